Source: an optimization exercise on an open RTL-to-GDS flow (aim: small area). Production flows keep margins and buffers that such runs may drop.
At most, simulation tests tie the RTL to the original design; equivalence was not proved.
Runs are listed by start time; runs that overlapped did not see each other's results, and the first one shown may already differ from the original design.
Not every run is shown, and edits may drop behaviour that the tests do not exercise.
For runs 3 and 4, only the layout was checked, not whether the RTL still works.

==> flow/design.v <==
module keypress(input logic Clk, input logic Reset, input logic [7:0] keyCode, input logic press, output logic [13:0]keys);
logic [13:0] key ; 
always_ff @ (posedge Clk)
begin
	if (Reset)
		key <= 14'd0;
	else
	case (keyCode)
	8'h1d:  
	begin
		if(press == 1'b1)
		begin
			key[13] <= 1'b1;
		end
		else if(press == 1'b0)
		begin
			key[13] <= 1'b0;
		end
	end
	8'h1c:  
	begin
		if(press == 1'b1)
		begin
			key[12] <= 1'b1;
		end
		else if(press == 1'b0)
		begin
			key[12] <= 1'b0;
		end
	end
	8'h1b:  
	begin
		if(press == 1'b1)
		begin
			key[11] <= 1'b1;
		end
		else if(press == 1'b0)
		begin
			key[11] <= 1'b0;
		end
	end
	8'h23:  
	begin
		if(press == 1'b1)
		begin
			key[10] <= 1'b1;
		end
		else if(press == 1'b0)
		begin
			key[10] <= 1'b0;
		end
	end
	8'h2c:  
	begin
		if(press == 1'b1)
		begin
			key[9] <= 1'b1;
		end
		else if(press == 1'b0)
		begin
			key[9] <= 1'b0;
		end
	end
	8'h35:  
	begin
		if(press == 1'b1)
		begin
			key[8] <= 1'b1;
		end
		else if(press == 1'b0)
		begin
			key[8] <= 1'b0;
		end
	end
	8'h3c:  
	begin
		if(press == 1'b1)
		begin
			key[7] <= 1'b1;
		end
		else if(press == 1'b0)
		begin
			key[7] <= 1'b0;
		end
	end
	8'h41:  
	begin
		if(press == 1'b1)
		begin
			key[2] <= 1'b1;
		end
		else if(press == 1'b0)
		begin
			key[2] <= 1'b0;
		end
	end
	8'h49:  
	begin
		if(press == 1'b1)
		begin
			key[1] <= 1'b1;
		end
		else if(press == 1'b0)
		begin
			key[1] <= 1'b0;
		end
	end
	8'h4a:  
	begin
		if(press == 1'b1)
		begin
			key[0] <= 1'b1;
		end
		else if(press == 1'b0)
		begin
			key[0] <= 1'b0;
		end
	end
	8'h75:  
	begin
		if(press == 1'b1)
		begin
			key[6] <= 1'b1;
		end
		else if(press == 1'b0)
		begin
			key[6] <= 1'b0;
		end
	end
	8'h6b:  
	begin
		if(press == 1'b1)
		begin
			key[4] <= 1'b1;
		end
		else if(press == 1'b0)
		begin
			key[4] <= 1'b0;
		end
	end
	8'h72:  
	begin
		if(press == 1'b1)
		begin
			key[5] <= 1'b1;
		end
		else if(press == 1'b0)
		begin
			key[5] <= 1'b0;
		end
	end
	8'h74:  
	begin
		if(press == 1'b1)
		begin
			key[3] <= 1'b1;
		end
		else if(press == 1'b0)
		begin
			key[3] <= 1'b0;
		end
	end
	endcase
end
assign keys = key;
endmodule
module gamestate(input logic Clk, input frame_clk, input logic Reset, input logic [13:0] keys, input logic ko, output logic st, output logic gamescreen, output logic dis, output logic [3:0] gamestate);
enum logic [3:0] {start, startgame, three, two, one, fight, game, KO} state, next_state;
logic [9:0] gameC;
assign gamestate = state;
logic frame_clk_delayed, frame_clk_rising_edge;
always_ff @ (posedge Clk)
begin
	if(Reset)
	begin
		state <= start;
		gameC <= 10'd0;
		frame_clk_delayed <= 1'b0;
		frame_clk_rising_edge <= 1'b0;
		st <= 1'b0;
		dis <= 1'b0;
	end
	else begin
	frame_clk_delayed <= frame_clk;
   frame_clk_rising_edge <= (frame_clk == 1'b1) && (frame_clk_delayed == 1'b0);
	if(frame_clk_rising_edge)
	begin
		state <= next_state;
		if(state == startgame)
			st <= 1'b1;
		else
			st <= 1'b0;
		if(state == startgame)
			gameC <= 10'd0;
		if(state == three || state == two || state == one || state == fight || state == KO)
		begin
			gameC <= gameC + 1;
			dis <= 1'b1;
		end
		else
			dis <= 1'b0;
	end
end
end
always_comb
begin
	case(state)
	start:
	begin
		gamescreen = 1'b1;
		if(keys[0] == 1)
			next_state = startgame;
		else
			next_state = start;
	end
	startgame:
	begin
		gamescreen = 1'b0;
		next_state = three;
	end
	three:
	begin
		gamescreen = 1'b0;
		if(gameC == 10'd90)
			next_state = two;
		else
			next_state = three;
	end
	two:
	begin
		gamescreen = 1'b0;
		if(gameC == 10'd180)
			next_state = one;
		else
			next_state = two;
	end
	one:
	begin
		gamescreen = 1'b0;
		if(gameC == 10'd270)
			next_state = fight;
		else
			next_state = one;
	end
	fight:
	begin
		gamescreen = 1'b0;
		if(gameC == 10'd360)
			next_state = game;
		else
			next_state = fight;
	end
	game:
	begin
		gamescreen = 1'b0;
		if(ko)
			next_state = KO;
		else 
			next_state = game;
	end
	KO:
	begin
		gamescreen = 1'b0;
		if(gameC == 10'd500)
			next_state = start;
		else
			next_state = KO;
	end
	default:
	begin
		gamescreen = 1'b0;
		next_state = start;
	end
	endcase
end
endmodule
module Ken(input logic Clk, input logic Reset, input logic frame_clk, input logic [13:0] key,input isdead, output logic [5:0] out, 
           output logic [7:0] jc, output logic hit, input logic [9:0] KS, output logic gen);
enum logic [5:0]{StartI, Idle1, Idle2, Idle3, StartW, Walk1, Walk2, Walk3,
			        StartP, Punch1, Punch2, Punch3, StartPu, Punish1, Punish2, Punish3,
					  StartK, Kick1, Kick2, Kick3, Crouch, StartCP, CrouchP, CrouchPunish,
					  StartJ, Jump1, Jump2, Jump3, Jump4, StartSpesh, Spesh1,Spesh2, Spesh3, startKO, KO1,KO2} state, next_state;
logic [7:0] IdleC;
logic [7:0] WalkC;
logic [7:0] PunchC;
logic [7:0] PunishC;
logic [7:0] KickC;
logic [7:0] CPunchC;
logic [7:0] JumpC;
logic [7:0] SpeshC;
logic [7:0] KOC;
logic [7:0] IdleC_n, WalkC_n, PunchC_n, PunishC_n, KickC_n, CPunchC_n, JumpC_n, SpeshC_n, KOC_n;
logic hit_n, gen_n;
	 logic frame_clk_delayed, frame_clk_rising_edge;
    always_comb begin
        IdleC_n = IdleC;
        WalkC_n = WalkC;
        PunchC_n = PunchC;
        PunishC_n = PunishC;
        KickC_n = KickC;
        CPunchC_n = CPunchC;
        JumpC_n = JumpC;
        SpeshC_n = SpeshC;
        KOC_n = KOC;
        hit_n = hit;
        gen_n = gen;
			if(state == StartI)
				IdleC_n = 8'd0;
			if(state == StartW)
				WalkC_n = 8'd0;
			if(state == StartP)
				PunchC_n = 8'd0;
			if(state == StartPu)
				PunishC_n = 8'd0;
			if(state == StartK)
				KickC_n = 8'd0;
			if(state == StartCP)
				CPunchC_n = 8'd0;
			if(state == StartJ)
				JumpC_n = 8'd0;
			if(state==StartSpesh)
				SpeshC_n = 8'D0;
			if(state == startKO)
				KOC_n = 8'd0;
			if(state == KO1)
				KOC_n = KOC_n + 1;
			if(SpeshC_n == 10'd44)
				gen_n = 1'b1;
			else
				gen_n = 1'b0;
			if(state == Jump1 || state == Jump2 || state == Jump3 || state == Jump4)
				JumpC_n = JumpC_n + 1;
			if(state == Kick1 || state == Kick2 || state == Kick3)
				KickC_n = KickC_n + 1;
			if(state == CrouchP)
				CPunchC_n = CPunchC_n + 1;
			if(state == Punish1 || state == Punish2 || state == Punish3)
				PunishC_n = PunishC_n + 1;
			if(state == Idle1 || state == Idle2 || state == Idle3)
				IdleC_n = IdleC_n + 1;
			if(state == Walk1 || state == Walk2 || state == Walk3)
				WalkC_n = WalkC_n + 1;
			if(state == Punch1 || state == Punch2 || state == Punch3)
				PunchC_n = PunchC_n + 1;
			if(state == Spesh1 || state==Spesh2 || state==Spesh3)
				SpeshC_n = SpeshC_n+1;
			if(PunchC_n == 8'd4 || KickC_n == 8'd4 || CPunchC_n == 8'd1)
				hit_n = 1'b1;
			else
				hit_n = 1'b0;
    end
    always_ff @ (posedge Clk) begin
      if (Reset) begin
        frame_clk_delayed <= 1'b0;
        frame_clk_rising_edge <= 1'b0;
        state <= StartI;
        IdleC <= 8'd0;
        WalkC <= 8'd0;
        PunchC <= 8'd0;
        PunishC <= 8'd0;
        KickC <= 8'd0;
        CPunchC <= 8'd0;
        JumpC <= 8'd0;
        SpeshC <= 8'd0;
        KOC <= 8'd0;
        hit <= 1'b0;
        gen <= 1'b0;
      end else begin
        frame_clk_delayed <= frame_clk;
        frame_clk_rising_edge <= (frame_clk == 1'b1) && (frame_clk_delayed == 1'b0);
        if (frame_clk_rising_edge) begin
          state <= next_state;
          IdleC <= IdleC_n;
          WalkC <= WalkC_n;
          PunchC <= PunchC_n;
          PunishC <= PunishC_n;
          KickC <= KickC_n;
          CPunchC <= CPunchC_n;
          JumpC <= JumpC_n;
          SpeshC <= SpeshC_n;
          KOC <= KOC_n;
          hit <= hit_n;
          gen <= gen_n;
        end
      end
    end
	always_comb
	begin 
		unique case(state)
		StartI:
		begin
			next_state = Idle1;
		end
		Idle1:
		begin
			if(key[13] == 1)
				next_state = StartJ;
			else if(key[11] == 1)
				next_state = Crouch;
			else if(key[8] == 1)
				next_state = StartK;
			else if(key[9] == 1)
				next_state = StartP;
			else if(key[12] == 1'b1 || key[10] == 1'b1)
				next_state = StartW;
			else if(key[7] == 1'b1 && KS == 10'd200)
				next_state = StartSpesh;
			else if(IdleC == 8'd8)
				next_state = Idle2;
         else if(isdead)
				next_state = startKO;
			else
				next_state = Idle1;
		end
		Idle2:
		begin
			if(key[13] == 1)
				next_state = StartJ;
			else if(key[11] == 1)
				next_state = Crouch;
			else if(key[8] == 1)
				next_state = StartK;
			else if(key[9] == 1)
				next_state = StartP;
			else if(key[12] == 1'b1 || key[10] == 1'b1)
				next_state = StartW;
			else if(key[7] == 1'b1 && KS == 10'd200)
				next_state = StartSpesh;
			else if(IdleC == 8'd16)
				next_state = Idle3;
			else if(isdead)
				next_state = startKO;
			else
				next_state = Idle2;
		end
		Idle3:
		begin
			if(key[13] == 1)
				next_state = StartJ;
			else if(key[11] == 1)
				next_state = Crouch;
			else if(key[8] == 1)
				next_state = StartK;
			else if(key[9] == 1)
				next_state = StartP;
			else if(key[12] == 1'b1 || key[10] == 1'b1)
				next_state = StartW;
			else if(key[7] == 1'b1 && KS == 10'd200)
				next_state = StartSpesh;
			else if(IdleC == 8'd24)
				next_state = StartI;
			else if(isdead)
				next_state = startKO;
			else
				next_state = Idle3;
		end
		StartW:
		begin
			next_state = Walk1;
		end
		Walk1:
		begin
			if(key[13] == 1)
				next_state = StartJ;
			else if(key[11] == 1)
				next_state = Crouch;
			else if(key[8] == 1)
				next_state = StartK;
			else if(key[9] == 1)
				next_state = StartP;
			else if(!(key[12] == 1'b1 || key[10] == 1'b1))
				next_state = StartI;
			else if(key[7] == 1'b1 && KS == 10'd200)
				next_state = StartSpesh;
			else if(WalkC == 8'd8)
				next_state = Walk2;
			else if(isdead)
				next_state = startKO;
			else
				next_state = Walk1;
		end
		Walk2:
		begin
			if(key[13] == 1)
				next_state = StartJ;
			else if(key[11] == 1)
				next_state = Crouch;
			else if(key[8] == 1)
				next_state = StartK;
			else if(key[9] == 1)
				next_state = StartP;
			else if(!(key[12] == 1'b1 || key[10] == 1'b1))
				next_state = StartI;
			else if(key[7] == 1'b1 && KS == 10'd200)
				next_state = StartSpesh;
			else if(WalkC == 8'd16)
				next_state = Walk3;
			else if(isdead)
				next_state = startKO;
			else
				next_state = Walk2;
		end
		Walk3:
		begin
			if(key[13] == 1)
				next_state = StartJ;
			else if(key[11] == 1)
				next_state = Crouch;
			else if(key[8] == 1)
				next_state = StartK;
			else if(key[9] == 1)
				next_state = StartP;
			else if(!(key[12] == 1'b1 || key[10] == 1'b1))
				next_state = StartI;
			else if(key[7] == 1'b1 && KS == 10'd200)
				next_state = StartSpesh;
			else if(WalkC == 8'd24)
				next_state = StartW;
			else if(isdead)
				next_state = startKO;
			else
				next_state = Walk3;
		end
		StartP:
		begin
			next_state = Punch1;
		end
		Punch1:
		begin
			if(PunchC == 8'd3)
				next_state = Punch2;
			else
				next_state = Punch1;
		end
		Punch2:
		begin
			if(PunchC == 8'd10)
				next_state = Punch3;
			else
				next_state = Punch2;
		end
		Punch3:
		begin
			if(PunchC == 8'd15)
				next_state = StartPu;
			else
				next_state = Punch3;
		end
		StartPu:
		begin
			next_state = Punish1;
		end
		Punish1:
		begin
			if(key[9] == 1 || key[8] == 1)
			begin
				if(PunishC == 8'd8)
					next_state = Punish2;
				else
					next_state = Punish1;
			end
			else
				next_state = StartI;
		end
		Punish2:
		begin
			if(key[9] == 1 || key[8] == 1)
			begin
				if(PunishC == 8'd16)
					next_state = Punish2;
				else
					next_state = Punish3;
			end
			else
				next_state = StartI;
		end
		Punish3:
		begin
			if(key[9] == 1 || key[8] == 1)
			begin
				if(PunishC == 8'd24)
					next_state = StartPu;
				else
					next_state = Punish3;
			end
			else
				next_state = StartI;
		end
		StartK:
		begin
			next_state = Kick1;
		end
		Kick1:
		begin
			if(KickC == 8'd3)
				next_state = Kick2;
			else
				next_state = Kick1;
		end
		Kick2:
		begin
			if(KickC == 8'd10)
				next_state = Kick3;
			else
				next_state = Kick2;
		end
		Kick3:
		begin
			if(KickC == 8'd15)
				next_state = StartPu;
			else
				next_state = Kick3;
		end
		Crouch:
		begin
			if(key[11] == 1)
			begin
				if(key[9] == 1)
					next_state = StartCP;
				else
					next_state = Crouch;
			end
		   else if(isdead)
				next_state = startKO;
			else
				next_state = StartI;
		end
		StartCP:
			next_state = CrouchP;
		CrouchP:
		begin
			if(CPunchC == 8'd5)
				next_state = CrouchPunish;
			else
				next_state = CrouchP;
		end
		CrouchPunish:
		begin
			if(key[9] == 1)
				next_state = CrouchPunish;
			else
				next_state = Crouch;
		end
		StartJ:
		begin
			next_state = Jump1;
		end
		Jump1:
		begin
			if(JumpC == 8'd5)
				next_state = Jump2;
			else
				next_state = Jump1;
		end
		Jump2:
		begin
			if(JumpC == 8'd15)
				next_state = Jump3;
			else
				next_state = Jump2;
		end
		Jump3:
		begin
			if(JumpC == 8'd35)
				next_state = Jump4;
			else
				next_state = Jump3;
		end
		Jump4:
		begin
			if(JumpC == 8'd45)
				next_state = StartI;
			else
				next_state = Jump4;
		end
		StartSpesh:
		begin
			next_state=Spesh1;
		end
		Spesh1:
		begin
			if(SpeshC==8'd15)
				next_state = Spesh2;
			else
				next_state = Spesh1;
		end
		Spesh2:
		begin
			if(SpeshC==8'd30)
				next_state = Spesh3;
			else
				next_state = Spesh2;
		end
		Spesh3:
		begin
			if(SpeshC==8'd45)
				next_state = StartI;
			else
				next_state = Spesh3;
		end
		startKO:
		begin
			next_state = KO1;
		end
		KO1:
		begin
			if(KOC == 8'd10)
			next_state=KO2;
			else
			next_state=KO1;
		end
		KO2:
		begin
			if(isdead)
			next_state=KO2;
			else
			next_state=StartI;
		end
		default:
		begin
			next_state = StartI;
		end
		endcase
	end
assign out = state;
assign jc = JumpC;
endmodule
module Bat(input logic Clk, input logic Reset, input logic frame_clk, input logic [13:0] key,input logic isdead, output logic [5:0] out, output logic [7:0] jc,
            output logic hit, input logic [9:0] BS, output logic gen);
enum logic [5:0]{StartI, Idle1, Idle2, Idle3, StartW, Walk1, Walk2, Walk3,
			        StartP, Punch1, Punch2, Punch3, StartPu, Punish1, Punish2, Punish3,
					  StartK, Kick1, Kick2, Kick3, Crouch, StartCP, CrouchP, CrouchPunish,
					  StartJ, Jump1, Jump2, Jump3, Jump4, StartSpesh ,Spesh1, Spesh2, Spesh3, startKO, KO1, KO2} state, next_state;
logic [7:0] IdleC;
logic [7:0] WalkC;
logic [7:0] PunchC;
logic [7:0] PunishC;
logic [7:0] KickC;
logic [7:0] CPunchC;
logic [7:0] JumpC;
logic [7:0] SpeshC;
logic [7:0] KOC;
logic [7:0] IdleC_n, WalkC_n, PunchC_n, PunishC_n, KickC_n, CPunchC_n, JumpC_n, SpeshC_n, KOC_n;
logic hit_n, gen_n;
	 logic frame_clk_delayed, frame_clk_rising_edge;
    always_comb begin
        IdleC_n = IdleC;
        WalkC_n = WalkC;
        PunchC_n = PunchC;
        PunishC_n = PunishC;
        KickC_n = KickC;
        CPunchC_n = CPunchC;
        JumpC_n = JumpC;
        SpeshC_n = SpeshC;
        KOC_n = KOC;
        hit_n = hit;
        gen_n = gen;
			if(state == StartI)
				IdleC_n = 8'd0;
			if(state == StartW)
				WalkC_n = 8'd0;
			if(state == StartP)
				PunchC_n = 8'd0;
			if(state == StartPu)
				PunishC_n = 8'd0;
			if(state == StartK)
				KickC_n = 8'd0;
			if(state == StartCP)
				CPunchC_n = 8'd0;
			if(state == StartJ)
				JumpC_n = 8'd0;
			if(state == StartSpesh)
				SpeshC_n = 8'd0;
			if(state == startKO)
				KOC_n = 8'd0;
			if(state == KO1)
				KOC_n = KOC_n + 1;
			if(SpeshC_n == 10'd44)
				gen_n = 1'b1;
			else
				gen_n = 1'b0;
			if(state == Jump1 || state == Jump2 || state == Jump3 || state == Jump4)
				JumpC_n = JumpC_n + 1;
			if(state == Kick1 || state == Kick2 || state == Kick3)
				KickC_n = KickC_n + 1;
			if(state == CrouchP)
				CPunchC_n = CPunchC_n + 1;
			if(state == Punish1 || state == Punish2 || state == Punish3)
				PunishC_n = PunishC_n + 1;
			if(state == Idle1 || state == Idle2 || state == Idle3)
				IdleC_n = IdleC_n + 1;
			if(state == Walk1 || state == Walk2 || state == Walk3)
				WalkC_n = WalkC_n + 1;
			if(state == Punch1 || state == Punch2 || state == Punch3)
				PunchC_n = PunchC_n + 1;
			if(state == Spesh1 || state == Spesh2 || state == Spesh3)
				SpeshC_n = SpeshC_n + 1;
			if(PunchC_n == 8'd4 || KickC_n == 8'd4 || CPunchC_n == 8'd1)
				hit_n = 1'b1;
			else
				hit_n = 1'b0;
    end
    always_ff @ (posedge Clk) begin
      if (Reset) begin
        frame_clk_delayed <= 1'b0;
        frame_clk_rising_edge <= 1'b0;
        state <= StartI;
        IdleC <= 8'd0;
        WalkC <= 8'd0;
        PunchC <= 8'd0;
        PunishC <= 8'd0;
        KickC <= 8'd0;
        CPunchC <= 8'd0;
        JumpC <= 8'd0;
        SpeshC <= 8'd0;
        KOC <= 8'd0;
        hit <= 1'b0;
        gen <= 1'b0;
      end else begin
        frame_clk_delayed <= frame_clk;
        frame_clk_rising_edge <= (frame_clk == 1'b1) && (frame_clk_delayed == 1'b0);
        if (frame_clk_rising_edge) begin
          state <= next_state;
          IdleC <= IdleC_n;
          WalkC <= WalkC_n;
          PunchC <= PunchC_n;
          PunishC <= PunishC_n;
          KickC <= KickC_n;
          CPunchC <= CPunchC_n;
          JumpC <= JumpC_n;
          SpeshC <= SpeshC_n;
          KOC <= KOC_n;
          hit <= hit_n;
          gen <= gen_n;
        end
      end
    end
	always_comb
	begin 
		unique case(state)
		StartI:
		begin
			next_state = Idle1;
		end
		Idle1:
		begin
			if(key[6] == 1)
				next_state = StartJ;
			else if(key[5] == 1)
				next_state = Crouch;
			else if(key[1] == 1)
				next_state = StartK;
			else if(key[2] == 1)
				next_state = StartP;
			else if(key[4] == 1'b1 || key[3] == 1'b1)
				next_state = StartW;
			else if(key[0] == 1'b1 && BS == 10'd200)
				next_state = StartSpesh;
			else if(IdleC == 8'd8)
				next_state = Idle2;
			else if(isdead)
				next_state = startKO;
			else
				next_state = Idle1;
		end
		Idle2:
		begin
			if(key[6] == 1)
				next_state = StartJ;
			else if(key[5] == 1)
				next_state = Crouch;
			else if(key[1] == 1)
				next_state = StartK;
			else if(key[2] == 1)
				next_state = StartP;
			else if(key[4] == 1'b1 || key[3] == 1'b1)
				next_state = StartW;
			else if(key[0] == 1'b1 && BS == 10'd200)
				next_state = StartSpesh;
			else if(IdleC == 8'd16)
				next_state = Idle3;
			else if(isdead)
				next_state = startKO;
			else
				next_state = Idle2;
		end
		Idle3:
		begin
			if(key[6] == 1)
				next_state = StartJ;
			else if(key[5] == 1)
				next_state = Crouch;
			else if(key[1] == 1)
				next_state = StartK;
			else if(key[2] == 1)
				next_state = StartP;
			else if(key[4] == 1'b1 || key[3] == 1'b1)
				next_state = StartW;
			else if(key[0] == 1'b1 && BS == 10'd200)
				next_state = StartSpesh;
			else if(IdleC == 8'd24)
				next_state = StartI;
			else if(isdead)
				next_state = startKO;
			else
				next_state = Idle3;
		end
		StartW:
		begin
			next_state = Walk1;
		end
		Walk1:
		begin
			if(key[6] == 1)
				next_state = StartJ;
			else if(key[5] == 1)
				next_state = Crouch;
			else if(key[1] == 1)
				next_state = StartK;
			else if(key[2] == 1)
				next_state = StartP;
			else if(!(key[4] == 1'b1 || key[3] == 1'b1))
				next_state = StartI;
			else if(key[0] == 1'b1 && BS == 10'd200)
				next_state = StartSpesh;
			else if(WalkC == 8'd8)
				next_state = Walk2;
			else if(isdead)
				next_state = startKO;
			else
				next_state = Walk1;
		end
		Walk2:
		begin
			if(key[6] == 1)
				next_state = StartJ;
			else if(key[5] == 1)
				next_state = Crouch;
			else if(key[1] == 1)
				next_state = StartK;
			else if(key[2] == 1)
				next_state = StartP;
			else if(!(key[4] == 1'b1 || key[3] == 1'b1))
				next_state = StartI;
			else if(key[0] == 1'b1 && BS == 10'd200)
				next_state = StartSpesh;
			else if(WalkC == 8'd16)
				next_state = Walk3;
			else if(isdead)
				next_state = startKO;
			else
				next_state = Walk2;
		end
		Walk3:
		begin
			if(key[6] == 1)
				next_state = StartJ;
			else if(key[5] == 1)
				next_state = Crouch;
			else if(key[1] == 1)
				next_state = StartK;
			else if(key[2] == 1)
				next_state = StartP;
			else if(!(key[4] == 1'b1 || key[3] == 1'b1))
				next_state = StartI;
			else if(key[0] == 1'b1 && BS == 10'd200)
				next_state = StartSpesh;
			else if(WalkC == 8'd24)
				next_state = StartW;
			else if(isdead)
				next_state = startKO;
			else
				next_state = Walk3;
		end
		StartP:
		begin
			next_state = Punch1;
		end
		Punch1:
		begin
			if(PunchC == 8'd3)
				next_state = Punch2;
			else
				next_state = Punch1;
		end
		Punch2:
		begin
			if(PunchC == 8'd10)
				next_state = Punch3;
			else
				next_state = Punch2;
		end
		Punch3:
		begin
			if(PunchC == 8'd15)
				next_state = StartPu;
			else
				next_state = Punch3;
		end
		StartPu:
		begin
			next_state = Punish1;
		end
		Punish1:
		begin
			if(key[2] == 1 || key[1] == 1)
			begin
				if(PunishC == 8'd8)
					next_state = Punish2;
				else
					next_state = Punish1;
			end
			else
				next_state = StartI;
		end
		Punish2:
		begin
			if(key[2] == 1 || key[1] == 1)
			begin
				if(PunishC == 8'd16)
					next_state = Punish2;
				else
					next_state = Punish3;
			end
			else
				next_state = StartI;
		end
		Punish3:
		begin
			if(key[2] == 1 || key[1] == 1)
			begin
				if(PunishC == 8'd24)
					next_state = StartPu;
				else
					next_state = Punish3;
			end
			else
				next_state = StartI;
		end
		StartK:
		begin
			next_state = Kick1;
		end
		Kick1:
		begin
			if(KickC == 8'd3)
				next_state = Kick2;
			else
				next_state = Kick1;
		end
		Kick2:
		begin
			if(KickC == 8'd10)
				next_state = Kick3;
			else
				next_state = Kick2;
		end
		Kick3:
		begin
			if(KickC == 8'd15)
				next_state = StartPu;
			else
				next_state = Kick3;
		end
		Crouch:
		begin
			if(key[5] == 1)
			begin
				if(key[2] == 1)
					next_state = StartCP;
				else
					next_state = Crouch;
			end
			else if(isdead)
				next_state = startKO;
			else
				next_state = StartI;
		end
		StartCP:
			next_state = CrouchP;
		CrouchP:
		begin
			if(CPunchC == 8'd5)
				next_state = CrouchPunish;
			else
				next_state = CrouchP;
		end
		CrouchPunish:
		begin
			if(key[2] == 1)
				next_state = CrouchPunish;
			else
				next_state = Crouch;
		end
		StartJ:
		begin
			next_state = Jump1;
		end
		Jump1:
		begin
			if(JumpC == 8'd5)
				next_state = Jump2;
			else
				next_state = Jump1;
		end
		Jump2:
		begin
			if(JumpC == 8'd15)
				next_state = Jump3;
			else
				next_state = Jump2;
		end
		Jump3:
		begin
			if(JumpC == 8'd55)
				next_state = Jump4;
			else
				next_state = Jump3;
		end
		Jump4:
		begin
			if(JumpC == 8'd75)
				next_state = StartI;
			else
				next_state = Jump4;
		end
		StartSpesh:
		begin
			next_state=Spesh1;
		end
		Spesh1:
		begin
			if(SpeshC == 8'd15)
				next_state=Spesh2;
			else
				next_state=Spesh1;
		end
		Spesh2:
		begin
			if(SpeshC==8'd30)
				next_state = Spesh3;
			else
				next_state = Spesh2;
		end
		Spesh3:
		begin
			if(SpeshC==8'd45)
				next_state = StartI;
			else 
				next_state = Spesh3;
		end
		startKO:
		begin
			next_state = KO1;
		end
		KO1:
		begin
			if(KOC == 8'd10)
			next_state=KO2;
			else
			next_state=KO1;
		end
		KO2:
		begin
			if(isdead)
			next_state=KO2;
			else
			next_state=StartI;
		end
		default:
		begin
			next_state = StartI;
		end
		endcase
	end
assign out = state;
assign jc = JumpC;
endmodule
module  ball ( input         Clk,                 
                             Reset,               
                             frame_clk,           
               input [9:0]   DrawX, DrawY,        
					input [13:0]   keycode,
					input [5:0] ken,
					input [5:0] bat,
					input [13:0] key,
					input [7:0] jc,
					input [7:0] jc2,
               output logic  is_ryu,
					output logic  is_bat,
					output logic  [9:0]Ryu_X,
					output logic  [9:0]Ryu_Y, 
					output logic  [9:0]Bat_X,
					output logic  [9:0]Bat_Y,
					output logic bato,
					output logic keno,
					output logic ishealth,
					output logic isLetter,
					input logic bhit,
					input logic khit,
					input logic Kengen,
					input logic Batgen,
					output logic isoutline,
					output logic isSp,
					output logic batdead,
					output logic kendead,
					output logic [9:0] KS,
					output logic [9:0] BS,
					output logic isKenSpecial,
					output logic isBatSpecial,
					input logic [3:0] gamestate,
					output logic [9:0] KSP,
					output logic [9:0] BSP,
					output logic [9:0] bX 
              );
    parameter [9:0] Ryu_X_Center = 10'd150;   
    parameter [9:0] Ryu_Y_Center = 10'd279;   
    parameter [9:0] Ryu_X_Min = 10'd0;        
    parameter [9:0] Ryu_X_Max = 10'd639;      
    parameter [9:0] Ryu_Y_Min = 10'd0;        
    parameter [9:0] Ryu_Y_Max = 10'd479;      
    parameter [9:0] Ryu_X_Step = 10'd5;       
    parameter [9:0] Ryu_Y_Step = 10'd5;       
	 logic [9:0] Ryu_X_Size ; 
	 logic [9:0] Ryu_Y_Size ; 
	 logic [9:0] BatSpecial;
	 logic [9:0] KenSpecial;
	 logic [9:0] BatSpecialin;
	 logic [9:0] KenSpecialin;
	 logic bsp;
	 logic ksp;
	 parameter [9:0] Bat_X_Min = 10'd0;        
    parameter [9:0] Bat_X_Max = 10'd639;      
    parameter [9:0] Bat_Y_Min = 10'd0;        
    parameter [9:0] Bat_Y_Max = 10'd479;      
    parameter [9:0] Bat_X_Step = 10'd5;       
    parameter [9:0] Bat_Y_Step = 10'd5;       
	 parameter [9:0] Bat_X_Center = 10'd330;   
    parameter [9:0] Bat_Y_Center = 10'd279;   
	 logic [9:0] Bat_X_Size ; 
	 logic [9:0] Bat_Y_Size ; 
	 logic [9:0] Bat_Sp;
	 logic [9:0] Ken_Sp;
	 assign KS = Ken_Sp;
	 assign BS = Bat_Sp;
	 logic isSpesh;
	 logic backl;
	 logic backr;
	 assign bX = backX;
    logic [9:0] Ryu_X_Pos, Ryu_X_Motion, Ryu_Y_Pos, Ryu_Y_Motion;
    logic [9:0] Ryu_X_Pos_in, Ryu_X_Motion_in, Ryu_Y_Pos_in, Ryu_Y_Motion_in;
	 logic [9:0] Bat_X_Pos, Bat_X_Motion, Bat_Y_Pos, Bat_Y_Motion;
    logic [9:0] Bat_X_Pos_in, Bat_X_Motion_in, Bat_Y_Pos_in, Bat_Y_Motion_in;
	 logic bathit;
	 logic kenhit;
	 logic batleftmove;
	 logic kenleftmove;
	 logic [9:0] kenhealth;
	 logic [9:0] bathealth;
	 logic [9:0] backX;
	 logic batspecialhit;
	 logic kenspecialhit;
	 always_comb
	 begin
		keno = 1'b1;
		bato = 1'b0;
		if(bathealth == 10'd0)
			batdead=1'b1;
		else
			batdead=1'b0;
		if(kenhealth == 10'd0)
			kendead=1'b1;
		else
			kendead=1'b0;
	 end
	 always_comb
	 begin
		case(ken)
		6'b00000:
		begin
			Ryu_X_Size = 10'd100;
			Ryu_Y_Size = 10'd200; 
			Ryu_Y_Pos_in = 10'd479 - 10'd200 - 10'd25;
		end
		6'b00001:
		begin
			Ryu_X_Size = 10'd100;
			Ryu_Y_Size = 10'd200;
			Ryu_Y_Pos_in = 10'd479 - 10'd200 - 10'd25;
		end
		6'b000010:
		begin
			Ryu_X_Size = 10'd100;
			Ryu_Y_Size = 10'd205;
			Ryu_Y_Pos_in = 10'd479 - 10'd205 - 10'd25;
		end
		6'b000011:
		begin
			Ryu_X_Size = 10'd100;
			Ryu_Y_Size = 10'd210;
			Ryu_Y_Pos_in = 10'd479 - 10'd210 - 10'd25;
		end
		6'b000100:
		begin
			Ryu_X_Size = 10'd100;
			Ryu_Y_Size = 10'd200;
			Ryu_Y_Pos_in = 10'd479 - 10'd200 - 10'd25;
		end
		6'b000101:
		begin
			Ryu_X_Size = 10'd100;
			Ryu_Y_Size = 10'd200;
			Ryu_Y_Pos_in = 10'd479 - 10'd200 - 10'd25;
		end
		6'b000110:
		begin
			Ryu_X_Size = 10'd100;
			Ryu_Y_Size = 10'd200;
			Ryu_Y_Pos_in = 10'd479 - 10'd200 - 10'd25;
		end
		6'b000111:
		begin
			Ryu_X_Size = 10'd100;
			Ryu_Y_Size = 10'd200;
			Ryu_Y_Pos_in = 10'd479 - 10'd200 - 10'd25;
		end
		6'b001000:
		begin
			Ryu_X_Size = 10'd100;
			Ryu_Y_Size = 10'd200;
			Ryu_Y_Pos_in = 10'd479 - 10'd200 - 10'd25;
		end
		6'b001001:
		begin
			Ryu_X_Size = 10'd100;
			Ryu_Y_Size = 10'd200;
			Ryu_Y_Pos_in = 10'd479 - 10'd200 - 10'd25;
		end
		6'b001010:
		begin
			Ryu_X_Size = 10'd150;
			Ryu_Y_Size = 10'd200;
			Ryu_Y_Pos_in = 10'd479 - 10'd200 - 10'd25;
		end
		6'b001011:
		begin
			Ryu_X_Size = 10'd100;
			Ryu_Y_Size = 10'd200;
			Ryu_Y_Pos_in = 10'd479 - 10'd200 - 10'd25;
		end
		6'b001100:
		begin
			Ryu_X_Size = 10'd100;
			Ryu_Y_Size = 10'd200;
			Ryu_Y_Pos_in = 10'd479 - 10'd200 - 10'd25;
		end
		6'b001101:
		begin
			Ryu_X_Size = 10'd100;
			Ryu_Y_Size = 10'd200;
			Ryu_Y_Pos_in = 10'd479 - 10'd200 - 10'd25;
		end
		6'b001110:
		begin
			Ryu_X_Size = 10'd100;
			Ryu_Y_Size = 10'd205;
			Ryu_Y_Pos_in = 10'd479 - 10'd205 - 10'd25;
		end
		6'b001111:
		begin
			Ryu_X_Size = 10'd100;
			Ryu_Y_Size = 10'd210;
			Ryu_Y_Pos_in = 10'd479 - 10'd210 - 10'd25;
		end
		6'b010000:
		begin
			Ryu_X_Size = 10'd100;
			Ryu_Y_Size = 10'd200;
			Ryu_Y_Pos_in = 10'd479 - 10'd200 - 10'd25;
		end
		6'b010001:
		begin
			Ryu_X_Size = 10'd100;
			Ryu_Y_Size = 10'd200;
			Ryu_Y_Pos_in = 10'd479 - 10'd200 - 10'd25;
		end
		6'b010010:
		begin
			Ryu_X_Size = 10'd150;
			Ryu_Y_Size = 10'd200;
			Ryu_Y_Pos_in = 10'd479 - 10'd200 - 10'd25;
		end
		6'b010011:
		begin
			Ryu_X_Size = 10'd100;
			Ryu_Y_Size = 10'd200;
			Ryu_Y_Pos_in = 10'd479 - 10'd200 - 10'd25;
		end
		6'b010100:  
		begin
			Ryu_X_Size = 10'd100;
			Ryu_Y_Size = 10'd150;
			Ryu_Y_Pos_in = 10'd479 - 10'd150 - 10'd25;
		end
		6'b010101:  
		begin
			Ryu_X_Size = 10'd100;
			Ryu_Y_Size = 10'd150;
			Ryu_Y_Pos_in = 10'd479 - 10'd150 - 10'd25;
		end
		6'b010110:  
		begin
			Ryu_X_Size = 10'd150;
			Ryu_Y_Size = 10'd150;
			Ryu_Y_Pos_in = 10'd479 - 10'd150 - 10'd25;
		end
		6'b010111:  
		begin
			Ryu_X_Size = 10'd100;
			Ryu_Y_Size = 10'd150;
			Ryu_Y_Pos_in = 10'd479 - 10'd150 - 10'd25;
		end
		6'b011000:  
		begin
			Ryu_X_Size = 10'd100;
			Ryu_Y_Size = 10'd250;
			Ryu_Y_Pos_in = 10'd479 - 10'd250 - 10'd25;
		end
		6'b011001:  
		begin
			Ryu_X_Size = 10'd100;
			Ryu_Y_Size = 10'd250;
			Ryu_Y_Pos_in = 10'd479 - 10'd250 - 10'd6*jc - 10'd25;
		end
		6'b011010:  
		begin
			Ryu_X_Size = 10'd100;
			Ryu_Y_Size = 10'd150;
			Ryu_Y_Pos_in = 10'd479 - 10'd250 - 10'd6*jc - 10'd25;
		end
		6'b011011:  
		begin
			Ryu_X_Size = 10'd100;
			Ryu_Y_Size = 10'd150;
			Ryu_Y_Pos_in = 10'd479 - 10'd250 - 10'd6*10'd30 + 10'd3*(jc-8'd15) - 10'd25;
		end
		6'b011100:  
		begin
			Ryu_X_Size = 10'd100;
			Ryu_Y_Size = 10'd250;
			Ryu_Y_Pos_in = 10'd479 - 10'd250 - 10'd6*10'd30 + 10'd3*(jc-8'd15) - 10'd25;
		end
		6'b011101:
		begin
			Ryu_X_Size = 10'd150;
			Ryu_Y_Size = 10'd200;
			Ryu_Y_Pos_in = 10'd479 - 10'd200 - 10'd25;
		end
		6'b011110:
		begin
			Ryu_X_Size = 10'd150;
			Ryu_Y_Size = 10'd200;
			Ryu_Y_Pos_in = 10'd479 - 10'd200 - 10'd25;
		end
		6'b011111:
		begin
			Ryu_X_Size = 10'd150;
			Ryu_Y_Size = 10'd200;
			Ryu_Y_Pos_in = 10'd479 - 10'd200 - 10'd25;
		end
		6'b100000:
		begin
			Ryu_X_Size = 10'd150;
			Ryu_Y_Size = 10'd200;
			Ryu_Y_Pos_in = 10'd479 - 10'd200 - 10'd25;
		end
		6'b100001:
		begin
		   Ryu_X_Size = 10'd150;
			Ryu_Y_Size = 10'd100;
			Ryu_Y_Pos_in = 10'd479 - 10'd100 - 10'd25;
		end
		6'b100010:
		begin
		   Ryu_X_Size = 10'd150;
			Ryu_Y_Size = 10'd100;
			Ryu_Y_Pos_in = 10'd479 - 10'd100 - 10'd25;
		end
		6'b100011:
		begin
		   Ryu_X_Size = 10'd200;
			Ryu_Y_Size = 10'd50;
			Ryu_Y_Pos_in = 10'd479 - 10'd50 - 10'd25;
		end
		default:
		begin
			Ryu_X_Size = 10'd100;
			Ryu_Y_Size = 10'd200;
			Ryu_Y_Pos_in = 10'd479 - 10'd200 - 10'd25;
		end
		endcase
	 end
	 always_comb
	 begin
		case(bat)
		6'b000000:
		begin
			Bat_X_Size = 10'd100;
			Bat_Y_Size = 10'd200;
			Bat_Y_Pos_in = 10'd479 - 10'd200 - 10'd25;
		end
		6'b000001:
		begin
			Bat_X_Size = 10'd100;
			Bat_Y_Size = 10'd200;
			Bat_Y_Pos_in = 10'd479 - 10'd200 - 10'd25;
		end
		6'b000010:
		begin
			Bat_X_Size = 10'd100;
			Bat_Y_Size = 10'd205;
			Bat_Y_Pos_in = 10'd479 - 10'd205 - 10'd25;
		end
		6'b000011:
		begin
			Bat_X_Size = 10'd100;
			Bat_Y_Size = 10'd210;
			Bat_Y_Pos_in = 10'd479 - 10'd210 - 10'd25;
		end
		6'b00100:
		begin
			Bat_X_Size = 10'd100;
			Bat_Y_Size = 10'd200;
			Bat_Y_Pos_in = 10'd479 - 10'd200 - 10'd25;
		end
		6'b000101:
		begin
			Bat_X_Size = 10'd100;
			Bat_Y_Size = 10'd200;
			Bat_Y_Pos_in = 10'd479 - 10'd200 - 10'd25;
		end
		6'b000110:
		begin
			Bat_X_Size = 10'd100;
			Bat_Y_Size = 10'd200;
			Bat_Y_Pos_in = 10'd479 - 10'd200 - 10'd25;
		end
		6'b000111:
		begin
			Bat_X_Size = 10'd100;
			Bat_Y_Size = 10'd200;
			Bat_Y_Pos_in = 10'd479 - 10'd200 - 10'd25;
		end
		6'b001000:
		begin
			Bat_X_Size = 10'd100;
			Bat_Y_Size = 10'd200;
			Bat_Y_Pos_in = 10'd479 - 10'd200 - 10'd25;
		end
		6'b001001:
		begin
			Bat_X_Size = 10'd100;
			Bat_Y_Size = 10'd200;
			Bat_Y_Pos_in = 10'd479 - 10'd200 - 10'd25;
		end
		6'b001010:
		begin
			Bat_X_Size = 10'd150;
			Bat_Y_Size = 10'd200;
			Bat_Y_Pos_in = 10'd479 - 10'd200 - 10'd25;
		end
		6'b001011:
		begin
			Bat_X_Size = 10'd100;
			Bat_Y_Size = 10'd200;
			Bat_Y_Pos_in = 10'd479 - 10'd200 - 10'd25;
		end
		6'b001100:
		begin
			Bat_X_Size = 10'd100;
			Bat_Y_Size = 10'd200;
			Bat_Y_Pos_in = 10'd479 - 10'd200 - 10'd25;
		end
		6'b001101:
		begin
			Bat_X_Size = 10'd100;
			Bat_Y_Size = 10'd200;
			Bat_Y_Pos_in = 10'd479 - 10'd200 - 10'd25;
		end
		6'b001110:
		begin
			Bat_X_Size = 10'd100;
			Bat_Y_Size = 10'd205;
			Bat_Y_Pos_in = 10'd479 - 10'd205 - 10'd25;
		end
		6'b001111:
		begin
			Bat_X_Size = 10'd100;
			Bat_Y_Size = 10'd210;
			Bat_Y_Pos_in = 10'd479 - 10'd210 - 10'd25;
		end 
		6'b010000:
		begin
			Bat_X_Size = 10'd100;
			Bat_Y_Size = 10'd200;
			Bat_Y_Pos_in = 10'd479 - 10'd200 - 10'd25;
		end
		6'b010001:
		begin
			Bat_X_Size = 10'd100;
			Bat_Y_Size = 10'd200;
			Bat_Y_Pos_in = 10'd479 - 10'd200 - 10'd25;
		end
		6'b010010:
		begin
			Bat_X_Size = 10'd150;
			Bat_Y_Size = 10'd200;
			Bat_Y_Pos_in = 10'd479 - 10'd200 - 10'd25;
		end
		6'b010011:
		begin
			Bat_X_Size = 10'd100;
			Bat_Y_Size = 10'd200;
			Bat_Y_Pos_in = 10'd479 - 10'd200 - 10'd25;
		end
		6'b010100:  
		begin
			Bat_X_Size = 10'd100;
			Bat_Y_Size = 10'd150;
			Bat_Y_Pos_in = 10'd479 - 10'd150 - 10'd25;
		end
		6'b010101:  
		begin
			Bat_X_Size = 10'd100;
			Bat_Y_Size = 10'd150;
			Bat_Y_Pos_in = 10'd479 - 10'd150 - 10'd25;
		end
		6'b010110:  
		begin
			Bat_X_Size = 10'd150;
			Bat_Y_Size = 10'd150;
			Bat_Y_Pos_in = 10'd479 - 10'd150 - 10'd25;
		end
		6'b010111:  
		begin
			Bat_X_Size = 10'd100;
			Bat_Y_Size = 10'd150;
			Bat_Y_Pos_in = 10'd479 - 10'd150 - 10'd25;
		end
		6'b011000:  
		begin
			Bat_X_Size = 10'd100;
			Bat_Y_Size = 10'd250;
			Bat_Y_Pos_in = 10'd479 - 10'd250 - 10'd25;
		end
		6'b011001:  
		begin
			Bat_X_Size = 10'd100;
			Bat_Y_Size = 10'd200;
			Bat_Y_Pos_in = 10'd479 - 10'd200 - 10'd15*jc2 - 10'd25;
		end
		6'b011010:  
		begin
			Bat_X_Size = 10'd100;
			Bat_Y_Size = 10'd200;
			Bat_Y_Pos_in = 10'd479 - 10'd200 - 10'd15*jc2 - 10'd25;
		end
		6'b011011:  
		begin
			Bat_X_Size = 10'd100;
			Bat_Y_Size = 10'd250;
			Bat_Y_Pos_in = 10'd479 - 10'd250 - 10'd175 + 10'd3*(jc2-8'd15) - 10'd25;
		end
		6'b011100:  
		begin
			Bat_X_Size = 10'd100;
			Bat_Y_Size = 10'd250;
			Bat_Y_Pos_in = 10'd479 - 10'd250 - 10'd175 + 10'd3*(jc2-8'd15) - 10'd25;
		end
		6'b011101:
		begin
			Bat_X_Size = 10'd100;
			Bat_Y_Size = 10'd200;
			Bat_Y_Pos_in = 10'd479 - 10'd200 - 10'd25;
		end
		6'b011110:
		begin
			Bat_X_Size = 10'd100;
			Bat_Y_Size = 10'd200;
			Bat_Y_Pos_in = 10'd479 - 10'd200 - 10'd25;
		end
		6'b011111:
		begin
			Bat_X_Size = 10'd150;
			Bat_Y_Size = 10'd200;
			Bat_Y_Pos_in = 10'd479 - 10'd200 - 10'd25;
		end
		6'b100000:
		begin
			Bat_X_Size = 10'd100;
			Bat_Y_Size = 10'd200;
			Bat_Y_Pos_in = 10'd479 - 10'd200 - 10'd25;
		end
		6'b100001:
		begin
			Bat_X_Size = 10'd150;
			Bat_Y_Size = 10'd100;
			Bat_Y_Pos_in = 10'd479 - 10'd100 - 10'd25;
		end
		6'b100010:
		begin
			Bat_X_Size = 10'd150;
			Bat_Y_Size = 10'd100;
			Bat_Y_Pos_in = 10'd479 - 10'd100 - 10'd25;
		end
		6'b100011:
		begin
			Bat_X_Size = 10'd200;
			Bat_Y_Size = 10'd50;
			Bat_Y_Pos_in = 10'd479 - 10'd50 - 10'd25;
		end
		default:
		begin
			Bat_X_Size = 10'd100;
			Bat_Y_Size = 10'd200;
			Bat_Y_Pos_in = 10'd479 - 10'd200 - 10'd25;
		end 
		endcase
	 end
	 assign Ryu_X = Ryu_X_Pos;
	 assign Ryu_Y = Ryu_Y_Pos;
	 assign Bat_X = Bat_X_Pos;
	 assign Bat_Y = Bat_Y_Pos;
    logic frame_clk_delayed, frame_clk_rising_edge;
    always_ff @ (posedge Clk) begin
        if (Reset) begin
            frame_clk_delayed <= 1'b0;
            frame_clk_rising_edge <= 1'b0;
        end else begin
            frame_clk_delayed <= frame_clk;
            frame_clk_rising_edge <= (frame_clk == 1'b1) && (frame_clk_delayed == 1'b0);
        end
    end
    logic [9:0] kenhealth_n, bathealth_n, backX_n;
    logic ksp_n, bsp_n;
    always_comb
    begin
        kenhealth_n = kenhealth;
        bathealth_n = bathealth;
        backX_n = backX;
        ksp_n = ksp;
        bsp_n = bsp;
		   if(bhit && kenhit && kenhealth_n >= 10'd5)
			begin
				kenhealth_n = kenhealth_n - 10'd5;
			end
			if(khit && bathit && bathealth_n >= 10'd5)
			begin
				bathealth_n = bathealth_n - 10'd5;
			end
			if(batspecialhit == 1'b1)
			begin
				if(bathealth_n >= 10'd20)
				bathealth_n = bathealth_n - 10'd20;
				else if(bathealth_n < 10'd20 && bathealth_n > 10'd0)
				bathealth_n = 10'd0;
				ksp_n = 1'b0;
			end
			if(kenspecialhit == 1'b1)
			begin
				if(kenhealth_n >= 10'd20)
				kenhealth_n = kenhealth_n - 10'd20;
				else if(kenhealth_n < 10'd20 && kenhealth_n > 10'd0)
				kenhealth_n = 10'd0;
				bsp_n = 1'b0;
			end
			if(backl == 1'b1)
				backX_n = backX_n - 10'd5;
			if(backr == 1'b1)
				backX_n = backX_n + 10'd5;
			if(Kengen)
				ksp_n = 1'b1;
			if(Batgen)
				bsp_n = 1'b1;
    end
    always_ff @ (posedge Clk)
    begin
        if (Reset)
        begin
            Ryu_X_Pos <= Ryu_X_Center;
            Ryu_Y_Pos <= 10'd10;
            Ryu_X_Motion <= 10'd0;
            Ryu_Y_Motion <= 10'd0;
				Bat_X_Pos <= 10'd550;
            Bat_Y_Pos <= 10'd10;
            Bat_X_Motion <= 10'd0;
            Bat_Y_Motion <= 10'd0;
				kenhealth <= 10'd200;
				bathealth <= 10'd200;
				Ken_Sp <= 10'd0;
				Bat_Sp <= 10'd0;
				ksp <= 1'b0;
				bsp <= 1'b0;
				KenSpecial <= 10'd0;
				BatSpecial <= 10'd0;
				backX <= 10'd106;
        end
        else
        begin
            Ryu_X_Pos <= Ryu_X_Pos_in;
				Ryu_Y_Pos <= Ryu_Y_Pos_in;
            Ryu_X_Motion <= Ryu_X_Motion_in;
            Ryu_Y_Motion <= Ryu_Y_Motion_in;
            Bat_X_Pos <= Bat_X_Pos_in;
				Bat_Y_Pos <= Bat_Y_Pos_in;
            Bat_X_Motion <= Bat_X_Motion_in;
            Bat_Y_Motion <= Bat_Y_Motion_in;
				KenSpecial <= KenSpecialin;
				BatSpecial <= BatSpecialin;
		  if(frame_clk_rising_edge)
		  begin
				kenhealth <= kenhealth_n;
				bathealth <= bathealth_n;
				backX <= backX_n;
				ksp <= ksp_n;
				bsp <= bsp_n;
			if(bhit && kenhit && Bat_Sp < 200)
			begin
				Bat_Sp <= Bat_Sp + 10'd20;
			end
			if(khit && bathit && Ken_Sp < 200)
			begin
				Ken_Sp <= Ken_Sp + 10'd20;
			end
			if(Kengen)
			begin
				Ken_Sp <= 10'd0;
			end
			if(Batgen)
			begin
				Bat_Sp <= 10'd0;
			end
		  end
        end
    end
	 always_comb
	 begin
			KenSpecialin = KenSpecial;
			BatSpecialin = BatSpecial;
		if(frame_clk_rising_edge)
		begin
		if(ksp == 1'b0)
			KenSpecialin = Ryu_X_Pos + Ryu_X_Size + 10'd5;
		else
			KenSpecialin = KenSpecial + 10'd5;
		if(bsp == 1'b0)
			BatSpecialin = Bat_X_Pos - Bat_X_Size - 10'd5;
		else
			BatSpecialin = BatSpecial - 10'd5;
		end
	 end
    always_comb
    begin
		  batspecialhit = 1'b0;
		  kenspecialhit = 1'b0;
		  bathit = 1'b0;
		  kenhit = 1'b0;
		  backl = 1'b0;
		  backr = 1'b0;
		  batleftmove = 1'b0;
		  kenleftmove = 1'b0;
		  Ryu_X_Pos_in = Ryu_X_Pos;
		  Ryu_X_Motion_in = Ryu_X_Motion;
		  Ryu_Y_Motion_in = Ryu_Y_Motion;
		  Bat_X_Pos_in = Bat_X_Pos;
		  Bat_X_Motion_in = Bat_X_Motion;
		  Bat_Y_Motion_in = Bat_Y_Motion;
        if (frame_clk_rising_edge)
        begin
			if(keno == 1'b1)
			begin
				if(Bat_X_Pos - Bat_X_Size <= KenSpecial && ksp == 1)
				begin
					batspecialhit = 1'b1;
					Bat_X_Motion_in = Bat_X_Step;
				end
				else if(Ryu_X_Pos + Ryu_X_Size >= BatSpecial && bsp == 1)
				begin
					kenspecialhit = 1'b1;
					Ryu_X_Motion_in = ~(Ryu_X_Step) + 1'b1;
				end
				else if(Ryu_X_Pos + Ryu_X_Size >= Bat_X_Pos - Bat_X_Size) 
				begin
					if((ken == 6'd18 && bat != 6'd20)|| ken == 6'd10 || ken == 6'd22)
					begin
						bathit = 1'b1;
						Bat_X_Pos_in = Ryu_X_Pos + Ryu_X_Size + Bat_X_Size + 1'b1;
					end
					else if((bat == 6'd18&& ken != 6'd20) || bat == 6'd22 || bat == 6'd10)
					begin
						kenhit = 1'b1;
						Ryu_X_Pos_in = Bat_X_Pos - Bat_X_Size - Ryu_X_Size - 1'b1;
						if(Ryu_X_Pos_in + 10'd50 < 10'd55)
						begin
							Ryu_X_Pos_in = 10'd5;
							Bat_X_Pos_in = 10'd5 + Ryu_X_Size+Bat_X_Size;
						end
					end
					else
					begin
						Bat_X_Motion_in = Bat_X_Step;
						Ryu_X_Motion_in = (~(Ryu_X_Step) + 1'b1);
					end
				end
				else
				begin  
					if ( Ryu_X_Pos + Ryu_X_Size >= Ryu_X_Max)
					begin  
						Ryu_X_Motion_in = (~(Ryu_X_Step) + 1'b1);
					end  
					else if ( Ryu_X_Pos + 10'd50<= Ryu_X_Min + 10'd6 + 10'd50)
					begin 
						if(Bat_X_Pos + 10'd5 <= Bat_X_Max && backX >= 10'd5)
						begin
							Ryu_X_Pos_in = Ryu_X_Pos + 10'd5;
							Bat_X_Pos_in = Bat_X_Pos + 10'd5;
							backl = 1'b1;
						end
						else
						Ryu_X_Motion_in = Ryu_X_Step;
					end  
					else
					begin  
						if(ken == 6'b001001 || ken == 6'b001010 || ken == 6'b001011 || ken == 6'b001000 ||
							ken == 6'b010000 || ken == 6'b010001 || ken == 6'b010010 || ken == 6'b010011 ||
							ken == 6'b010100 || ken == 6'b010101 || ken == 6'b010110 || ken == 6'b010111 ||
							ken == 6'b011101 || ken == 6'b011110 || ken == 6'b011111 || ken == 6'b100000)
							Ryu_X_Motion_in = 10'd0;
						else if(key[12] == 1'b1)
							Ryu_X_Motion_in = (~(Ryu_X_Step) + 1'b1);
						else if(key[10] == 1'b1) 
							Ryu_X_Motion_in = Ryu_X_Step;
						else
							Ryu_X_Motion_in = 10'd0;
					end  
					if ( Bat_X_Pos >= Bat_X_Max)
					begin  
						if(Ryu_X_Pos > Ryu_X_Min + 10'd10 && backX <= 10'd208)
						begin
							Ryu_X_Pos_in = Ryu_X_Pos - 10'd5;
							Bat_X_Pos_in = Bat_X_Pos - 10'd5;
							backr = 1'b1;
						end
						else
						Bat_X_Motion_in = (~(Bat_X_Step) + 1'b1);
					end  
					else if (Bat_X_Pos - Bat_X_Size <= Bat_X_Min + 3'd5)
					begin 
						Bat_X_Motion_in = Bat_X_Step;
					end 
					else
					begin 
						if(bat == 6'b001001 || bat == 6'b001010 || bat == 6'b001011 || bat == 6'b001000 ||
							bat == 6'b010000 || bat == 6'b010001 || bat == 6'b010010 || bat == 6'b010011 ||
							bat == 6'b010100 || bat == 6'b010101 || bat == 6'b010110 || bat == 6'b010111 ||
							bat == 6'b011101 || bat == 6'b011110 || bat == 6'b011111 || bat == 6'b100000)
							Bat_X_Motion_in = 10'd0;
						else if(key[4] == 1'b1)
							Bat_X_Motion_in = (~(Bat_X_Step) + 1'b1);
						else if(key[3] == 1'b1) 
							Bat_X_Motion_in = Bat_X_Step;
						else
							Bat_X_Motion_in = 10'd0;
					end 
				end 
		   end 
			 if(bathit == 1'b0 && kenhit == 1'b0 && backr == 1'b0 && backl == 1'b0)
			 begin
			 Ryu_X_Pos_in = Ryu_X_Pos + Ryu_X_Motion;
			 Bat_X_Pos_in = Bat_X_Pos + Bat_X_Motion;
		    end
	 end  
	end  
	always_comb
	begin
		isSpesh = 1'b0;
		if((DrawX > 10'd5 && DrawX < Ken_Sp + 10'd5 && DrawY > 10'd25 && DrawY < 10'd35) || 
		(DrawX + Bat_Sp > 10'd434 + 10'd200 && DrawX < 10'd634 && DrawY > 10'd25 && DrawY < 10'd35))
		begin
			isSpesh = 1'b1;
		end
	end
	 always_comb
	 begin
		ishealth = 1'b0;
		isoutline = 1'b0;
		if(
		(
		(DrawY == 10'd5 || DrawY == 10'd25)&&
		((DrawX >= 10'd5 && DrawX <= 10'd205) || (DrawX >= 10'd434 && DrawX <= 10'd634))
		)|| 
		(
		(DrawX == 10'd5 || DrawX == 10'd205 || DrawX == 10'd434 || DrawX == 10'd634) 
		&& 
		(DrawY >= 10'd5 && DrawY <= 10'd25))
		)
		begin
			isoutline = 1'b1;
		end
		else if((DrawX > 10'd5 && DrawX < kenhealth + 10'd5 && DrawY > 10'd5 && DrawY < 10'd25) || 
		(DrawX + bathealth > 10'd434 + 10'd200 && DrawX < 10'd634 && DrawY > 10'd5 && DrawY < 10'd25))
		begin
			ishealth = 1'b1;
		end
	 end
    always_comb begin
		if(keno == 1'b1) 
		begin
			if(DrawX >= 10'd283 && DrawX < 10'd358 && DrawY >= 10'd150 && DrawY < 10'd225 && (gamestate == 4'b0010 || gamestate == 4'b0011 || gamestate == 4'b0100))
				isLetter = 1'b1;
			else if(DrawX >= 10'd270 && DrawX < 10'd370 && DrawY >= 10'd150 && DrawY < 10'd225 && (gamestate == 4'b0111))
				isLetter = 1'b1;
			else if(DrawX >= 10'd220 && DrawX < 10'd420 && DrawY >= 10'd150 && DrawY < 10'd225 && (gamestate == 4'b0101))
				isLetter = 1'b1;
			else
				isLetter = 1'b0;
        if (DrawX >= Ryu_X_Pos && DrawX < (Ryu_X_Pos + Ryu_X_Size) && DrawY >= Ryu_Y_Pos && DrawY < (Ryu_Y_Pos + Ryu_Y_Size)) 
            is_ryu = 1'b1;
        else
            is_ryu = 1'b0;
        if (DrawX >= (Bat_X_Pos - Bat_X_Size) && DrawX < Bat_X_Pos && DrawY >= Bat_Y_Pos && DrawY < (Bat_Y_Pos + Bat_Y_Size)) 
            is_bat = 1'b1;
        else
            is_bat = 1'b0;
		  if (DrawX >= KenSpecial && DrawX < KenSpecial + 10'd50 && DrawY >= (10'd479 - 10'd200) && DrawY < (10'd479 - 10'd150) && ksp == 1'b1)
				isKenSpecial = 1'b1;
			else
				isKenSpecial = 1'b0;
		  if (DrawX + 10'd50 >= BatSpecial&& DrawX < BatSpecial && DrawY >= (10'd479 - 10'd200) && DrawY < (10'd479 - 10'd150) && bsp == 1'b1)
				isBatSpecial = 1'b1;
			else
				isBatSpecial = 1'b0;	
		end
		else
		begin
			isLetter =1'b0;
			isBatSpecial = 1'b0;
			isKenSpecial = 1'b0;
		  if (DrawX >= (Ryu_X_Pos - Ryu_X_Size) && DrawX < Ryu_X_Pos && DrawY >= Ryu_Y_Pos && DrawY < (Ryu_Y_Pos + Ryu_Y_Size)) 
            is_ryu = 1'b1;
        else
            is_ryu = 1'b0;
        if (DrawX >= Bat_X_Pos && DrawX < (Bat_X_Pos + Bat_X_Size) && DrawY >= Bat_Y_Pos && DrawY < (Bat_Y_Pos + Bat_Y_Size)) 
            is_bat = 1'b1;
        else
            is_bat = 1'b0;
		end
    end
	 	 assign isSp = isSpesh;
		 assign KSP = KenSpecial;
		 assign BSP = BatSpecial;
endmodule
module sf2_game (
    input  logic       clk,
    input  logic       reset,         
    input  logic       frame_clk,     
    input  logic [7:0] key_code,      
    input  logic       key_press,     
    input  logic [9:0] draw_x,        
    input  logic [9:0] draw_y,
    output logic [9:0] ken_x,
    output logic [9:0] ken_y,
    output logic [9:0] bat_x,
    output logic [9:0] bat_y,
    output logic [5:0] ken_sprite,
    output logic [5:0] bat_sprite,
    output logic [9:0] ken_special_meter,
    output logic [9:0] bat_special_meter,
    output logic [9:0] background_x,
    output logic       ken_dead,
    output logic       bat_dead,
    output logic [3:0] game_state,
    output logic       game_screen,
    output logic       is_ken,
    output logic       is_bat,
    output logic       is_health,
    output logic       is_outline,
    output logic       is_special_bar,
    output logic       is_ken_projectile,
    output logic       is_bat_projectile,
    output logic       is_letter
);
    logic [13:0] keys;
    logic [5:0]  ken, bat;
    logic [7:0]  jc, jc2;
    logic        khit, bhit, kengen, batgen;
    logic        kenot, batot, st, dis;
    logic [9:0]  KSP, BSP;
    keypress key (.Clk(clk), .Reset(reset), .keyCode(key_code), .press(key_press), .keys(keys));
    gamestate gms (.Clk(clk), .Reset(reset), .frame_clk(frame_clk), .keys(keys),
                   .ko(ken_dead | bat_dead), .st(st), .gamescreen(game_screen), .dis(dis),
                   .gamestate(game_state));
    Ken k (.Clk(clk), .Reset(reset), .frame_clk(frame_clk), .key(keys), .isdead(ken_dead),
           .out(ken), .jc(jc), .hit(khit), .KS(ken_special_meter), .gen(kengen));
    Bat b (.Clk(clk), .Reset(reset), .frame_clk(frame_clk), .key(keys), .isdead(bat_dead),
           .out(bat), .jc(jc2), .hit(bhit), .BS(bat_special_meter), .gen(batgen));
    ball ball_instance (.Clk(clk), .Reset(reset), .frame_clk(frame_clk),
        .DrawX(draw_x), .DrawY(draw_y), .keycode(14'd0), .ken(ken), .bat(bat), .key(keys),
        .jc(jc), .jc2(jc2), .is_ryu(is_ken), .is_bat(is_bat),
        .Ryu_X(ken_x), .Ryu_Y(ken_y), .Bat_X(bat_x), .Bat_Y(bat_y),
        .bato(batot), .keno(kenot), .ishealth(is_health), .isLetter(is_letter),
        .bhit(bhit), .khit(khit), .Kengen(kengen), .Batgen(batgen),
        .isoutline(is_outline), .isSp(is_special_bar), .batdead(bat_dead), .kendead(ken_dead),
        .KS(ken_special_meter), .BS(bat_special_meter),
        .isKenSpecial(is_ken_projectile), .isBatSpecial(is_bat_projectile),
        .gamestate(game_state), .KSP(KSP), .BSP(BSP), .bX(background_x));
    assign ken_sprite = ken;
    assign bat_sprite = bat;
endmodule
==> flow/run.sh <==
#!/bin/bash
# synth_recipe.tcl (not shown) runs the flow's synth.tcl, then flattens the netlist and writes it again
# the make line also repeats each setting of config.mk as NAME=value (left out here)
make -C /OpenROAD-flow-scripts/flow DESIGN_CONFIG=/design/flow/config.mk WORK_HOME=/design/flow/orfs CLKGATE_MAP_FILE= SYNTH_SCRIPT=/design/flow/synth_recipe.tcl finish
==> flow/config.mk <==
export PLATFORM = sky130hd
export DESIGN_NAME = sf2_game
export DESIGN_NICKNAME = sf2_game
export VERILOG_FILES = /design/flow/design.v
export SDC_FILE = /design/flow/constraint.sdc
export NUM_CORES = 4
export LEC_CHECK = 0
export CAP_MARGIN = 20
export CORE_MARGIN = 2
export CORE_UTILIZATION = 40
export SLEW_MARGIN = 20
==> flow/constraint.sdc <==
create_clock -name core_clock -period 12.0 [get_ports {clk}]
set_input_delay 2.4000 -clock core_clock [delete_from_list [all_inputs] [get_ports {clk}]]
set_output_delay 2.4000 -clock core_clock [all_outputs]
set_load 0.01 [all_outputs]
==> results of run 1 <==
==> per-layer routing <==
metal  track usage [%]  vias to the layer above  routed length, um
met4              6.84                        4               2800
met3              3.75                      170               6600
met2              42.1                     1001              48100
met5                 0                        -                 24
met1              34.0                    14628              47800
li1                  -                    15346                  -
==> state kept, by name, indices dropped and copies added (netlist names), 10 cells and up <==
name / flops
ball_instance.Ryu_X_Pos: 10
ball_instance.kenhealth: 10
key.key: 14
ball_instance.backX: 10
ball_instance.BatSpecial: 10
ball_instance.bathealth: 10
gms.gameC: 10
ball_instance.Bat_X_Pos: 10
ball_instance.Ryu_Y_Pos: 10
ball_instance.Bat_Y_Pos: 10
ball_instance.KenSpecial: 10
==> area by class of cell <==
| class | instances | area share [%] |
|---|---|---|
| tap | 1040 | 3.73 |
| timing repair buffer | 179 | 4.74 |
| inverter | 238 | 2.56 |
| clock buffer | 57 | 3.46 |
| multi-input combinational | 3512 | 67.5 |
| sequential | 303 | 17.4 |
| clock inverter | 17 | 0.599 |
==> stage by stage <==
| stage | worst slack (ps) | hold WS [ps] | util, % | std cells | cell area (sq um) |
|---|---|---|---|---|---|
| finish | 1730 | 372 | 45.1 | 5346 | 34900 |
| global route | 1250 | 399 | 45.1 | 5346 | 34900 |
| CTS | 1740 | 373 | 45.1 | 5346 | 34900 |
| detailed placement | 2420 | 370 | 43.3 | 5272 | 33500 |
| global placement | 2710 | 363 | 43.3 | 5272 | 33500 |
| floorplan | 4270 | 367 | - | 4255 | 31300 |
==> worst paths after layout <==
check	startpoint	end	slack (ps)
worst min register to register	k.frame_clk_delayed	k.frame_clk_rising_edge	370
worst min-delay path	k.frame_clk_delayed	k.frame_clk_rising_edge	370
worst max register to register	k.state[1]	ball_instance.Ryu_X_Motion[8]	3120
worst max-delay path	k.state[1]	is_ken	1730
==> layout by cell type (no fill, tap or decap), types with 56 or more instances in the layout <==
master / instances
buf_4: 56
clkdlybuf4s50_1: 122
ha_1: 380
inv_1: 233
a21oi_1: 319
nand3_1: 116
xnor2_1: 200
dfxtp_1: 302
nor2b_1: 68
a21o_1: 85
xor2_1: 93
nor2_1: 492
nand4_1: 87
nand2b_1: 60
nor3_1: 135
nand2_1: 398
o21ai_0: 233
==> worst reg2reg max path: stages, from the launching register on <==
cell,delay [ps]
dfxtp_1,710
inv_1,400
nor2_1,600
a32oi_1,190
o21ai_0,240
buf_4,240
inv_1,80
ha_1,240
inv_1,160
nand2_1,160
inv_1,180
ha_1,200
inv_1,60
fa_1,390
nand2b_1,180
a21oi_1,280
o31a_1,240
o211a_1,320
inv_2,140
ha_1,360
and2_0,190
or3_1,360
a311oi_2,1000
nor3_1,360
o31ai_1,930
a311oi_1,250
a211oi_1,330
==> cells by family after synthesis <==
group                    count (synthesis)
AND/OR/NAND/NOR                       1647
AO/OA/AOI/OAI                         1116
buffers and inverters                  440
adder cells (fa/ha/maj)                408
flip-flops                             303
XOR/XNOR                               295
multiplexers                            41
other                                    1
==> metrics.md, run 1 <==
| Metric | Value |
|---|---|
| EDFF count, synth | `0` |
| Ant. Diodes | `0` |
| Vias per cell | `5.83` |
| Total CTS buffers | `slightly above 40` |
| Synthesis-stage register bit count | `roughly 300` |
| XOR/XNOR Fraction of Synth Area | `between 8 and 9%` |
| Clk pin slew, worst setup/hold paths | `roughly 60 ps` |
| Crit path capture type | `output pin` |
| Cts repair resizes | `0` |
| Number of stages on the worst hold path | `1` |
| Area grow syn2layout | `11.7%` |
| Fillers | `~8100` |
| Global-route wire length before repair | `about 170 mm` |
| Ys Warns | `5` |
| TritonRoute pass-1 iters | `6` |
| Final WL | `105 mm` |
| Minimum clock period | `10270 ps` |
| Unrepaired setup endpoints after global routing | `no` |
| Clk Latency, worst-skew pair | `slightly below 600 ps` |
| Largest area contributor in the netlist | `dfxtp_1` |
| Unique masters post-synth | `slightly below 100` |
| Pin count of the biggest net entering global routing | `73` |
| IO Pins | `129` |
| Synth top area share | `19.4%` |
| Proportion of layout cells with a drive suffix above 1 | `under 10%` |
| Final #Nets | `between 4000 and 5000` |
| Num rows | `102` |
| Height of the chip | `roughly 280 um` |
| Post-synthesis adder-cell area fraction | `~17%` |
| Area occupied by multi-input gates | `between 0.02 and 0.025 sq mm` |
| Status | `complete, no violations` |
| Kind of critical path | `flip-flop to output pin` |
| Main flop type after synthesis | `dfxtp_1` |
| Initial cell density of the core | `around two fifths` |
| Final Hold Vio Count | `0` |
| Clk Tree Root Cell | `clkbuf_16` |
| Grt ovf | `0` |
| CP arrival | `between 7000 and 8000 ps` |
| GRT Overall Usage | `between 20% and 30%` |
| Max-cap violations | `0` |
| Post-Syn Area | `roughly 0.031 sq mm` |
| CP bufs+invs | `8` |
| Max incr delay on CP | `710 ps` |
| CP required | `9600 ps` |
| Max_slew headroom | `a little over a fifth` |
| RePlAce Congestion | `0.948` |
| Antenna viol nets, final | `0` |
| WL per Instance | `between 15 and 20 um` |
| CP top delay family | `buffers and inverters` |
| Ratio of final minimum period to clock period | `85.6%` |
| Min-delay worst type | `flip-flop to flip-flop` |
| Largest family of logic cells by synthesized area | `simple AND/OR/NAND/NOR gates` |
| Die area | `~0.080 sq mm` |
| Post-synthesis mux area share | `under 10%` |
| Most common library cells after synthesis | `nor2_1 (494), nand2_1 (398), ha_1 (380), a21oi_1 (319), dfxtp_1 (303)` |
| Worst Path Max Fanout | `19` |
| Post CTS Setup Buffer Count | `0` |
| Post-route setup TNS | `0 ps` |
| Synth async-reset ratio | `0%` |
| Initial antenna violation count | `3` |
| DRC | `0` |
| Vias in the first global route | `approximately 29000` |
| Critical path depth | `25` |
| DR iter-0 viols | `between 2000 and 3000` |
| Core area | `0.0773 sq mm` |
| Port Buf Inserts | `123` |
| Hold-fix buffer count after cts | `0` |
| Count leader, synth | `nor2_1` |
| Crit-path slowest cell | `dfxtp_1` |
| CTS Buffer Depth | `3` |
| Crit-path most repeated cell | `inv_1` |
| Cells on worst reg2reg path | `26` |
| Clock Skew | `25.3 ps` |
| Dpl hpwl | `~80 mm` |
| CTS tree | `done` |
| Mapped Avg Cell Area | `about 7.4 sq um` |
| Worst-Margin Slew | `between 1000 and 1500 ps` |
| Post-Synth Simple-Gate Area | `between 20% and 30%` |
| Top post-synthesis cells by area | `dfxtp_1 (19%), ha_1 (15%), nor2_1 (5.9%), xnor2_1 (5.6%), a21oi_1 (5.1%)` |
| Register Area | `between 0.006 and 0.007 sq mm` |
| Clock sinks | `303` |
| Slew Viols, Final | `0` |
| DR vias | `roughly 31000` |
| Max Freq | `97.3 MHz` |
| Post-synthesis sequential area ratio | `approximately a fifth` |
| H-tree Lvls | `2` |
| Die X | `about 280 um` |
| Mapped Cells | `4251` |
| Compound-Gate Fraction of Synth Area | `a little under a quarter` |
| Final setup violation count | `0` |
| CP startpoint kind | `flip-flop` |
Power of run 1 is not shown: the default activity estimate is doubtful for this run.
==> run 2, diff against run 1 <==
==> flow/design.v (replaced) <==
module keypress (
    input  logic        Clk,
    input  logic        Reset,
    input  logic [7:0]  keyCode,
    input  logic        press,
    output logic [13:0] keys
);
    always_ff @(posedge Clk) begin
        if (Reset)
            keys <= 14'd0;
        else
            case (keyCode)
                8'h1d: keys[13] <= press;   
                8'h1c: keys[12] <= press;   
                8'h1b: keys[11] <= press;   
                8'h23: keys[10] <= press;   
                8'h2c: keys[9]  <= press;   
                8'h35: keys[8]  <= press;   
                8'h3c: keys[7]  <= press;   
                8'h75: keys[6]  <= press;   
                8'h72: keys[5]  <= press;   
                8'h6b: keys[4]  <= press;   
                8'h74: keys[3]  <= press;   
                8'h41: keys[2]  <= press;   
                8'h49: keys[1]  <= press;   
                8'h4a: keys[0]  <= press;   
                default: ;
            endcase
    end
endmodule
module gamestate (
    input  logic       Clk,
    input  logic       Reset,
    input  logic       fre,         
    input  logic       start_key,   
    input  logic       ko,
    output logic       gamescreen,
    output logic [3:0] gamestate
);
    localparam logic [2:0] START = 3'd0, STARTGAME = 3'd1, THREE = 3'd2, TWO = 3'd3,
                           ONE = 3'd4, FIGHT = 3'd5, GAME = 3'd6, KO = 3'd7;
    logic [2:0] state, next_state;
    logic [8:0] gameC;
    assign gamestate  = {1'b0, state};
    assign gamescreen = (state == START);
    always_comb begin
        next_state = state;
        case (state)
            START:     if (start_key) next_state = STARTGAME;
            STARTGAME: next_state = THREE;
            THREE:     if (gameC == 9'd90)  next_state = TWO;
            TWO:       if (gameC == 9'd180) next_state = ONE;
            ONE:       if (gameC == 9'd270) next_state = FIGHT;
            FIGHT:     if (gameC == 9'd360) next_state = GAME;
            GAME:      if (ko) next_state = KO;
            KO:        if (gameC == 9'd500) next_state = START;
        endcase
    end
    always_ff @(posedge Clk) begin
        if (Reset) begin
            state <= START;
            gameC <= 9'd0;
        end else if (fre) begin
            state <= next_state;
            if (state == STARTGAME)
                gameC <= 9'd0;
            else if (state != START && state != GAME)
                gameC <= gameC + 9'd1;
        end
    end
endmodule
module fighter #(
    parameter int CW = 6,             
    parameter int J3 = 35,            
    parameter int J4 = 45             
) (
    input  logic          Clk,
    input  logic          Reset,
    input  logic          fre,
    input  logic          kj,         
    input  logic          kc,         
    input  logic          kk,         
    input  logic          kp,         
    input  logic          kw,         
    input  logic          ks,         
    input  logic          full,       
    input  logic          isdead,
    output logic [5:0]    state,
    output logic [CW-1:0] cnt,
    output logic          hit,
    output logic          gen
);
    localparam logic [5:0]
        StartI = 6'd0, Idle1 = 6'd1, Idle2 = 6'd2, Idle3 = 6'd3,
        StartW = 6'd4, Walk1 = 6'd5, Walk2 = 6'd6, Walk3 = 6'd7,
        StartP = 6'd8, Punch1 = 6'd9, Punch2 = 6'd10, Punch3 = 6'd11,
        StartPu = 6'd12, Punish1 = 6'd13, Punish2 = 6'd14, Punish3 = 6'd15,
        StartK = 6'd16, Kick1 = 6'd17, Kick2 = 6'd18, Kick3 = 6'd19,
        Crouch = 6'd20, StartCP = 6'd21, CrouchP = 6'd22, CrouchPunish = 6'd23,
        StartJ = 6'd24, Jump1 = 6'd25, Jump2 = 6'd26, Jump3 = 6'd27, Jump4 = 6'd28,
        StartSpesh = 6'd29, Spesh1 = 6'd30, Spesh2 = 6'd31, Spesh3 = 6'd32,
        StartKO = 6'd33, KO1 = 6'd34, KO2 = 6'd35;
    logic [5:0] next_state;
    logic       is_start;
    always_comb begin
        next_state = StartI;
        case (state)
            StartI:  next_state = Idle1;
            Idle1, Idle2, Idle3: begin
                if (kj) next_state = StartJ;
                else if (kc) next_state = Crouch;
                else if (kk) next_state = StartK;
                else if (kp) next_state = StartP;
                else if (kw) next_state = StartW;
                else if (ks && full) next_state = StartSpesh;
                else if (state == Idle1 && (cnt == 8))  next_state = Idle2;
                else if (state == Idle2 && (cnt == 16)) next_state = Idle3;
                else if (state == Idle3 && (cnt == 24)) next_state = StartI;
                else if (isdead) next_state = StartKO;
                else next_state = state;
            end
            StartW:  next_state = Walk1;
            Walk1, Walk2, Walk3: begin
                if (kj) next_state = StartJ;
                else if (kc) next_state = Crouch;
                else if (kk) next_state = StartK;
                else if (kp) next_state = StartP;
                else if (!kw) next_state = StartI;
                else if (ks && full) next_state = StartSpesh;
                else if (state == Walk1 && (cnt == 8))  next_state = Walk2;
                else if (state == Walk2 && (cnt == 16)) next_state = Walk3;
                else if (state == Walk3 && (cnt == 24)) next_state = StartW;
                else if (isdead) next_state = StartKO;
                else next_state = state;
            end
            StartP:  next_state = Punch1;
            Punch1:  next_state = (cnt == 3)  ? Punch2  : Punch1;
            Punch2:  next_state = (cnt == 10) ? Punch3  : Punch2;
            Punch3:  next_state = (cnt == 15) ? StartPu : Punch3;
            StartPu: next_state = Punish1;
            Punish1: next_state = !(kp || kk) ? StartI : (cnt == 8)  ? Punish2 : Punish1;
            Punish2: next_state = !(kp || kk) ? StartI : (cnt == 16) ? Punish2 : Punish3;
            Punish3: next_state = !(kp || kk) ? StartI : (cnt == 24) ? StartPu : Punish3;
            StartK:  next_state = Kick1;
            Kick1:   next_state = (cnt == 3)  ? Kick2   : Kick1;
            Kick2:   next_state = (cnt == 10) ? Kick3   : Kick2;
            Kick3:   next_state = (cnt == 15) ? StartPu : Kick3;
            Crouch:  next_state = kc ? (kp ? StartCP : Crouch) : isdead ? StartKO : StartI;
            StartCP: next_state = CrouchP;
            CrouchP: next_state = (cnt == 5) ? CrouchPunish : CrouchP;
            CrouchPunish: next_state = kp ? CrouchPunish : Crouch;
            StartJ:  next_state = Jump1;
            Jump1:   next_state = (cnt == 5)  ? Jump2 : Jump1;
            Jump2:   next_state = (cnt == 15) ? Jump3 : Jump2;
            Jump3:   next_state = (cnt == J3) ? Jump4 : Jump3;
            Jump4:   next_state = (cnt == J4) ? StartI : Jump4;
            StartSpesh: next_state = Spesh1;
            Spesh1:  next_state = (cnt == 15) ? Spesh2 : Spesh1;
            Spesh2:  next_state = (cnt == 30) ? Spesh3 : Spesh2;
            Spesh3:  next_state = (cnt == 45) ? StartI : Spesh3;
            StartKO: next_state = KO1;
            KO1:     next_state = (cnt == 10) ? KO2 : KO1;
            KO2:     next_state = isdead ? KO2 : StartI;
            default: next_state = StartI;
        endcase
    end
    assign is_start = (state == StartI) || (state == StartW) || (state == StartP) ||
                      (state == StartPu) || (state == StartK) || (state == StartCP) ||
                      (state == StartJ) || (state == StartSpesh) || (state == StartKO);
    always_ff @(posedge Clk) begin
        if (Reset) begin
            state <= StartI;
            cnt   <= '0;
            hit   <= 1'b0;
            gen   <= 1'b0;
        end else if (fre) begin
            state <= next_state;
            cnt   <= is_start ? '0 : cnt + 1'b1;
            hit   <= ((state == Punch1 || state == Kick1) && (cnt == 3)) ||
                     (state == CrouchP && (cnt == 0));
            gen   <= (state == Spesh3) && (cnt == 44);
        end
    end
endmodule
module ball (
    input  logic       Clk,
    input  logic       Reset,
    input  logic       fre,
    input  logic [9:0] DrawX,
    input  logic [9:0] DrawY,
    input  logic [5:0] ken,
    input  logic [5:0] bat,
    input  logic [5:0] jc,           
    input  logic [6:0] jc2,          
    input  logic       k_left, k_right, b_left, b_right,
    input  logic       khit, bhit, Kengen, Batgen,
    input  logic [3:0] gamestate,
    output logic [9:0] Ryu_X, Ryu_Y, Bat_X, Bat_Y,
    output logic [9:0] KS, BS,
    output logic       ks_full, bs_full,
    output logic [9:0] bX,
    output logic       kendead, batdead,
    output logic       is_ryu, is_bat, ishealth, isoutline, isSp,
    output logic       isKenSpecial, isBatSpecial, isLetter
);
    logic [9:0] RX, BX, RY, BY;
    logic       rpos, rneg, bpos, bneg;       
    logic [7:0] kh, bh;                       
    logic [3:0] kk, bk;                       
    logic       ksp, bsp;                     
    logic [9:0] KSpec, BSpec;                 
    logic [7:0] backX;
    logic [9:0] RS, BSz, RYS, BYS, RY_in, BY_in;
    always_comb begin
        case (ken)
            6'd10, 6'd18, 6'd22, 6'd29, 6'd30, 6'd31, 6'd32, 6'd33, 6'd34: RS = 10'd150;
            6'd35: RS = 10'd200;
            default: RS = 10'd100;
        endcase
        case (bat)
            6'd10, 6'd18, 6'd22, 6'd31, 6'd33, 6'd34: BSz = 10'd150;
            6'd35: BSz = 10'd200;
            default: BSz = 10'd100;
        endcase
    end
    always_comb begin
        case (ken)
            6'd2, 6'd14:  begin RYS = 10'd205; RY_in = 10'd249; end
            6'd3, 6'd15:  begin RYS = 10'd210; RY_in = 10'd244; end
            6'd20, 6'd21, 6'd22, 6'd23: begin RYS = 10'd150; RY_in = 10'd304; end
            6'd24: begin RYS = 10'd250; RY_in = 10'd204; end
            6'd25: begin RYS = 10'd250; RY_in = 10'd204 - 10'd6 * {6'd0, jc[3:0]}; end
            6'd26: begin RYS = 10'd150; RY_in = 10'd204 - 10'd6 * {6'd0, jc[3:0]}; end
            6'd27: begin RYS = 10'd150; RY_in = 10'd3 * {4'd0, jc} - 10'd21; end
            6'd28: begin RYS = 10'd250; RY_in = 10'd3 * {4'd0, jc} - 10'd21; end
            6'd33, 6'd34: begin RYS = 10'd100; RY_in = 10'd354; end
            6'd35: begin RYS = 10'd50;  RY_in = 10'd404; end
            default: begin RYS = 10'd200; RY_in = 10'd254; end
        endcase
        case (bat)
            6'd2, 6'd14:  begin BYS = 10'd205; BY_in = 10'd249; end
            6'd3, 6'd15:  begin BYS = 10'd210; BY_in = 10'd244; end
            6'd20, 6'd21, 6'd22, 6'd23: begin BYS = 10'd150; BY_in = 10'd304; end
            6'd24: begin BYS = 10'd250; BY_in = 10'd204; end
            6'd25, 6'd26: begin BYS = 10'd200; BY_in = 10'd254 - 10'd15 * {6'd0, jc2[3:0]}; end
            6'd27, 6'd28: begin BYS = 10'd250; BY_in = 10'd3 * {3'd0, jc2} - 10'd16; end
            6'd33, 6'd34: begin BYS = 10'd100; BY_in = 10'd354; end
            6'd35: begin BYS = 10'd50;  BY_in = 10'd404; end
            default: begin BYS = 10'd200; BY_in = 10'd254; end
        endcase
    end
    logic [9:0] RE, BL;
    assign RE = RX + RS;       
    assign BL = BX - BSz;      
    logic c_bsp, c_ksp, coll, katk, batk, bathit, kenhit, bump, free;
    logic kwall, kleft, backl, bwall, bleftw, backr, kstill, bstill;
    logic [9:0] kt, RX_n, BX_n;
    logic rpos_n, rneg_n, bpos_n, bneg_n;
    always_comb begin
        c_bsp  = ksp && (BL <= KSpec);
        c_ksp  = !c_bsp && bsp && (RE >= BSpec);
        coll   = !c_bsp && !c_ksp && (RE >= BL);
        katk   = (ken == 6'd18 && bat != 6'd20) || ken == 6'd10 || ken == 6'd22;
        batk   = (bat == 6'd18 && ken != 6'd20) || bat == 6'd22 || bat == 6'd10;
        bathit = coll && katk;
        kenhit = coll && !katk && batk;
        bump   = coll && !katk && !batk;
        free   = !c_bsp && !c_ksp && !coll;
        kwall  = RE >= 10'd639;
        kleft  = !kwall && (RX + 10'd50 <= 10'd56);
        backl  = free && kleft && (BX + 10'd5 <= 10'd639) && (backX >= 8'd5);
        bwall  = BX >= 10'd639;
        backr  = free && bwall && (RX > 10'd10) && (backX <= 8'd208);
        bleftw = !bwall && (BL <= 10'd5);
        kstill = (ken >= 6'd8 && ken <= 6'd11) || (ken >= 6'd16 && ken <= 6'd23) || (ken >= 6'd29 && ken <= 6'd32);
        bstill = (bat >= 6'd8 && bat <= 6'd11) || (bat >= 6'd16 && bat <= 6'd23) || (bat >= 6'd29 && bat <= 6'd32);
        rpos_n = rpos;
        rneg_n = rneg;
        if (c_ksp || bump || (free && kwall)) begin
            rpos_n = 1'b0; rneg_n = 1'b1;
        end else if (free && kleft) begin
            if (!backl) begin rpos_n = 1'b1; rneg_n = 1'b0; end
        end else if (free) begin
            rpos_n = !kstill && !k_left && k_right;
            rneg_n = !kstill && k_left;
        end
        bpos_n = bpos;
        bneg_n = bneg;
        if (c_bsp || bump || (free && bleftw)) begin
            bpos_n = 1'b1; bneg_n = 1'b0;
        end else if (free && bwall) begin
            if (!backr) begin bpos_n = 1'b0; bneg_n = 1'b1; end
        end else if (free) begin
            bpos_n = !bstill && !b_left && b_right;
            bneg_n = !bstill && b_left;
        end
        kt = BL - RS - 10'd1;
        if (bathit) begin
            RX_n = RX;
            BX_n = RE + BSz + 10'd1;
        end else if (kenhit) begin
            if (kt + 10'd50 < 10'd55) begin
                RX_n = 10'd5;
                BX_n = 10'd5 + RS + BSz;
            end else begin
                RX_n = kt;
                BX_n = BX;
            end
        end else if (backr) begin
            RX_n = RX - 10'd5;
            BX_n = BX - 10'd5;
        end else if (backl) begin
            RX_n = RX + 10'd5;
            BX_n = BX + 10'd5;
        end else begin
            RX_n = rpos ? RX + 10'd5 : rneg ? RX - 10'd5 : RX;
            BX_n = bpos ? BX + 10'd5 : bneg ? BX - 10'd5 : BX;
        end
    end
    logic [7:0] kh_n, bh_n, backX_n;
    logic [3:0] kk_n, bk_n;
    logic       ksp_n, bsp_n;
    always_comb begin
        kh_n = kh;
        if (bhit && kenhit && kh >= 8'd5) kh_n = kh - 8'd5;
        if (c_ksp) kh_n = (kh >= 8'd20) ? kh - 8'd20 : 8'd0;
        bh_n = bh;
        if (khit && bathit && bh >= 8'd5) bh_n = bh - 8'd5;
        if (c_bsp) bh_n = (bh >= 8'd20) ? bh - 8'd20 : 8'd0;
        backX_n = backX;
        if (backl && !backr) backX_n = backX - 8'd5;
        if (backr && !backl) backX_n = backX + 8'd5;
        ksp_n = Kengen ? 1'b1 : c_bsp ? 1'b0 : ksp;
        bsp_n = Batgen ? 1'b1 : c_ksp ? 1'b0 : bsp;
        kk_n = kk;
        if (khit && bathit && kk != 4'd10) kk_n = kk + 4'd1;
        if (Kengen) kk_n = 4'd0;
        bk_n = bk;
        if (bhit && kenhit && bk != 4'd10) bk_n = bk + 4'd1;
        if (Batgen) bk_n = 4'd0;
    end
    always_ff @(posedge Clk) begin
        if (Reset) begin
            RX <= 10'd150;
            BX <= 10'd550;
            RY <= 10'd10;
            BY <= 10'd10;
            rpos <= 1'b0; rneg <= 1'b0;
            bpos <= 1'b0; bneg <= 1'b0;
            kh <= 8'd200;
            bh <= 8'd200;
            kk <= 4'd0;
            bk <= 4'd0;
            ksp <= 1'b0;
            bsp <= 1'b0;
            KSpec <= 10'd0;
            BSpec <= 10'd0;
            backX <= 8'd106;
        end else begin
            RY <= RY_in;
            BY <= BY_in;
            if (fre) begin
                RX <= RX_n;
                BX <= BX_n;
                rpos <= rpos_n; rneg <= rneg_n;
                bpos <= bpos_n; bneg <= bneg_n;
                kh <= kh_n;
                bh <= bh_n;
                kk <= kk_n;
                bk <= bk_n;
                ksp <= ksp_n;
                bsp <= bsp_n;
                backX <= backX_n;
                KSpec <= ksp ? KSpec + 10'd5 : RE + 10'd5;
                BSpec <= bsp ? BSpec - 10'd5 : BL - 10'd5;
            end
        end
    end
    logic [9:0] KSv, BSv;
    assign KSv = {kk, 4'd0} + {2'd0, kk, 2'd0};
    assign BSv = {bk, 4'd0} + {2'd0, bk, 2'd0};
    assign KS = KSv;
    assign BS = BSv;
    assign ks_full = (kk == 4'd10);
    assign bs_full = (bk == 4'd10);
    assign Ryu_X = RX;
    assign Ryu_Y = RY;
    assign Bat_X = BX;
    assign Bat_Y = BY;
    assign bX = {2'd0, backX};
    assign kendead = (kh == 8'd0);
    assign batdead = (bh == 8'd0);
    logic y_sp, y_hp;
    always_comb begin
        y_sp = DrawY > 10'd25 && DrawY < 10'd35;
        isSp = y_sp && ((DrawX > 10'd5 && DrawX < KSv + 10'd5) ||
                        (DrawX < 10'd634 && DrawX + BSv > 10'd634));
        isoutline = ((DrawY == 10'd5 || DrawY == 10'd25) &&
                     ((DrawX >= 10'd5 && DrawX <= 10'd205) || (DrawX >= 10'd434 && DrawX <= 10'd634))) ||
                    ((DrawX == 10'd5 || DrawX == 10'd205 || DrawX == 10'd434 || DrawX == 10'd634) &&
                     (DrawY >= 10'd5 && DrawY <= 10'd25));
        y_hp = DrawY > 10'd5 && DrawY < 10'd25;
        ishealth = !isoutline && y_hp &&
                   ((DrawX > 10'd5 && DrawX < {2'd0, kh} + 10'd5) ||
                    (DrawX < 10'd634 && DrawX + {2'd0, bh} > 10'd634));
        isLetter = DrawY >= 10'd150 && DrawY < 10'd225 &&
                   ((DrawX >= 10'd283 && DrawX < 10'd358 &&
                     (gamestate == 4'd2 || gamestate == 4'd3 || gamestate == 4'd4)) ||
                    (DrawX >= 10'd270 && DrawX < 10'd370 && gamestate == 4'd7) ||
                    (DrawX >= 10'd220 && DrawX < 10'd420 && gamestate == 4'd5));
        is_ryu = DrawX >= RX && DrawX < RE && DrawY >= RY && DrawY < RY + RYS;
        is_bat = DrawX >= BL && DrawX < BX && DrawY >= BY && DrawY < BY + BYS;
        isKenSpecial = ksp && DrawX >= KSpec && DrawX < KSpec + 10'd50 &&
                       DrawY >= 10'd279 && DrawY < 10'd329;
        isBatSpecial = bsp && DrawX + 10'd50 >= BSpec && DrawX < BSpec &&
                       DrawY >= 10'd279 && DrawY < 10'd329;
    end
endmodule
module sf2_game (
    input  logic       clk,
    input  logic       reset,         
    input  logic       frame_clk,     
    input  logic [7:0] key_code,      
    input  logic       key_press,     
    input  logic [9:0] draw_x,        
    input  logic [9:0] draw_y,
    output logic [9:0] ken_x,
    output logic [9:0] ken_y,
    output logic [9:0] bat_x,
    output logic [9:0] bat_y,
    output logic [5:0] ken_sprite,
    output logic [5:0] bat_sprite,
    output logic [9:0] ken_special_meter,
    output logic [9:0] bat_special_meter,
    output logic [9:0] background_x,
    output logic       ken_dead,
    output logic       bat_dead,
    output logic [3:0] game_state,
    output logic       game_screen,
    output logic       is_ken,
    output logic       is_bat,
    output logic       is_health,
    output logic       is_outline,
    output logic       is_special_bar,
    output logic       is_ken_projectile,
    output logic       is_bat_projectile,
    output logic       is_letter
);
    logic [13:0] keys;
    logic [5:0]  kcnt;
    logic [6:0]  bcnt;
    logic        khit, bhit, kengen, batgen, kfull, bfull;
    logic frame_clk_delayed, fre;
    always_ff @(posedge clk) begin
        if (reset) begin
            frame_clk_delayed <= 1'b0;
            fre <= 1'b0;
        end else begin
            frame_clk_delayed <= frame_clk;
            fre <= frame_clk && !frame_clk_delayed;
        end
    end
    keypress key (.Clk(clk), .Reset(reset), .keyCode(key_code), .press(key_press), .keys(keys));
    gamestate gms (.Clk(clk), .Reset(reset), .fre(fre), .start_key(keys[0]),
                   .ko(ken_dead | bat_dead), .gamescreen(game_screen), .gamestate(game_state));
    fighter #(.CW(6), .J3(35), .J4(45)) k (
        .Clk(clk), .Reset(reset), .fre(fre),
        .kj(keys[13]), .kc(keys[11]), .kk(keys[8]), .kp(keys[9]),
        .kw(keys[12] | keys[10]), .ks(keys[7]), .full(kfull), .isdead(ken_dead),
        .state(ken_sprite), .cnt(kcnt), .hit(khit), .gen(kengen));
    fighter #(.CW(7), .J3(55), .J4(75)) b (
        .Clk(clk), .Reset(reset), .fre(fre),
        .kj(keys[6]), .kc(keys[5]), .kk(keys[1]), .kp(keys[2]),
        .kw(keys[4] | keys[3]), .ks(keys[0]), .full(bfull), .isdead(bat_dead),
        .state(bat_sprite), .cnt(bcnt), .hit(bhit), .gen(batgen));
    ball ball_instance (
        .Clk(clk), .Reset(reset), .fre(fre), .DrawX(draw_x), .DrawY(draw_y),
        .ken(ken_sprite), .bat(bat_sprite), .jc(kcnt), .jc2(bcnt),
        .k_left(keys[12]), .k_right(keys[10]), .b_left(keys[4]), .b_right(keys[3]),
        .khit(khit), .bhit(bhit), .Kengen(kengen), .Batgen(batgen),
        .gamestate(game_state),
        .Ryu_X(ken_x), .Ryu_Y(ken_y), .Bat_X(bat_x), .Bat_Y(bat_y),
        .KS(ken_special_meter), .BS(bat_special_meter),
        .ks_full(kfull), .bs_full(bfull), .bX(background_x),
        .kendead(ken_dead), .batdead(bat_dead),
        .is_ryu(is_ken), .is_bat(is_bat), .ishealth(is_health), .isoutline(is_outline),
        .isSp(is_special_bar), .isKenSpecial(is_ken_projectile),
        .isBatSpecial(is_bat_projectile), .isLetter(is_letter));
endmodule
==> run 2 against run 1 <==
Net effect: largest cell class unchanged; synthesized cell count down 33%; critical endpoint unchanged; utilization shrank 0.099 points; clock skew is 7.2 ps lower; synthesized area is 33% lower.
==> metrics.md, run 2 <==
| Metric | Value |
|---|---|
| CP required | `roughly 9600 ps` |
| Clk pin slew, worst setup/hold paths | `approximately 60 ps` |
| Die area | `0.0539 sq mm` |
| Mapped Cells | `2844` |
| Crit-path most repeated cell | `inv_1` |
| Worst-Margin Slew | `roughly 1000 ps` |
| CTS tree | `done` |
| EDFF count, synth | `0` |
| Vias in the first global route | `between 20000 and 25000` |
| Antenna viol nets, final | `0` |
| Synth top area share | `between 10% and 20%` |
| Status | `complete, no violations` |
| Clk Tree Root Cell | `clkbuf_16` |
| Dpl hpwl | `between 50 and 60 mm` |
| Max-cap violations | `0` |
| Final WL | `around 75 mm` |
| Proportion of layout cells with a drive suffix above 1 | `3.93%` |
| Num rows | `83` |
| Vias per cell | `6.12` |
| Register Area | `approximately 0.0031 sq mm` |
| Core area | `approximately 0.051 sq mm` |
| Largest family of logic cells by synthesized area | `compound AO/OA/AOI/OAI gates` |
| Port Buf Inserts | `about 120` |
| Cells on worst reg2reg path | `29` |
| Ys Warns | `6` |
| Min-delay worst type | `flip-flop to flip-flop` |
| Number of stages on the worst hold path | `1` |
| Final Hold Vio Count | `0` |
| Place WS | `approximately 2700 ps` |
| Largest area contributor in the netlist | `ha_1` |
| Clk Latency, worst-skew pair | `500 ps` |
| Commonest non-fill, non-tap cell in the layout | `ha_1` |
| DR vias | `21917` |
| Synthesis-stage register bit count | `around 160` |
| Area grow syn2layout | `11.2%` |
| Post-synthesis sequential area ratio | `around 15%` |
| Post-synthesis adder-cell area fraction | `a little over a fifth` |
| Initial antenna violation count | `2` |
| DRC | `0` |
| Die X | `around 230 um` |
| Mapped Avg Cell Area | `roughly 7.3 sq um` |
| Top post-synthesis cells by area | `ha_1 (19%), dfxtp_1 (15%), a21oi_1 (5.4%), nor2_1 (5.0%), o21ai_0 (4.3%)` |
| Count leader, synth | `ha_1` |
| Post CTS Setup Buffer Count | `0` |
| WL per Instance | `between 20 and 25 um` |
| Reg with most FFs | `key.keys` |
| Compound-Gate Fraction of Synth Area | `26.6%` |
| Cts repair resizes | `0` |
| CP startpoint kind | `flip-flop` |
| Post-synthesis mux area share | `between 1.5 and 2%` |
| CP bufs+invs | `7` |
| Post-Synth Simple-Gate Area | `between 20% and 30%` |
| Unique masters post-synth | `between 100 and 150` |
| Minimum clock period | `about 9900 ps` |
| CTS Buffer Depth | `2` |
| Non-filler instance count after layout | `3580` |
| Hold-fix buffer count after cts | `0` |
| Crit path cell chain | `nor2b_1 > a22oi_1 > o32ai_1 > buf_4 > inv_1 > ha_1 > inv_1 > nand2_1 > inv_1 > ha_1 > inv_1 > fa_1 > nor2b_1 > o21ai_0 > xnor2_1 > inv_1 > ha_1 > o21a_1 > o21ai_0 > nand2b_1 > a21oi_1 > o21ai_0 > nor4_1 > clkdlybuf4s50_1` |
| Pin count of the biggest net entering global routing | `72` |
| Post-route setup TNS | `0 ps` |
| DR iter-0 viols | `about 2100` |
| Max_slew headroom | `between 20 and 30%` |
| Crit path capture type | `output pin` |
| Worst Path Max Fanout | `22` |
| Unrepaired setup endpoints after global routing | `no` |
| Total CTS buffers | `17` |
| Final #Nets | `approximately 3300` |
| Area occupied by multi-input gates | `between 0.015 and 0.02 sq mm` |
| Final WS setup | `between 2000 and 2500 ps` |
| Final setup violation count | `0` |
| IO Pins | `between 100 and 150` |
| XOR/XNOR Fraction of Synth Area | `about 6.6%` |
| Most common library cells after synthesis | `ha_1 (320), nor2_1 (275), nand2_1 (233), a21oi_1 (226), inv_1 (185)` |
| Height of the chip | `about 230 um` |
| H-tree Lvls | `4` |
| Most frequent cells in the layout | `ha_1 (320), nor2_1 (275), nand2_1 (233)` |
| Max incr delay on CP | `slightly below 800 ps` |
| GRT Overall Usage | `roughly 28%` |
| Ratio of final minimum period to clock period | `82.7%` |
| Post-Syn Area | `roughly 0.021 sq mm` |
| Grt ovf | `0` |
| Dpl cells | `about 3500` |
| Kind of critical path | `flip-flop to output pin` |
| RePlAce Congestion | `between 0.9 and 1` |
| Initial cell density of the core | `approximately 40%` |
| Max reg flops | `14` |
| Max Freq | `approximately 100 MHz` |
| Fillers | `about 5200` |
| Slew Viols, Final | `0` |
| Main flop type after synthesis | `dfxtp_1` |
| Clock Skew | `around 18 ps` |
| Clock sinks | `155` |
| TritonRoute pass-1 iters | `6` |
| Critical path depth | `24` |
| CP top delay family | `buffers and inverters` |
| Global-route wire length before repair | `between 100 and 150 mm` |
| CP arrival | `roughly 7500 ps` |
| Synth async-reset ratio | `0%` |
| Crit-path slowest cell | `dfxtp_1` |
run 2: cell count changes in the layout (fill, tap and decap cells not counted), moves of 48 or more:
cell,previous run,this run
a21oi_1,319,226
nor3_1,135,87
nand4_1,87,34
nor2_1,492,275
nand2_1,398,233
xnor2_1,200,96
ha_1,380,320
o21ai_0,233,177
dfxtp_1,302,154
inv_1,233,185
run 2: logic make-up (layout without fill, tap and decap cells):
group           after synthesis  in the layout
buf+inv                     336            383
other cells                   2             11
xor+xnor                    156            156
flops                       155            155
simple gates                973            973
compound gates              846            846
fa+ha+maj                   340            340
mux                          36             36
run 2: final timing paths:
check                         to  slack [ps]              start
min reg2reg                  fre         380  frame_clk_delayed
min                          fre         380  frame_clk_delayed
max                       is_ken        2080         k.state[3]
max reg2reg  ball_instance.BX[9]        2970         k.state[3]
run 2: per-stage QoR:
stage / area [sq um] / util, % / hold WS, ps
CTS: 23100 / 45.0 / 376
global placement: 22600 / 44.0 / 364
global route: 23100 / 45.0 / 392
detailed placement: 22600 / 44.0 / 367
floorplan: 20800 / - / 367
finish: 23100 / 45.0 / 376
run 2: layer usage:
metal	vias to the layer above	GRT usage [%]	wire [um]
met5	-	0	11
met4	2	10.9	2490
met3	158	4.63	5910
met2	947	43.7	33500
met1	10391	37.4	33600
li1	10419	-	-
run 2: layout make-up:
class	count	area share [%]
Antenna cell	1	0.0108
Clock buffer	21	2.03
Clock inverter	9	0.281
Inverter	191	3.10
Multi-Input combinational cell	2361	71.0
Sequential cell	155	13.4
Tap cell	680	3.68
Timing Repair Buffer	162	6.53
Power of run 2 is not shown: the default activity estimate is doubtful for this run.
==> run 3, diff against run 2 <==
--- a/flow/design.v
+++ b/flow/design.v
@@ -41,6 +41,14 @@
                            ONE = 3'd4, FIGHT = 3'd5, GAME = 3'd6, KO = 3'd7;
     logic [2:0] state, next_state;
     logic [8:0] gameC;
+    function automatic logic [8:0] inc9(input logic [8:0] a);
+        logic c;
+        c = 1'b1;
+        for (int i = 0; i < 9; i++) begin
+            inc9[i] = a[i] ^ c;
+            c = c & a[i];
+        end
+    endfunction
     assign gamestate  = {1'b0, state};
     assign gamescreen = (state == START);
     always_comb begin
@@ -65,7 +73,7 @@
             if (state == STARTGAME)
                 gameC <= 9'd0;
             else if (state != START && state != GAME)
-                gameC <= gameC + 9'd1;
+                gameC <= inc9(gameC);
         end
     end
 endmodule
@@ -101,6 +109,14 @@
         StartSpesh = 6'd29, Spesh1 = 6'd30, Spesh2 = 6'd31, Spesh3 = 6'd32,
         StartKO = 6'd33, KO1 = 6'd34, KO2 = 6'd35;
     logic [5:0] next_state;
+    function automatic logic [CW-1:0] inc(input logic [CW-1:0] a);
+        logic c;
+        c = 1'b1;
+        for (int i = 0; i < CW; i++) begin
+            inc[i] = a[i] ^ c;
+            c = c & a[i];
+        end
+    endfunction
     logic       is_start;
     always_comb begin
         next_state = StartI;
@@ -175,7 +191,7 @@
             gen   <= 1'b0;
         end else if (fre) begin
             state <= next_state;
-            cnt   <= is_start ? '0 : cnt + 1'b1;
+            cnt   <= is_start ? '0 : inc(cnt);
             hit   <= ((state == Punch1 || state == Kick1) && (cnt == 3)) ||
                      (state == CrouchP && (cnt == 0));
             gen   <= (state == Spesh3) && (cnt == 44);
@@ -186,6 +202,7 @@
     input  logic       Clk,
     input  logic       Reset,
     input  logic       fre,
+    input  logic       fd,           
     input  logic [9:0] DrawX,
     input  logic [9:0] DrawY,
     input  logic [5:0] ken,
@@ -203,6 +220,21 @@
     output logic       is_ryu, is_bat, ishealth, isoutline, isSp,
     output logic       isKenSpecial, isBatSpecial, isLetter
 );
+    function automatic logic [9:0] add(input logic [9:0] a, input logic [9:0] b, input logic ci);
+        logic c;
+        c = ci;
+        for (int i = 0; i < 10; i++) begin
+            add[i] = a[i] ^ b[i] ^ c;
+            c = (a[i] & b[i]) | (a[i] & c) | (b[i] & c);
+        end
+    endfunction
+    function automatic logic lt(input logic [9:0] a, input logic [9:0] b);
+        logic c;
+        c = 1'b1;                        
+        for (int i = 0; i < 10; i++)
+            c = (a[i] & ~b[i]) | (a[i] & c) | (~b[i] & c);
+        lt = ~c;
+    endfunction
     logic [9:0] RX, BX, RY, BY;
     logic       rpos, rneg, bpos, bneg;       
     logic [7:0] kh, bh;                       
@@ -211,67 +243,88 @@
     logic [9:0] KSpec, BSpec;                 
     logic [7:0] backX;
     logic [9:0] RS, BSz, RYS, BYS, RY_in, BY_in;
+    logic [1:0] rsel, bsel;                   
     always_comb begin
         case (ken)
-            6'd10, 6'd18, 6'd22, 6'd29, 6'd30, 6'd31, 6'd32, 6'd33, 6'd34: RS = 10'd150;
-            6'd35: RS = 10'd200;
-            default: RS = 10'd100;
+            6'd10, 6'd18, 6'd22, 6'd29, 6'd30, 6'd31, 6'd32, 6'd33, 6'd34: rsel = 2'd1;
+            6'd35: rsel = 2'd2;
+            default: rsel = 2'd0;
         endcase
         case (bat)
-            6'd10, 6'd18, 6'd22, 6'd31, 6'd33, 6'd34: BSz = 10'd150;
-            6'd35: BSz = 10'd200;
-            default: BSz = 10'd100;
+            6'd10, 6'd18, 6'd22, 6'd31, 6'd33, 6'd34: bsel = 2'd1;
+            6'd35: bsel = 2'd2;
+            default: bsel = 2'd0;
         endcase
+        RS  = rsel[1] ? 10'd200 : rsel[0] ? 10'd150 : 10'd100;
+        BSz = bsel[1] ? 10'd200 : bsel[0] ? 10'd150 : 10'd100;
     end
+    logic       rjump, bjump, rset, bset;
+    logic [9:0] RYc, BYc, rdy, bdy;
     always_comb begin
+        rjump = (ken >= 6'd25 && ken <= 6'd28);
+        rset  = 1'b0;
+        rdy   = 10'd0;
         case (ken)
-            6'd2, 6'd14:  begin RYS = 10'd205; RY_in = 10'd249; end
-            6'd3, 6'd15:  begin RYS = 10'd210; RY_in = 10'd244; end
-            6'd20, 6'd21, 6'd22, 6'd23: begin RYS = 10'd150; RY_in = 10'd304; end
-            6'd24: begin RYS = 10'd250; RY_in = 10'd204; end
-            6'd25: begin RYS = 10'd250; RY_in = 10'd204 - 10'd6 * {6'd0, jc[3:0]}; end
-            6'd26: begin RYS = 10'd150; RY_in = 10'd204 - 10'd6 * {6'd0, jc[3:0]}; end
-            6'd27: begin RYS = 10'd150; RY_in = 10'd3 * {4'd0, jc} - 10'd21; end
-            6'd28: begin RYS = 10'd250; RY_in = 10'd3 * {4'd0, jc} - 10'd21; end
-            6'd33, 6'd34: begin RYS = 10'd100; RY_in = 10'd354; end
-            6'd35: begin RYS = 10'd50;  RY_in = 10'd404; end
-            default: begin RYS = 10'd200; RY_in = 10'd254; end
+            6'd2, 6'd14:  begin RYS = 10'd205; RYc = 10'd249; end
+            6'd3, 6'd15:  begin RYS = 10'd210; RYc = 10'd244; end
+            6'd20, 6'd21, 6'd22, 6'd23: begin RYS = 10'd150; RYc = 10'd304; end
+            6'd24: begin RYS = 10'd250; RYc = 10'd204; end
+            6'd25: begin RYS = 10'd250; RYc = 10'd204; rdy = (jc == 6'd0) ? 10'd0 : 10'h3fa; end
+            6'd26: begin RYS = 10'd150; RYc = 10'd204; rdy = 10'h3fa; end
+            6'd27: begin RYS = 10'd150; RYc = 10'd27; rset = (jc == 6'd16); rdy = 10'd3; end
+            6'd28: begin RYS = 10'd250; RYc = 10'd27; rdy = 10'd3; end
+            6'd33, 6'd34: begin RYS = 10'd100; RYc = 10'd354; end
+            6'd35: begin RYS = 10'd50;  RYc = 10'd404; end
+            default: begin RYS = 10'd200; RYc = 10'd254; end
         endcase
+        bjump = (bat >= 6'd25 && bat <= 6'd28);
+        bset  = 1'b0;
+        bdy   = 10'd0;
         case (bat)
-            6'd2, 6'd14:  begin BYS = 10'd205; BY_in = 10'd249; end
-            6'd3, 6'd15:  begin BYS = 10'd210; BY_in = 10'd244; end
-            6'd20, 6'd21, 6'd22, 6'd23: begin BYS = 10'd150; BY_in = 10'd304; end
-            6'd24: begin BYS = 10'd250; BY_in = 10'd204; end
-            6'd25, 6'd26: begin BYS = 10'd200; BY_in = 10'd254 - 10'd15 * {6'd0, jc2[3:0]}; end
-            6'd27, 6'd28: begin BYS = 10'd250; BY_in = 10'd3 * {3'd0, jc2} - 10'd16; end
-            6'd33, 6'd34: begin BYS = 10'd100; BY_in = 10'd354; end
-            6'd35: begin BYS = 10'd50;  BY_in = 10'd404; end
-            default: begin BYS = 10'd200; BY_in = 10'd254; end
+            6'd2, 6'd14:  begin BYS = 10'd205; BYc = 10'd249; end
+            6'd3, 6'd15:  begin BYS = 10'd210; BYc = 10'd244; end
+            6'd20, 6'd21, 6'd22, 6'd23: begin BYS = 10'd150; BYc = 10'd304; end
+            6'd24: begin BYS = 10'd250; BYc = 10'd204; end
+            6'd25: begin BYS = 10'd200; BYc = 10'd254; bset = (jc2 == 7'd0); bdy = 10'h3f1; end
+            6'd26: begin BYS = 10'd200; BYc = 10'd254; bdy = 10'h3f1; end
+            6'd27, 6'd28: begin BYS = 10'd250; BYc = 10'd254; bdy = 10'd3; end
+            6'd33, 6'd34: begin BYS = 10'd100; BYc = 10'd354; end
+            6'd35: begin BYS = 10'd50;  BYc = 10'd404; end
+            default: begin BYS = 10'd200; BYc = 10'd254; end
         endcase
-    end
-    logic [9:0] RE, BL;
-    assign RE = RX + RS;       
-    assign BL = BX - BSz;      
+        if (!rjump || rset) RY_in = RYc;
+        else if (fd)        RY_in = add(RY, rdy, 1'b0);
+        else                RY_in = RY;
+        if (!bjump || bset) BY_in = BYc;
+        else if (fd)        BY_in = add(BY, bdy, 1'b0);
+        else                BY_in = BY;
+    end
+    logic [9:0] RE, BL, T;
+    assign RE = add(RX, RS, 1'b0);        
+    assign BL = add(BX, ~BSz, 1'b1);      
+    assign T  = RS + BSz;                 
     logic c_bsp, c_ksp, coll, katk, batk, bathit, kenhit, bump, free;
     logic kwall, kleft, backl, bwall, bleftw, backr, kstill, bstill;
-    logic [9:0] kt, RX_n, BX_n;
+    logic [9:0] rd, bd, ra, rb, ba, bb, rsum, bsum, RX_n, BX_n;
+    logic rc, bc, ktsmall;
     logic rpos_n, rneg_n, bpos_n, bneg_n;
     always_comb begin
-        c_bsp  = ksp && (BL <= KSpec);
-        c_ksp  = !c_bsp && bsp && (RE >= BSpec);
-        coll   = !c_bsp && !c_ksp && (RE >= BL);
+        c_bsp  = ksp && !lt(KSpec, BL);
+        c_ksp  = !c_bsp && bsp && !lt(RE, BSpec);
+        coll   = !c_bsp && !c_ksp && !lt(RE, BL);
         katk   = (ken == 6'd18 && bat != 6'd20) || ken == 6'd10 || ken == 6'd22;
         batk   = (bat == 6'd18 && ken != 6'd20) || bat == 6'd22 || bat == 6'd10;
         bathit = coll && katk;
         kenhit = coll && !katk && batk;
         bump   = coll && !katk && !batk;
         free   = !c_bsp && !c_ksp && !coll;
-        kwall  = RE >= 10'd639;
-        kleft  = !kwall && (RX + 10'd50 <= 10'd56);
-        backl  = free && kleft && (BX + 10'd5 <= 10'd639) && (backX >= 8'd5);
-        bwall  = BX >= 10'd639;
-        backr  = free && bwall && (RX > 10'd10) && (backX <= 8'd208);
-        bleftw = !bwall && (BL <= 10'd5);
+        kwall  = !lt(RE, 10'd639);
+        kleft  = !kwall && (!lt(RX, 10'd974) || lt(RX, 10'd7));           
+        backl  = free && kleft && (lt(BX, 10'd635) || !lt(BX, 10'd1019))  
+                 && (backX >= 8'd5);
+        bwall  = !lt(BX, 10'd639);
+        backr  = free && bwall && lt(10'd10, RX) && (backX <= 8'd208);
+        bleftw = !bwall && lt(BL, 10'd6);
         kstill = (ken >= 6'd8 && ken <= 6'd11) || (ken >= 6'd16 && ken <= 6'd23) || (ken >= 6'd29 && ken <= 6'd32);
         bstill = (bat >= 6'd8 && bat <= 6'd11) || (bat >= 6'd16 && bat <= 6'd23) || (bat >= 6'd29 && bat <= 6'd32);
         rpos_n = rpos;
@@ -294,28 +347,23 @@
             bpos_n = !bstill && !b_left && b_right;
             bneg_n = !bstill && b_left;
         end
-        kt = BL - RS - 10'd1;
-        if (bathit) begin
-            RX_n = RX;
-            BX_n = RE + BSz + 10'd1;
-        end else if (kenhit) begin
-            if (kt + 10'd50 < 10'd55) begin
-                RX_n = 10'd5;
-                BX_n = 10'd5 + RS + BSz;
-            end else begin
-                RX_n = kt;
-                BX_n = BX;
-            end
-        end else if (backr) begin
-            RX_n = RX - 10'd5;
-            BX_n = BX - 10'd5;
-        end else if (backl) begin
-            RX_n = RX + 10'd5;
-            BX_n = BX + 10'd5;
-        end else begin
-            RX_n = rpos ? RX + 10'd5 : rneg ? RX - 10'd5 : RX;
-            BX_n = bpos ? BX + 10'd5 : bneg ? BX - 10'd5 : BX;
-        end
+        if (backr)      rd = 10'h3fb;
+        else if (backl) rd = 10'd5;
+        else if (bathit || !(rpos || rneg)) rd = 10'd0;
+        else            rd = rpos ? 10'd5 : 10'h3fb;
+        if (backr)      bd = 10'h3fb;
+        else if (backl) bd = 10'd5;
+        else if (kenhit || !(bpos || bneg)) bd = 10'd0;
+        else            bd = bpos ? 10'd5 : 10'h3fb;
+        ra = kenhit ? BX : RX;
+        rb = kenhit ? ~T : rd;
+        rsum = add(ra, rb, 1'b0);
+        ktsmall = !lt(rsum, 10'd974) || lt(rsum, 10'd5);                
+        RX_n = (kenhit && ktsmall) ? 10'd5 : rsum;
+        ba = bathit ? RX : BX;
+        bb = bathit ? T : bd;
+        bsum = add(ba, bb, bathit);
+        BX_n = (kenhit && ktsmall) ? T + 10'd5 : bsum;
     end
     logic [7:0] kh_n, bh_n, backX_n;
     logic [3:0] kk_n, bk_n;
@@ -371,16 +419,16 @@
                 ksp <= ksp_n;
                 bsp <= bsp_n;
                 backX <= backX_n;
-                KSpec <= ksp ? KSpec + 10'd5 : RE + 10'd5;
-                BSpec <= bsp ? BSpec - 10'd5 : BL - 10'd5;
+                KSpec <= add(ksp ? KSpec : RE, 10'd5, 1'b0);
+                BSpec <= add(bsp ? BSpec : BL, 10'h3fb, 1'b0);
             end
         end
     end
-    logic [9:0] KSv, BSv;
-    assign KSv = {kk, 4'd0} + {2'd0, kk, 2'd0};
-    assign BSv = {bk, 4'd0} + {2'd0, bk, 2'd0};
-    assign KS = KSv;
-    assign BS = BSv;
+    logic [7:0] k20, b20;
+    assign k20 = {kk, 4'd0} + {2'd0, kk, 2'd0};
+    assign b20 = {bk, 4'd0} + {2'd0, bk, 2'd0};
+    assign KS = {2'd0, k20};
+    assign BS = {2'd0, b20};
     assign ks_full = (kk == 4'd10);
     assign bs_full = (bk == 4'd10);
     assign Ryu_X = RX;
@@ -390,29 +438,35 @@
     assign bX = {2'd0, backX};
     assign kendead = (kh == 8'd0);
     assign batdead = (bh == 8'd0);
-    logic y_sp, y_hp;
+    logic [9:0] xm5, xr, dyr, dyb, dxk, dxb;
+    logic xl, xrr;
     always_comb begin
-        y_sp = DrawY > 10'd25 && DrawY < 10'd35;
-        isSp = y_sp && ((DrawX > 10'd5 && DrawX < KSv + 10'd5) ||
-                        (DrawX < 10'd634 && DrawX + BSv > 10'd634));
+        xm5 = add(DrawX, 10'h3fb, 1'b0);
+        xr  = add(10'd634, ~DrawX, 1'b1);
+        xl  = lt(10'd5, DrawX);
+        xrr = lt(DrawX, 10'd634);
+        isSp = (DrawY > 10'd25 && DrawY < 10'd35) &&
+               ((xl && lt(xm5, {2'd0, k20})) || (xrr && lt(xr, {2'd0, b20})));
         isoutline = ((DrawY == 10'd5 || DrawY == 10'd25) &&
                      ((DrawX >= 10'd5 && DrawX <= 10'd205) || (DrawX >= 10'd434 && DrawX <= 10'd634))) ||
                     ((DrawX == 10'd5 || DrawX == 10'd205 || DrawX == 10'd434 || DrawX == 10'd634) &&
                      (DrawY >= 10'd5 && DrawY <= 10'd25));
-        y_hp = DrawY > 10'd5 && DrawY < 10'd25;
-        ishealth = !isoutline && y_hp &&
-                   ((DrawX > 10'd5 && DrawX < {2'd0, kh} + 10'd5) ||
-                    (DrawX < 10'd634 && DrawX + {2'd0, bh} > 10'd634));
+        ishealth = !isoutline && (DrawY > 10'd5 && DrawY < 10'd25) &&
+                   ((xl && lt(xm5, {2'd0, kh})) || (xrr && lt(xr, {2'd0, bh})));
         isLetter = DrawY >= 10'd150 && DrawY < 10'd225 &&
                    ((DrawX >= 10'd283 && DrawX < 10'd358 &&
                      (gamestate == 4'd2 || gamestate == 4'd3 || gamestate == 4'd4)) ||
                     (DrawX >= 10'd270 && DrawX < 10'd370 && gamestate == 4'd7) ||
                     (DrawX >= 10'd220 && DrawX < 10'd420 && gamestate == 4'd5));
-        is_ryu = DrawX >= RX && DrawX < RE && DrawY >= RY && DrawY < RY + RYS;
-        is_bat = DrawX >= BL && DrawX < BX && DrawY >= BY && DrawY < BY + BYS;
-        isKenSpecial = ksp && DrawX >= KSpec && DrawX < KSpec + 10'd50 &&
+        dyr = add(DrawY, ~RY, 1'b1);
+        dyb = add(DrawY, ~BY, 1'b1);
+        is_ryu = !lt(DrawX, RX) && lt(DrawX, RE) && lt(dyr, RYS);
+        is_bat = !lt(DrawX, BL) && lt(DrawX, BX) && lt(dyb, BYS);
+        dxk = add(DrawX, ~KSpec, 1'b1);
+        isKenSpecial = ksp && lt(dxk, 10'd50) && lt(KSpec, 10'd974) &&
                        DrawY >= 10'd279 && DrawY < 10'd329;
-        isBatSpecial = bsp && DrawX + 10'd50 >= BSpec && DrawX < BSpec &&
+        dxb = add(BSpec, ~DrawX, 1'b0);   
+        isBatSpecial = bsp && lt(dxb, 10'd50) && lt(DrawX, 10'd974) &&
                        DrawY >= 10'd279 && DrawY < 10'd329;
     end
 endmodule
@@ -450,14 +504,16 @@
     logic [5:0]  kcnt;
     logic [6:0]  bcnt;
     logic        khit, bhit, kengen, batgen, kfull, bfull;
-    logic frame_clk_delayed, fre;
+    logic frame_clk_delayed, fre, fd;
     always_ff @(posedge clk) begin
         if (reset) begin
             frame_clk_delayed <= 1'b0;
             fre <= 1'b0;
+            fd <= 1'b0;
         end else begin
             frame_clk_delayed <= frame_clk;
             fre <= frame_clk && !frame_clk_delayed;
+            fd <= fre;
         end
     end
     keypress key (.Clk(clk), .Reset(reset), .keyCode(key_code), .press(key_press), .keys(keys));
@@ -474,7 +530,7 @@
         .kw(keys[4] | keys[3]), .ks(keys[0]), .full(bfull), .isdead(bat_dead),
         .state(bat_sprite), .cnt(bcnt), .hit(bhit), .gen(batgen));
     ball ball_instance (
-        .Clk(clk), .Reset(reset), .fre(fre), .DrawX(draw_x), .DrawY(draw_y),
+        .Clk(clk), .Reset(reset), .fre(fre), .fd(fd), .DrawX(draw_x), .DrawY(draw_y),
         .ken(ken_sprite), .bat(bat_sprite), .jc(kcnt), .jc2(bcnt),
         .k_left(keys[12]), .k_right(keys[10]), .b_left(keys[4]), .b_right(keys[3]),
         .khit(khit), .bhit(bhit), .Kengen(kengen), .Batgen(batgen),
--- a/flow/config.mk
+++ b/flow/config.mk
@@ -5,6 +5,7 @@
 export SDC_FILE = /design/flow/constraint.sdc
 export NUM_CORES = 4
 export LEC_CHECK = 0
+export ABC_AREA = 1
 export CAP_MARGIN = 20
 export CORE_MARGIN = 2
 export CORE_UTILIZATION = 40
==> run 3 against run 2 <==
Net effect: hold slack improved by 6.8 ps; via count decreased by 21%; worst setup slack got worse by 940 ps; global-route usage increased by 1.1 points; routed wire length decreased by 22%; register-to-register slack got worse by 1800 ps; clock skew about the same; critical endpoint is now ball_instance.RX[1].
==> metrics.md, run 3 <==
| Metric | Value |
|---|---|
| H-tree Lvls | `4` |
| Crit-path slowest cell | `nor2_4` |
| Num rows | `73` |
| R2R Setup Slk | `between 1000 and 1500 ps` |
| Die area | `approximately 0.042 sq mm` |
| CP arrival | `11200 ps` |
| Max reg flops | `14` |
| GRT Overall Usage | `28.7%` |
| Status | `complete, no violations` |
| Unique masters post-synth | `72` |
| Main flop type after synthesis | `dfxtp_1` |
| Ratio of final minimum period to clock period | `about 90%` |
| Largest family of logic cells by synthesized area | `simple AND/OR/NAND/NOR gates` |
| Clk Tree Root Cell | `clkbuf_16` |
| Top post-synthesis cells by area | `dfxtp_1 (19%), nand2_1 (9.9%), fa_1 (9.6%), inv_1 (8.6%), ha_1 (7.8%)` |
| Fillers | `approximately 4000` |
| Initial cell density of the core | `roughly two fifths` |
| CP top delay family | `adder cells` |
| Mapped Avg Cell Area | `6.65 sq um` |
| Unrepaired setup endpoints after global routing | `no` |
| Pin count of the biggest net entering global routing | `70` |
| Max_slew headroom | `between 30% and 40%` |
| DR vias | `about 17000` |
| IO Pins | `129` |
| Final #Nets | `around 2700` |
| Kind of critical path | `flip-flop to flip-flop` |
| Mapped Cells | `2416` |
| Synthesis-stage register bit count | `between 150 and 200` |
| Final Hold Vio Count | `0` |
| DRC | `0` |
| Crit-path most repeated cell | `fa_1` |
| Grt ovf | `0` |
| Synth top area share | `19.4%` |
| WL per Instance | `about 20 um` |
| Post-synthesis adder-cell area fraction | `approximately 17%` |
| Compound-Gate Fraction of Synth Area | `22.2%` |
| Cts repair resizes | `0` |
| Die X | `between 200 and 250 um` |
| Post-synthesis mux area share | `0.0623%` |
| Commonest non-fill, non-tap cell in the layout | `nand2_1` |
| Hold-fix buffer count after cts | `0` |
| Height of the chip | `a little over 200 um` |
| DR iter-0 viols | `1690` |
| Max incr delay on CP | `roughly 590 ps` |
| Ant. Diodes | `0` |
| Total CTS buffers | `17` |
| CP bufs+invs | `11` |
| Post-Syn Area | `about 0.016 sq mm` |
| Max-cap violations | `0` |
| Post CTS Setup Buffer Count | `0` |
| Post-Synth Simple-Gate Area | `27.2%` |
| EDFF count, synth | `0` |
| Core area | `0.0397 sq mm` |
| Clk pin slew, worst setup/hold paths | `60 ps` |
| RePlAce Congestion | `between 0.9 and 1` |
| Post-synthesis sequential area ratio | `just under 20%` |
| Vias per cell | `about 5.7` |
| XOR/XNOR Fraction of Synth Area | `under 10%` |
| Area grow syn2layout | `13.8%` |
| Largest area contributor in the netlist | `dfxtp_1` |
| Post-route setup TNS | `0 ps` |
| Dpl hpwl | `around 46 mm` |
| Final setup violation count | `0` |
| Final WL | `just under 60 mm` |
| Clk Latency, worst-skew pair | `500 ps` |
| Count leader, synth | `nand2_1` |
| TritonRoute pass-1 iters | `6` |
| Antenna viol nets, final | `0` |
| Ys Warns | `6` |
| Vias in the first global route | `~16000` |
| CTS Buffer Depth | `2` |
| Minimum clock period | `roughly 11000 ps` |
| Clock Skew | `about 18 ps` |
| Min-delay worst type | `flip-flop to flip-flop` |
| Clock sinks | `between 150 and 200` |
| Most common library cells after synthesis | `nand2_1 (423), inv_1 (370), nor2_1 (256), o21ai_0 (181), a21oi_1 (174)` |
| Worst-Margin Slew | `just over 900 ps` |
| Slew Viols, Final | `0` |
| CP startpoint kind | `flip-flop` |
| Synth async-reset ratio | `0%` |
| Port Buf Inserts | `117` |
| Max Freq | `around 90 MHz` |
| Worst Path Max Fanout | `33` |
| Crit path capture type | `flip-flop` |
| Initial antenna violation count | `0` |
| Most frequent cells in the layout | `nand2_1 (423), inv_1 (369), nor2_1 (256)` |
| Global-route wire length before repair | `a little over 90 mm` |
| Proportion of layout cells with a drive suffix above 1 | `4.51%` |
| CTS tree | `done` |
| CP required | `12340 ps` |
| Reg with most FFs | `key.keys` |
[run 3: cell count changes after synthesis, sizes merged, moves of 47 or more]
cell and change:
ha -220, inv +202, nand2 +201, xnor2 -83, a21o -72, fa +60, a21oi -52, nor2b -52
nand2b -47
[run 3: cells by family after synthesis]
family	count (synthesis)
compound gates	583
xor+xnor	39
fa+ha+maj	177
buf+inv	475
flops	156
mux	1
other cells	1
simple gates	984
[run 3: path summary, 6_finish.rpt]
check,start,end,cells past startpoint
worst max-delay path,k.state[5],ball_instance.RX[1],48
worst min register to register,frame_clk_delayed,fre,1
worst min-delay path,frame_clk_delayed,fre,1
worst max register to register,k.state[5],ball_instance.RX[1],48
[run 3: layout make-up]
type                    instances  area [sq um]  share of cell area (%)
multi-input cells            1795         11100                    60.8
flip-flops and latches        156          3120                    17.1
inverters                     394          1480                    8.09
repair buffers                129          1260                    6.88
well taps                     525           657                    3.59
clock buffers                  19           453                    2.48
clock inverters                13           189                    1.03
[run 3: routing by layer]
layer  wire (um)  vias to the layer above  track usage (%)
met2       27000                      625             46.5
met5           0                        -                0
met3        3740                      118             4.61
li1            -                     8304                -
met4        2000                        0             11.1
met1       26400                     8215             38.4
[run 3: through the flow]
step / worst slack, ps / std cells / cell area, sq um / hold slack (ps) / utilization (%)
2_1_floorplan: 2560 / 2426 / 16100 / 374 / -
3_3_place_gp: 1610 / 2999 / 17600 / 374 / 44.4
3_5_place_dp: 1310 / 2999 / 17600 / 378 / 44.4
4_1_cts: 1270 / 3031 / 18300 / 387 / 46.0
5_1_grt: 408 / 3031 / 18300 / 399 / 46.0
6_report: 1140 / 3031 / 18300 / 383 / 46.0
Power of run 3 is not shown: the default activity estimate is doubtful for this run.
==> run 4, diff against run 3 <==
--- a/flow/design.v
+++ b/flow/design.v
@@ -56,12 +56,12 @@
         case (state)
             START:     if (start_key) next_state = STARTGAME;
             STARTGAME: next_state = THREE;
-            THREE:     if (gameC == 9'd90)  next_state = TWO;
-            TWO:       if (gameC == 9'd180) next_state = ONE;
-            ONE:       if (gameC == 9'd270) next_state = FIGHT;
-            FIGHT:     if (gameC == 9'd360) next_state = GAME;
+            THREE:     if (gameC[6] & gameC[4] & gameC[3] & gameC[1])  next_state = TWO;
+            TWO:       if (gameC[7] & gameC[5] & gameC[4] & gameC[2]) next_state = ONE;
+            ONE:       if (gameC[8] & gameC[3] & gameC[2] & gameC[1]) next_state = FIGHT;
+            FIGHT:     if (gameC[8] & gameC[6] & gameC[5] & gameC[3]) next_state = GAME;
             GAME:      if (ko) next_state = KO;
-            KO:        if (gameC == 9'd500) next_state = START;
+            KO:        if (gameC[8] & gameC[7] & gameC[6] & gameC[5] & gameC[4] & gameC[2]) next_state = START;
         endcase
     end
     always_ff @(posedge Clk) begin
@@ -109,6 +109,16 @@
         StartSpesh = 6'd29, Spesh1 = 6'd30, Spesh2 = 6'd31, Spesh3 = 6'd32,
         StartKO = 6'd33, KO1 = 6'd34, KO2 = 6'd35;
     logic [5:0] next_state;
+    logic       j3end, j4end;
+    generate
+        if (J3 == 35) begin : g_ken
+            assign j3end = cnt[5] & cnt[1] & cnt[0];             
+            assign j4end = cnt[3] & cnt[2] & cnt[0];             
+        end else begin : g_bat
+            assign j3end = cnt[5] & cnt[4] & cnt[2] & cnt[1] & cnt[0];   
+            assign j4end = cnt[6] & cnt[3] & cnt[1] & cnt[0];            
+        end
+    endgenerate
     function automatic logic [CW-1:0] inc(input logic [CW-1:0] a);
         logic c;
         c = 1'b1;
@@ -129,9 +139,9 @@
                 else if (kp) next_state = StartP;
                 else if (kw) next_state = StartW;
                 else if (ks && full) next_state = StartSpesh;
-                else if (state == Idle1 && (cnt == 8))  next_state = Idle2;
-                else if (state == Idle2 && (cnt == 16)) next_state = Idle3;
-                else if (state == Idle3 && (cnt == 24)) next_state = StartI;
+                else if (state == Idle1 && cnt[3])  next_state = Idle2;
+                else if (state == Idle2 && cnt[4]) next_state = Idle3;
+                else if (state == Idle3 && cnt[3]) next_state = StartI;
                 else if (isdead) next_state = StartKO;
                 else next_state = state;
             end
@@ -143,39 +153,39 @@
                 else if (kp) next_state = StartP;
                 else if (!kw) next_state = StartI;
                 else if (ks && full) next_state = StartSpesh;
-                else if (state == Walk1 && (cnt == 8))  next_state = Walk2;
-                else if (state == Walk2 && (cnt == 16)) next_state = Walk3;
-                else if (state == Walk3 && (cnt == 24)) next_state = StartW;
+                else if (state == Walk1 && cnt[3])  next_state = Walk2;
+                else if (state == Walk2 && cnt[4]) next_state = Walk3;
+                else if (state == Walk3 && cnt[3]) next_state = StartW;
                 else if (isdead) next_state = StartKO;
                 else next_state = state;
             end
             StartP:  next_state = Punch1;
-            Punch1:  next_state = (cnt == 3)  ? Punch2  : Punch1;
-            Punch2:  next_state = (cnt == 10) ? Punch3  : Punch2;
-            Punch3:  next_state = (cnt == 15) ? StartPu : Punch3;
+            Punch1:  next_state = (cnt[1] & cnt[0])  ? Punch2  : Punch1;
+            Punch2:  next_state = (cnt[3] & cnt[1]) ? Punch3  : Punch2;
+            Punch3:  next_state = (cnt[2] & cnt[1] & cnt[0]) ? StartPu : Punch3;
             StartPu: next_state = Punish1;
-            Punish1: next_state = !(kp || kk) ? StartI : (cnt == 8)  ? Punish2 : Punish1;
-            Punish2: next_state = !(kp || kk) ? StartI : (cnt == 16) ? Punish2 : Punish3;
-            Punish3: next_state = !(kp || kk) ? StartI : (cnt == 24) ? StartPu : Punish3;
+            Punish1: next_state = !(kp || kk) ? StartI : cnt[3] ? Punish2 : Punish1;
+            Punish2: next_state = !(kp || kk) ? StartI : Punish3;
+            Punish3: next_state = !(kp || kk) ? StartI : (cnt[4] & cnt[3]) ? StartPu : Punish3;
             StartK:  next_state = Kick1;
-            Kick1:   next_state = (cnt == 3)  ? Kick2   : Kick1;
-            Kick2:   next_state = (cnt == 10) ? Kick3   : Kick2;
-            Kick3:   next_state = (cnt == 15) ? StartPu : Kick3;
+            Kick1:   next_state = (cnt[1] & cnt[0])  ? Kick2   : Kick1;
+            Kick2:   next_state = (cnt[3] & cnt[1]) ? Kick3   : Kick2;
+            Kick3:   next_state = (cnt[2] & cnt[1] & cnt[0]) ? StartPu : Kick3;
             Crouch:  next_state = kc ? (kp ? StartCP : Crouch) : isdead ? StartKO : StartI;
             StartCP: next_state = CrouchP;
-            CrouchP: next_state = (cnt == 5) ? CrouchPunish : CrouchP;
+            CrouchP: next_state = (cnt[2] & cnt[0]) ? CrouchPunish : CrouchP;
             CrouchPunish: next_state = kp ? CrouchPunish : Crouch;
             StartJ:  next_state = Jump1;
-            Jump1:   next_state = (cnt == 5)  ? Jump2 : Jump1;
-            Jump2:   next_state = (cnt == 15) ? Jump3 : Jump2;
-            Jump3:   next_state = (cnt == J3) ? Jump4 : Jump3;
-            Jump4:   next_state = (cnt == J4) ? StartI : Jump4;
+            Jump1:   next_state = (cnt[2] & cnt[0])  ? Jump2 : Jump1;
+            Jump2:   next_state = (cnt[3] & cnt[2] & cnt[1] & cnt[0]) ? Jump3 : Jump2;
+            Jump3:   next_state = j3end ? Jump4 : Jump3;
+            Jump4:   next_state = j4end ? StartI : Jump4;
             StartSpesh: next_state = Spesh1;
-            Spesh1:  next_state = (cnt == 15) ? Spesh2 : Spesh1;
-            Spesh2:  next_state = (cnt == 30) ? Spesh3 : Spesh2;
-            Spesh3:  next_state = (cnt == 45) ? StartI : Spesh3;
+            Spesh1:  next_state = (cnt[3] & cnt[2] & cnt[1] & cnt[0]) ? Spesh2 : Spesh1;
+            Spesh2:  next_state = (cnt[4] & cnt[3] & cnt[2] & cnt[1]) ? Spesh3 : Spesh2;
+            Spesh3:  next_state = (cnt[5] & cnt[3] & cnt[2] & cnt[0]) ? StartI : Spesh3;
             StartKO: next_state = KO1;
-            KO1:     next_state = (cnt == 10) ? KO2 : KO1;
+            KO1:     next_state = (cnt[3] & cnt[1]) ? KO2 : KO1;
             KO2:     next_state = isdead ? KO2 : StartI;
             default: next_state = StartI;
         endcase
@@ -192,9 +202,9 @@
         end else if (fre) begin
             state <= next_state;
             cnt   <= is_start ? '0 : inc(cnt);
-            hit   <= ((state == Punch1 || state == Kick1) && (cnt == 3)) ||
-                     (state == CrouchP && (cnt == 0));
-            gen   <= (state == Spesh3) && (cnt == 44);
+            hit   <= ((state == Punch1 || state == Kick1) && cnt[1] && cnt[0]) ||
+                     (state == CrouchP && !cnt[2] && !cnt[1] && !cnt[0]);
+            gen   <= (state == Spesh3) && cnt[5] && cnt[3] && cnt[2] && !cnt[0];
         end
     end
 endmodule
@@ -269,9 +279,9 @@
             6'd3, 6'd15:  begin RYS = 10'd210; RYc = 10'd244; end
             6'd20, 6'd21, 6'd22, 6'd23: begin RYS = 10'd150; RYc = 10'd304; end
             6'd24: begin RYS = 10'd250; RYc = 10'd204; end
-            6'd25: begin RYS = 10'd250; RYc = 10'd204; rdy = (jc == 6'd0) ? 10'd0 : 10'h3fa; end
+            6'd25: begin RYS = 10'd250; RYc = 10'd204; rdy = (jc[2:0] == 3'd0) ? 10'd0 : 10'h3fa; end
             6'd26: begin RYS = 10'd150; RYc = 10'd204; rdy = 10'h3fa; end
-            6'd27: begin RYS = 10'd150; RYc = 10'd27; rset = (jc == 6'd16); rdy = 10'd3; end
+            6'd27: begin RYS = 10'd150; RYc = 10'd27; rset = (jc[5] == 1'b0 && jc[3:0] == 4'd0); rdy = 10'd3; end
             6'd28: begin RYS = 10'd250; RYc = 10'd27; rdy = 10'd3; end
             6'd33, 6'd34: begin RYS = 10'd100; RYc = 10'd354; end
             6'd35: begin RYS = 10'd50;  RYc = 10'd404; end
@@ -285,7 +295,7 @@
             6'd3, 6'd15:  begin BYS = 10'd210; BYc = 10'd244; end
             6'd20, 6'd21, 6'd22, 6'd23: begin BYS = 10'd150; BYc = 10'd304; end
             6'd24: begin BYS = 10'd250; BYc = 10'd204; end
-            6'd25: begin BYS = 10'd200; BYc = 10'd254; bset = (jc2 == 7'd0); bdy = 10'h3f1; end
+            6'd25: begin BYS = 10'd200; BYc = 10'd254; bset = (jc2[2:0] == 3'd0); bdy = 10'h3f1; end
             6'd26: begin BYS = 10'd200; BYc = 10'd254; bdy = 10'h3f1; end
             6'd27, 6'd28: begin BYS = 10'd250; BYc = 10'd254; bdy = 10'd3; end
             6'd33, 6'd34: begin BYS = 10'd100; BYc = 10'd354; end
--- a/flow/config.mk
+++ b/flow/config.mk
@@ -6,7 +6,8 @@
 export NUM_CORES = 4
 export LEC_CHECK = 0
 export ABC_AREA = 1
-export CAP_MARGIN = 20
+export CAP_MARGIN = 0
 export CORE_MARGIN = 2
 export CORE_UTILIZATION = 40
-export SLEW_MARGIN = 20
+export CTS_BUF_LIST = sky130_fd_sc_hd__clkbuf_8
+export SLEW_MARGIN = 0
==> run 4 against run 3 <==
Net effect: fmax is 3.3% lower; synthesized area down 1.7%; worst setup slack got worse by 380 ps; synthesized cell count down 3.3%; non-clock buffer count shrank 2; largest cell class unchanged; sequential share of layout area rose by 0.49 points; utilization down 0.25 points; global-route usage grew 1.4 points; hold slack got worse by 7.9 ps; first-iteration DRC count decreased by 22%.
==> metrics.md, run 4 <==
| Metric | Value |
|---|---|
| Status | `complete, no violations` |
| Critical path depth | `50` |
| Slew Viols, Final | `0` |
| Proportion of layout cells with a drive suffix above 1 | `under 10%` |
| Dpl cells | `2909` |
| Largest area contributor in the netlist | `dfxtp_1` |
| Ratio of final minimum period to clock period | `a little over nine tenths` |
| Final WL | `just over 60 mm` |
| Unique masters post-synth | `70` |
| IO Pins | `about 130` |
| Mapped Cells | `2336` |
| R2R Setup Slk | `around 760 ps` |
| Final #Nets | `around 2600` |
| Core area | `between 0.03 and 0.04 sq mm` |
| CP bufs+invs | `10` |
| Grt ovf | `0` |
| Clock Skew | `19.4 ps` |
| Max reg flops | `14` |
| Initial cell density of the core | `between 40% and 50%` |
| H-tree Lvls | `4` |
| Kind of critical path | `flip-flop to flip-flop` |
| WL per Instance | `approximately 21 um` |
| Ant. Diodes | `0` |
| GRT Overall Usage | `30.1%` |
| Clk pin slew, worst setup/hold paths | `approximately 100 ps` |
| Total CTS buffers | `17` |
| Synth top area share | `about a fifth` |
| CTS tree | `done` |
| Post-synthesis sequential area ratio | `a little under 20%` |
| Clock sinks | `156` |
| Max_slew headroom | `27.3%` |
| Dpl hpwl | `47.4 mm` |
| Unrepaired setup endpoints after global routing | `no` |
| Post-Syn Area | `roughly 0.016 sq mm` |
| Die area | `approximately 0.041 sq mm` |
| Clk Tree Root Cell | `clkbuf_8` |
| Mapped Avg Cell Area | `about 6.8 sq um` |
| Max-cap violations | `0` |
| Clk Latency, worst-skew pair | `roughly 580 ps` |
| TritonRoute pass-1 iters | `5` |
| Most frequent cells in the layout | `nand2_1 (372), inv_1 (368), nor2_1 (235)` |
| Max Freq | `89.0 MHz` |
| Most common library cells after synthesis | `nand2_1 (372), inv_1 (368), nor2_1 (235), o21ai_0 (175), dfxtp_1 (156)` |
| Die X | `~200 um` |
| Area grow syn2layout | `12.5%` |
| Port Buf Inserts | `around 120` |
| DR iter-0 viols | `between 1000 and 1500` |
| Worst Path Max Fanout | `24` |
| Post-route setup TNS | `0 ps` |
| Ys Warns | `6` |
| CP startpoint | `k.state[1]` |
| CTS Buffer Depth | `2` |
| CP startpoint kind | `flip-flop` |
| Count leader, synth | `nand2_1` |
| Post CTS Setup Buffer Count | `0` |
| Top post-synthesis cells by area | `dfxtp_1 (20%), fa_1 (9.6%), nand2_1 (8.8%), inv_1 (8.7%), ha_1 (7.4%)` |
| Crit-path most repeated cell | `fa_1` |
| Commonest non-fill, non-tap cell in the layout | `nand2_1` |
| Number of stages on the worst hold path | `1` |
| Final Hold Vio Count | `0` |
| DRC | `0` |
| EDFF count, synth | `0` |
| CP arrival | `between 10000 and 15000 ps` |
| Reg with most FFs | `key.keys` |
| DR vias | `approximately 17000` |
| Worst-Margin Slew | `between 1000 and 1500 ps` |
| Crit-path slowest cell | `dfxtp_1` |
| Hold path start | `frame_clk_delayed` |
| Initial antenna violation count | `0` |
| Synthesis-stage register bit count | `~160` |
| Critical R2R Capture | `ball_instance.BX[4]` |
| Hold EP | `fre` |
| Cts repair resizes | `0` |
| Synth async-reset ratio | `0%` |
| Height of the chip | `slightly above 200 um` |
| Worst reg2reg startpoint | `k.state[1]` |
| RePlAce Congestion | `~0.98` |
| Hold-fix buffer count after cts | `0` |
| Non-filler instance count after layout | `2941` |
| Minimum clock period | `~11000 ps` |
| Cells on worst reg2reg path | `50` |
| Num rows | `approximately 70` |
| Final setup violation count | `0` |
| Antenna viol nets, final | `0` |
| Crit path capture type | `flip-flop` |
| Vias per cell | `5.79` |
| Global-route wire length before repair | `roughly 96 mm` |
| CP required | `12480 ps` |
| Pin count of the biggest net entering global routing | `71` |
| Main flop type after synthesis | `dfxtp_1` |
| Max incr delay on CP | `around 630 ps` |
| Vias in the first global route | `around 17000` |
| CP top delay family | `adder cells` |
| Min-delay worst type | `flip-flop to flip-flop` |
-- run 4: cell types whose count changed after synthesis, moves of 8 or more --
cell and delta:
a21oi_1 -26, nor2_1 -21, nand3_1 -12, o211ai_1 +10, nand2_1 -51, o22ai_1 +8, a31oi_1 +18
-- run 4: cell type report --
class,count,area (sq um)
fillers,4063,21100
multi-input cells,1716,10800
flip-flops and latches,156,3120
inverters,392,1470
repair buffers,127,1240
well taps,518,648
clock buffers,18,248
clock inverters,14,194
-- run 4: worst reg2reg max path, delay by kind of cell (launching register included) --
family / cells / cell delay (ps)
adders and majority gates: 16 / 5630
buffers and inverters: 10 / 1430
DFF: 1 / 630
AOI/OAI and AO/OA: 3 / 400
and+or+nand+nor: 21 / 3040
-- run 4: logic make-up after synthesis --
kind of cell / after synthesis / synth area share, %
adder cells (fa/ha/maj): 169 / 17.0
buffers and inverters: 474 / 11.8
XOR/XNOR: 39 / 2.16
other: 1 / 0.0237
multiplexers: 1 / 0.0634
flip-flops: 156 / 19.8
AO/OA/AOI/OAI: 592 / 23.3
AND/OR/NAND/NOR: 904 / 25.8
-- run 4: layer usage --
| metal | global-route usage (%) | vias to the layer above | wire [um] |
|---|---|---|---|
| met5 | 0 | - | 0 |
| met2 | 51.2 | 673 | 29400 |
| met3 | 5.46 | 137 | 3740 |
| met4 | 13.4 | 0 | 2470 |
| met1 | 37.2 | 8120 | 25700 |
| li1 | - | 8102 | - |
-- run 4: worst max path at each step --
stage / end / slack [ps]
CTS: ball_instance.BX[4] / 950
detailed placement: ball_instance.BX[5] / 1020
global placement: ball_instance.BX[1] / 1320
global route: ball_instance.BX[4] / 30
finish: ball_instance.BX[4] / 760
floorplan: ball_instance.BX[1] / 2360
-- run 4: through the flow --
step	area, sq um	worst slack, ps	hold slack [ps]	util (%)
2_1_floorplan	15800	2360	374	-
3_3_place_gp	17300	1320	370	44.6
3_5_place_dp	17300	1020	378	44.6
4_1_cts	17800	947	377	45.8
5_1_grt	17800	33.3	392	45.8
6_report	17800	764	375	45.8
Power of run 4 is not shown: the default activity estimate is doubtful for this run.
==> run 5, diff against run 4 <==
--- a/flow/design.v
+++ b/flow/design.v
@@ -238,6 +238,21 @@
             c = (a[i] & b[i]) | (a[i] & c) | (b[i] & c);
         end
     endfunction
+    function automatic logic [7:0] add8(input logic [7:0] a, input logic [7:0] b);
+        logic c;
+        c = 1'b0;
+        for (int i = 0; i < 8; i++) begin
+            add8[i] = a[i] ^ b[i] ^ c;
+            c = (a[i] & b[i]) | (a[i] & c) | (b[i] & c);
+        end
+    endfunction
+    function automatic logic lt8(input logic [7:0] a, input logic [7:0] b);
+        logic c;
+        c = 1'b1;
+        for (int i = 0; i < 8; i++)
+            c = (a[i] & ~b[i]) | (a[i] & c) | (~b[i] & c);
+        lt8 = ~c;
+    endfunction
     function automatic logic lt(input logic [9:0] a, input logic [9:0] b);
         logic c;
         c = 1'b1;                        
@@ -312,7 +327,16 @@
     logic [9:0] RE, BL, T;
     assign RE = add(RX, RS, 1'b0);        
     assign BL = add(BX, ~BSz, 1'b1);      
-    assign T  = RS + BSz;                 
+    logic [9:0] T5;
+    always_comb begin                     
+        case ({rsel, bsel})
+            4'b0000: begin T = 10'd200; T5 = 10'd205; end
+            4'b0001, 4'b0100: begin T = 10'd250; T5 = 10'd255; end
+            4'b0101, 4'b0010, 4'b1000: begin T = 10'd300; T5 = 10'd305; end
+            4'b0110, 4'b1001: begin T = 10'd350; T5 = 10'd355; end
+            default: begin T = 10'd400; T5 = 10'd405; end
+        endcase
+    end
     logic c_bsp, c_ksp, coll, katk, batk, bathit, kenhit, bump, free;
     logic kwall, kleft, backl, bwall, bleftw, backr, kstill, bstill;
     logic [9:0] rd, bd, ra, rb, ba, bb, rsum, bsum, RX_n, BX_n;
@@ -331,9 +355,9 @@
         kwall  = !lt(RE, 10'd639);
         kleft  = !kwall && (!lt(RX, 10'd974) || lt(RX, 10'd7));           
         backl  = free && kleft && (lt(BX, 10'd635) || !lt(BX, 10'd1019))  
-                 && (backX >= 8'd5);
+                 && !lt8(backX, 8'd5);
         bwall  = !lt(BX, 10'd639);
-        backr  = free && bwall && lt(10'd10, RX) && (backX <= 8'd208);
+        backr  = free && bwall && lt(10'd10, RX) && lt8(backX, 8'd209);
         bleftw = !bwall && lt(BL, 10'd6);
         kstill = (ken >= 6'd8 && ken <= 6'd11) || (ken >= 6'd16 && ken <= 6'd23) || (ken >= 6'd29 && ken <= 6'd32);
         bstill = (bat >= 6'd8 && bat <= 6'd11) || (bat >= 6'd16 && bat <= 6'd23) || (bat >= 6'd29 && bat <= 6'd32);
@@ -373,28 +397,28 @@
         ba = bathit ? RX : BX;
         bb = bathit ? T : bd;
         bsum = add(ba, bb, bathit);
-        BX_n = (kenhit && ktsmall) ? T + 10'd5 : bsum;
+        BX_n = (kenhit && ktsmall) ? T5 : bsum;
     end
     logic [7:0] kh_n, bh_n, backX_n;
     logic [3:0] kk_n, bk_n;
     logic       ksp_n, bsp_n;
     always_comb begin
         kh_n = kh;
-        if (bhit && kenhit && kh >= 8'd5) kh_n = kh - 8'd5;
-        if (c_ksp) kh_n = (kh >= 8'd20) ? kh - 8'd20 : 8'd0;
+        if (bhit && kenhit && !lt8(kh, 8'd5)) kh_n = add8(kh, 8'hfb);
+        if (c_ksp) kh_n = !lt8(kh, 8'd20) ? add8(kh, 8'hec) : 8'd0;
         bh_n = bh;
-        if (khit && bathit && bh >= 8'd5) bh_n = bh - 8'd5;
-        if (c_bsp) bh_n = (bh >= 8'd20) ? bh - 8'd20 : 8'd0;
+        if (khit && bathit && !lt8(bh, 8'd5)) bh_n = add8(bh, 8'hfb);
+        if (c_bsp) bh_n = !lt8(bh, 8'd20) ? add8(bh, 8'hec) : 8'd0;
         backX_n = backX;
-        if (backl && !backr) backX_n = backX - 8'd5;
-        if (backr && !backl) backX_n = backX + 8'd5;
+        if (backl && !backr) backX_n = add8(backX, 8'hfb);
+        if (backr && !backl) backX_n = add8(backX, 8'd5);
         ksp_n = Kengen ? 1'b1 : c_bsp ? 1'b0 : ksp;
         bsp_n = Batgen ? 1'b1 : c_ksp ? 1'b0 : bsp;
         kk_n = kk;
-        if (khit && bathit && kk != 4'd10) kk_n = kk + 4'd1;
+        if (khit && bathit && kk != 4'd10) kk_n = {kk[3] ^ (kk[2] & kk[1] & kk[0]), kk[2] ^ (kk[1] & kk[0]), kk[1] ^ kk[0], ~kk[0]};
         if (Kengen) kk_n = 4'd0;
         bk_n = bk;
-        if (bhit && kenhit && bk != 4'd10) bk_n = bk + 4'd1;
+        if (bhit && kenhit && bk != 4'd10) bk_n = {bk[3] ^ (bk[2] & bk[1] & bk[0]), bk[2] ^ (bk[1] & bk[0]), bk[1] ^ bk[0], ~bk[0]};
         if (Batgen) bk_n = 4'd0;
     end
     always_ff @(posedge Clk) begin
@@ -435,8 +459,11 @@
         end
     end
     logic [7:0] k20, b20;
-    assign k20 = {kk, 4'd0} + {2'd0, kk, 2'd0};
-    assign b20 = {bk, 4'd0} + {2'd0, bk, 2'd0};
+    function automatic logic [7:0] x20(input logic [3:0] k);
+        x20 = add8({k, 4'd0}, {2'd0, k, 2'd0});
+    endfunction
+    assign k20 = x20(kk);
+    assign b20 = x20(bk);
     assign KS = {2'd0, k20};
     assign BS = {2'd0, b20};
     assign ks_full = (kk == 4'd10);
@@ -455,29 +482,29 @@
         xr  = add(10'd634, ~DrawX, 1'b1);
         xl  = lt(10'd5, DrawX);
         xrr = lt(DrawX, 10'd634);
-        isSp = (DrawY > 10'd25 && DrawY < 10'd35) &&
+        isSp = (lt(10'd25, DrawY) && lt(DrawY, 10'd35)) &&
                ((xl && lt(xm5, {2'd0, k20})) || (xrr && lt(xr, {2'd0, b20})));
         isoutline = ((DrawY == 10'd5 || DrawY == 10'd25) &&
-                     ((DrawX >= 10'd5 && DrawX <= 10'd205) || (DrawX >= 10'd434 && DrawX <= 10'd634))) ||
+                     ((!lt(DrawX, 10'd5) && lt(DrawX, 10'd206)) || (!lt(DrawX, 10'd434) && lt(DrawX, 10'd635)))) ||
                     ((DrawX == 10'd5 || DrawX == 10'd205 || DrawX == 10'd434 || DrawX == 10'd634) &&
-                     (DrawY >= 10'd5 && DrawY <= 10'd25));
-        ishealth = !isoutline && (DrawY > 10'd5 && DrawY < 10'd25) &&
+                     (!lt(DrawY, 10'd5) && lt(DrawY, 10'd26)));
+        ishealth = !isoutline && (lt(10'd5, DrawY) && lt(DrawY, 10'd25)) &&
                    ((xl && lt(xm5, {2'd0, kh})) || (xrr && lt(xr, {2'd0, bh})));
-        isLetter = DrawY >= 10'd150 && DrawY < 10'd225 &&
-                   ((DrawX >= 10'd283 && DrawX < 10'd358 &&
+        isLetter = !lt(DrawY, 10'd150) && lt(DrawY, 10'd225) &&
+                   ((!lt(DrawX, 10'd283) && lt(DrawX, 10'd358) &&
                      (gamestate == 4'd2 || gamestate == 4'd3 || gamestate == 4'd4)) ||
-                    (DrawX >= 10'd270 && DrawX < 10'd370 && gamestate == 4'd7) ||
-                    (DrawX >= 10'd220 && DrawX < 10'd420 && gamestate == 4'd5));
+                    (!lt(DrawX, 10'd270) && lt(DrawX, 10'd370) && gamestate == 4'd7) ||
+                    (!lt(DrawX, 10'd220) && lt(DrawX, 10'd420) && gamestate == 4'd5));
         dyr = add(DrawY, ~RY, 1'b1);
         dyb = add(DrawY, ~BY, 1'b1);
         is_ryu = !lt(DrawX, RX) && lt(DrawX, RE) && lt(dyr, RYS);
         is_bat = !lt(DrawX, BL) && lt(DrawX, BX) && lt(dyb, BYS);
         dxk = add(DrawX, ~KSpec, 1'b1);
         isKenSpecial = ksp && lt(dxk, 10'd50) && lt(KSpec, 10'd974) &&
-                       DrawY >= 10'd279 && DrawY < 10'd329;
+                       !lt(DrawY, 10'd279) && lt(DrawY, 10'd329);
         dxb = add(BSpec, ~DrawX, 1'b0);   
         isBatSpecial = bsp && lt(dxb, 10'd50) && lt(DrawX, 10'd974) &&
-                       DrawY >= 10'd279 && DrawY < 10'd329;
+                       !lt(DrawY, 10'd279) && lt(DrawY, 10'd329);
     end
 endmodule
 module sf2_game (
==> run 5 against run 4 <==
Net effect: via count shrank 1.5%; utilization decreased by 0.27 points; critical path type unchanged; first-iteration DRC count grew 24%; die area fell by 1.8%; largest cell class unchanged; cell count decreased by 1.3%; routed wire length decreased by 1.3%; worst setup slack better by 68 ps; highest routed layer unchanged.
==> metrics.md, run 5 <==
| Metric | Value |
|---|---|
| Status | `complete, no violations` |
| Final #Nets | `2597` |
| Initial cell density of the core | `about two fifths` |
| Critical R2R Capture | `ball_instance.BX[7]` |
| Clock Skew | `~27 ps` |
| Crit path capture type | `flip-flop` |
| Antenna viol nets, final | `0` |
| Synth top area share | `between 20% and 30%` |
| Number of stages on the worst hold path | `1` |
| Most frequent cells in the layout | `nand2_1 (387), inv_1 (352), nor2_1 (209)` |
| Max reg flops | `14` |
| Die X | `~200 um` |
| Die area | `0.0404 sq mm` |
| IO Pins | `~130` |
| Kind of critical path | `flip-flop to flip-flop` |
| Post-synthesis sequential area ratio | `around a fifth` |
| Total CTS buffers | `17` |
| Crit-path slowest cell | `fa_1` |
| R2R Setup Slk | `around 830 ps` |
| Initial antenna violation count | `0` |
| Final setup violation count | `0` |
| Dpl hpwl | `~48 mm` |
| Clk Latency, worst-skew pair | `approximately 520 ps` |
| Main flop type after synthesis | `dfxtp_1` |
| Grt ovf | `0` |
| Unrepaired setup endpoints after global routing | `no` |
| Count leader, synth | `nand2_1` |
| Cell Area, Placed | `about 0.017 sq mm` |
| Unique masters post-synth | `67` |
| WL per Instance | `20.9 um` |
| Clock sinks | `156` |
| Hold-fix buffer count after cts | `0` |
| Fillers | `4047` |
| Post-Syn Area | `between 0.015 and 0.02 sq mm` |
| TritonRoute pass-1 iters | `8` |
| Max-cap violations | `0` |
| Synthesis-stage register bit count | `156` |
| Hold path start | `frame_clk_delayed` |
| Final Hold Vio Count | `0` |
| Clk pin slew, worst setup/hold paths | `around 110 ps` |
| CP required | `roughly 12000 ps` |
| GRT Overall Usage | `~30%` |
| Register Area | `around 0.0031 sq mm` |
| Worst Path Max Fanout | `16` |
| Clk Tree Root Cell | `clkbuf_8` |
| Ys Warns | `6` |
| Max_slew headroom | `approximately 30%` |
| Area grow syn2layout | `12.8%` |
| Cts repair resizes | `0` |
| Hold EP | `fre` |
| Min-delay worst type | `flip-flop to flip-flop` |
| Port Buf Inserts | `~120` |
| Height of the chip | `roughly 200 um` |
| Ratio of final minimum period to clock period | `between 90% and 100%` |
| Top post-synthesis cells by area | `dfxtp_1 (20%), fa_1 (9.8%), nand2_1 (9.4%), ha_1 (9.4%), inv_1 (8.5%)` |
| H-tree Lvls | `4` |
| DR iter-0 viols | `about 1600` |
| DRC | `0` |
| Minimum clock period | `roughly 11000 ps` |
| Reg with most FFs | `key.keys` |
| EDFF count, synth | `0` |
| Max Freq | `about 90 MHz` |
| Slew Viols, Final | `0` |
| Max incr delay on CP | `approximately 540 ps` |
| Post CTS Setup Buffer Count | `0` |
| Crit-path most repeated cell | `fa_1` |
| Final WL | `60.6 mm` |
| Worst reg2reg startpoint | `b.state[5]` |
| DR vias | `16784` |
| CP arrival | `between 10000 and 15000 ps` |
| Area occupied by multi-input gates | `around 0.011 sq mm` |
| Post-Layout Inst Area | `about 0.018 sq mm` |
| Cells on worst reg2reg path | `52` |
| CTS tree | `done` |
| Ant. Diodes | `0` |
| Mapped Cells | `2288` |
| Worst-Margin Slew | `around 1000 ps` |
| CTS Buffer Depth | `2` |
| Most common library cells after synthesis | `nand2_1 (387), inv_1 (350), nor2_1 (210), o21ai_0 (189), a21oi_1 (162)` |
| Pin count of the biggest net entering global routing | `61` |
| CP startpoint kind | `flip-flop` |
| Post-route setup TNS | `0 ps` |
| RePlAce Congestion | `between 0.9 and 1` |
| Synth async-reset ratio | `0%` |
| Largest area contributor in the netlist | `dfxtp_1` |
| Proportion of layout cells with a drive suffix above 1 | `~5.0%` |
| Vias per cell | `~5.8` |
| Commonest non-fill, non-tap cell in the layout | `nand2_1` |
| Num rows | `a little over 70` |
| Global-route wire length before repair | `approximately 94 mm` |
| Vias in the first global route | `around 16000` |
| Mapped Avg Cell Area | `between 6 and 7 sq um` |
| Core area | `roughly 0.038 sq mm` |
run 5: cell count changes after synthesis, sizes merged, moves of 6 or more:
| cell | change |
|---|---|
| a2111oi | -6 |
| a211oi | -9 |
| a21oi | +14 |
| clkbuf | -7 |
| ha | +23 |
| inv | -18 |
| nand2 | +14 |
| nand3 | +9 |
| nor2 | -27 |
| nor3 | -6 |
| nor4 | -6 |
| o21ai | +12 |
| or2 | +6 |
| xor2 | -18 |
run 5: per-stage QoR:
| step | std cells | hold WS (ps) | util, % | setup slack [ps] |
|---|---|---|---|---|
| finish | 2904 | 387 | 45.5 | 831 |
| CTS | 2904 | 391 | 45.5 | 638 |
| detailed placement | 2872 | 376 | 44.5 | 700 |
| floorplan | 2298 | 374 | - | 1760 |
| global placement | 2872 | 369 | 44.5 | 1050 |
| global route | 2904 | 395 | 45.5 | 30.6 |
run 5: worst max-delay path by stage:
stage | start | endpoint | slack [ps] | cells after the start
finish | b.state[5] | ball_instance.BX[7] | 830 | 52
global route | b.state[5] | ball_instance.BX[7] | 30 | 50
CTS | b.state[5] | ball_instance.BX[7] | 640 | 52
detailed placement | b.state[5] | ball_instance.BX[7] | 700 | 52
global placement | b.state[5] | ball_instance.BX[7] | 1050 | 52
floorplan | b.state[5] | ball_instance.BX[5] | 1760 | 52
run 5: area by class of cell:
| cell class | instances | area share [%] |
|---|---|---|
| inverters | 374 | 8.02 |
| flip-flops and latches | 156 | 17.8 |
| well taps | 518 | 3.70 |
| clock buffers | 19 | 1.49 |
| repair buffers | 134 | 7.41 |
| clock inverters | 13 | 0.665 |
| multi-input cells | 1690 | 60.9 |
run 5: worst max-delay path: cells and delay by family, from the launching register on:
family	cells	cell delay [ps]
AOI/OAI and AO/OA	4	540
adders and majority gates	18	6050
buffers and inverters	11	980
DFF	1	430
and+or+nand+nor	19	3080
run 5: layer usage:
metal  up-vias  track usage, %  wire length [um]
li1       7935               -                 -
met1      8080            43.0             28100
met2       685            46.4             26800
met3        84            3.72              4000
met4         0            9.02              1610
met5         -               0                 0
run 5: logic make-up (layout without fill, tap and decap cells):
logic type	Yosys count	in the layout	share of synthesized area (%)
fa+ha+maj	194	194	19.3
compound gates	578	578	22.5
mux	1	1	0.0645
flops	156	156	20.1
buf+inv	452	540	11.5
xor+xnor	19	19	1.07
other cells	1	11	0.0242
simple gates	887	887	25.4
Power of run 5 is not shown: the default activity estimate is doubtful for this run.
==> run 6, diff against run 5 <==
--- a/flow/design.v
+++ b/flow/design.v
@@ -65,11 +65,13 @@
         endcase
     end
     always_ff @(posedge Clk) begin
-        if (Reset) begin
+        if (Reset)
             state <= START;
-            gameC <= 9'd0;
-        end else if (fre) begin
+        else if (fre)
             state <= next_state;
+    end
+    always_ff @(posedge Clk) begin
+        if (fre) begin
             if (state == STARTGAME)
                 gameC <= 9'd0;
             else if (state != START && state != GAME)
@@ -119,6 +121,14 @@
             assign j4end = cnt[6] & cnt[3] & cnt[1] & cnt[0];            
         end
     endgenerate
+    function automatic logic [5:0] inc6(input logic [5:0] a);
+        logic c;
+        c = 1'b1;
+        for (int i = 0; i < 6; i++) begin
+            inc6[i] = a[i] ^ c;
+            c = c & a[i];
+        end
+    endfunction
     function automatic logic [CW-1:0] inc(input logic [CW-1:0] a);
         logic c;
         c = 1'b1;
@@ -128,84 +138,86 @@
         end
     endfunction
     logic       is_start;
+    logic       adv, hold, endc;
+    logic [5:0] tgt;
     always_comb begin
-        next_state = StartI;
         case (state)
-            StartI:  next_state = Idle1;
-            Idle1, Idle2, Idle3: begin
-                if (kj) next_state = StartJ;
-                else if (kc) next_state = Crouch;
-                else if (kk) next_state = StartK;
-                else if (kp) next_state = StartP;
-                else if (kw) next_state = StartW;
-                else if (ks && full) next_state = StartSpesh;
-                else if (state == Idle1 && cnt[3])  next_state = Idle2;
-                else if (state == Idle2 && cnt[4]) next_state = Idle3;
-                else if (state == Idle3 && cnt[3]) next_state = StartI;
-                else if (isdead) next_state = StartKO;
-                else next_state = state;
+            Idle1, Walk1, Punish1: endc = cnt[3];                       
+            Idle2, Walk2:     endc = cnt[4];                            
+            Idle3, Walk3:     endc = cnt[3];                            
+            Punch1, Kick1:    endc = cnt[1] & cnt[0];                   
+            Punch2, Kick2, KO1: endc = cnt[3] & cnt[1];                 
+            Punch3, Kick3:    endc = cnt[2] & cnt[1] & cnt[0];          
+            Punish3:          endc = cnt[4] & cnt[3];                   
+            CrouchP, Jump1:   endc = cnt[2] & cnt[0];                   
+            Jump2, Spesh1:    endc = cnt[3] & cnt[2] & cnt[1] & cnt[0];  
+            Jump3:            endc = j3end;
+            Jump4:            endc = j4end;
+            Spesh2:           endc = cnt[4] & cnt[3] & cnt[2] & cnt[1];  
+            Spesh3:           endc = cnt[5] & cnt[3] & cnt[2] & cnt[0];  
+            default:          endc = 1'b1;
+        endcase
+        adv  = 1'b0;
+        hold = 1'b0;
+        tgt  = StartI;
+        case (state)
+            Idle1, Idle2, Idle3, Walk1, Walk2, Walk3: begin
+                if (kj) tgt = StartJ;
+                else if (kc) tgt = Crouch;
+                else if (kk) tgt = StartK;
+                else if (kp) tgt = StartP;
+                else if (state[2] ? !kw : kw) tgt = state[2] ? StartI : StartW;
+                else if (ks && full) tgt = StartSpesh;
+                else if (endc) begin
+                    if (state == Idle3) tgt = StartI;
+                    else if (state == Walk3) tgt = StartW;
+                    else adv = 1'b1;
+                end
+                else if (isdead) tgt = StartKO;
+                else hold = 1'b1;
+            end
+            Punish1, Punish2, Punish3: begin
+                if (!(kp || kk)) tgt = StartI;
+                else if (state == Punish3) begin
+                    if (endc) tgt = StartPu; else hold = 1'b1;
+                end
+                else if (endc || state == Punish2) adv = 1'b1;
+                else hold = 1'b1;
             end
-            StartW:  next_state = Walk1;
-            Walk1, Walk2, Walk3: begin
-                if (kj) next_state = StartJ;
-                else if (kc) next_state = Crouch;
-                else if (kk) next_state = StartK;
-                else if (kp) next_state = StartP;
-                else if (!kw) next_state = StartI;
-                else if (ks && full) next_state = StartSpesh;
-                else if (state == Walk1 && cnt[3])  next_state = Walk2;
-                else if (state == Walk2 && cnt[4]) next_state = Walk3;
-                else if (state == Walk3 && cnt[3]) next_state = StartW;
-                else if (isdead) next_state = StartKO;
-                else next_state = state;
+            Kick3: if (endc) tgt = StartPu; else hold = 1'b1;
+            Jump4, Spesh3: if (endc) tgt = StartI; else hold = 1'b1;
+            Crouch: begin
+                if (kc) begin
+                    if (kp) adv = 1'b1; else hold = 1'b1;
+                end
+                else if (isdead) tgt = StartKO;
+                else tgt = StartI;
             end
-            StartP:  next_state = Punch1;
-            Punch1:  next_state = (cnt[1] & cnt[0])  ? Punch2  : Punch1;
-            Punch2:  next_state = (cnt[3] & cnt[1]) ? Punch3  : Punch2;
-            Punch3:  next_state = (cnt[2] & cnt[1] & cnt[0]) ? StartPu : Punch3;
-            StartPu: next_state = Punish1;
-            Punish1: next_state = !(kp || kk) ? StartI : cnt[3] ? Punish2 : Punish1;
-            Punish2: next_state = !(kp || kk) ? StartI : Punish3;
-            Punish3: next_state = !(kp || kk) ? StartI : (cnt[4] & cnt[3]) ? StartPu : Punish3;
-            StartK:  next_state = Kick1;
-            Kick1:   next_state = (cnt[1] & cnt[0])  ? Kick2   : Kick1;
-            Kick2:   next_state = (cnt[3] & cnt[1]) ? Kick3   : Kick2;
-            Kick3:   next_state = (cnt[2] & cnt[1] & cnt[0]) ? StartPu : Kick3;
-            Crouch:  next_state = kc ? (kp ? StartCP : Crouch) : isdead ? StartKO : StartI;
-            StartCP: next_state = CrouchP;
-            CrouchP: next_state = (cnt[2] & cnt[0]) ? CrouchPunish : CrouchP;
-            CrouchPunish: next_state = kp ? CrouchPunish : Crouch;
-            StartJ:  next_state = Jump1;
-            Jump1:   next_state = (cnt[2] & cnt[0])  ? Jump2 : Jump1;
-            Jump2:   next_state = (cnt[3] & cnt[2] & cnt[1] & cnt[0]) ? Jump3 : Jump2;
-            Jump3:   next_state = j3end ? Jump4 : Jump3;
-            Jump4:   next_state = j4end ? StartI : Jump4;
-            StartSpesh: next_state = Spesh1;
-            Spesh1:  next_state = (cnt[3] & cnt[2] & cnt[1] & cnt[0]) ? Spesh2 : Spesh1;
-            Spesh2:  next_state = (cnt[4] & cnt[3] & cnt[2] & cnt[1]) ? Spesh3 : Spesh2;
-            Spesh3:  next_state = (cnt[5] & cnt[3] & cnt[2] & cnt[0]) ? StartI : Spesh3;
-            StartKO: next_state = KO1;
-            KO1:     next_state = (cnt[3] & cnt[1]) ? KO2 : KO1;
-            KO2:     next_state = isdead ? KO2 : StartI;
-            default: next_state = StartI;
+            CrouchPunish: if (kp) hold = 1'b1; else tgt = Crouch;
+            KO2: if (isdead) hold = 1'b1; else tgt = StartI;
+            Punch1, Punch2, Punch3, Kick1, Kick2, CrouchP, Jump1, Jump2, Jump3,
+            Spesh1, Spesh2, KO1: if (endc) adv = 1'b1; else hold = 1'b1;
+            StartI, StartW, StartP, StartPu, StartK, StartCP, StartJ, StartSpesh, StartKO:
+                adv = 1'b1;
+            default: tgt = StartI;
         endcase
+        next_state = adv ? inc6(state) : hold ? state : tgt;
     end
+    assign hit = ((state == Punch2 || state == Kick2) && !cnt[3] && !cnt[1] && !cnt[0]) ||
+                 (state == CrouchP && !cnt[2] && !cnt[1] && cnt[0]);
+    assign gen = (state == Spesh3) && cnt[5] && cnt[3] && cnt[2] && cnt[0];
     assign is_start = (state == StartI) || (state == StartW) || (state == StartP) ||
                       (state == StartPu) || (state == StartK) || (state == StartCP) ||
                       (state == StartJ) || (state == StartSpesh) || (state == StartKO);
     always_ff @(posedge Clk) begin
-        if (Reset) begin
+        if (Reset)
             state <= StartI;
-            cnt   <= '0;
-            hit   <= 1'b0;
-            gen   <= 1'b0;
-        end else if (fre) begin
+        else if (fre)
             state <= next_state;
-            cnt   <= is_start ? '0 : inc(cnt);
-            hit   <= ((state == Punch1 || state == Kick1) && cnt[1] && cnt[0]) ||
-                     (state == CrouchP && !cnt[2] && !cnt[1] && !cnt[0]);
-            gen   <= (state == Spesh3) && cnt[5] && cnt[3] && cnt[2] && !cnt[0];
-        end
+    end
+    always_ff @(posedge Clk) begin
+        if (fre)
+            cnt <= is_start ? '0 : inc(cnt);
     end
 endmodule
 module ball (
@@ -435,8 +447,6 @@
             bk <= 4'd0;
             ksp <= 1'b0;
             bsp <= 1'b0;
-            KSpec <= 10'd0;
-            BSpec <= 10'd0;
             backX <= 8'd106;
         end else begin
             RY <= RY_in;
@@ -453,11 +463,15 @@
                 ksp <= ksp_n;
                 bsp <= bsp_n;
                 backX <= backX_n;
-                KSpec <= add(ksp ? KSpec : RE, 10'd5, 1'b0);
-                BSpec <= add(bsp ? BSpec : BL, 10'h3fb, 1'b0);
             end
         end
     end
+    always_ff @(posedge Clk) begin
+        if (fre) begin
+            KSpec <= add(ksp ? KSpec : RE, 10'd5, 1'b0);
+            BSpec <= add(bsp ? BSpec : BL, 10'h3fb, 1'b0);
+        end
+    end
     logic [7:0] k20, b20;
     function automatic logic [7:0] x20(input logic [3:0] k);
         x20 = add8({k, 4'd0}, {2'd0, k, 2'd0});
@@ -546,13 +560,13 @@
         if (reset) begin
             frame_clk_delayed <= 1'b0;
             fre <= 1'b0;
-            fd <= 1'b0;
         end else begin
             frame_clk_delayed <= frame_clk;
             fre <= frame_clk && !frame_clk_delayed;
-            fd <= fre;
         end
     end
+    always_ff @(posedge clk)
+        fd <= fre;
     keypress key (.Clk(clk), .Reset(reset), .keyCode(key_code), .press(key_press), .keys(keys));
     gamestate gms (.Clk(clk), .Reset(reset), .fre(fre), .start_key(keys[0]),
                    .ko(ken_dead | bat_dead), .gamescreen(game_screen), .gamestate(game_state));
==> flow/flow/run.sh (new file) <==
#!/bin/bash
# The standard layout with three changes to how the layout is made:
#  1. after the standard synthesis (standard.sh synth, unchanged), the logic
#     between the registers is re-mapped with a stronger ABC script
#     (flow/remap.sh): the registers stay exactly as the standard synthesis
#     made them, and ABC's cec must prove the new logic equal to the old, else
#     the standard netlist is kept;
#  2. the ports are buffered with buf_1 cells (every port still gets its own
#     buffer);
#  3. CTS builds its tree from clkbuf_8 with clusters of at most 12 sinks.
# Logs: synth.log, remap_*.log and standard.log here, ORFS's own under orfs/logs/.
set -euo pipefail
W=$(pwd)
RES=$W/orfs/results/$FLOW_PLATFORM/sf2_game/base
LOGS=$W/orfs/logs/$FLOW_PLATFORM/sf2_game/base

bash standard.sh synth > synth.log 2>&1

export DONT_USE_ARGS=$(grep -o -- "-dont_use [^ ]*" "$LOGS/1_2_yosys.log" | sort -u | tr '\n' ' ')
export FLOW_HOME FLOW_PLATFORM FLOW_TOP
cp "$RES/1_2_yosys.v" "$W/std.v"
mkdir -p "$W/remap"
for s in 1 2 3; do
  bash flow/remap.sh "$W/std.v" "$W/remap/r$s.v" $s "$W/remap_$s.log" || true &
done
wait
best=""; best_area=""
for s in 1 2 3; do
  if grep -q "Networks are equivalent" "$W/remap_$s.log" && [[ -s $W/remap/r$s.stat && -s $W/remap/r$s.v ]]; then
    a=$(grep "Chip area" "$W/remap/r$s.stat" | awk '{print $NF}')
    if [[ -z $best_area ]] || awk "BEGIN{exit !($a < $best_area)}"; then best=$s; best_area=$a; fi
  fi
done
echo "remap: best=${best:-none} area=${best_area:-}" > remap.log
if [[ -n $best ]]; then
  cp "$W/remap/r$best.v" "$RES/1_2_yosys.v"
  rm -f "$RES/1_synth.odb" "$RES/1_synth.sdc"
fi

bash standard.sh \
  BUFFER_PORTS_ARGS="-buffer_cell sky130_fd_sc_hd__buf_1" \
  CTS_ARGS="-sink_clustering_enable -repair_clock_nets -buf_list sky130_fd_sc_hd__clkbuf_8 -sink_clustering_size 12" \
  finish > standard.log 2>&1
==> flow/flow/remap.sh (new file) <==
#!/bin/bash
# usage: remap.sh in.v out.v seed log
# Re-maps the combinational logic of the standard synthesis's netlist with a
# stronger ABC script.  Every sequential cell is read as a black box, so each
# register keeps its instance name, cell type and connections; ABC only sees
# the logic between them.  ABC's cec then checks the new logic against the old,
# and the log says whether it passed.
set -euo pipefail
IN=$1; OUT=$2; SEED=$3; LOG=$4
HERE=$(cd "$(dirname "$0")" && pwd)
W=$(dirname "$OUT")
LIB=$FLOW_HOME/platforms/$FLOW_PLATFORM/lib/sky130_fd_sc_hd__tt_025C_1v80.lib
YOSYS=$FLOW_HOME/../tools/install/yosys/bin/yosys
[[ -x $YOSYS ]] || YOSYS=yosys
STUBS=${OUT%.v}.stubs.v
REF=${OUT%.v}.ref.blif
SCRIPT=${OUT%.v}.abc
python3 "$HERE/seqstubs.py" "$LIB" "$STUBS"
cat > "$SCRIPT" <<EOT
strash
write_blif $REF
&get -n
&deepsyn -T 45 -S $SEED
&dch -f
&nf -R 1000 -p
&put
topo
cec $REF
EOT
"$YOSYS" -p "
read_verilog $STUBS
read_liberty -ignore_miss_func -nooverwrite $LIB
read_verilog $IN
hierarchy -top $FLOW_TOP
flatten
attrmap -remove capacitance -remove hdlname
rename -hide w:_*_.*
opt_clean -purge
abc -liberty $LIB $DONT_USE_ARGS -script $SCRIPT
read_liberty -lib -overwrite $LIB
opt_clean -purge
hilomap -hicell sky130_fd_sc_hd__conb_1 HI -locell sky130_fd_sc_hd__conb_1 LO
insbuf -buf sky130_fd_sc_hd__buf_1 A X
opt_clean -purge
check -assert -mapped
tee -o ${OUT%.v}.stat stat -liberty $LIB
select $FLOW_TOP
write_verilog -noattr -nohex -nodec -selected $OUT
" > "$LOG" 2>&1
==> flow/flow/seqstubs.py (new file) <==
# Writes black-box Verilog stubs for the liberty file's sequential cells.
import re, sys
s = open(sys.argv[1]).read()
heads = list(re.finditer(r'\n\s*cell\s*\(\s*"?(\w+)"?\s*\)\s*\{', s))
out = []
for i, m in enumerate(heads):
    body = s[m.end(): heads[i + 1].start() if i + 1 < len(heads) else len(s)]
    if not re.search(r'\b(ff|latch|statetable)\s*\(', body):
        continue
    pins = []
    for p in re.finditer(r'\bpin\s*\(\s*"?(\w+)"?\s*\)\s*\{', body):
        d = re.search(r'direction\s*:\s*"?(\w+)"?', body[p.end():p.end() + 3000])
        pins.append((p.group(1), d.group(1) if d else 'input'))
    ports = ', '.join(('output ' if d == 'output' else 'input ') + n for n, d in pins)
    out.append(f'(* blackbox *)\nmodule {m.group(1)}({ports});\nendmodule\n')
open(sys.argv[2], 'w').write(''.join(out))
==> flow/standard.sh (new file) <==
#!/bin/bash
# synth_recipe.tcl (not shown) runs the flow's synth.tcl, then flattens the netlist and writes it again
# the make line also repeats each setting of config.mk as NAME=value (left out here)
make -C /OpenROAD-flow-scripts/flow DESIGN_CONFIG=/design/flow/config.mk WORK_HOME=/design/flow/orfs CLKGATE_MAP_FILE= SYNTH_SCRIPT=/design/flow/synth_recipe.tcl "${@:-finish}"
removed: flow/run.sh
==> run 6 against run 5 <==
Net effect: still clean; worst setup slack better by 27 ps; sequential cell count is 4 lower; synthesized area decreased by 17%; sequential share of layout area rose by 6.2 points; non-clock buffer count increased by 19; global-route usage shrank 1.5 points; via count down 13%; register-to-register slack improved by 30 ps; largest cell class unchanged; hold slack gained 5.7 ps.
==> metrics.md, run 6 <==
| Metric | Value |
|---|---|
| Clock Skew | `around 23 ps` |
| RePlAce Congestion | `0.960` |
| Final WL | `approximately 48 mm` |
| CP required | `around 12000 ps` |
| Pin count of the biggest net entering global routing | `34` |
| Clk pin slew, worst setup/hold paths | `around 100 ps` |
| Mapped Cells | `1791` |
| Status | `complete, no violations` |
| Ratio of final minimum period to clock period | `92.8%` |
| H-tree Lvls | `4` |
| CP top delay family | `compound AO/OA/AOI/OAI gates` |
| Num rows | `65` |
| Post-Syn Area | `between 0.01 and 0.015 sq mm` |
| Die area | `~0.033 sq mm` |
| Die X | `about 180 um` |
| Port Buf Inserts | `approximately 120` |
| CP bufs+invs | `5` |
| DRC | `0` |
| CTS tree | `done` |
| Max_slew headroom | `between 10% and 20%` |
| Min-delay worst type | `flip-flop to flip-flop` |
| Global-route wire length before repair | `74.7 mm` |
| Total CTS buffers | `17` |
| Max Freq | `approximately 90 MHz` |
| Clock sinks | `around 150` |
| CP startpoint kind | `flip-flop` |
| Crit-path slowest cell | `dfxtp_2` |
| Clk Latency, worst-skew pair | `~520 ps` |
| Unrepaired setup endpoints after global routing | `no` |
| Ys Warns | `6` |
| Crit-path most repeated cell | `a21oi_1` |
| CP arrival | `between 10000 and 15000 ps` |
| Slew Viols, Final | `0` |
| Reg with most FFs | `key.keys` |
| CTS Buffer Depth | `2` |
| GRT Overall Usage | `28.3%` |
| Final setup violation count | `0` |
| Area grow syn2layout | `12.5%` |
| Initial cell density of the core | `approximately two fifths` |
| Post-route setup TNS | `0 ps` |
| Max-cap violations | `0` |
| Height of the chip | `between 150 and 200 um` |
| DR iter-0 viols | `about 1600` |
| Commonest non-fill, non-tap cell in the layout | `nand2_1` |
| Vias in the first global route | `between 10000 and 15000` |
| Post CTS Setup Buffer Count | `0` |
| Kind of critical path | `flip-flop to flip-flop` |
| Worst Path Max Fanout | `15` |
| Mapped Avg Cell Area | `7.15 sq um` |
| Max reg flops | `14` |
| IO Pins | `129` |
| Final Hold Vio Count | `0` |
| Most frequent cells in the layout | `nand2_1 (211), nor2_1 (209), a21oi_1 (180)` |
| Vias per cell | `approximately 6.2` |
| Clk Tree Root Cell | `clkbuf_8` |
| WL per Instance | `between 20 and 25 um` |
| Crit path capture type | `flip-flop` |
| Max incr delay on CP | `~520 ps` |
| Grt ovf | `0` |
| Proportion of layout cells with a drive suffix above 1 | `4.39%` |
| Final #Nets | `just under 2000` |
| TritonRoute pass-1 iters | `8` |
| Dpl hpwl | `36.2 mm` |
| Worst-Margin Slew | `1210 ps` |
| Core area | `0.0316 sq mm` |
| Initial antenna violation count | `1` |
| DR vias | `~15000` |
| Antenna viol nets, final | `0` |
| Minimum clock period | `11140 ps` |
==> run 6: cell types whose count changed in the layout (fill, tap and decap cells not counted), sizes merged, moves of 73 or more <==
cell and delta:
buf +134, clkdlybuf4s50 -116, fa -76, ha -116, inv -370, nand2 -187, xnor2 +73
==> run 6: per-stage QoR <==
stage / hold WS (ps) / area [sq um] / utilization [%] / cells / worst slack (ps)
2_1_floorplan: 367 / 12800 / - / 1791 / 766
3_3_place_gp: 368 / 14000 / 44.2 / 2328 / 732
3_5_place_dp: 382 / 14000 / 44.2 / 2328 / 425
4_1_cts: 395 / 14400 / 45.5 / 2360 / 328
5_1_grt: 426 / 14400 / 45.7 / 2361 / 51.3
6_report: 392 / 14400 / 45.7 / 2361 / 858
==> run 6: what timing repair did <==
action	in CTS	in global routing
hold buffers	0	0
gates resized for setup	0	17
setup endpoints to repair	0	19
==> run 6: final timing paths <==
kind	to	depth (start not counted)	slack (ps)	from
worst min-delay path	fre	1	390	frame_clk_delayed
worst min register to register	fre	1	390	frame_clk_delayed
worst max register to register	ball_instance.BX[6]	51	860	b.state[4]
worst max-delay path	ball_instance.BX[6]	51	860	b.state[4]
==> run 6: worst register-to-register path, delay by kind of cell (launching register included) <==
kind	cells	cell delay (ps)
xor gates and xnor gates	2	390
adders and majority gates	7	2470
AOI/OAI and AO/OA	25	4500
DFF	1	520
buffers and inverters	5	1060
and+or+nand+nor	12	2110
==> run 6: layout make-up <==
type,count,area [sq um]
sequential,152,3470
antenna,1,2.50
inverter,63,236
clock buffer,18,248
timing repair buffer,153,711
tap,402,503
multi-input combinational,1558,9100
fill,3321,17100
clock inverter,14,141
==> run 6: layer usage <==
metal  GRT usage (%)  up-vias  routed length (um)
li1                -     6979                   -
met1            38.8     6929               21200
met2            45.1      655               22000
met3            3.93       74                3420
met4            11.0        0                1340
met5               0        -                   0
Power of run 6 is not shown: the default activity estimate is doubtful for this run.
==> run 7, diff against run 6 <==
--- a/flow/flow/run.sh
+++ b/flow/flow/run.sh
@@ -7,7 +7,10 @@
 #     the standard netlist is kept;
 #  2. the ports are buffered with buf_1 cells (every port still gets its own
 #     buffer);
-#  3. CTS builds its tree from clkbuf_8 with clusters of at most 12 sinks.
+#  3. CTS builds its tree from clkbuf_8 with clusters of at most 12 sinks and
+#     inserts no dummy loads;
+#  4. after synthesis, the resizer may not use buffers larger than buf_2 or
+#     delay cells (the platform's don't-use cells stay don't-use).
 # Logs: synth.log, remap_*.log and standard.log here, ORFS's own under orfs/logs/.
 set -euo pipefail
 W=$(pwd)
@@ -37,7 +40,15 @@
   rm -f "$RES/1_synth.odb" "$RES/1_synth.sdc"
 fi
 
+DONT_USE_LAYOUT="$(grep -o -- "-dont_use [^ ]*" "$LOGS/1_2_yosys.log" | awk '{print $2}' | sort -u | tr '\n' ' ')"
+DONT_USE_LAYOUT="$DONT_USE_LAYOUT sky130_fd_sc_hd__buf_4 sky130_fd_sc_hd__buf_6 sky130_fd_sc_hd__buf_8 sky130_fd_sc_hd__buf_12 sky130_fd_sc_hd__buf_16"
+DONT_USE_LAYOUT="$DONT_USE_LAYOUT sky130_fd_sc_hd__bufbuf_8 sky130_fd_sc_hd__bufbuf_16 sky130_fd_sc_hd__dlygate4sd1_1 sky130_fd_sc_hd__dlygate4sd2_1 sky130_fd_sc_hd__dlygate4sd3_1"
+DONT_USE_LAYOUT="$DONT_USE_LAYOUT sky130_fd_sc_hd__dlymetal6s2s_1 sky130_fd_sc_hd__dlymetal6s4s_1 sky130_fd_sc_hd__dlymetal6s6s_1"
+DONT_USE_LAYOUT="$DONT_USE_LAYOUT sky130_fd_sc_hd__clkdlybuf4s15_1 sky130_fd_sc_hd__clkdlybuf4s15_2 sky130_fd_sc_hd__clkdlybuf4s18_1 sky130_fd_sc_hd__clkdlybuf4s18_2"
+DONT_USE_LAYOUT="$DONT_USE_LAYOUT sky130_fd_sc_hd__clkdlybuf4s25_1 sky130_fd_sc_hd__clkdlybuf4s25_2 sky130_fd_sc_hd__clkdlybuf4s50_1 sky130_fd_sc_hd__clkdlybuf4s50_2"
+
 bash standard.sh \
+  DONT_USE_CELLS="$DONT_USE_LAYOUT" \
   BUFFER_PORTS_ARGS="-buffer_cell sky130_fd_sc_hd__buf_1" \
-  CTS_ARGS="-sink_clustering_enable -repair_clock_nets -buf_list sky130_fd_sc_hd__clkbuf_8 -sink_clustering_size 12" \
+  CTS_ARGS="-sink_clustering_enable -repair_clock_nets -buf_list sky130_fd_sc_hd__clkbuf_8 -sink_clustering_size 12 -dont_use_dummy_load" \
   finish > standard.log 2>&1
==> run 7 against run 6 <==
Net effect: critical path depth fell by 5; fmax rose by 1.7%; non-clock buffer count fell by 1; worst setup slack improved by 190 ps; via count rose by 0.51%; die area did not move; sequential share of layout area rose by 0.53 points; sequential cell count did not move; hold slack got worse by 15 ps; critical path type unchanged; largest cell class unchanged; highest routed layer unchanged.
==> metrics.md, run 7 <==
| Metric | Value |
|---|---|
| Clk Latency, worst-skew pair | `approximately 500 ps` |
| Antenna viol nets, final | `0` |
| CP arrival | `roughly 11000 ps` |
| Proportion of layout cells with a drive suffix above 1 | `1.54%` |
| Worst reg2reg startpoint | `b.state[5]` |
| Mapped Avg Cell Area | `7.15 sq um` |
| Minimum clock period | `approximately 11000 ps` |
| Max_slew headroom | `15.6%` |
| Global-route wire length before repair | `between 70 and 80 mm` |
| Slew Viols, Final | `0` |
| Hold-fix buffer count after cts | `0` |
| Commonest non-fill, non-tap cell in the layout | `nand2_1` |
| Hold path start | `frame_clk_delayed` |
| Worst-Margin Slew | `about 1200 ps` |
| DRC | `0` |
| Crit-path slowest cell | `dfxtp_1` |
| Mapped Cells | `around 1800` |
| Layout Utilization | `44.6%` |
| Initial antenna violation count | `4` |
| Clk Tree Root Cell | `clkbuf_8` |
| Non-filler instance count after layout | `around 2300` |
| Kind of critical path | `flip-flop to flip-flop` |
| H-tree Lvls | `4` |
| Grt ovf | `0` |
| Post-Syn Area | `0.0128 sq mm` |
| Core area | `between 0.03 and 0.04 sq mm` |
| Die X | `between 150 and 200 um` |
| Ratio of final minimum period to clock period | `about 91%` |
| Max-cap violations | `0` |
| Unrepaired setup endpoints after global routing | `no` |
| Final setup violation count | `0` |
| CTS Buffer Depth | `2` |
| Vias per cell | `about 6.3` |
| Clk pin slew, worst setup/hold paths | `80 ps` |
| Port Buf Inserts | `117` |
| Reg with most FFs | `key.keys` |
| DR vias | `~15000` |
| Die area | `0.0335 sq mm` |
| CP required | `between 10000 and 15000 ps` |
| Max Freq | `approximately 90 MHz` |
| IO Pins | `~130` |
| Vias in the first global route | `13144` |
| Total CTS buffers | `17` |
| DR iter-0 viols | `between 1500 and 2000` |
| Dpl cells | `approximately 2300` |
| Most frequent cells in the layout | `nand2_1 (211), nor2_1 (210), a21oi_1 (180)` |
| CP startpoint | `b.state[5]` |
| Dpl hpwl | `between 30 and 40 mm` |
| Pin count of the biggest net entering global routing | `25` |
| Post-route setup TNS | `0 ps` |
| Ys Warns | `6` |
| Area grow syn2layout | `9.96%` |
| Worst Path Max Fanout | `17` |
| TritonRoute pass-1 iters | `8` |
| Crit path capture type | `flip-flop` |
| Clock Skew | `37.3 ps` |
| Min-delay worst type | `flip-flop to flip-flop` |
| Max incr delay on CP | `680 ps` |
| Height of the chip | `between 150 and 200 um` |
| WL per Instance | `between 20 and 25 um` |
| Status | `complete, no violations` |
| Num rows | `65` |
| Final #Nets | `1976` |
| Clock sinks | `152` |
| Final Hold Vio Count | `0` |
| Final WL | `approximately 48 mm` |
| GRT Overall Usage | `approximately 28%` |
| CP startpoint kind | `flip-flop` |
| Max reg flops | `14` |
| CTS tree | `done` |
| RePlAce Congestion | `0.979` |
| Initial cell density of the core | `between 40 and 50%` |
-- run 7: final timing paths --
check / end / slack, ps / depth (start not counted)
min reg2reg: fre / 380 / 1
min: fre / 380 / 1
max: ball_instance.BX[6] / 1050 / 46
max reg2reg: ball_instance.BX[6] / 1050 / 46
-- run 7: metal layers --
metal | up-vias | GRT usage, % | wire (um)
li1 | 6960 | - | -
met1 | 7039 | 37.5 | 20800
met2 | 616 | 45.5 | 21900
met3 | 96 | 4.07 | 3380
met4 | 0 | 11.2 | 1570
met5 | - | 0 | 0
-- run 7: per-stage QoR --
step,area (sq um),hold slack (ps),setup slack (ps)
detailed placement,13800,366,691
floorplan,12800,367,766
CTS,14100,377,617
global route,14100,417,18.7
finish,14100,377,1050
global placement,13800,364,1050
-- run 7: worst max-delay path, delay by kind of cell, from the launching register on --
kind                     cells  cell delay, ps
flip-flops                   1             680
XOR/XNOR                     2             460
buffers and inverters        1             210
AND/OR/NAND/NOR             12            2530
AO/OA/AOI/OAI               24            4420
adder cells (fa/ha/maj)      7            2530
-- run 7: timing repair --
action / CTS / global route
gates resized for setup: 0 / 7
endpoints found under the setup margin: 0 / 19
buffers inserted: 0 / 0
-- run 7: layout make-up --
cell class / instances / area (sq um)
repair buffers: 152 / 577
multi-input cells: 1558 / 9060
diodes: 4 / 10.0
well taps: 402 / 503
fillers: 3303 / 17500
clock buffers: 17 / 234
flip-flops and latches: 152 / 3470
inverters: 63 / 236
Power of run 7 is not shown: the default activity estimate is doubtful for this run.
==> run 8, diff against run 7 <==
--- a/flow/design.v
+++ b/flow/design.v
@@ -65,13 +65,11 @@
         endcase
     end
     always_ff @(posedge Clk) begin
-        if (Reset)
+        if (Reset) begin
             state <= START;
-        else if (fre)
+            gameC <= 9'd0;
+        end else if (fre) begin
             state <= next_state;
-    end
-    always_ff @(posedge Clk) begin
-        if (fre) begin
             if (state == STARTGAME)
                 gameC <= 9'd0;
             else if (state != START && state != GAME)
@@ -210,14 +208,13 @@
                       (state == StartPu) || (state == StartK) || (state == StartCP) ||
                       (state == StartJ) || (state == StartSpesh) || (state == StartKO);
     always_ff @(posedge Clk) begin
-        if (Reset)
+        if (Reset) begin
             state <= StartI;
-        else if (fre)
+            cnt   <= '0;
+        end else if (fre) begin
             state <= next_state;
-    end
-    always_ff @(posedge Clk) begin
-        if (fre)
-            cnt <= is_start ? '0 : inc(cnt);
+            cnt   <= is_start ? '0 : inc(cnt);
+        end
     end
 endmodule
 module ball (
@@ -447,6 +444,8 @@
             bk <= 4'd0;
             ksp <= 1'b0;
             bsp <= 1'b0;
+            KSpec <= 10'd0;
+            BSpec <= 10'd0;
             backX <= 8'd106;
         end else begin
             RY <= RY_in;
@@ -463,15 +462,11 @@
                 ksp <= ksp_n;
                 bsp <= bsp_n;
                 backX <= backX_n;
+                KSpec <= add(ksp ? KSpec : RE, 10'd5, 1'b0);
+                BSpec <= add(bsp ? BSpec : BL, 10'h3fb, 1'b0);
             end
         end
     end
-    always_ff @(posedge Clk) begin
-        if (fre) begin
-            KSpec <= add(ksp ? KSpec : RE, 10'd5, 1'b0);
-            BSpec <= add(bsp ? BSpec : BL, 10'h3fb, 1'b0);
-        end
-    end
     logic [7:0] k20, b20;
     function automatic logic [7:0] x20(input logic [3:0] k);
         x20 = add8({k, 4'd0}, {2'd0, k, 2'd0});
@@ -560,13 +555,13 @@
         if (reset) begin
             frame_clk_delayed <= 1'b0;
             fre <= 1'b0;
+            fd <= 1'b0;
         end else begin
             frame_clk_delayed <= frame_clk;
             fre <= frame_clk && !frame_clk_delayed;
+            fd <= fre;
         end
     end
-    always_ff @(posedge clk)
-        fd <= fre;
     keypress key (.Clk(clk), .Reset(reset), .keyCode(key_code), .press(key_press), .keys(keys));
     gamestate gms (.Clk(clk), .Reset(reset), .fre(fre), .start_key(keys[0]),
                    .ko(ken_dead | bat_dead), .gamescreen(game_screen), .gamestate(game_state));
--- a/flow/flow/run.sh
+++ b/flow/flow/run.sh
@@ -23,12 +23,12 @@
 export FLOW_HOME FLOW_PLATFORM FLOW_TOP
 cp "$RES/1_2_yosys.v" "$W/std.v"
 mkdir -p "$W/remap"
-for s in 1 2 3; do
+for s in 1 2 3 4; do
   bash flow/remap.sh "$W/std.v" "$W/remap/r$s.v" $s "$W/remap_$s.log" || true &
 done
 wait
 best=""; best_area=""
-for s in 1 2 3; do
+for s in 1 2 3 4; do
   if grep -q "Networks are equivalent" "$W/remap_$s.log" && [[ -s $W/remap/r$s.stat && -s $W/remap/r$s.v ]]; then
     a=$(grep "Chip area" "$W/remap/r$s.stat" | awk '{print $NF}')
     if [[ -z $best_area ]] || awk "BEGIN{exit !($a < $best_area)}"; then best=$s; best_area=$a; fi
--- a/flow/flow/remap.sh
+++ b/flow/flow/remap.sh
@@ -20,9 +20,9 @@
 strash
 write_blif $REF
 &get -n
-&deepsyn -T 45 -S $SEED
+&deepsyn -T 150 -S $SEED
 &dch -f
-&nf -R 1000 -p
+&nf -R 1000 -p -C 32 -F 8 -A 4
 &put
 topo
 cec $REF
==> run 8 against run 7 <==
Net effect: critical path depth is 2 lower; first-iteration DRC count is 20% lower; routed wire length is 1.3% higher; die area is 3.2% lower; synthesized area is 3.3% lower; cell count is 1.2% lower.
==> metrics.md, run 8 <==
| Metric | Value |
|---|---|
| Status | `complete, no violations` |
| Post CTS Setup Buffer Count | `0` |
| Minimum clock period | `11090 ps` |
| Clk pin slew, worst setup/hold paths | `~90 ps` |
| Cells on worst reg2reg path | `44` |
| Num rows | `64` |
| Post-Syn Area | `0.0124 sq mm` |
| Final WL | `48.3 mm` |
| Vias per cell | `slightly above 6` |
| Ratio of final minimum period to clock period | `slightly above 90%` |
| WL per Instance | `~21 um` |
| Crit path capture type | `flip-flop` |
| TritonRoute pass-1 iters | `7` |
| IO Pins | `between 100 and 150` |
| GRT Overall Usage | `approximately 29%` |
| Antenna viol nets, final | `0` |
| DRC | `0` |
| Final Hold Vio Count | `0` |
| Reg with most FFs | `key.keys` |
| Most frequent cells in the layout | `nor2_1 (191), nand2_1 (181), a21oi_1 (178)` |
| Port Buf Inserts | `roughly 120` |
| Worst Path Max Fanout | `12` |
| Max incr delay on CP | `approximately 480 ps` |
| Die area | `0.0324 sq mm` |
| Commonest non-fill, non-tap cell in the layout | `nor2_1` |
| Mapped Cells | `about 1800` |
| Max_slew headroom | `9.83%` |
| Unrepaired setup endpoints after global routing | `no` |
| Clock sinks | `152` |
| Initial cell density of the core | `40.6%` |
| Vias in the first global route | `12950` |
| CP arrival | `approximately 11000 ps` |
| Crit-path slowest cell | `nor2_1` |
| Worst-Margin Slew | `between 1000 and 1500 ps` |
| RePlAce Congestion | `0.967` |
| Final setup violation count | `0` |
| CP bufs+invs | `0` |
| Pin count of the biggest net entering global routing | `22` |
| Non-filler instance count after layout | `around 2300` |
| Dpl cells | `~2300` |
| CP required | `12350 ps` |
| Core area | `between 0.03 and 0.04 sq mm` |
| Die X | `~180 um` |
| Height of the chip | `roughly 180 um` |
| Crit-path most repeated cell | `o21ai_0` |
| Proportion of layout cells with a drive suffix above 1 | `between 1.5 and 2%` |
| Post-route setup TNS | `0 ps` |
| Max reg flops | `14` |
| Ant. Diodes | `0` |
| Critical R2R Capture | `ball_instance.BX[2]` |
| Hold path start | `frame_clk_delayed` |
| R2R Setup Slk | `around 910 ps` |
| Min-delay worst type | `flip-flop to flip-flop` |
| Initial antenna violation count | `0` |
| Kind of critical path | `flip-flop to flip-flop` |
| Slew Viols, Final | `0` |
| Total CTS buffers | `17` |
| H-tree Lvls | `4` |
| Clk Latency, worst-skew pair | `between 400 and 500 ps` |
| CP startpoint kind | `flip-flop` |
| Clock Skew | `about 34 ps` |
| Ys Warns | `6` |
| CTS Buffer Depth | `2` |
| DR vias | `14473` |
| Final #Nets | `approximately 2000` |
| Grt ovf | `0` |
| Hold EP | `fre` |
| Max-cap violations | `0` |
| Max Freq | `between 90 and 100 MHz` |
| CTS tree | `done` |
| Mapped Avg Cell Area | `around 7 sq um` |
| Number of stages on the worst hold path | `1` |
| Dpl hpwl | `36.9 mm` |
| CP top delay family | `compound AO/OA/AOI/OAI gates` |
| Area grow syn2layout | `10.6%` |
| Clk Tree Root Cell | `clkbuf_8` |
| DR iter-0 viols | `about 1200` |
| Global-route wire length before repair | `between 70 and 80 mm` |
| Fillers | `~3300` |
| Worst reg2reg startpoint | `k.state[2]` |
## run 8: layout make-up
class,count,area (sq um),area share [%]
multi-input cells,1522,9040,66.0
repair buffers,155,589,4.30
inverters,78,293,2.14
flip-flops and latches,152,3040,22.2
well taps,396,495,3.62
clock buffers,17,234,1.71
## run 8: stage by stage
stage / setup WS, ps / util [%] / hold WS (ps) / instance area, sq um
detailed placement: 503 / 44.0 / 375 / 13400
global route: 105 / 44.9 / 401 / 13700
CTS: 362 / 44.8 / 384 / 13700
global placement: 897 / 44.0 / 371 / 13400
floorplan: 1560 / - / 367 / 12400
finish: 913 / 44.9 / 384 / 13700
## run 8: per-layer routing
| metal | GRT usage, % | wire length [um] | vias up | share of wire [%] |
|---|---|---|---|---|
| li1 | - | - | 6867 | - |
| met1 | 38.8 | 21300 | 6797 | 44 |
| met2 | 44.4 | 21000 | 702 | 43 |
| met3 | 5.06 | 4110 | 107 | 8.5 |
| met4 | 13.1 | 1950 | 0 | 4.0 |
| met5 | 0 | 0 | - | 0 |
## run 8: how the worst max path moves through the flow
stage / depth (start not counted) / end / from
finish: 44 / ball_instance.BX[2] / k.state[2]
global route: 44 / ball_instance.BX[2] / k.state[2]
CTS: 41 / ball_instance.BX[2] / k.state[3]
detailed placement: 41 / ball_instance.BX[6] / k.state[3]
global placement: 41 / ball_instance.BX[6] / k.state[3]
floorplan: 43 / ball_instance.BX[6] / k.state[2]
## run 8: what timing repair did
| item | 4_1_cts | 5_1_grt |
|---|---|---|
| setup endpoints to repair | 0 | 20 |
| hold buffers | 0 | 0 |
| resized for setup | 0 | 12 |
Power of run 8 is not shown: the default activity estimate is doubtful for this run.
==> run 9, diff against run 8 <==
--- a/flow/design.v
+++ b/flow/design.v
@@ -269,7 +269,8 @@
             c = (a[i] & ~b[i]) | (a[i] & c) | (~b[i] & c);
         lt = ~c;
     endfunction
-    logic [9:0] RX, BX, RY, BY;
+    logic [9:0] RX, BX;
+    logic [8:0] RY, BY;                       
     logic       rpos, rneg, bpos, bneg;       
     logic [7:0] kh, bh;                       
     logic [3:0] kk, bk;                       
@@ -327,11 +328,11 @@
             default: begin BYS = 10'd200; BYc = 10'd254; end
         endcase
         if (!rjump || rset) RY_in = RYc;
-        else if (fd)        RY_in = add(RY, rdy, 1'b0);
-        else                RY_in = RY;
+        else if (fd)        RY_in = add({1'b0, RY}, rdy, 1'b0);
+        else                RY_in = {1'b0, RY};
         if (!bjump || bset) BY_in = BYc;
-        else if (fd)        BY_in = add(BY, bdy, 1'b0);
-        else                BY_in = BY;
+        else if (fd)        BY_in = add({1'b0, BY}, bdy, 1'b0);
+        else                BY_in = {1'b0, BY};
     end
     logic [9:0] RE, BL, T;
     assign RE = add(RX, RS, 1'b0);        
@@ -434,8 +435,8 @@
         if (Reset) begin
             RX <= 10'd150;
             BX <= 10'd550;
-            RY <= 10'd10;
-            BY <= 10'd10;
+            RY <= 9'd10;
+            BY <= 9'd10;
             rpos <= 1'b0; rneg <= 1'b0;
             bpos <= 1'b0; bneg <= 1'b0;
             kh <= 8'd200;
@@ -448,8 +449,8 @@
             BSpec <= 10'd0;
             backX <= 8'd106;
         end else begin
-            RY <= RY_in;
-            BY <= BY_in;
+            RY <= RY_in[8:0];
+            BY <= BY_in[8:0];
             if (fre) begin
                 RX <= RX_n;
                 BX <= BX_n;
@@ -478,9 +479,9 @@
     assign ks_full = (kk == 4'd10);
     assign bs_full = (bk == 4'd10);
     assign Ryu_X = RX;
-    assign Ryu_Y = RY;
+    assign Ryu_Y = {1'b0, RY};
     assign Bat_X = BX;
-    assign Bat_Y = BY;
+    assign Bat_Y = {1'b0, BY};
     assign bX = {2'd0, backX};
     assign kendead = (kh == 8'd0);
     assign batdead = (bh == 8'd0);
@@ -504,8 +505,8 @@
                      (gamestate == 4'd2 || gamestate == 4'd3 || gamestate == 4'd4)) ||
                     (!lt(DrawX, 10'd270) && lt(DrawX, 10'd370) && gamestate == 4'd7) ||
                     (!lt(DrawX, 10'd220) && lt(DrawX, 10'd420) && gamestate == 4'd5));
-        dyr = add(DrawY, ~RY, 1'b1);
-        dyb = add(DrawY, ~BY, 1'b1);
+        dyr = add(DrawY, ~{1'b0, RY}, 1'b1);
+        dyb = add(DrawY, ~{1'b0, BY}, 1'b1);
         is_ryu = !lt(DrawX, RX) && lt(DrawX, RE) && lt(dyr, RYS);
         is_bat = !lt(DrawX, BL) && lt(DrawX, BX) && lt(dyb, BYS);
         dxk = add(DrawX, ~KSpec, 1'b1);
--- a/flow/flow/remap.sh
+++ b/flow/flow/remap.sh
@@ -20,7 +20,7 @@
 strash
 write_blif $REF
 &get -n
-&deepsyn -T 150 -S $SEED
+&deepsyn -T 300 -S $SEED
 &dch -f
 &nf -R 1000 -p -C 32 -F 8 -A 4
 &put
@@ -40,6 +40,7 @@
 read_liberty -lib -overwrite $LIB
 opt_clean -purge
 hilomap -hicell sky130_fd_sc_hd__conb_1 HI -locell sky130_fd_sc_hd__conb_1 LO
+opt_clean -purge
 insbuf -buf sky130_fd_sc_hd__buf_1 A X
 opt_clean -purge
 check -assert -mapped
--- a/flow/config.mk
+++ b/flow/config.mk
@@ -6,8 +6,8 @@
 export NUM_CORES = 4
 export LEC_CHECK = 0
 export ABC_AREA = 1
-export CAP_MARGIN = 0
+export CAP_MARGIN = 15
 export CORE_MARGIN = 2
 export CORE_UTILIZATION = 40
 export CTS_BUF_LIST = sky130_fd_sc_hd__clkbuf_8
-export SLEW_MARGIN = 0
+export SLEW_MARGIN = 15
==> run 9 against run 8 <==
Net effect: design area down 0.58%; hold slack better by 4.7 ps; die area down 1.0%; largest cell class unchanged; fmax increased by 0.54%.
==> metrics.md, run 9 <==
| Metric | Value |
|---|---|
| Status | `complete, no violations` |
| Max Freq | `slightly above 90 MHz` |
| Port Buf Inserts | `115` |
| Initial antenna violation count | `1` |
| Final WL | `around 49 mm` |
| Total CTS buffers | `17` |
| DR vias | `between 10000 and 15000` |
| Clock sinks | `150` |
| Minimum clock period | `roughly 11000 ps` |
| Pin count of the biggest net entering global routing | `26` |
| Reg with most FFs | `key.keys` |
| Vias per cell | `6.23` |
| Kind of critical path | `flip-flop to flip-flop` |
| Most frequent cells in the layout | `nor2_1 (217), nand2_1 (200), a21oi_1 (192)` |
| CTS Buffer Depth | `2` |
| Vias in the first global route | `about 13000` |
| GRT Overall Usage | `between 30% and 40%` |
| Area grow syn2layout | `11.0%` |
| Max-cap violations | `0` |
| Max_slew headroom | `about a fifth` |
| Min-delay worst type | `flip-flop to flip-flop` |
| CP startpoint kind | `flip-flop` |
| Num rows | `between 60 and 70` |
| Height of the chip | `around 180 um` |
| Worst-Margin Slew | `about 1200 ps` |
| CP required | `around 12000 ps` |
| Clk Tree Root Cell | `clkbuf_8` |
| Clk pin slew, worst setup/hold paths | `roughly 80 ps` |
| Met1 usage | `between 40% and 50%` |
| Crit path capture type | `flip-flop` |
| TritonRoute pass-1 iters | `6` |
| Initial cell density of the core | `40.3%` |
| DR iter-0 viols | `1574` |
| H-tree Lvls | `4` |
| Final #Nets | `between 1500 and 2000` |
| IO Pins | `roughly 130` |
| Clk Latency, worst-skew pair | `between 400 and 500 ps` |
| RePlAce Congestion | `0.989` |
| Global-route wire length before repair | `74.8 mm` |
| Proportion of layout cells with a drive suffix above 1 | `1.79%` |
| Max incr delay on CP | `approximately 480 ps` |
| Core area | `between 0.03 and 0.04 sq mm` |
| Post-Syn Area | `0.0123 sq mm` |
| M3 GR Usage | `between 6 and 7%` |
| Mapped Avg Cell Area | `a little under 7 sq um` |
| Ratio of final minimum period to clock period | `between 90% and 100%` |
| Post-route setup TNS | `0 ps` |
| Mapped Cells | `roughly 1800` |
| CTS tree | `done` |
| Dpl hpwl | `between 30 and 40 mm` |
| CP bufs+invs | `5` |
| Ys Warns | `6` |
| Hold-fix buffer count after cts | `0` |
| Max reg flops | `14` |
| CP arrival | `roughly 11000 ps` |
| Crit-path most repeated cell | `maj3_1` |
| Final Hold Vio Count | `0` |
| WL per Instance | `20.7 um` |
| Cts repair resizes | `0` |
| Unrepaired setup endpoints after global routing | `no` |
| Final setup violation count | `0` |
| Layout Utilization | `44.8%` |
| Grt ovf | `0` |
| Post CTS Setup Buffer Count | `0` |
| CP top delay family | `compound AO/OA/AOI/OAI gates` |
| Gr busiest metal | `met2` |
| Crit-path slowest cell | `dfxtp_1` |
| Worst Path Max Fanout | `9` |
| Antenna viol nets, final | `0` |
| Clock Skew | `around 21 ps` |
| Die X | `179 um` |
| Slew Viols, Final | `0` |
| Commonest non-fill, non-tap cell in the layout | `nor2_1` |
| Met2 global-route usage | `approximately 46%` |
| DRC | `0` |
| Die area | `0.0321 sq mm` |
==> run 9: cell types whose count changed in the layout (fill, tap and decap cells not counted), sizes merged, moves of 8 or more <==
cell    change
a21oi      +15
a22o       -10
a31oi      -11
nand2      +19
nand3      +19
nor2       +26
nor2b       -8
o211ai      +9
o21ai      +16
o221ai     -12
xnor2       -9
==> run 9: metal layers <==
layer | vias to the layer above | share of wire (%)
met5 | - | 0
li1 | 6951 | -
met4 | 0 | 4.0
met3 | 120 | 9.1
met1 | 6868 | 44
met2 | 744 | 43
==> run 9: path summary, 6_finish.rpt <==
| check | start | to | depth (start not counted) | slack [ps] |
|---|---|---|---|---|
| max reg2reg | k.state[0] | ball_instance.RX[5] | 42 | 970 |
| min reg2reg | frame_clk_delayed | fre | 1 | 390 |
| max | k.state[0] | ball_instance.RX[5] | 42 | 970 |
| min | frame_clk_delayed | fre | 1 | 390 |
==> run 9: area by class of cell <==
| cell class | count | area [sq um] |
|---|---|---|
| fill | 3203 | 16800 |
| multi-input combinational | 1560 | 8990 |
| sequential | 150 | 3010 |
| timing repair buffer | 158 | 603 |
| tap | 396 | 495 |
| inverter | 74 | 282 |
| clock buffer | 17 | 234 |
| antenna | 1 | 2.50 |
==> run 9: stage by stage <==
stage          cell area, sq um  instances  setup slack (ps)  hold WS [ps]
2_1_floorplan             12300       1789              1530           367
3_3_place_gp              13300       2338               966           371
3_5_place_dp              13300       2338               581           379
4_1_cts                   13600       2355               530           388
5_1_grt                   13600       2356              1.08           412
6_report                  13600       2356               973           389
Power of run 9 is not shown: the default activity estimate is doubtful for this run.
==> run 10, diff against run 9 <==
--- a/flow/flow/run.sh
+++ b/flow/flow/run.sh
@@ -1,10 +1,10 @@
 #!/bin/bash
-# The standard layout with three changes to how the layout is made:
+# The standard layout with four changes to how the layout is made:
 #  1. after the standard synthesis (standard.sh synth, unchanged), the logic
 #     between the registers is re-mapped with a stronger ABC script
-#     (flow/remap.sh): the registers stay exactly as the standard synthesis
-#     made them, and ABC's cec must prove the new logic equal to the old, else
-#     the standard netlist is kept;
+#     (flow/remap.sh, two passes of four seeds): the registers stay exactly as
+#     the standard synthesis made them, and ABC's cec must prove the new logic
+#     equal to the old, else the standard netlist is kept;
 #  2. the ports are buffered with buf_1 cells (every port still gets its own
 #     buffer);
 #  3. CTS builds its tree from clkbuf_8 with clusters of at most 12 sinks and
@@ -23,20 +23,26 @@
 export FLOW_HOME FLOW_PLATFORM FLOW_TOP
 cp "$RES/1_2_yosys.v" "$W/std.v"
 mkdir -p "$W/remap"
-for s in 1 2 3 4; do
-  bash flow/remap.sh "$W/std.v" "$W/remap/r$s.v" $s "$W/remap_$s.log" || true &
+# Two passes of four seeds each; the second starts from the first's best.  Each
+# result counts only if ABC's cec proved it equal to its input.
+cur="$W/std.v"; cur_area=""
+for pass in 1 2; do
+  for k in 1 2 3 4; do
+    s=$(( (pass - 1) * 4 + k ))
+    bash flow/remap.sh "$cur" "$W/remap/r$s.v" $s "$W/remap_$s.log" || true &
+  done
+  wait
+  for k in 1 2 3 4; do
+    s=$(( (pass - 1) * 4 + k ))
+    if grep -q "Networks are equivalent" "$W/remap_$s.log" && [[ -s $W/remap/r$s.stat && -s $W/remap/r$s.v ]]; then
+      a=$(grep "Chip area" "$W/remap/r$s.stat" | awk '{print $NF}')
+      if [[ -z $cur_area ]] || awk "BEGIN{exit !($a < $cur_area)}"; then cur="$W/remap/r$s.v"; cur_area=$a; fi
+    fi
+  done
 done
-wait
-best=""; best_area=""
-for s in 1 2 3 4; do
-  if grep -q "Networks are equivalent" "$W/remap_$s.log" && [[ -s $W/remap/r$s.stat && -s $W/remap/r$s.v ]]; then
-    a=$(grep "Chip area" "$W/remap/r$s.stat" | awk '{print $NF}')
-    if [[ -z $best_area ]] || awk "BEGIN{exit !($a < $best_area)}"; then best=$s; best_area=$a; fi
-  fi
-done
-echo "remap: best=${best:-none} area=${best_area:-}" > remap.log
-if [[ -n $best ]]; then
-  cp "$W/remap/r$best.v" "$RES/1_2_yosys.v"
+echo "remap: best=$cur area=${cur_area:-}" > remap.log
+if [[ -n $cur_area ]]; then
+  cp "$cur" "$RES/1_2_yosys.v"
   rm -f "$RES/1_synth.odb" "$RES/1_synth.sdc"
 fi
 
==> run 10 against run 9 <==
Net effect: still clean; sequential cell count is the same; critical path depth shrank 9; fmax grew 7.0%; non-clock buffer count shrank 3; clock skew grew 13 ps; synthesized cell count shrank 1.2%; routed wire length shrank 0.55%; global-route usage is essentially flat; design area shrank 0.62%; die area shrank 0.23%; cell count shrank 1.1%; first-iteration DRC count shrank 4.2%; critical endpoint is now ball_instance.BX[1].
==> metrics.md, run 10 <==
| Metric | Value |
|---|---|
| RePlAce Congestion | `about 0.96` |
| Crit-path slowest cell | `o21ai_0` |
| Critical R2R Capture | `ball_instance.BX[1]` |
| Core area | `roughly 0.03 sq mm` |
| DRC | `0` |
| Pin count of the biggest net entering global routing | `30` |
| CTS Buffer Depth | `2` |
| Clk pin slew, worst setup/hold paths | `roughly 100 ps` |
| Final #Nets | `between 1500 and 2000` |
| Mapped Cells | `1768` |
| Antenna viol nets, final | `0` |
| Hold-fix buffer count after cts | `0` |
| Max-cap violations | `0` |
| Max_slew headroom | `between 20% and 30%` |
| Post-Layout Inst Area | `0.0135 sq mm` |
| Hold EP | `fre` |
| Crit-path most repeated cell | `o21ai_0` |
| Final WS setup | `1700 ps` |
| R2R Setup Slk | `1700 ps` |
| Clock Skew | `34.6 ps` |
| Fillers | `about 3200` |
| Register Area | `~0.0030 sq mm` |
| Initial cell density of the core | `40.3%` |
| Total CTS buffers | `17` |
| CP startpoint kind | `flip-flop` |
| Ratio of final minimum period to clock period | `around 86%` |
| Post-route setup TNS | `0 ps` |
| CP arrival | `between 10000 and 15000 ps` |
| Worst-Margin Slew | `between 1000 and 1500 ps` |
| GRT Overall Usage | `approximately 30%` |
| DR vias | `between 10000 and 15000` |
| Final WL | `48.6 mm` |
| Clk Tree Root Cell | `clkbuf_8` |
| CTS tree | `done` |
| Min-delay worst type | `flip-flop to flip-flop` |
| Minimum clock period | `10300 ps` |
| IO Pins | `about 130` |
| Post-Syn Area | `0.0122 sq mm` |
| Place WS | `1960 ps` |
| Unrepaired setup endpoints after global routing | `no` |
| Cts repair resizes | `0` |
| Global-route wire length before repair | `74.7 mm` |
| H-tree Lvls | `4` |
| Num rows | `64` |
| Status | `complete, no violations` |
| Mapped Avg Cell Area | `~6.9 sq um` |
| WL per Instance | `around 21 um` |
| Cell Area, Placed | `between 0.01 and 0.015 sq mm` |
| Final Hold Vio Count | `0` |
| Clk Latency, worst-skew pair | `about 500 ps` |
| Initial antenna violation count | `0` |
| Vias in the first global route | `around 13000` |
| Post CTS Setup Buffer Count | `0` |
| Proportion of layout cells with a drive suffix above 1 | `1.14%` |
| Most frequent cells in the layout | `nor2_1 (217), nand2_1 (192), a21oi_1 (172)` |
| Ant. Diodes | `0` |
| Non-filler instance count after layout | `2331` |
| Area grow syn2layout | `10.6%` |
| Dpl hpwl | `between 30 and 40 mm` |
| Commonest non-fill, non-tap cell in the layout | `nor2_1` |
| Ys Warns | `6` |
| DR iter-0 viols | `about 1500` |
| Height of the chip | `between 150 and 200 um` |
| TritonRoute pass-1 iters | `6` |
| Max Freq | `just under 100 MHz` |
| Clock sinks | `150` |
| Slew Viols, Final | `0` |
| Crit path capture type | `flip-flop` |
| Final setup violation count | `0` |
| CP required | `approximately 12000 ps` |
| Max reg flops | `14` |
| Kind of critical path | `flip-flop to flip-flop` |
| Worst Path Max Fanout | `22` |
| Max incr delay on CP | `about 820 ps` |
| Dpl cells | `approximately 2300` |
| Worst reg2reg startpoint | `b.state[2]` |
| Hold path start | `frame_clk_delayed` |
| Vias per cell | `6.19` |
| Port Buf Inserts | `roughly 120` |
| Area occupied by multi-input gates | `between 0.008 and 0.009 sq mm` |
| Reg with most FFs | `key.keys` |
| Grt ovf | `0` |
| Die X | `179 um` |
| Die area | `about 0.032 sq mm` |
| Cells on worst reg2reg path | `33` |
| Number of stages on the worst hold path | `1` |
## run 10: cell types whose count changed in the layout (fill, tap and decap cells not counted), moves of 8 or more
cell,delta
nor3_1,-8
a21oi_1,-20
mux2i_1,+9
maj3_1,-18
nand3_1,-10
nand2_1,-8
o21ai_0,-15
nor2b_1,+13
and3_1,-10
## run 10: worst max-delay path: cells and delay by family, from the launching register on
family                    cells  cell delay, ps
xor gates and xnor gates      3             800
and+or+nand+nor              12            3060
muxes                         1             330
DFF                           1             810
AOI/OAI and AO/OA            17            5140
## run 10: worst max path at each step
stage | to | slack (ps) | startpoint | cells after the start
6_report | ball_instance.BX[1] | 1700 | b.state[2] | 33
4_1_cts | ball_instance.BX[1] | 1940 | b.state[2] | 33
3_3_place_gp | ball_instance.BX[1] | 2310 | b.state[2] | 33
3_5_place_dp | ball_instance.BX[1] | 1960 | b.state[2] | 33
2_1_floorplan | ball_instance.BX[1] | 3520 | b.state[2] | 34
5_1_grt | ball_instance.BX[1] | 680 | b.state[2] | 33
## run 10: through the flow
step	utilization, %	hold WS (ps)
detailed placement	43.8	394
global route	44.6	422
global placement	43.8	386
CTS	44.6	404
finish	44.6	401
floorplan	-	367
## run 10: final cells by class
class                   instances  share of cell area (%)
well taps                     396                    3.66
clock buffers                  17                    1.73
multi-input cells            1534                    65.9
inverters                      79                    2.19
flip-flops and latches        150                    22.2
repair buffers                155                    4.35
## run 10: per-layer routing
layer	part of all wire (%)	up-vias	global-route usage [%]
met4	3.9	0	12.8
met1	42	6725	39.5
met5	0	-	0
li1	-	6893	-
met3	9.2	132	6.98
met2	44	680	47.4
Power of run 10 is not shown: the default activity estimate is doubtful for this run.
==> run 11, diff against run 10 <==
--- a/flow/flow/run.sh
+++ b/flow/flow/run.sh
@@ -2,7 +2,7 @@
 # The standard layout with four changes to how the layout is made:
 #  1. after the standard synthesis (standard.sh synth, unchanged), the logic
 #     between the registers is re-mapped with a stronger ABC script
-#     (flow/remap.sh, two passes of four seeds): the registers stay exactly as
+#     (flow/remap.sh, three passes of four seeds): the registers stay exactly as
 #     the standard synthesis made them, and ABC's cec must prove the new logic
 #     equal to the old, else the standard netlist is kept;
 #  2. the ports are buffered with buf_1 cells (every port still gets its own
@@ -23,10 +23,8 @@
 export FLOW_HOME FLOW_PLATFORM FLOW_TOP
 cp "$RES/1_2_yosys.v" "$W/std.v"
 mkdir -p "$W/remap"
-# Two passes of four seeds each; the second starts from the first's best.  Each
-# result counts only if ABC's cec proved it equal to its input.
 cur="$W/std.v"; cur_area=""
-for pass in 1 2; do
+for pass in 1 2 3; do
   for k in 1 2 3 4; do
     s=$(( (pass - 1) * 4 + k ))
     bash flow/remap.sh "$cur" "$W/remap/r$s.v" $s "$W/remap_$s.log" || true &
==> run 11 against run 10 <==
Net effect: still clean; register-to-register slack worse by 800 ps; sequential cell count unchanged; fmax down 7.2%; largest cell class unchanged.
==> metrics.md, run 11 <==
| Metric | Value |
|---|---|
| R2R Setup Slk | `900 ps` |
| Ys Warns | `6` |
| Commonest non-fill, non-tap cell in the layout | `nor2_1` |
| Crit path capture type | `flip-flop` |
| Port Buf Inserts | `115` |
| M3 GR Usage | `approximately 6.5%` |
| Height of the chip | `between 150 and 200 um` |
| Cts repair resizes | `0` |
| Post-Layout Inst Area | `0.0135 sq mm` |
| Die area | `0.0319 sq mm` |
| Initial cell density of the core | `between 40 and 50%` |
| Grt ovf | `0` |
| Worst reg2reg startpoint | `b.state[3]` |
| Pin count of the biggest net entering global routing | `25` |
| Ant. Diodes | `0` |
| Critical R2R Capture | `ball_instance.RX[2]` |
| Number of stages on the worst hold path | `1` |
| RePlAce Congestion | `about 0.97` |
| Mapped Avg Cell Area | `6.94 sq um` |
| Max reg flops | `14` |
| DRC | `0` |
| CP required | `approximately 12000 ps` |
| Cells on worst reg2reg path | `40` |
| Status | `complete, no violations` |
| CTS tree | `done` |
| Core area | `0.0298 sq mm` |
| CP startpoint | `b.state[3]` |
| Die X | `179 um` |
| Post-Syn Area | `about 0.012 sq mm` |
| Max Freq | `between 90 and 100 MHz` |
| Vias in the first global route | `12970` |
| Final setup violation count | `0` |
| Antenna viol nets, final | `0` |
| DR vias | `about 14000` |
| Hold_ws | `386 ps` |
| GRT Overall Usage | `between 20% and 30%` |
| Unrepaired setup endpoints after global routing | `no` |
| Initial antenna violation count | `0` |
| H-tree Lvls | `4` |
| Mapped Cells | `~1800` |
| Hold EP | `fre` |
| Crit-path slowest cell | `dfxtp_1` |
| CTS Buffer Depth | `2` |
| Hold path start | `frame_clk_delayed` |
| Clk pin slew, worst setup/hold paths | `about 80 ps` |
| Post-route setup TNS | `0 ps` |
| Proportion of layout cells with a drive suffix above 1 | `under 10%` |
| Reg with most FFs | `key.keys` |
| Clk Tree Root Cell | `clkbuf_8` |
| Final #Nets | `1956` |
| TritonRoute pass-1 iters | `7` |
| Max_slew headroom | `around 25%` |
| Clk Latency, worst-skew pair | `500 ps` |
| Dpl hpwl | `between 30 and 40 mm` |
| Ratio of final minimum period to clock period | `a little over 90%` |
| Max incr delay on CP | `around 680 ps` |
| CP arrival | `roughly 11000 ps` |
| Crit-path most repeated cell | `nor2_1` |
| Clock sinks | `150` |
| CP startpoint kind | `flip-flop` |
| WL per Instance | `20.7 um` |
| Kind of critical path | `flip-flop to flip-flop` |
| Min-delay worst type | `flip-flop to flip-flop` |
| Most frequent cells in the layout | `nor2_1 (230), nand2_1 (176), a21oi_1 (175)` |
| IO Pins | `about 130` |
| Cell Area, Placed | `approximately 0.013 sq mm` |
| Total CTS buffers | `17` |
| Clock Skew | `34.1 ps` |
| Met2 global-route usage | `46.7%` |
| Minimum clock period | `approximately 11000 ps` |
| Worst Path Max Fanout | `16` |
| Layout Utilization | `between 40% and 50%` |
| Met1 usage | `around two fifths` |
| Max-cap violations | `0` |
| Final Hold Vio Count | `0` |
| Post CTS Setup Buffer Count | `0` |
| Worst-Margin Slew | `about 1100 ps` |
| Num rows | `between 60 and 70` |
| Hold-fix buffer count after cts | `0` |
| Vias per cell | `approximately 6.2` |
| Final WL | `47.8 mm` |
| Area grow syn2layout | `10.6%` |
| Global-route wire length before repair | `~73 mm` |
| Gr busiest metal | `met2` |
| DR iter-0 viols | `between 1500 and 2000` |
| Slew Viols, Final | `0` |
run 11: area by class of cell:
type	count	area (sq um)
multi-input cells	1521	8880
clock buffers	17	234
inverters	82	308
repair buffers	152	578
well taps	390	488
fillers	3179	16300
flip-flops and latches	150	3000
run 11: worst max-delay path, delay by kind of cell, from the launching register on:
family / cells / cell delay (ps)
compound gates: 14 / 3470
flops: 1 / 680
mux: 2 / 520
buf+inv: 2 / 680
xor+xnor: 3 / 800
fa+ha+maj: 3 / 1130
simple gates: 16 / 3700
run 11: routing by layer:
layer / part of all wire (%) / vias up
met5: 0 / -
met4: 2.8 / 0
met3: 8.5 / 93
met2: 45 / 628
met1: 44 / 6744
li1: - / 6875
run 11: worst max-delay path by stage:
stage	to	cells after the start
floorplan	ball_instance.RX[2]	41
global placement	ball_instance.RX[2]	40
detailed placement	ball_instance.RX[2]	40
CTS	ball_instance.RX[2]	40
global route	ball_instance.RX[6]	42
finish	ball_instance.RX[2]	40
run 11: per-stage QoR:
step	setup WS, ps	std cells
3_5_place_dp	1240	2295
5_1_grt	143	2312
4_1_cts	1180	2312
6_report	900	2312
3_3_place_gp	1650	2295
2_1_floorplan	2010	1758
Power of run 11 is not shown: the default activity estimate is doubtful for this run.
==> run 12, diff against run 11 <==
--- a/flow/flow/run.sh
+++ b/flow/flow/run.sh
@@ -2,7 +2,7 @@
 # The standard layout with four changes to how the layout is made:
 #  1. after the standard synthesis (standard.sh synth, unchanged), the logic
 #     between the registers is re-mapped with a stronger ABC script
-#     (flow/remap.sh, three passes of four seeds): the registers stay exactly as
+#     (flow/remap.sh, four passes of four seeds): the registers stay exactly as
 #     the standard synthesis made them, and ABC's cec must prove the new logic
 #     equal to the old, else the standard netlist is kept;
 #  2. the ports are buffered with buf_1 cells (every port still gets its own
@@ -24,7 +24,7 @@
 cp "$RES/1_2_yosys.v" "$W/std.v"
 mkdir -p "$W/remap"
 cur="$W/std.v"; cur_area=""
-for pass in 1 2 3; do
+for pass in 1 2 3 4; do
   for k in 1 2 3 4; do
     s=$(( (pass - 1) * 4 + k ))
     bash flow/remap.sh "$cur" "$W/remap/r$s.v" $s "$W/remap_$s.log" || true &
==> run 12 against run 11 <==
Net effect: synthesized cell count rose by 0.74%; critical path depth rose by 2; utilization fell by 0.11 points; first-iteration DRC count rose by 25%; critical endpoint is now ball_instance.BX[1]; highest routed layer is now met5.
==> metrics.md, run 12 <==
| Metric | Value |
|---|---|
| Hold EP | `fre` |
| Ratio of final minimum period to clock period | `91.8%` |
| DRC | `0` |
| Final setup violation count | `0` |
| Crit-path slowest cell | `dfxtp_1` |
| CP required | `roughly 12000 ps` |
| Die X | `178 um` |
| Commonest non-fill, non-tap cell in the layout | `nor2_1` |
| Reg with most FFs | `key.keys` |
| TritonRoute pass-1 iters | `6` |
| Vias per cell | `between 6 and 7` |
| Minimum clock period | `approximately 11000 ps` |
| Die area | `0.0318 sq mm` |
| Clock Skew | `~40 ps` |
| Kind of critical path | `flip-flop to flip-flop` |
| Initial cell density of the core | `between 40% and 50%` |
| Final WL | `47.1 mm` |
| Clk Tree Root Cell | `clkbuf_8` |
| Critical R2R Capture | `ball_instance.BX[1]` |
| H-tree Lvls | `4` |
| Crit path capture type | `flip-flop` |
| Min-delay worst type | `flip-flop to flip-flop` |
| CP arrival | `about 11000 ps` |
| CTS Buffer Depth | `2` |
| Layout Utilization | `45.2%` |
| Initial antenna violation count | `1` |
| Most frequent cells in the layout | `nor2_1 (219), nand2_1 (217), o21ai_0 (180)` |
| Cells on worst reg2reg path | `42` |
| Post-Syn Area | `0.0122 sq mm` |
| Global-route wire length before repair | `roughly 73 mm` |
| CP startpoint kind | `flip-flop` |
| Crit-path most repeated cell | `o21ai_0` |
| Clk pin slew, worst setup/hold paths | `approximately 90 ps` |
| Num rows | `63` |
| Worst Path Max Fanout | `21` |
| Total CTS buffers | `17` |
| Unrepaired setup endpoints after global routing | `no` |
| Final #Nets | `1967` |
| Post CTS Setup Buffer Count | `0` |
| Slew Viols, Final | `0` |
| Antenna viol nets, final | `0` |
| Dpl hpwl | `36.1 mm` |
| DR vias | `14397` |
| Max incr delay on CP | `roughly 630 ps` |
| Hold path start | `frame_clk_delayed` |
| Clock sinks | `150` |
| Worst-Margin Slew | `1100 ps` |
| Cell Area, Placed | `0.0132 sq mm` |
| Pin count of the biggest net entering global routing | `26` |
| Status | `complete, no violations` |
| Max reg flops | `14` |
| Fillers | `approximately 3200` |
| Grt ovf | `0` |
| Area occupied by multi-input gates | `between 0.008 and 0.009 sq mm` |
| Post-route setup TNS | `0 ps` |
| DR iter-0 viols | `about 1900` |
| Max-cap violations | `0` |
| Max_slew headroom | `a little over a quarter` |
| Register Area | `roughly 0.0030 sq mm` |
| Proportion of layout cells with a drive suffix above 1 | `1.24%` |
| Hold_ws | `approximately 350 ps` |
| R2R Setup Slk | `990 ps` |
| Height of the chip | `about 180 um` |
| WL per Instance | `~20 um` |
| Port Buf Inserts | `around 120` |
| Number of stages on the worst hold path | `1` |
| Worst reg2reg startpoint | `k.state[1]` |
| GRT Overall Usage | `a little under 30%` |
| Clk Latency, worst-skew pair | `about 490 ps` |
| Core area | `approximately 0.030 sq mm` |
| Final Hold Vio Count | `0` |
| Hold-fix buffer count after cts | `0` |
| Max Freq | `90.8 MHz` |
| Vias in the first global route | `12921` |
| Ys Warns | `6` |
| Mapped Avg Cell Area | `6.87 sq um` |
| Mapped Cells | `1771` |
| Post-Layout Inst Area | `0.0135 sq mm` |
| Ant. Diodes | `0` |
| CP startpoint | `k.state[1]` |
| IO Pins | `129` |
| CTS tree | `done` |
| Area grow syn2layout | `10.6%` |
| RePlAce Congestion | `0.966` |
==> run 12: cell types whose count changed in the layout (fill, tap and decap cells not counted), sizes merged, moves of 8 or more <==
cell    previous run  this run
nand3b            16         7
nor2             230       219
a221oi            22         7
nor3              81        67
nand2b            48        36
a21oi            175       166
o21ai            158       180
xnor2             81        90
nand2            176       217
nand4             20        12
nand3             37        53
==> run 12: worst max path at each step <==
stage                                endpoint  slack, ps  cells past startpoint
after CTS                 ball_instance.BX[9]       1070                     44
after global routing      ball_instance.BX[1]          4                     44
after global placement    ball_instance.BX[2]       1620                     44
after detailed placement  ball_instance.BX[9]       1170                     44
final                     ball_instance.BX[1]        990                     42
after floorplan           ball_instance.BX[2]       2410                     42
==> run 12: metrics by stage <==
step / setup slack [ps] / cells
floorplan: 2410 / 1771
global placement: 1620 / 2305
detailed placement: 1170 / 2305
finish: 986 / 2323
global route: 3.88 / 2323
CTS: 1070 / 2322
==> run 12: critical path: cells and delay by family, from the launching register on <==
kind | cells | cell delay, ps
AO/OA/AOI/OAI | 21 | 4750
XOR/XNOR | 2 | 490
adder cells (fa/ha/maj) | 6 | 2160
buffers and inverters | 1 | 100
flip-flops | 1 | 630
AND/OR/NAND/NOR | 12 | 2710
==> run 12: cell type report <==
class / instances / area share, %
Clock buffer: 17 / 1.74
Sequential cell: 150 / 22.3
Multi-Input combinational cell: 1535 / 65.8
Timing Repair Buffer: 150 / 4.22
Inverter: 81 / 2.26
Tap cell: 390 / 3.63
==> run 12: layer usage <==
layer  global-route usage, %  vias up  wire, um
met5                       0        -        13
met4                    11.2        2      1670
met3                    5.05      112      3920
met2                    46.4      700     20700
met1                    40.0     6733     20800
li1                        -     6850         -
==> run 12: repair_timing <==
| action | 4_1_cts | 5_1_grt |
|---|---|---|
| setup endpoints to repair | 0 | 2 |
| hold endpoints to repair | 0 | 0 |
| gates resized for setup | 0 | 1 |
Power of run 12 is not shown: the default activity estimate is doubtful for this run.

-- re-timing with driven ports --
The results above use ideal ports. As a check the final layouts listed here were re-extracted and re-timed, cells and wires unchanged. Step 1 sets driving cells, clkbuf_16 on the clock port and buf_2 on the other inputs (assumed; they add their load-dependent delay and slew). Step 2 moves the port delays by t, midway between the first and last clock arrival at a register: inputs arrive t later, outputs are due t later. That takes back most of the time a late clock gives input paths. Slacks: no drivers / after step 1 / after step 2; pairs: no drivers / after step 1.
| run | shift t [ns] | slack for setup (ns) | worst setup path at the end | worst data-port slew with drivers (ns) |
|---|---|---|---|---|
| run 1 | 0.643 | 1.728 / 1.660 / 2.303 | register to output | 0.11 |
| run 2 | 0.550 | 2.076 / 2.018 / 2.568 | register to output | 0.12 |
| run 3 | 0.542 | 1.140 / 1.140 / 1.140 | register to register | 0.03 |
| run 4 | 0.623 | 0.764 / 0.764 / 0.764 | register to register | 0.06 |
| run 5 | 0.561 | 0.831 / 0.831 / 0.831 | register to register | 0.04 |
| run 6 | 0.558 | 0.858 / 0.858 / 0.858 | register to register | 0.08 |
| run 7 | 0.530 | 1.048 / 1.048 / 1.048 | register to register | 0.09 |
| run 8 | 0.521 | 0.913 / 0.913 / 0.913 | register to register | 0.04 |
| run 9 | 0.530 | 0.973 / 0.973 / 0.973 | register to register | 0.07 |
| run 10 | 0.526 | 1.699 / 1.699 / 1.699 | register to register | 0.03 |
| run 11 | 0.531 | 0.900 / 0.900 / 0.900 | register to register | 0.06 |
| run 12 | 0.513 | 0.986 / 0.986 / 0.986 | register to register | 0.04 |
After both steps setup and hold are still met in every run listed.
